What follows belongs to an exercise in optimizing a design on an open flow for small area, a short achievable clock period and few clock cycles per item; a production flow would make more cautious choices.
Function was checked by simulation only, so behaviour that the tests miss may differ from the original.
Order is by start time. A run may have started before the one above it ended, and the first run may already hold edits.
Some runs may be left out. An edit can pass the tests and still lose a function that they never use.
Power figures rest on the tool's default switching activity, not on a simulated workload.

==> design/flow/design.v <==
module input_buffer #(parameter DATA_WIDTH = 8, parameter SIZE = 64)(
    input logic clk,
    input logic rst,
    input logic write_en,
    input logic [DATA_WIDTH-1:0] data_in,
    output logic [DATA_WIDTH-1:0] data_out,
    input logic [$clog2(SIZE)-1:0] read_addr,
    input logic [$clog2(SIZE)-1:0] write_addr
);
    logic [DATA_WIDTH-1:0] buffer [0:SIZE-1];
    always_ff @(posedge clk or posedge rst) begin
        if (rst)
            for (int i = 0; i < SIZE; i++) buffer[i] <= 0;
        else if (write_en)
            buffer[write_addr] <= data_in;
    end
    assign data_out = buffer[read_addr];
endmodule
module weight_buffer #(parameter DATA_WIDTH = 8, parameter SIZE = 9)(
    input logic clk,
    input logic rst,
    input logic write_en,
    input logic [DATA_WIDTH-1:0] data_in,
    input logic [$clog2(SIZE)-1:0] write_addr,
    output logic [SIZE*DATA_WIDTH-1:0] weights
);
    logic [DATA_WIDTH-1:0] buffer [0:SIZE-1];
    always_ff @(posedge clk or posedge rst) begin
        if (rst)
            for (int i = 0; i < SIZE; i++) buffer[i] <= 0;
        else if (write_en)
            buffer[write_addr] <= data_in;
    end
    for (genvar g = 0; g < SIZE; g++) begin : g_out
        assign weights[g*DATA_WIDTH +: DATA_WIDTH] = buffer[g];
    end
endmodule
module conv2d_core #(parameter DATA_WIDTH = 8)(
    input logic clk,
    input logic rst,
    input logic [9*DATA_WIDTH-1:0] input_window,
    input logic [9*DATA_WIDTH-1:0] weights,
    output logic signed [2*DATA_WIDTH-1:0] conv_out
);
    logic signed [2*DATA_WIDTH-1:0] acc, acc_next;
    always_comb begin
        acc_next = 0;
        for (int i = 0; i < 9; i++) begin
            acc_next += $signed(input_window[i*DATA_WIDTH +: DATA_WIDTH]) * $signed(weights[i*DATA_WIDTH +: DATA_WIDTH]);
        end
    end
    always_ff @(posedge clk or posedge rst) begin
        if (rst)
            acc <= 0;
        else
            acc <= acc_next;
    end
    assign conv_out = acc;
endmodule
module relu #(parameter DATA_WIDTH = 16)(
    input logic signed [DATA_WIDTH-1:0] in,
    output logic signed [DATA_WIDTH-1:0] out
);
    assign out = (in > 0) ? in : 0;
endmodule
module max_pool #(parameter DATA_WIDTH = 8)(
    input logic [DATA_WIDTH-1:0] in0, in1, in2, in3,
    output logic [DATA_WIDTH-1:0] out
);
    assign out = (in0 > in1) ? (in0 > in2 ? (in0 > in3 ? in0 : in3) : (in2 > in3 ? in2 : in3)) :
                              (in1 > in2 ? (in1 > in3 ? in1 : in3) : (in2 > in3 ? in2 : in3));
endmodule
module cnn_accel (
    input  logic        clk,
    input  logic        rst,
    input  logic        wr_en,
    input  logic        wr_sel,      
    input  logic [5:0]  wr_addr,
    input  logic [7:0]  wr_data,
    input  logic        start,
    output logic        ready,
    output logic        out_valid,
    output logic [15:0] out_data
);
    typedef enum logic [1:0] {S_IDLE, S_READ, S_CONV, S_POOL} state_t;
    state_t state;
    logic [3:0] k;           
    logic [1:0] s;           
    logic [1:0] py, px;      
    logic [7:0]  pix;
    logic [5:0]  rd_addr;
    logic [71:0] weights;
    logic [7:0]  win [0:8];
    logic [71:0] win_flat;
    logic signed [15:0] conv_out, relu_out;
    logic [15:0] pool_r [0:3];
    logic [15:0] pool_out;
    logic        out_valid_r;
    assign ready = (state == S_IDLE);
    input_buffer #(.DATA_WIDTH(8), .SIZE(64)) u_ibuf (
        .clk(clk), .rst(rst),
        .write_en(wr_en & ~wr_sel & ready),
        .data_in(wr_data),
        .data_out(pix),
        .read_addr(rd_addr),
        .write_addr(wr_addr)
    );
    weight_buffer #(.DATA_WIDTH(8), .SIZE(9)) u_wbuf (
        .clk(clk), .rst(rst),
        .write_en(wr_en & wr_sel & ready),
        .data_in(wr_data),
        .write_addr(wr_addr[3:0]),
        .weights(weights)
    );
    conv2d_core #(.DATA_WIDTH(8)) u_conv (
        .clk(clk), .rst(rst),
        .input_window(win_flat),
        .weights(weights),
        .conv_out(conv_out)
    );
    for (genvar g = 0; g < 9; g++) begin : g_win
        assign win_flat[g*8 +: 8] = win[g];
    end
    relu #(.DATA_WIDTH(16)) u_relu (.in(conv_out), .out(relu_out));
    max_pool #(.DATA_WIDTH(16)) u_pool (
        .in0(pool_r[0]), .in1(pool_r[1]), .in2(pool_r[2]), .in3(pool_r[3]),
        .out(pool_out)
    );
    logic [1:0] ky, kx;
    always_comb begin
        case (k)
            4'd0: begin ky = 2'd0; kx = 2'd0; end
            4'd1: begin ky = 2'd0; kx = 2'd1; end
            4'd2: begin ky = 2'd0; kx = 2'd2; end
            4'd3: begin ky = 2'd1; kx = 2'd0; end
            4'd4: begin ky = 2'd1; kx = 2'd1; end
            4'd5: begin ky = 2'd1; kx = 2'd2; end
            4'd6: begin ky = 2'd2; kx = 2'd0; end
            4'd7: begin ky = 2'd2; kx = 2'd1; end
            default: begin ky = 2'd2; kx = 2'd2; end
        endcase
    end
    logic [2:0] row, col;
    assign row = {py, 1'b0} + {2'b00, s[1]} + {1'b0, ky};
    assign col = {px, 1'b0} + {2'b00, s[0]} + {1'b0, kx};
    assign rd_addr = {row, col};
    always_ff @(posedge clk or posedge rst) begin
        if (rst) begin
            state       <= S_IDLE;
            k           <= 4'd0;
            s           <= 2'd0;
            py          <= 2'd0;
            px          <= 2'd0;
            out_valid_r <= 1'b0;
            for (int i = 0; i < 9; i++) win[i] <= 8'd0;
            for (int i = 0; i < 4; i++) pool_r[i] <= 16'd0;
        end else begin
            out_valid_r <= 1'b0;
            case (state)
                S_IDLE: begin
                    if (start) begin
                        state <= S_READ;
                        k  <= 4'd0;
                        s  <= 2'd0;
                        py <= 2'd0;
                        px <= 2'd0;
                    end
                end
                S_READ: begin
                    win[k] <= pix;
                    if (k == 4'd8) state <= S_CONV;
                    else k <= k + 4'd1;
                end
                S_CONV: begin
                    state <= S_POOL;
                end
                S_POOL: begin
                    pool_r[s] <= relu_out;
                    k <= 4'd0;
                    if (s == 2'd3) begin
                        out_valid_r <= 1'b1;
                        s <= 2'd0;
                        if (px == 2'd2) begin
                            px <= 2'd0;
                            if (py == 2'd2) begin
                                py <= 2'd0;
                                state <= S_IDLE;
                            end else begin
                                py <= py + 2'd1;
                                state <= S_READ;
                            end
                        end else begin
                            px <= px + 2'd1;
                            state <= S_READ;
                        end
                    end else begin
                        s <= s + 2'd1;
                        state <= S_READ;
                    end
                end
                default: state <= S_IDLE;
            endcase
        end
    end
    assign out_valid = out_valid_r;
    assign out_data  = pool_out;
endmodule
==> design/flow/run.sh <==
#!/bin/bash
# synth_recipe.tcl (not shown) runs the flow's synth.tcl, then flattens the netlist and writes it again
# the make line also repeats each setting of config.mk as NAME=value (left out here)
make -C /OpenROAD-flow-scripts/flow DESIGN_CONFIG=/design/flow/config.mk WORK_HOME=/design/flow/orfs CLKGATE_MAP_FILE= SYNTH_SCRIPT=/design/flow/synth_recipe.tcl finish
==> design/flow/config.mk <==
export PLATFORM = sky130hd
export DESIGN_NAME = cnn_accel
export DESIGN_NICKNAME = cnn_accel
export VERILOG_FILES = /design/flow/design.v
export SDC_FILE = /design/flow/constraint.sdc
export NUM_CORES = 4
export LEC_CHECK = 0
export CAP_MARGIN = 20
export CORE_MARGIN = 2
export CORE_UTILIZATION = 40
export SLEW_MARGIN = 20
==> design/flow/constraint.sdc <==
create_clock -name core_clock -period 10.0 [get_ports {clk}]
set_input_delay 2.0000 -clock core_clock [delete_from_list [all_inputs] [get_ports {clk}]]
set_output_delay 2.0000 -clock core_clock [all_outputs]
set_load 0.01 [all_outputs]
==> flow_summary.toml, run 1 <==
[critical_path]
critPathRequiredTime_ps = 10500
cpPeakStageDelay_ps = 1030
reg2reg_depth = 25
critical-path-top-delay-family = "adder cells"
worstPathArrival_ps = 9540
path_class = "reg2reg"
r2r_end = "u_conv.acc[15]"
cpMostUsedCell = "fa_1"
crit_fanout = 9
path_buf_inv = 8
reg2reg_from = "u_wbuf.buffer[7][0]"
end_kind = "flop"
cp_slowest_cell = "o41ai_1"
start_kind = "flop"
rrSetupSlack_ps = 960

[job]
max-cap-violations = 0

[logic_synthesis]
synth.largest_area_cell = "dfrtp_1"
synth_common_cells = "860 x inv_1, 749 x dfrtp_1, 691 x fa_1"
synth_edf_count = 0
syn_avg_cell_area_um2 = 10.8
synth_ff_type = "dfrtp_1"
ys_types = 88
yosysTopAreaCellShare_pct = 31.3
yosysMostFrequentCell = "inv_1"
yosys_warnings = 10
ys_seq_area_share_pct = 31.3
synthTopCellsByArea = "dfrtp_1 31%, fa_1 23%, mux2_2 11%"
synth_cells = 5561
async_flop_share_pct = 100
synth_nets = 6564
yosys_register_bits = 749
syn_area_um2 = 59900

[worst_hold_path]
hp-start = "pool_r[3][9]"
hold_path.class = "reg2reg"
whs_endpoint = "pool_r[3][9]"
hold-path-cell-count = 2

[timing]
post-route-min-period_ps = 9040
setup_ws_ps = 960
rsz0062_at_grt = "false"
skew_ps = 88.7
setup_viol = 0
worst_pin_slew_ps = 1270
slew_viol_final = 0
slew_headroom_pct = 15.4
whs_ps = 480
hold_violations = 0
fmax_mhz = 111
period_share_pct = 90.4

[layout]
syn2layout_area_growth_pct = 9.46
register_area_um2 = 18700
fillers = 14010
fin_nets = 6524
drive_above_1_share_pct = 16.1
multi_input_area_um2 = 37100

[place]
pre_cts_slack_ps = 1160
dp_hpwl_um = 143000
gp_congestion = 0.946
io_buffers = 36

[detailed_routing]
first_pass_iters = 6
drc = 0
wl_per_cell_um = 25.5
ant_nets = 0
vias = 42455
vias_per_cell = 5.63
drt_iter0_drc = 3767
wirelength_um = 192000

[clocking]
cts_resized = 0
post_cts_buffers = 0
cts_root_buffer = "clkbuf_16"
ctsHtreeMaxLevel = 3
cts_buffer_depth = 3
clock-sinks = 749
clk_pin_slew_ps = 60
clk_latency_ps = 750
hold_buffers = 0
cts_tree = "done"
numCtsBuffers = 88

[global_routing]
antenna_found_initial = 3
grt_usage_pct = 25.6
grt_pass1_wl_um = 292000
grt_start_max_net_pins = 169
grt_pass1_vias = 44075
grt_overflow = 0

[floorplanning]
ios = 37
core_um2 = 149000
std_cell_rows = 142
die_area_um2 = 153000
start_util_pct = 40.2
die_h_um = 391
die_x_um = 391

[status]
status = "no timing/DRC/antenna violations"
-- layout by cell type, fill, tap and decap left out, types with 13 or more instances in the layout --
master and instances:
a211oi_1 24, a221oi_1 26, mux2i_1 37, clkbuf_16 88, dfrtp_1 749, clkdlybuf4s50_1 28, nor3_1 40, ha_1 291
a22oi_1 54, nand3_1 86, fa_1 689, a21oi_1 76, clkbuf_8 19, buf_4 89, o22ai_1 30, clkinv_2 13
nor2b_1 54, and3_1 27, a21o_1 27, or4_1 18, inv_1 859, nand4_1 36, xnor2_1 78, a22o_1 22
o31ai_1 48, nand2b_1 51, o311ai_0 31, a32o_1 17, nand2_1 486, o21ai_0 161, a32oi_1 22, nor2_1 102
o2111ai_1 20, o211ai_1 39, clkbuf_1 19, mux2_2 608, a31oi_1 24, and2_1 292
-- registers in the layout, summed over array words and instances (netlist names), 4 cells and up --
| signal | flops |
|---|---|
| k | 4 |
| u_ibuf.buffer | 512 |
| pool_r | 64 |
| u_wbuf.buffer | 72 |
| u_conv.acc | 16 |
| win | 72 |
-- routing by layer --
layer,global-route usage (%),share of wire (%)
met5,0.415,0.056
met2,41.6,47
met3,4.53,7.0
met4,11.1,5.0
met1,33.5,41
-- worst max path at each step --
| stage | start | end | slack [ps] | cells after the start |
|---|---|---|---|---|
| 2_1_floorplan | rst | k[0] | -2270 | 1 |
| 3_3_place_gp | win[3][5] | u_conv.acc[15] | 1260 | 22 |
| 3_5_place_dp | u_wbuf.buffer[7][0] | u_conv.acc[15] | 1160 | 25 |
| 4_1_cts | u_wbuf.buffer[7][0] | u_conv.acc[15] | 1070 | 25 |
| 5_1_grt | u_wbuf.buffer[7][0] | u_conv.acc[15] | 690 | 25 |
| 6_report | u_wbuf.buffer[7][0] | u_conv.acc[15] | 960 | 25 |
-- cells by family (layout without fill, tap and decap cells) --
group	after synthesis	after routing	share of synthesized area, %
simple gates	1255	1255	10.6
buf+inv	1120	1149	7.14
fa+ha+maj	984	984	29.2
flops	749	749	31.3
compound gates	714	714	8.35
mux	646	646	12.1
xor+xnor	93	93	1.38
other cells	0	1	0
-- worst reg2reg max path, delay by kind of cell (launching register included) --
| kind | cells | cell delay (ps) |
|---|---|---|
| fa+ha+maj | 11 | 5240 |
| compound gates | 3 | 1740 |
| simple gates | 2 | 630 |
| buf+inv | 8 | 580 |
| flops | 1 | 510 |
| xor+xnor | 1 | 130 |
-- through the flow --
step,setup TNS [ps],utilization (%),instances,area [um^2]
6_report,0,44.0,7535,65600
5_1_grt,0,44.0,7534,65600
4_1_cts,0,43.9,7532,65600
3_5_place_dp,0,41.9,7373,62500
3_3_place_gp,0,41.9,7371,62500
2_1_floorplan,-1698260,-,5561,59900
-- layout make-up --
class                           instances  area share [%]
Timing Repair Buffer                  127            1.66
Inverter                              863            4.94
Clock buffer                          126            3.86
Sequential cell                       749            28.6
Multi-Input combinational cell       3692            56.5
Antenna cell                            1         0.00381
Clock inverter                         33           0.769
Tap cell                             1944            3.71
Testbench counts, summed over its fixed seeds: cycles 45,120, frames 96.
Power of run 1 is not shown: default switching activity piles up to over one toggle a cycle in this logic, so the estimate is an artifact.
==> run 2, diff against run 1 <==
==> design/flow/design.v (replaced) <==
module input_buffer (
    input  logic        clk,
    input  logic        rst,
    input  logic        write_en,
    input  logic [5:0]  write_addr,
    input  logic [7:0]  data_in,
    input  logic [2:0]  rd_row,
    input  logic [2:0]  rd_col,
    output logic [23:0] data_out
);
    logic [7:0] buffer [0:63];
    always_ff @(posedge clk or posedge rst) begin
        if (rst)
            for (int i = 0; i < 64; i++) buffer[i] <= 8'd0;
        else if (write_en)
            buffer[write_addr] <= data_in;
    end
    logic [7:0] colv [0:7];
    always_comb
        for (int y = 0; y < 8; y++) colv[y] = buffer[{y[2:0], rd_col}];
    assign data_out[7:0]   = colv[rd_row];
    assign data_out[15:8]  = colv[rd_row + 3'd1];
    assign data_out[23:16] = colv[rd_row + 3'd2];
endmodule
module weight_buffer (
    input  logic        clk,
    input  logic        rst,
    input  logic        write_en,
    input  logic [3:0]  write_addr,
    input  logic [7:0]  data_in,
    input  logic        load,
    output logic [71:0] weights
);
    logic [7:0] buffer [0:8];
    logic [7:0] active [0:8];
    always_ff @(posedge clk or posedge rst) begin
        if (rst)
            for (int i = 0; i < 9; i++) buffer[i] <= 8'd0;
        else if (write_en)
            buffer[write_addr] <= data_in;
    end
    always_ff @(posedge clk)
        if (load) for (int i = 0; i < 9; i++) active[i] <= buffer[i];
    for (genvar g = 0; g < 9; g++) begin : g_out
        assign weights[g*8 +: 8] = active[g];
    end
endmodule
module conv2d_core (
    input  logic        clk,
    input  logic [23:0] column,
    input  logic [71:0] weights,
    output logic [15:0] conv_out
);
    logic signed [7:0]  p [0:2];
    logic signed [7:0]  w [0:8];
    logic signed [15:0] m [0:8];    
    for (genvar g = 0; g < 3; g++) begin : g_p
        assign p[g] = column[g*8 +: 8];
    end
    for (genvar g = 0; g < 9; g++) begin : g_m
        assign w[g] = weights[g*8 +: 8];
        assign m[g] = p[g/3] * w[g];
    end
    logic [15:0] acc1, acc2;
    always_ff @(posedge clk) begin
        acc1     <= m[0] + m[3] + m[6];
        acc2     <= acc1 + m[1] + m[4] + m[7];
        conv_out <= acc2 + m[2] + m[5] + m[8];
    end
endmodule
module relu (
    input  logic [15:0] in,
    output logic [14:0] out
);
    assign out = in[15] ? 15'd0 : in[14:0];
endmodule
module max_pool (
    input  logic [14:0] a,
    input  logic [14:0] b,
    output logic [14:0] out
);
    assign out = (a > b) ? a : b;
endmodule
module cnn_accel (
    input  logic        clk,
    input  logic        rst,
    input  logic        wr_en,
    input  logic        wr_sel,      
    input  logic [5:0]  wr_addr,
    input  logic [7:0]  wr_data,
    input  logic        start,
    output logic        ready,
    output logic        out_valid,
    output logic [15:0] out_data
);
    logic       a_v, a_st, a_sel, b_v, b_st, b_sel;
    logic [5:0] a_addr, b_addr;
    logic [7:0] a_data, b_data;
    logic       ready_q;
    logic       busy;            
    logic [2:0] r, j;            
    logic       h_v, h_st, h_sel, h_blk, apply;
    logic [5:0] h_addr;
    logic [7:0] h_data;
    assign h_v    = b_v | a_v;
    assign h_st   = b_v ? b_st   : a_st;
    assign h_sel  = b_v ? b_sel  : a_sel;
    assign h_addr = b_v ? b_addr : a_addr;
    assign h_data = b_v ? b_data : a_data;
    assign h_blk  = busy & (h_st | (~h_sel & (h_addr[5:3] >= r)));
    assign apply  = h_v & ~h_blk;
    always_ff @(posedge clk or posedge rst) begin
        if (rst) begin
            a_v <= 1'b0; a_st <= 1'b0;
            b_v <= 1'b0; b_st <= 1'b0;
            ready_q <= 1'b1;
        end else begin
            if (b_v) begin
                if (apply) begin
                    b_v <= a_v; b_st <= a_st;
                    a_v <= 1'b0;
                end
                ready_q <= apply & ~a_v;
            end else begin
                if (a_v & h_blk) begin
                    b_v <= 1'b1; b_st <= a_st;
                end
                a_v <= wr_en | start; a_st <= start;
                ready_q <= ~(a_v & h_blk);
            end
        end
    end
    always_ff @(posedge clk) begin
        if (b_v) begin
            if (apply) begin
                b_sel <= a_sel; b_addr <= a_addr; b_data <= a_data;
            end
        end else begin
            if (a_v & h_blk) begin
                b_sel <= a_sel; b_addr <= a_addr; b_data <= a_data;
            end
            a_sel <= wr_sel; a_addr <= wr_addr; a_data <= wr_data;
        end
    end
    assign ready = ready_q;
    logic do_start;
    assign do_start = apply & h_st;
    logic [23:0] column;
    logic [71:0] weights;
    input_buffer u_ibuf (
        .clk(clk), .rst(rst),
        .write_en(apply & ~h_st & ~h_sel),
        .write_addr(h_addr),
        .data_in(h_data),
        .rd_row(r), .rd_col(j),
        .data_out(column)
    );
    weight_buffer u_wbuf (
        .clk(clk), .rst(rst),
        .write_en(apply & ~h_st & h_sel),
        .write_addr(h_addr[3:0]),
        .data_in(h_data),
        .load(do_start),
        .weights(weights)
    );
    always_ff @(posedge clk or posedge rst) begin
        if (rst) begin
            busy <= 1'b0; r <= 3'd0; j <= 3'd0;
        end else if (do_start) begin
            busy <= 1'b1; r <= 3'd0; j <= 3'd0;
        end else if (busy) begin
            j <= j + 3'd1;
            if (j == 3'd7) begin
                r <= r + 3'd1;
                if (r == 3'd5) busy <= 1'b0;
            end
        end
    end
    logic [23:0] col_q;
    logic        v1, v2, v3;
    logic [2:0]  j1, j2;
    logic        ro1, ro2, ro3;       
    always_ff @(posedge clk) col_q <= column;
    always_ff @(posedge clk or posedge rst) begin
        if (rst) begin
            v1 <= 1'b0; v2 <= 1'b0;
        end else begin
            v1 <= busy;
            v2 <= v1;
        end
    end
    always_ff @(posedge clk) begin
        j1 <= j;  ro1 <= r[0];
        j2 <= j1; ro2 <= ro1;
    end
    logic [15:0] conv_out;
    conv2d_core u_conv (
        .clk(clk), .column(col_q), .weights(weights), .conv_out(conv_out)
    );
    logic [14:0] rl, pm, pair_max, pair;
    relu u_relu (.in(conv_out), .out(rl));
    max_pool u_pair (.a(pm), .b(rl), .out(pair_max));
    logic c_ok;
    assign c_ok = v2 & (j2[2] | j2[1]);
    always_ff @(posedge clk) begin
        if (c_ok & ~j2[0]) pm <= rl;
        if (c_ok & j2[0])  pair <= pair_max;
        if (v3) begin
            rb2 <= pair; rb1 <= rb2; rb0 <= rb1;
        end
        ro3 <= ro2;
    end
    logic [14:0] rb0, rb1, rb2, win_max;
    max_pool u_pool (.a(rb0), .b(pair), .out(win_max));
    logic        ov;
    logic [14:0] od;
    always_ff @(posedge clk or posedge rst) begin
        if (rst) begin
            v3 <= 1'b0; ov <= 1'b0;
        end else begin
            v3 <= c_ok & j2[0];
            ov <= v3 & ro3;
        end
    end
    always_ff @(posedge clk) if (v3 & ro3) od <= win_max;
    assign out_valid = ov;
    assign out_data  = {1'b0, od};
endmodule
==> run 2 against run 1 <==
Compared with the run above: final cell count fell by 1.6%; clock-buffer cell count rose by 6; die area increased by 1.7%; area after synthesis increased by 1.7%; first-iteration DRC count down 10%; critical path type unchanged; critical endpoint is now u_conv.conv_out[15]; largest cell class unchanged.
==> flow_summary.toml, run 2 <==
[status]
status = "no timing/DRC/antenna violations"

[global_routing]
grt_pass1_vias = 41871
grt_overflow = 0
grt_usage_pct = 21.3
grt_start_max_net_pins = 167
grt_pass1_wl_um = 255000
antenna_found_initial = 7

[critical_path]
cpMostUsedCell = "fa_1"
path_class = "reg2reg"
cpPeakStageDelay_ps = 550
worstPathArrival_ps = 7420
reg2reg_from = "col_q[7]"
critPathRequiredTime_ps = 10570
start_kind = "flop"
cp_slowest_cell = "fa_1"
rrSetupSlack_ps = 3150
crit_fanout = 24
reg2reg_depth = 19
path_cells = "buf_4 > and2_1 > inv_1 > fa_1 > fa_1 > inv_1 > fa_1 > fa_1 > fa_1 > fa_1 > inv_1 > fa_1 > inv_1 > ha_1 > o41ai_1 > o21ai_0 > o41ai_1 > o21ai_0 > xnor2_1"
r2r_end = "u_conv.conv_out[15]"
end_kind = "flop"

[timing]
rsz0062_at_grt = "false"
skew_ps = 37.0
slew_viol_final = 0
fmax_mhz = 146
worst_pin_slew_ps = 1070
period_share_pct = 68.5
finalSetupTns_ps = 0
hold_violations = 0
slew_headroom_pct = 27.2
setup_viol = 0
post-route-min-period_ps = 6850
setup_ws_ps = 3150

[logic_synthesis]
ys_seq_area_share_pct = 36.8
yosysMostFrequentCell = "inv_1"
ys_types = 70
synth_edf_count = 192
yosysTopAreaCellShare_pct = 24.6
syn_area_um2 = 60900
async_flop_share_pct = 68.7
yosys_register_bits = 873
synth_nets = 6305
synth_ff_type = "dfrtp_1"
syn_avg_cell_area_um2 = 11.4
synth.largest_area_cell = "dfrtp_1"
synthTopCellsByArea = "dfrtp_1 25%, fa_1 22%, mux2_2 11%"
synth_cells = 5330
yosys_warnings = 11
synth_common_cells = "868 x inv_1, 663 x fa_1, 600 x mux2_2"

[place]
dp_hpwl_um = 115000
io_buffers = 35
pre_cts_slack_ps = 3160
gp_congestion = 0.922
place_inst = 7237

[clocking]
cts_root_buffer = "clkbuf_16"
numCtsBuffers = 93
clk_pin_slew_ps = 60
post_cts_buffers = 0
cts_buffer_depth = 3
clock-sinks = 873
ctsHtreeMaxLevel = 3
cts_resized = 0
cts_tree = "done"
clk_latency_ps = 720
hold_buffers = 0

[floorplanning]
core_um2 = 152000
start_util_pct = 40.2
die_x_um = 394
die_h_um = 394
die_area_um2 = 155000
ios = 37
std_cell_rows = 143

[detailed_routing]
wirelength_um = 162000
drt-met1-wl_um = 72500
vias = 39524
wl_met3_um = 9530
drc = 0
first_pass_iters = 8
wl_per_cell_um = 21.9
routed.top_layer = "met4"
ant_nets = 0
vias_per_cell = 5.33
drt_iter0_drc = 3382
route.met2.wl_um = 75900

[layout]
drive_above_1_share_pct = 16.0
fin_cells = 7416
final_cell_mix = "867 x inv_1, 663 x fa_1, 600 x mux2_2"
layout_commonest_cell = "inv_1"
fin_nets = 6278
max_flop_register = "u_ibuf.buffer"
largest_reg_flops = 512
final_util_pct = 44.1
largestRegisters = "u_ibuf.buffer x512, u_wbuf.active x72, u_wbuf.buffer x72"
syn2layout_area_growth_pct = 9.73

[worst_hold_path]
hold_path.class = "reg2reg"
hold-path-cell-count = 0
hp-start = "j1[0]"
whs_endpoint = "j2[0]"

[job]
max-cap-violations = 0
[run 2: changes by cell type in the layout (fill, tap and decap cells not counted), sizes merged, moves of 46 or more]
cell    before  now
o31ai       48    1
dfxtp        0   81
nor2       109  189
a222oi       4   88
edfxtp       0  192
nand3       87   29
nand2      487  441
dfrtp      749  599
[run 2: layout make-up]
class | instances | area (um^2)
flip-flops and latches | 873 | 22400
inverters | 870 | 3270
clock buffers | 132 | 2730
clock inverters | 44 | 528
repair buffers | 115 | 1010
diodes | 2 | 5.00
well taps | 2030 | 2540
fillers | 14089 | 84700
multi-input cells | 3350 | 34400
[run 2: routing by layer]
metal / vias to the layer above / track usage (%)
met4: 0 / 5.71
li1: 17473 / -
met2: 1109 / 34.3
met5: - / 0
met1: 20721 / 29.8
met3: 221 / 3.43
[run 2: worst max-delay path by stage]
stage / depth (start not counted) / slack, ps / from / endpoint
global placement: 19 / 3280 / col_q[7] / u_conv.conv_out[15]
global route: 19 / 2770 / col_q[7] / u_conv.conv_out[15]
CTS: 19 / 3130 / col_q[7] / u_conv.conv_out[15]
detailed placement: 19 / 3160 / col_q[7] / u_conv.conv_out[15]
finish: 19 / 3150 / col_q[7] / u_conv.conv_out[15]
floorplan: 1 / -180 / rst / a_st
[run 2: kinds of logic (layout without fill, tap and decap cells)]
kind of cell / count (synthesis) / in the layout / synth area share (%)
adders and majority gates: 957 / 957 / 27.8
other: 1 / 3 / 0.00615
muxes: 632 / 632 / 11.6
xor gates and xnor gates: 113 / 113 / 1.62
and+or+nand+nor: 1135 / 1135 / 8.98
buffers and inverters: 1107 / 1161 / 6.88
DFF: 873 / 873 / 36.8
AOI/OAI and AO/OA: 512 / 512 / 6.29
[run 2: critical path, delay by kind of cell, from the launching register on]
| family | cells | cell delay (ps) |
|---|---|---|
| buffers and inverters | 5 | 660 |
| flip-flops | 1 | 310 |
| XOR/XNOR | 1 | 150 |
| AND/OR/NAND/NOR | 1 | 480 |
| AO/OA/AOI/OAI | 4 | 1490 |
| adder cells (fa/ha/maj) | 8 | 3630 |
[run 2: metrics by stage]
| step | area, um^2 | hold slack, ps |
|---|---|---|
| floorplan | 60900 | 310 |
| global placement | 63600 | 311 |
| detailed placement | 63600 | 315 |
| CTS | 66800 | 330 |
| global route | 66900 | 338 |
| finish | 66900 | 328 |
Testbench counts for the RTL of run 2, summed over its fixed seeds: cycles 7,520, frames 96.
Power of run 2 is left out for the same reason.
--- run 3: outline of the changes from run 2 ---
design/flow/design.v: 228 -> 1499 lines; modules unchanged: 2
  input_buffer: edited, 24 -> 38 lines
  weight_buffer: edited, 23 -> 49 lines
  conv2d_core: edited, 23 -> 1249 lines, shown in part
  cnn_accel: edited, 145 -> 150 lines
==> module input_buffer as of run 3 <==
module input_buffer (
    input  logic        clk,
    input  logic        rst,
    input  logic        write_en,
    input  logic [5:0]  write_addr,
    input  logic [7:0]  data_in,
    input  logic [2:0]  rd_row,
    input  logic [2:0]  rd_col,
    output logic [23:0] data_out
);
    logic [7:0] buffer [0:63];
    logic [7:0] rv;
    logic [2:0] wy, wx;
    assign wy = write_addr[5:3];
    assign wx = write_addr[2:0];
    always_ff @(posedge clk or posedge rst) begin
        if (rst) rv <= 8'd0;
        else if (write_en) rv[wy] <= 1'b1;
    end
    logic [7:0] dcol [0:7];
    always_comb
        for (int x = 0; x < 8; x++) dcol[x] = (wx == 3'(x)) ? data_in : 8'd0;
    always_ff @(posedge clk) begin
        for (int y = 0; y < 8; y++)
            for (int x = 0; x < 8; x++)
                if (write_en & (wy == 3'(y)) & ((wx == 3'(x)) | ~rv[y]))
                    buffer[y*8+x] <= dcol[x];
    end
    logic [7:0] colv [0:7];
    always_comb
        for (int y = 0; y < 8; y++) colv[y] = buffer[{y[2:0], rd_col}];
    logic [2:0] r1, r2;
    assign r1 = rd_row + 3'd1;
    assign r2 = rd_row + 3'd2;
    assign data_out[7:0]   = rv[rd_row] ? colv[rd_row] : 8'd0;
    assign data_out[15:8]  = rv[r1]     ? colv[r1]     : 8'd0;
    assign data_out[23:16] = rv[r2]     ? colv[r2]     : 8'd0;
endmodule
==> module weight_buffer as of run 3 <==
module weight_buffer (
    input  logic        clk,
    input  logic        rst,
    input  logic        write_en,
    input  logic [3:0]  write_addr,
    input  logic [7:0]  data_in,
    input  logic        load,
    output logic [35:0] dg_one,
    output logic [35:0] dg_two,
    output logic [35:0] dg_neg,
    output logic [15:0] k
);
    logic [7:0] buffer [0:8];
    logic       wv;
    always_ff @(posedge clk or posedge rst) begin
        if (rst) wv <= 1'b0;
        else if (write_en) wv <= 1'b1;
    end
    always_ff @(posedge clk) begin
        for (int i = 0; i < 9; i++)
            if (write_en & ((write_addr == 4'(i)) | ~wv))
                buffer[i] <= (write_addr == 4'(i)) ? data_in : 8'd0;
    end
    logic [35:0] one_n, two_n, neg_n;
    always_comb begin
        for (int i = 0; i < 9; i++) begin
            logic [8:0] w;
            w = {wv ? buffer[i] : 8'd0, 1'b0};      
            for (int d = 0; d < 4; d++) begin
                one_n[i*4+d] = w[2*d+1] ^ w[2*d];
                two_n[i*4+d] = (w[2*d+2] & ~w[2*d+1] & ~w[2*d]) |
                               (~w[2*d+2] & w[2*d+1] & w[2*d]);
                neg_n[i*4+d] = w[2*d+2] & ~(w[2*d+1] & w[2*d]);
            end
        end
    end
    always_ff @(posedge clk) begin
        if (load) begin
            dg_one <= one_n; dg_two <= two_n; dg_neg <= neg_n;
        end
    end
    logic [15:0] k_n;
    always_comb begin
        k_n = 16'd1536;
        for (int i = 0; i < 9; i++)
            k_n = k_n + {9'd0, dg_neg[i*4+3], 1'b0, dg_neg[i*4+2], 1'b0, dg_neg[i*4+1], 1'b0, dg_neg[i*4]};
    end
    always_ff @(posedge clk) k <= k_n;
endmodule
==> module conv2d_core, changes in run 3, first 41 of 1266 lines <==
@@ -1,23 +1,1249 @@
 module conv2d_core (
     input  logic        clk,
     input  logic [23:0] column,
-    input  logic [71:0] weights,
-    output logic [15:0] conv_out
+    input  logic [35:0] dg_one,
+    input  logic [35:0] dg_two,
+    input  logic [35:0] dg_neg,
+    input  logic [15:0] k,
+    output logic [15:0] conv_s,
+    output logic [15:0] conv_c
 );
-    logic signed [7:0]  p [0:2];
-    logic signed [7:0]  w [0:8];
-    logic signed [15:0] m [0:8];    
-    for (genvar g = 0; g < 3; g++) begin : g_p
-        assign p[g] = column[g*8 +: 8];
-    end
-    for (genvar g = 0; g < 9; g++) begin : g_m
-        assign w[g] = weights[g*8 +: 8];
-        assign m[g] = p[g/3] * w[g];
-    end
-    logic [15:0] acc1, acc2;
+    logic [7:0] p0, p1, p2, p1d1, p2d1;
+    assign p0 = column[7:0];
+    assign p1 = column[15:8];
+    assign p2 = column[23:16];
+    logic [15:0] acc0_s, acc0_c, acc1_s, acc1_c, acc2_s, acc2_c;
+    logic [15:0] n0_s, n0_c, n1_s, n1_c, n2_s, n2_c, n3_s, n3_c;
+    wire pp1 = ((dg_one[0] & p0[0])) ^ dg_neg[0];
+    wire pp2 = ((dg_one[0] & p0[1]) | (dg_two[0] & p0[0])) ^ dg_neg[0];
+    wire pp3 = ((dg_one[0] & p0[2]) | (dg_two[0] & p0[1])) ^ dg_neg[0];
+    wire pp4 = ((dg_one[0] & p0[3]) | (dg_two[0] & p0[2])) ^ dg_neg[0];
+    wire pp5 = ((dg_one[0] & p0[4]) | (dg_two[0] & p0[3])) ^ dg_neg[0];
+    wire pp6 = ((dg_one[0] & p0[5]) | (dg_two[0] & p0[4])) ^ dg_neg[0];
+    wire pp7 = ((dg_one[0] & p0[6]) | (dg_two[0] & p0[5])) ^ dg_neg[0];
+    wire pp8 = ((dg_one[0] & p0[7]) | (dg_two[0] & p0[6])) ^ dg_neg[0];
+    wire pp9 = ((dg_one[0] & p0[7]) | (dg_two[0] & p0[7])) ^ dg_neg[0];
+    wire pp10 = ~(((dg_one[0] & p0[7]) | (dg_two[0] & p0[7])) ^ dg_neg[0]);
+    wire pp11 = ((dg_one[1] & p0[0])) ^ dg_neg[1];
==> module cnn_accel as of run 3 <==
module cnn_accel (
    input  logic        clk,
    input  logic        rst,
    input  logic        wr_en,
    input  logic        wr_sel,      
    input  logic [5:0]  wr_addr,
    input  logic [7:0]  wr_data,
    input  logic        start,
    output logic        ready,
    output logic        out_valid,
    output logic [15:0] out_data
);
    logic       a_v, a_st, a_sel, b_v, b_st, b_sel;
    logic [5:0] a_addr, b_addr;
    logic [7:0] a_data, b_data;
    logic       ready_q;
    logic       busy;            
    logic       v1;              
    logic [2:0] r, j;            
    logic       h_v, h_st, h_sel, h_blk, apply;
    logic [5:0] h_addr;
    logic [7:0] h_data;
    assign h_v    = b_v | a_v;
    assign h_st   = b_v ? b_st   : a_st;
    assign h_sel  = b_v ? b_sel  : a_sel;
    assign h_addr = b_v ? b_addr : a_addr;
    assign h_data = b_v ? b_data : a_data;
    assign h_blk  = h_st ? (busy | v1) : (busy & ~h_sel & (h_addr[5:3] >= r));
    assign apply  = h_v & ~h_blk;
    always_ff @(posedge clk or posedge rst) begin
        if (rst) begin
            a_v <= 1'b0; a_st <= 1'b0;
            b_v <= 1'b0; b_st <= 1'b0;
            ready_q <= 1'b1;
        end else begin
            if (b_v) begin
                if (apply) begin
                    b_v <= a_v; b_st <= a_st;
                    a_v <= 1'b0;
                end
                ready_q <= apply & ~a_v;
            end else begin
                if (a_v & h_blk) begin
                    b_v <= 1'b1; b_st <= a_st;
                end
                a_v <= wr_en | start; a_st <= start;
                ready_q <= ~(a_v & h_blk);
            end
        end
    end
    always_ff @(posedge clk) begin
        if (b_v) begin
            if (apply) begin
                b_sel <= a_sel; b_addr <= a_addr; b_data <= a_data;
            end
        end else begin
            if (a_v & h_blk) begin
                b_sel <= a_sel; b_addr <= a_addr; b_data <= a_data;
            end
            a_sel <= wr_sel; a_addr <= wr_addr; a_data <= wr_data;
        end
    end
    assign ready = ready_q;
    logic do_start;
    assign do_start = apply & h_st;
    logic [23:0] column;
    logic [35:0] dg_one, dg_two, dg_neg;
    logic [15:0] kc;
    input_buffer u_ibuf (
        .clk(clk), .rst(rst),
        .write_en(apply & ~h_st & ~h_sel),
        .write_addr(h_addr),
        .data_in(h_data),
        .rd_row(r), .rd_col(j),
        .data_out(column)
    );
    weight_buffer u_wbuf (
        .clk(clk), .rst(rst),
        .write_en(apply & ~h_st & h_sel),
        .write_addr(h_addr[3:0]),
        .data_in(h_data),
        .load(do_start),
        .dg_one(dg_one), .dg_two(dg_two), .dg_neg(dg_neg), .k(kc)
    );
    always_ff @(posedge clk or posedge rst) begin
        if (rst) begin
            busy <= 1'b0; r <= 3'd0; j <= 3'd0;
        end else if (do_start) begin
            busy <= 1'b1; r <= 3'd0; j <= 3'd0;
        end else if (busy) begin
            j <= j + 3'd1;
            if (j == 3'd7) begin
                r <= r + 3'd1;
                if (r == 3'd5) busy <= 1'b0;
            end
        end
    end
    logic [23:0] col_q;
    always_ff @(posedge clk) col_q <= column;
    logic [4:0] cv;      
    logic [4:0] codd;    
    logic [4:0] rodd;    
    always_ff @(posedge clk or posedge rst) begin
        if (rst) begin
            v1 <= 1'b0;
            cv <= 5'd0;
        end else begin
            v1 <= busy;
            cv <= {cv[3:0], busy & ~(j[2] & j[1])};
        end
    end
    always_ff @(posedge clk) begin
        codd <= {codd[3:0], j[0]};
        rodd <= {rodd[3:0], r[0]};
    end
    logic [15:0] conv_s, conv_c, conv_sum;
    conv2d_core u_conv (
        .clk(clk), .column(col_q),
        .dg_one(dg_one), .dg_two(dg_two), .dg_neg(dg_neg), .k(kc),
        .conv_s(conv_s), .conv_c(conv_c)
    );
    assign conv_sum = conv_s + conv_c;
    logic [14:0] rl, pm, pair_max, pair;
    relu u_relu (.in(conv_sum), .out(rl));
    max_pool u_pair (.a(pm), .b(rl), .out(pair_max));
    logic        v3, ro3;
    logic [14:0] rb0, rb1, rb2, win_max;
    always_ff @(posedge clk) begin
        if (cv[4] & ~codd[4]) pm <= rl;
        if (cv[4] & codd[4])  pair <= pair_max;
        if (v3) begin
            rb2 <= pair; rb1 <= rb2; rb0 <= rb1;
        end
        ro3 <= rodd[4];
    end
    max_pool u_pool (.a(rb0), .b(pair), .out(win_max));
    logic        ov;
    logic [14:0] od;
    always_ff @(posedge clk or posedge rst) begin
        if (rst) begin
            v3 <= 1'b0; ov <= 1'b0;
        end else begin
            v3 <= cv[4] & codd[4];
            ov <= v3 & ro3;
        end
    end
    always_ff @(posedge clk) if (v3 & ro3) od <= win_max;
    assign out_valid = ov;
    assign out_data  = {1'b0, od};
endmodule
==> run 3 against run 2 <==
Compared with the run above: still clean; utilization rose by 0.66 points; sequential cell count grew 159; via count fell by 11%; final cell count shrank 17%; register-to-register slack improved by 1600 ps; critical path type unchanged; highest routed layer is now met5.
==> flow_summary.toml, run 3 <==
[critical_path]
r2r_end = "col_q[15]"
start_kind = "flop"
worstPathArrival_ps = 5870
reg2reg_depth = 11
critPathRequiredTime_ps = 10620
end_kind = "flop"
reg2reg_from = "j[2]"
path_class = "reg2reg"
rrSetupSlack_ps = 4750
crit_fanout = 68

[worst_hold_path]
hp-start = "codd[2]"
whs_endpoint = "codd[3]"
hold-path-cell-count = 0
hold_path.class = "reg2reg"

[clocking]
hold_buffers = 0
ctsHtreeMaxLevel = 3
cts_buffer_depth = 3
clock-sinks = 1032
clk_pin_slew_ps = 60
numCtsBuffers = 109
cts_resized = 0
cts_root_buffer = "clkbuf_16"
clk_latency_ps = 760
post_cts_buffers = 0
cts_tree = "done"

[floorplanning]
core_um2 = 136000
start_util_pct = 40.3
die_area_um2 = 140000
ios = 37
die_h_um = 374
die_x_um = 374
std_cell_rows = 135

[timing]
slew_viol_final = 0
period_share_pct = 52.5
fmax_mhz = 190
setup_viol = 0
finalSetupTns_ps = 0
skew_ps = 96.5
rsz0062_at_grt = "false"
setup_ws_ps = 4750
post-route-min-period_ps = 5250
worst_pin_slew_ps = 1290
hold_violations = 0
slew_headroom_pct = 14.3

[global_routing]
grt_pass1_wl_um = 241000
grt_start_max_net_pins = 108
grt_overflow = 0
grt_usage_pct = 23.6
grt_pass1_vias = 33999
antenna_found_initial = 6

[logic_synthesis]
synth_edf_count = 812
async_flop_share_pct = 2.81
yosysTopAreaCellShare_pct = 44.6
ys_seq_area_share_pct = 52.9
yosys_register_bits = 1032
syn_area_um2 = 54700
synth_common_cells = "812 x edfxtp_1, 436 x inv_1, 339 x fa_1"
syn_avg_cell_area_um2 = 12.6
ys_types = 79
synth_cells = 4347
synth_nets = 4867
yosysMostFrequentCell = "edfxtp_1"
synth.largest_area_cell = "edfxtp_1"
synthTopCellsByArea = "edfxtp_1 45%, fa_1 12%, dfxtp_1 7.0%"
yosys_warnings = 8
synth_ff_type = "edfxtp_1"

[place]
gp_congestion = 0.934
io_buffers = 35
place_inst = 5948
pre_cts_slack_ps = 4870
dp_hpwl_um = 120000

[layout]
max_flop_register = "u_ibuf.buffer"
multi_input_area_um2 = 23000
fin_cells = 6156
largest_reg_flops = 512
fillers = 12214
final_util_pct = 44.8
largestRegisters = "u_ibuf.buffer x512, u_wbuf.buffer x72"
syn2layout_area_growth_pct = 11.0
fin_nets = 4800
drive_above_1_share_pct = 10.1
layout_commonest_cell = "edfxtp_1"
final_cell_mix = "812 x edfxtp_1, 435 x inv_1, 339 x fa_1"
register_area_um2 = 28900

[status]
status = "no timing/DRC/antenna violations"

[detailed_routing]
ant_nets = 0
drt_iter0_drc = 4995
first_pass_iters = 8
vias_per_cell = 5.72
wirelength_um = 168000
drc = 0
vias = 35222
wl_per_cell_um = 27.2

[job]
max-cap-violations = 0
run 3: cell types whose count changed after synthesis, moves of 74 or more:
cell and change:
clkbuf_1 +74, ha_1 -131, dfrtp_1 -571, xnor2_1 +116, inv_1 -432, edfxtp_1 +620
mux2_2 -501, xor2_1 +139, dfxtp_1 +110, a21oi_1 +95, and2_1 -191, nand2_1 -210
fa_1 -324, a22oi_1 +277
run 3: worst max path at each step:
stage | start | end | slack, ps | cells past startpoint
final | j[2] | col_q[15] | 4750 | 11
after global routing | j[2] | col_q[15] | 4490 | 11
after CTS | j[2] | col_q[15] | 4860 | 11
after detailed placement | j[2] | col_q[15] | 4870 | 11
after global placement | u_conv.conv_s[1] | pair[0] | 4860 | 13
after floorplan | b_v | u_wbuf.dg_neg[0] | 510 | 4
run 3: logic make-up (layout without fill, tap and decap cells):
logic type / after synthesis / count (layout) / synth area share, %
adder cells (fa/ha/maj): 503 / 503 / 16.2
other: 1 / 4 / 0.00686
XOR/XNOR: 368 / 368 / 5.89
multiplexers: 124 / 124 / 2.58
flip-flops: 1032 / 1032 / 52.9
AND/OR/NAND/NOR: 724 / 724 / 5.99
buffers and inverters: 753 / 778 / 5.36
AO/OA/AOI/OAI: 842 / 842 / 11.1
run 3: final cells by class:
class	count	share of cell area, %
inverter	437	2.70
tap	1781	3.67
clock buffer	144	4.91
timing repair buffer	138	1.85
clock inverter	59	1.34
antenna	3	0.0124
sequential	1032	47.6
multi-input combinational	2562	37.9
run 3: per-layer routing:
layer / vias up / track usage [%] / share of wire, %
met5: - / 0 / 0.021
met2: 2057 / 36.2 / 45
met4: 6 / 11.5 / 5.4
met3: 384 / 4.33 / 9.5
met1: 17621 / 32.4 / 40
li1: 15154 / - / -
run 3: through the flow:
stage | hold WS (ps) | instance area [um^2]
global placement | 310 | 56900
detailed placement | 312 | 56900
floorplan | 310 | 54700
global route | 317 | 60700
finish | 302 | 60700
CTS | 299 | 60700
run 3: worst max-delay path, cell delays in order, from the launching register on:
cell and delay, ps:
dfrtp_4 710, inv_1 800, ha_2 320, buf_4 610, or4_4 320, or2_4 450, buf_4 660, a41oi_1 360
a22o_1 320, nor3_1 170, a31oi_1 60, o221a_1 250
Testbench counts for the RTL of run 3, summed over its fixed seeds: cycles 7,528, frames 96.
Power of run 3 is not shown: the default activity estimate is doubtful for this run.
==> run 4, diff against run 3 <==
--- a/design/flow/design.v
+++ b/design/flow/design.v
@@ -1,44 +1,35 @@
 module input_buffer (
     input  logic        clk,
-    input  logic        rst,
+    input  logic [2:0]  ph,
+    input  logic        flip,
+    input  logic        flush,
     input  logic        write_en,
     input  logic [5:0]  write_addr,
     input  logic [7:0]  data_in,
-    input  logic [2:0]  rd_row,
-    input  logic [2:0]  rd_col,
-    output logic [23:0] data_out
+    output logic [63:0] taps           
 );
-    logic [7:0] buffer [0:63];
-    logic [7:0] rv;
-    logic [2:0] wy, wx;
+    logic [7:0] ring [0:7][0:7];
+    logic [2:0] wy, tq;
     assign wy = write_addr[5:3];
-    assign wx = write_addr[2:0];
-    always_ff @(posedge clk or posedge rst) begin
-        if (rst) rv <= 8'd0;
-        else if (write_en) rv[wy] <= 1'b1;
-    end
-    logic [7:0] dcol [0:7];
-    always_comb
-        for (int x = 0; x < 8; x++) dcol[x] = (wx == 3'(x)) ? data_in : 8'd0;
+    assign tq = write_addr[2:0] - ph - {2'd0, flip} - 3'd1;
+    logic [7:0] dport;
+    assign dport = flush ? 8'd0 : data_in;
     always_ff @(posedge clk) begin
         for (int y = 0; y < 8; y++)
-            for (int x = 0; x < 8; x++)
-                if (write_en & (wy == 3'(y)) & ((wx == 3'(x)) | ~rv[y]))
-                    buffer[y*8+x] <= dcol[x];
+            for (int q = 0; q < 8; q++) begin
+                if (q[0] && (flush || (write_en && wy == 3'(y) && tq[2:1] == 2'(q >> 1))))
+                    ring[y][q] <= dport;
+                else
+                    ring[y][q] <= ring[y][(q + 1) % 8];
+            end
+    end
+    for (genvar y = 0; y < 8; y++) begin : g_tap
+        assign taps[8*y +: 8] = ring[y][0];
     end
-    logic [7:0] colv [0:7];
-    always_comb
-        for (int y = 0; y < 8; y++) colv[y] = buffer[{y[2:0], rd_col}];
-    logic [2:0] r1, r2;
-    assign r1 = rd_row + 3'd1;
-    assign r2 = rd_row + 3'd2;
-    assign data_out[7:0]   = rv[rd_row] ? colv[rd_row] : 8'd0;
-    assign data_out[15:8]  = rv[r1]     ? colv[r1]     : 8'd0;
-    assign data_out[23:16] = rv[r2]     ? colv[r2]     : 8'd0;
 endmodule
 module weight_buffer (
     input  logic        clk,
-    input  logic        rst,
+    input  logic        flush,
     input  logic        write_en,
     input  logic [3:0]  write_addr,
     input  logic [7:0]  data_in,
@@ -49,21 +40,16 @@
     output logic [15:0] k
 );
     logic [7:0] buffer [0:8];
-    logic       wv;
-    always_ff @(posedge clk or posedge rst) begin
-        if (rst) wv <= 1'b0;
-        else if (write_en) wv <= 1'b1;
-    end
     always_ff @(posedge clk) begin
         for (int i = 0; i < 9; i++)
-            if (write_en & ((write_addr == 4'(i)) | ~wv))
-                buffer[i] <= (write_addr == 4'(i)) ? data_in : 8'd0;
+            if (flush | (write_en & (write_addr == 4'(i))))
+                buffer[i] <= flush ? 8'd0 : data_in;
     end
     logic [35:0] one_n, two_n, neg_n;
     always_comb begin
         for (int i = 0; i < 9; i++) begin
             logic [8:0] w;
-            w = {wv ? buffer[i] : 8'd0, 1'b0};      
+            w = {buffer[i], 1'b0};               
             for (int d = 0; d < 4; d++) begin
                 one_n[i*4+d] = w[2*d+1] ^ w[2*d];
                 two_n[i*4+d] = (w[2*d+2] & ~w[2*d+1] & ~w[2*d]) |
@@ -1359,14 +1345,20 @@
     output logic        out_valid,
     output logic [15:0] out_data
 );
+    logic [1:0] fl;              
+    logic       flush;
+    logic [2:0] ph;              
+    logic       virgin;          
+    logic       armed;           
+    logic       busy;            
+    logic [2:0] r;               
+    logic       v1;              
+    assign flush = (fl != 2'd0);
     logic       a_v, a_st, a_sel, b_v, b_st, b_sel;
     logic [5:0] a_addr, b_addr;
     logic [7:0] a_data, b_data;
     logic       ready_q;
-    logic       busy;            
-    logic       v1;              
-    logic [2:0] r, j;            
-    logic       h_v, h_st, h_sel, h_blk, apply;
+    logic       h_v, h_st, h_sel, h_blk, apply, flip;
     logic [5:0] h_addr;
     logic [7:0] h_data;
     assign h_v    = b_v | a_v;
@@ -1374,14 +1366,24 @@
     assign h_sel  = b_v ? b_sel  : a_sel;
     assign h_addr = b_v ? b_addr : a_addr;
     assign h_data = b_v ? b_data : a_data;
-    assign h_blk  = h_st ? (busy | v1) : (busy & ~h_sel & (h_addr[5:3] >= r));
-    assign apply  = h_v & ~h_blk;
+    logic misal, pix_blk;
+    assign misal   = h_addr[0] ^ ph[0];
+    assign flip    = virgin & ~armed & ~busy & misal;
+    assign pix_blk = armed | (busy & (h_addr > {r, ph})) | (misal & ~flip);
+    assign h_blk   = h_st ? (armed | busy | v1) : (~h_sel & pix_blk);
+    assign apply   = h_v & ~h_blk & ~flush;
+    logic pix_we, wgt_we, do_start;
+    assign pix_we   = apply & ~h_st & ~h_sel;
+    assign wgt_we   = apply & ~h_st & h_sel;
+    assign do_start = apply & h_st;
     always_ff @(posedge clk or posedge rst) begin
         if (rst) begin
             a_v <= 1'b0; a_st <= 1'b0;
             b_v <= 1'b0; b_st <= 1'b0;
-            ready_q <= 1'b1;
+            ready_q <= 1'b0;
+            fl <= 2'd2;
         end else begin
+            if (flush) fl <= fl - 2'd1;
             if (b_v) begin
                 if (apply) begin
                     b_v <= a_v; b_st <= a_st;
@@ -1389,11 +1391,11 @@
                 end
                 ready_q <= apply & ~a_v;
             end else begin
-                if (a_v & h_blk) begin
+                if (a_v & ~apply) begin
                     b_v <= 1'b1; b_st <= a_st;
                 end
                 a_v <= wr_en | start; a_st <= start;
-                ready_q <= ~(a_v & h_blk);
+                ready_q <= ~(a_v & ~apply) & (fl[1] == 1'b0);
             end
         end
     end
@@ -1403,49 +1405,49 @@
                 b_sel <= a_sel; b_addr <= a_addr; b_data <= a_data;
             end
         end else begin
-            if (a_v & h_blk) begin
+            if (a_v & ~apply) begin
                 b_sel <= a_sel; b_addr <= a_addr; b_data <= a_data;
             end
             a_sel <= wr_sel; a_addr <= wr_addr; a_data <= wr_data;
         end
     end
     assign ready = ready_q;
-    logic do_start;
-    assign do_start = apply & h_st;
-    logic [23:0] column;
+    logic [63:0] taps;
     logic [35:0] dg_one, dg_two, dg_neg;
     logic [15:0] kc;
     input_buffer u_ibuf (
-        .clk(clk), .rst(rst),
-        .write_en(apply & ~h_st & ~h_sel),
-        .write_addr(h_addr),
-        .data_in(h_data),
-        .rd_row(r), .rd_col(j),
-        .data_out(column)
+        .clk(clk), .ph(ph), .flip(flip), .flush(flush),
+        .write_en(pix_we), .write_addr(h_addr), .data_in(h_data),
+        .taps(taps)
     );
     weight_buffer u_wbuf (
-        .clk(clk), .rst(rst),
-        .write_en(apply & ~h_st & h_sel),
-        .write_addr(h_addr[3:0]),
-        .data_in(h_data),
+        .clk(clk), .flush(flush),
+        .write_en(wgt_we), .write_addr(h_addr[3:0]), .data_in(h_data),
         .load(do_start),
         .dg_one(dg_one), .dg_two(dg_two), .dg_neg(dg_neg), .k(kc)
     );
     always_ff @(posedge clk or posedge rst) begin
         if (rst) begin
-            busy <= 1'b0; r <= 3'd0; j <= 3'd0;
-        end else if (do_start) begin
-            busy <= 1'b1; r <= 3'd0; j <= 3'd0;
-        end else if (busy) begin
-            j <= j + 3'd1;
-            if (j == 3'd7) begin
+            ph <= 3'd0; virgin <= 1'b1;
+            armed <= 1'b0; busy <= 1'b0; r <= 3'd0;
+        end else begin
+            ph <= ph + 3'd1 + {2'd0, flip & pix_we};
+            if (pix_we) virgin <= 1'b0;
+            if (do_start) armed <= 1'b1;
+            else if (armed & (ph == 3'd7)) begin
+                armed <= 1'b0; busy <= 1'b1; r <= 3'd0;
+            end else if (busy & (ph == 3'd7)) begin
                 r <= r + 3'd1;
                 if (r == 3'd5) busy <= 1'b0;
             end
         end
     end
+    logic [7:0] tap [0:7];
+    for (genvar y = 0; y < 8; y++) begin : g_tap
+        assign tap[y] = taps[8*y +: 8];
+    end
     logic [23:0] col_q;
-    always_ff @(posedge clk) col_q <= column;
+    always_ff @(posedge clk) col_q <= {tap[r + 3'd2], tap[r + 3'd1], tap[r]};
     logic [4:0] cv;      
     logic [4:0] codd;    
     logic [4:0] rodd;    
@@ -1455,11 +1457,11 @@
             cv <= 5'd0;
         end else begin
             v1 <= busy;
-            cv <= {cv[3:0], busy & ~(j[2] & j[1])};
+            cv <= {cv[3:0], busy & ~(ph[2] & ph[1])};
         end
     end
     always_ff @(posedge clk) begin
-        codd <= {codd[3:0], j[0]};
+        codd <= {codd[3:0], ph[0]};
         rodd <= {rodd[3:0], r[0]};
     end
     logic [15:0] conv_s, conv_c, conv_sum;
@@ -1469,22 +1471,20 @@
         .conv_s(conv_s), .conv_c(conv_c)
     );
     assign conv_sum = conv_s + conv_c;
-    logic [14:0] rl, pm, pair_max, pair;
+    logic [14:0] rl, pm, pair_max;
     relu u_relu (.in(conv_sum), .out(rl));
     max_pool u_pair (.a(pm), .b(rl), .out(pair_max));
-    logic        v3, ro3;
+    logic v3, ro3, ov;
+    always_ff @(posedge clk)
+        if (cv[4]) pm <= codd[4] ? pair_max : rl;
     logic [14:0] rb0, rb1, rb2, win_max;
+    max_pool u_pool (.a(rb0), .b(pm), .out(win_max));
     always_ff @(posedge clk) begin
-        if (cv[4] & ~codd[4]) pm <= rl;
-        if (cv[4] & codd[4])  pair <= pair_max;
         if (v3) begin
-            rb2 <= pair; rb1 <= rb2; rb0 <= rb1;
+            rb2 <= ro3 ? win_max : pm; rb1 <= rb2; rb0 <= rb1;
         end
         ro3 <= rodd[4];
     end
-    max_pool u_pool (.a(rb0), .b(pair), .out(win_max));
-    logic        ov;
-    logic [14:0] od;
     always_ff @(posedge clk or posedge rst) begin
         if (rst) begin
             v3 <= 1'b0; ov <= 1'b0;
@@ -1493,7 +1493,6 @@
             ov <= v3 & ro3;
         end
     end
-    always_ff @(posedge clk) if (v3 & ro3) od <= win_max;
     assign out_valid = ov;
-    assign out_data  = {1'b0, od};
+    assign out_data  = {1'b0, rb2};
 endmodule
==> run 4 against run 3 <==
Compared with the run above: still clean; first-iteration DRC count shrank 54%; non-clock buffer count down 53; clock skew down 42 ps; routed wire length fell by 34%; register-to-register slack improved by 890 ps; critical path depth up 3; worst setup slack better by 890 ps; via count is 20% lower; maximum frequency rose by 20%; area after synthesis is 13% lower; sequential cell count down 35; largest cell class unchanged.
==> flow_summary.toml, run 4 <==
[critical_path]
cp_slowest_cell = "a2111oi_0"
path_cells = "ha_1 > fa_1 > a21oi_1 > o2111a_1 > o21ai_0 > a2111oi_0 > o21a_1 > o21ai_0 > ha_1 > and4_1 > nand3_1 > o31a_1 > a21boi_1 > buf_4"
path_class = "reg2reg"
critPathRequiredTime_ps = 10350
end_kind = "flop"
reg2reg_depth = 14
crit_fanout = 13
rrSetupSlack_ps = 5640
reg2reg_from = "u_conv.conv_s[0]"
cpPeakStageDelay_ps = 530
crit_path_start = "u_conv.conv_s[0]"
start_kind = "flop"
worstPathArrival_ps = 4710
r2r_end = "pm[12]"

[logic_synthesis]
yosysMostFrequentCell = "dfxtp_1"
ys_types = 68
synth.largest_area_cell = "dfxtp_1"
synth_edf_count = 270
yosys_register_bits = 997
ys_seq_area_share_pct = 48.1
yosysTopAreaCellShare_pct = 29.7
syn_avg_cell_area_um2 = 11.8
synth_nets = 4530
synth_common_cells = "703 x dfxtp_1, 416 x inv_1, 366 x nand2_1"
syn_area_um2 = 47300
async_flop_share_pct = 2.41
yosys_warnings = 7
synthTopCellsByArea = "dfxtp_1 30%, edfxtp_1 17%, fa_1 14%"
synth_ff_type = "dfxtp_1"
synth_cells = 4010

[timing]
slew_viol_final = 0
period_share_pct = 43.6
setup_viol = 0
skew_ps = 55.0
post-route-min-period_ps = 4360
whs_ps = 284
worst_pin_slew_ps = 1140
fmax_mhz = 229
hold_violations = 0
slew_headroom_pct = 23.5
finalSetupTns_ps = 0
rsz0062_at_grt = "false"

[detailed_routing]
drc = 0
wl_per_cell_um = 20.0
drt_iter0_drc = 2299
wirelength_um = 111000
vias_per_cell = 5.05
ant_nets = 0
vias = 28062
first_pass_iters = 6

[clocking]
cts_root_buffer = "clkbuf_16"
clock-sinks = 997
numCtsBuffers = 102
cts_tree = "done"
ctsHtreeMaxLevel = 3
hold_buffers = 0
clk_latency_ps = 710
post_cts_buffers = 0
clk_pin_slew_ps = 60
cts_resized = 0
cts_buffer_depth = 3

[layout]
layout_commonest_cell = "dfxtp_1"
fin_cells = 5559
drive_above_1_share_pct = 7.68
syn2layout_area_growth_pct = 10.8
final_cell_mix = "703 x dfxtp_1, 416 x inv_1, 366 x nand2_1"
max_flop_register = "u_ibuf.ring"
largestRegisters = "u_ibuf.ring x512, u_wbuf.buffer x72"
fillers = 10696
antenna_cells = 0
largest_reg_flops = 512
fin_nets = 4456

[job]
max-cap-violations = 0

[floorplanning]
start_util_pct = 40.2
die_area_um2 = 121000
die_h_um = 348
std_cell_rows = 126
die_x_um = 348
core_um2 = 118000
ios = 37

[global_routing]
grt_usage_pct = 18.5
grt_pass1_vias = 28417
grt_overflow = 0
antenna_found_initial = 2
grt_start_max_net_pins = 106
grt_pass1_wl_um = 173000

[worst_hold_path]
whs_endpoint = "u_ibuf.ring[56][7]"
hold_path.class = "reg2reg"
hold-path-cell-count = 0
hp-start = "u_ibuf.ring[57][7]"

[place]
dp_hpwl_um = 78300
gp_congestion = 0.884
place_inst = 5367
io_buffers = 35

[status]
status = "no timing/DRC/antenna violations"
==> run 4: cell count changes after synthesis, sizes merged, moves of 49 or more <==
cell    change
a21oi      -79
and2       -78
dfxtp     +512
a222oi     -49
edfxtp    -542
mux2i     +242
nor2      -174
nand2     +135
==> run 4: layout make-up <==
class / instances / area (um^2) / area share, %
clock buffer: 139 / 2860 / 5.46
tap: 1536 / 1920 / 3.67
clock inverter: 52 / 572 / 1.09
multi-input combinational: 2330 / 22000 / 41.9
inverter: 420 / 1580 / 3.01
timing repair buffer: 85 / 732 / 1.40
sequential: 997 / 22800 / 43.5
==> run 4: worst max-delay path by stage <==
stage	end	slack (ps)
detailed placement	pm[13]	5670
CTS	pm[12]	5610
global placement	pm[13]	5790
global route	pm[12]	5280
floorplan	u_wbuf.dg_neg[0]	2980
finish	pm[12]	5640
==> run 4: kinds of logic (layout without fill, tap and decap cells) <==
| kind of cell | after synthesis | count (layout) | synth area share, % |
|---|---|---|---|
| AOI/OAI and AO/OA | 526 | 526 | 7.76 |
| xor gates and xnor gates | 367 | 367 | 6.79 |
| adders and majority gates | 501 | 501 | 18.6 |
| buffers and inverters | 683 | 696 | 5.47 |
| DFF | 997 | 997 | 48.1 |
| muxes | 319 | 319 | 6.92 |
| other | 1 | 1 | 0.00792 |
| and+or+nand+nor | 616 | 616 | 6.27 |
==> run 4: routing by layer <==
metal | share of wire [%] | track usage (%)
met1 | 45 | 25.7
met2 | 47 | 30.1
met3 | 5.5 | 2.96
met4 | 2.1 | 4.73
met5 | 0 | 0
==> run 4: worst max-delay path, delay by kind of cell, from the launching register on <==
| family | cells | cell delay (ps) |
|---|---|---|
| flops | 1 | 300 |
| compound gates | 8 | 2090 |
| fa+ha+maj | 3 | 980 |
| buf+inv | 1 | 290 |
| simple gates | 2 | 350 |
==> run 4: metrics by stage <==
step                      area, um^2  utilization (%)  setup slack, ps
after detailed placement       49000             41.6             5670
final                          52400             44.5             5640
after global placement         49000             41.6             5790
after floorplan                47300                -             2980
after global routing           52400             44.5             5280
after CTS                      52400             44.5             5610
Testbench counts for the RTL of run 4, summed over its fixed seeds: cycles 7,568, frames 96.
Power of run 4 is not shown: default switching activity piles up to over one toggle a cycle in this logic, so the estimate is an artifact.
==> run 5: too many edits to list; what changed since run 4 <==
design/flow/design.v: 1498 -> 1548 lines; modules unchanged: 3
  weight_buffer: edited, 44 -> 36 lines
  conv2d_core: edited, 1249 -> 1310 lines, shown in part
  cnn_accel: edited, 163 -> 160 lines
==> module weight_buffer, changes in run 5 <==
@@ -7,8 +7,7 @@
     input  logic        load,
     output logic [35:0] dg_one,
     output logic [35:0] dg_two,
-    output logic [35:0] dg_neg,
-    output logic [15:0] k
+    output logic [35:0] dg_neg
 );
     logic [7:0] buffer [0:8];
     always_ff @(posedge clk) begin
@@ -34,11 +33,4 @@
             dg_one <= one_n; dg_two <= two_n; dg_neg <= neg_n;
         end
     end
-    logic [15:0] k_n;
-    always_comb begin
-        k_n = 16'd1536;
-        for (int i = 0; i < 9; i++)
-            k_n = k_n + {9'd0, dg_neg[i*4+3], 1'b0, dg_neg[i*4+2], 1'b0, dg_neg[i*4+1], 1'b0, dg_neg[i*4]};
-    end
-    always_ff @(posedge clk) k <= k_n;
 endmodule
==> module conv2d_core as of run 5, first 30 of 1310 lines <==
module conv2d_core (
    input  logic        clk,
    input  logic [23:0] column,
    input  logic [35:0] dg_one,
    input  logic [35:0] dg_two,
    input  logic [35:0] dg_neg,
    output logic [15:0] conv_s,
    output logic [15:0] conv_c
);
    logic [7:0] p_00, p_10, p_20, p_01, p_11, p_21, p_02, p_12, p_22;
    logic [15:0] acc0_s, acc0_c, acc1_s, acc1_c, acc2_s, acc2_c;
    logic [15:0] n0_s, n0_c, n1_s, n1_c, n2_s, n2_c, n3_s, n3_c;
    wire pp1 = ((dg_one[0] & p_00[0])) ^ dg_neg[0];
    wire pp2 = ((dg_one[0] & p_00[1]) | (dg_two[0] & p_00[0])) ^ dg_neg[0];
    wire pp3 = ((dg_one[0] & p_00[2]) | (dg_two[0] & p_00[1])) ^ dg_neg[0];
    wire pp4 = ((dg_one[0] & p_00[3]) | (dg_two[0] & p_00[2])) ^ dg_neg[0];
    wire pp5 = ((dg_one[0] & p_00[4]) | (dg_two[0] & p_00[3])) ^ dg_neg[0];
    wire pp6 = ((dg_one[0] & p_00[5]) | (dg_two[0] & p_00[4])) ^ dg_neg[0];
    wire pp7 = ((dg_one[0] & p_00[6]) | (dg_two[0] & p_00[5])) ^ dg_neg[0];
    wire pp8 = ((dg_one[0] & p_00[7]) | (dg_two[0] & p_00[6])) ^ dg_neg[0];
    wire pp9 = ((dg_one[0] & p_00[7]) | (dg_two[0] & p_00[7])) ^ dg_neg[0];
    wire pp10 = ~(((dg_one[0] & p_00[7]) | (dg_two[0] & p_00[7])) ^ dg_neg[0]);
    wire pp11 = ((dg_one[1] & p_00[0])) ^ dg_neg[1];
    wire pp12 = ((dg_one[1] & p_00[1]) | (dg_two[1] & p_00[0])) ^ dg_neg[1];
    wire pp13 = ((dg_one[1] & p_00[2]) | (dg_two[1] & p_00[1])) ^ dg_neg[1];
    wire pp14 = ((dg_one[1] & p_00[3]) | (dg_two[1] & p_00[2])) ^ dg_neg[1];
    wire pp15 = ((dg_one[1] & p_00[4]) | (dg_two[1] & p_00[3])) ^ dg_neg[1];
    wire pp16 = ((dg_one[1] & p_00[5]) | (dg_two[1] & p_00[4])) ^ dg_neg[1];
    wire pp17 = ((dg_one[1] & p_00[6]) | (dg_two[1] & p_00[5])) ^ dg_neg[1];
    wire pp18 = ((dg_one[1] & p_00[7]) | (dg_two[1] & p_00[6])) ^ dg_neg[1];
==> module cnn_accel as of run 5 <==
module cnn_accel (
    input  logic        clk,
    input  logic        rst,
    input  logic        wr_en,
    input  logic        wr_sel,      
    input  logic [5:0]  wr_addr,
    input  logic [7:0]  wr_data,
    input  logic        start,
    output logic        ready,
    output logic        out_valid,
    output logic [15:0] out_data
);
    logic [1:0] fl;              
    logic       flush;
    logic [2:0] ph;              
    logic       virgin;          
    logic       armed;           
    logic       busy;            
    logic [2:0] r, r1, r2;       
    logic       v1;              
    assign flush = (fl != 2'd0);
    logic       h_v, h_st, h_sel, t_v, t_st, t_sel;
    logic [5:0] h_addr, t_addr;
    logic [7:0] h_data, t_data;
    logic       ready_q;
    logic       in_v;
    assign in_v = wr_en | start;
    logic h_blk, apply, flip;
    logic misal, pix_blk;
    assign misal   = h_addr[0] ^ ph[0];
    assign flip    = virgin & ~armed & ~busy & misal;
    assign pix_blk = armed | (busy & (h_addr > {r, ph})) | (misal & ~flip);
    assign h_blk   = h_st ? (armed | busy | v1) : (~h_sel & pix_blk);
    assign apply   = h_v & ~h_blk;
    logic pix_we, wgt_we, do_start;
    assign pix_we   = apply & ~h_st & ~h_sel;
    assign wgt_we   = apply & ~h_st & h_sel;
    assign do_start = apply & h_st;
    logic h_free;
    assign h_free = ~h_v | apply;
    always_ff @(posedge clk or posedge rst) begin
        if (rst) begin
            h_v <= 1'b0; h_st <= 1'b0;
            t_v <= 1'b0; t_st <= 1'b0;
            ready_q <= 1'b0;
            fl <= 2'd2;
        end else begin
            if (flush) fl <= fl - 2'd1;
            if (h_free) begin
                if (t_v) begin
                    h_st <= t_st; t_v <= 1'b0;
                end else begin
                    h_v <= in_v; h_st <= start;
                end
            end else if (~t_v) begin
                t_v <= in_v; t_st <= start;
            end
            ready_q <= ~(~h_free & (t_v | in_v)) & ~fl[1];
        end
    end
    always_ff @(posedge clk) begin
        if (h_free) begin
            if (t_v) begin
                h_sel <= t_sel; h_addr <= t_addr; h_data <= t_data;
            end else begin
                h_sel <= wr_sel; h_addr <= wr_addr; h_data <= wr_data;
            end
        end else if (~t_v) begin
            t_sel <= wr_sel; t_addr <= wr_addr; t_data <= wr_data;
        end
    end
    assign ready = ready_q;
    logic [63:0] taps;
    logic [35:0] dg_one, dg_two, dg_neg;
    input_buffer u_ibuf (
        .clk(clk), .ph(ph), .flip(flip), .flush(flush),
        .write_en(pix_we), .write_addr(h_addr), .data_in(h_data),
        .taps(taps)
    );
    weight_buffer u_wbuf (
        .clk(clk), .flush(flush),
        .write_en(wgt_we), .write_addr(h_addr[3:0]), .data_in(h_data),
        .load(load_q),
        .dg_one(dg_one), .dg_two(dg_two), .dg_neg(dg_neg)
    );
    logic load_q;
    always_ff @(posedge clk or posedge rst)
        if (rst) load_q <= 1'b0;
        else     load_q <= do_start;
    always_ff @(posedge clk or posedge rst) begin
        if (rst) begin
            ph <= 3'd0; virgin <= 1'b1;
            armed <= 1'b0; busy <= 1'b0; r <= 3'd0; r1 <= 3'd1; r2 <= 3'd2;
        end else begin
            ph <= ph + 3'd1 + {2'd0, flip & pix_we};
            if (pix_we) virgin <= 1'b0;
            if (do_start) armed <= 1'b1;
            else if (armed & (ph == 3'd7)) begin
                armed <= 1'b0; busy <= 1'b1; r <= 3'd0; r1 <= 3'd1; r2 <= 3'd2;
            end else if (busy & (ph == 3'd7)) begin
                r <= r1; r1 <= r2; r2 <= r2 + 3'd1;
                if (r == 3'd5) busy <= 1'b0;
            end
        end
    end
    logic [7:0] tap [0:7];
    for (genvar y = 0; y < 8; y++) begin : g_tap
        assign tap[y] = taps[8*y +: 8];
    end
    logic [23:0] column;
    assign column = {tap[r2], tap[r1], tap[r]};
    logic [5:0] cv;      
    logic [5:0] codd;    
    logic [5:0] rodd;    
    always_ff @(posedge clk or posedge rst) begin
        if (rst) begin
            v1 <= 1'b0;
            cv <= 6'd0;
        end else begin
            v1 <= busy;
            cv <= {cv[4:0], busy & ~(ph[2] & ph[1])};
        end
    end
    always_ff @(posedge clk) begin
        codd <= {codd[4:0], ph[0]};
        rodd <= {rodd[4:0], r[0]};
    end
    logic [15:0] conv_s, conv_c, conv_sum;
    conv2d_core u_conv (
        .clk(clk), .column(column),
        .dg_one(dg_one), .dg_two(dg_two), .dg_neg(dg_neg),
        .conv_s(conv_s), .conv_c(conv_c)
    );
    assign conv_sum = conv_s + conv_c;
    logic [14:0] rl_n, rl, pm, pair_max;
    relu u_relu (.in(conv_sum), .out(rl_n));
    always_ff @(posedge clk) rl <= rl_n;
    max_pool u_pair (.a(pm), .b(rl), .out(pair_max));
    logic v3, ro3, ov;
    always_ff @(posedge clk)
        if (cv[5]) pm <= codd[5] ? pair_max : rl;
    logic [14:0] rb0, rb1, rb2, win_max;
    max_pool u_pool (.a(rb0), .b(pm), .out(win_max));
    always_ff @(posedge clk) begin
        if (v3) begin
            rb2 <= ro3 ? win_max : pm; rb1 <= rb2; rb0 <= rb1;
        end
        ro3 <= rodd[5];
    end
    always_ff @(posedge clk or posedge rst) begin
        if (rst) begin
            v3 <= 1'b0; ov <= 1'b0;
        end else begin
            v3 <= cv[5] & codd[5];
            ov <= v3 & ro3;
        end
    end
    assign out_valid = ov;
    assign out_data  = {1'b0, rb2};
endmodule
==> run 5 against run 4 <==
Compared with the run above: register-to-register slack worse by 160 ps; utilization down 0.082 points; area after synthesis up 2.3%; critical path depth down 3; global-route usage up 0.16 points.
==> flow_summary.toml, run 5 <==
[timing]
slew_headroom_pct = 19.5
setup_viol = 0
skew_ps = 48.4
rsz0062_at_grt = "false"
hold_violations = 0
fmax_mhz = 221
period_share_pct = 45.2
finalSetupTns_ps = 0
post-route-min-period_ps = 4520
slew_viol_final = 0
worst_pin_slew_ps = 1210

[logic_synthesis]
synth_nets = 4579
yosysTopAreaCellShare_pct = 29.3
synth_top_family_by_area = "adder cells"
syn_area_um2 = 48400
synth_common_cells = "708 x dfxtp_1, 472 x inv_1, 331 x fa_1"
yosys_warnings = 7
async_flop_share_pct = 3.17
yosys_register_bits = 1010
synth_edf_count = 270
synth.largest_area_cell = "dfxtp_1"
synthXorXnorAreaFrac_pct = 6.75
syn_avg_cell_area_um2 = 11.8
ys_seq_area_share_pct = 47.7
ys_types = 75
yosysMostFrequentCell = "dfxtp_1"
synth_cells = 4086
synthSimpleGateAreaFrac_pct = 7.90
synth_adder_area_share_pct = 17.6
synth_ff_type = "dfxtp_1"
synthTopCellsByArea = "dfxtp_1 29%, edfxtp_1 17%, fa_1 14%"
synth_compound_area_share_pct = 7.14
muxShareOfSynthArea_pct = 7.07

[detailed_routing]
drc = 0
first_pass_iters = 5
vias_per_cell = 5.01
drt_iter0_drc = 1996
vias = 28430
wirelength_um = 113000
wl_per_cell_um = 20.0
ant_nets = 0

[clocking]
cts_tree = "done"
clk_pin_slew_ps = 60
cts_resized = 0
numCtsBuffers = 100
cts_root_buffer = "clkbuf_16"
clock-sinks = 1010
post_cts_buffers = 0
clk_latency_ps = 690
cts_buffer_depth = 3
hold_buffers = 0
ctsHtreeMaxLevel = 3

[place]
gp_congestion = 0.882
io_buffers = 35
place_inst = 5493
dp_hpwl_um = 80900

[job]
max-cap-violations = 0

[layout]
fin_cells = 5675
drive_above_1_share_pct = 6.69
layout_commonest_cell = "dfxtp_1"
max_flop_register = "u_ibuf.ring"
largest_reg_flops = 512
largestRegisters = "u_ibuf.ring x512, u_wbuf.buffer x72"
fin_nets = 4477
fillers = 11039
final_cell_mix = "708 x dfxtp_1, 472 x inv_1, 331 x fa_1"
multi_input_area_um2 = 22500
syn2layout_area_growth_pct = 10.2
register_area_um2 = 23100
antenna_cells = 0

[floorplanning]
die_x_um = 352
core_um2 = 120000
die_h_um = 352
ios = 37
std_cell_rows = 127
die_area_um2 = 124000
start_util_pct = 40.3

[global_routing]
grt_overflow = 0
grt_pass1_vias = 28954
grt_usage_pct = 18.6
antenna_found_initial = 3
grt_start_max_net_pins = 107
grt_pass1_wl_um = 176000

[critical_path]
cp_slowest_cell = "dfxtp_1"
start_kind = "flop"
critPathRequiredTime_ps = 10530
path_class = "reg2reg"
worstPathArrival_ps = 5050
end_kind = "flop"
crit_fanout = 24
cpPeakStageDelay_ps = 1110
cpMostUsedCell = "fa_1"
path_cells = "a22oi_1 > xnor2_1 > fa_1 > inv_1 > fa_1 > inv_1 > fa_1 > inv_1 > fa_1 > inv_1 > fa_1"

[worst_hold_path]
hold_path.class = "reg2reg"

[pwr]
peakVddDrop_mv = 0.171
pwr_density_cell_nw_per_um2 = 293
leakagePower_uw = 0.0211

[status]
status = "no timing/DRC/antenna violations"
[run 5: per-layer routing]
metal	GRT usage (%)	vias to the layer above	share of wire, %
met5	0	-	0
met4	6.04	0	2.6
met2	30.5	754	47
met1	25.6	14237	45
li1	-	13246	-
met3	2.50	193	4.7
[run 5: area by class of cell]
class                      count  area share, %
clock buffer                 157           5.49
clock inverter                24          0.605
inverter                     473           3.33
multi-input combinational   2323           42.2
sequential                  1010           43.3
tap                         1612           3.78
timing repair buffer          76           1.23
[run 5: worst max-delay path, delay by kind of cell (launching register included)]
family | cells | cell delay [ps]
fa+ha+maj | 5 | 2520
flops | 1 | 1110
compound gates | 1 | 250
xor+xnor | 1 | 220
buf+inv | 4 | 220
[run 5: power by group]
part	total (uW)	internal (uW)	switching (uW)
combinational	6070	2470	3600
clock	3670	2080	1590
sequential	5860	5330	530
[run 5: worst paths after layout]
kind                                     from            endpoint  slack [ps]  cells after the start
hold reg to reg            u_ibuf.ring[37][1]  u_ibuf.ring[36][1]         320                      0
setup / recovery               u_conv.p_00[4]    u_conv.acc1_c[4]        5480                     11
min in group asynchronous                 rst                  ov        1710                      3
hold / removal             u_ibuf.ring[37][1]  u_ibuf.ring[36][1]         320                      0
max in group asynchronous                 rst              virgin        7940                      3
setup reg to reg               u_conv.p_00[4]    u_conv.acc1_c[4]        5480                     11
[run 5: metrics by stage]
stage	total power, uW	setup slack [ps]	instance area, um^2	util (%)	hold WS, ps
after CTS	15900	5510	53300	44.4	307
after floorplan	10000	6220	48400	-	310
final	15600	5480	53300	44.4	315
after detailed placement	12200	5570	50100	41.7	312
after global routing	17000	5350	53300	44.4	307
after global placement	11900	5630	50000	41.7	310
[run 5: kinds of logic (layout without fill, tap and decap cells)]
kind of cell | Yosys count | after routing
flops | 1010 | 1010
compound gates | 496 | 496
other cells | 1 | 1
simple gates | 650 | 650
mux | 321 | 321
buf+inv | 753 | 730
fa+ha+maj | 482 | 482
xor+xnor | 373 | 373
Testbench counts for the RTL of run 5, summed over its fixed seeds: cycles 7,576, frames 96.
==> run 6, diff against run 5 <==
==> design/flow/flow/run.sh (new file) <==
#!/bin/bash
# The standard layout, with the timing repair aiming at a 3 ns period
# (setup margin 7 ns on the design's 10 ns clock) on the worst paths only.
set -euo pipefail
bash standard.sh SETUP_SLACK_MARGIN=7 TNS_END_PERCENT=0 finish > flow_make.log 2>&1
==> design/flow/standard.sh (new file) <==
#!/bin/bash
# synth_recipe.tcl (not shown) runs the flow's synth.tcl, then flattens the netlist and writes it again
# the make line also repeats each setting of config.mk as NAME=value (left out here)
make -C /OpenROAD-flow-scripts/flow DESIGN_CONFIG=/design/flow/config.mk WORK_HOME=/design/flow/orfs CLKGATE_MAP_FILE= SYNTH_SCRIPT=/design/flow/synth_recipe.tcl "${@:-finish}"
removed: design/flow/run.sh
==> run 6 against run 5 <==
Compared with the run above: synthesized cell count is the same; die area stayed put; area after synthesis stayed put; cell area grew 4.8%; clock skew rose by 7.8 ps; routed wire length increased by 5.5%; final cell count is 3.2% higher; register-to-register slack gained 930 ps; critical path depth stayed put; sequential cell count did not move.
==> flow_summary.toml, run 6 <==
[detailed_routing]
vias = 29394
wl_per_cell_um = 20.4
drt_iter0_drc = 2187
first_pass_iters = 8
wirelength_um = 120000
ant_nets = 0
drc = 0
vias_per_cell = 5.02

[layout]
max_flop_register = "u_ibuf.ring"
largestRegisters = "u_ibuf.ring x512, u_wbuf.buffer x72"
fillers = 10810
final_cell_mix = "689 x dfxtp_1, 470 x inv_1, 305 x nor2b_1"
antenna_cells = 0
drive_above_1_share_pct = 14.3
layout_commonest_cell = "dfxtp_1"
largest_reg_flops = 512
syn2layout_area_growth_pct = 15.5
fin_nets = 4646

[clocking]
cts_buffer_depth = 3
clk_latency_ps = 700
cts_tree = "done"
clk_pin_slew_ps = 70
numCtsBuffers = 102
clock-sinks = 1010
hold_buffers = 0
ctsHtreeMaxLevel = 3
cts_root_buffer = "clkbuf_16"

[critical_path]
critPathRequiredTime_ps = 10650
worstPathArrival_ps = 4240
cp_slowest_cell = "edfxtp_1"
reg2reg_from = "u_wbuf.dg_one[6]"
path_cells = "nand2_2 > xnor2_2 > fa_1 > inv_1 > fa_1 > inv_1 > fa_1 > inv_1 > fa_1 > inv_1 > fa_2"
crit_path_start = "u_wbuf.dg_one[6]"
start_kind = "flop"
end_kind = "flop"
critical-path-top-delay-family = "adder cells"
path_buf_inv = 4
crit_fanout = 8
cpPeakStageDelay_ps = 560
path_class = "reg2reg"

[floorplanning]
core_um2 = 120000
start_util_pct = 40.3
die_area_um2 = 124000
ios = 37
std_cell_rows = 127
die_x_um = 352
die_h_um = 352

[timing]
post-route-min-period_ps = 3590
setup_viol = 0
worst_pin_slew_ps = 1070
period_share_pct = 35.9
fmax_mhz = 278
slew_headroom_pct = 28.4
slew_viol_final = 0
rsz0062_at_grt = "true"
setup_ws_ps = 6410
finalSetupTns_ps = 0
skew_ps = 56.2
hold_violations = 0

[global_routing]
grt_pass1_vias = 29372
grt_start_max_net_pins = 103
grt_usage_pct = 19.5
antenna_found_initial = 0
grt_pass1_wl_um = 183000
grt_overflow = 0

[logic_synthesis]
async_flop_share_pct = 3.17
synth_common_cells = "708 x dfxtp_1, 472 x inv_1, 331 x fa_1"
syn_avg_cell_area_um2 = 11.8
synth_nets = 4579
syn_area_um2 = 48400
synth_ff_type = "dfxtp_1"
ys_seq_area_share_pct = 47.7
yosysMostFrequentCell = "dfxtp_1"
yosys_warnings = 7
synth_edf_count = 270
ys_types = 75
synth.largest_area_cell = "dfxtp_1"
synth_cells = 4086
yosys_register_bits = 1010
synthTopCellsByArea = "dfxtp_1 29%, edfxtp_1 17%, fa_1 14%"
yosysTopAreaCellShare_pct = 29.3

[pwr]
p_comb_share_pct = 38.9
peakVddDrop_mv = 0.169
p_int_uw = 10200
power_switching_uw = 5860
clkPwrFrac_pct = 24.7
leakagePower_uw = 0.0223
p_seq_share_pct = 36.4
swShare_pct = 36.5
pwr_density_cell_nw_per_um2 = 287

[place]
pre_cts_slack_ps = 5950
io_buffers = 35
gp_congestion = 0.884
dp_hpwl_um = 80100

[worst_hold_path]
hold_path.class = "reg2reg"
hp-start = "u_ibuf.ring[35][2]"

[status]
status = "no timing/DRC/antenna violations"

[job]
max-cap-violations = 0
run 6: path summary, 6_finish.rpt:
kind,depth (start not counted),slack [ps],endpoint
setup / recovery,11,6410,u_conv.acc1_c[4]
hold / removal,0,320,u_ibuf.ring[34][2]
setup reg to reg,11,6410,u_conv.acc1_c[4]
hold reg to reg,0,320,u_ibuf.ring[34][2]
max in group asynchronous,3,7910,load_q
min in group asynchronous,3,1710,fl[0]
run 6: kinds of logic after synthesis:
group,share of synthesized area (%)
buf+inv,5.87
mux,7.07
other cells,0.00775
compound gates,7.14
flops,47.7
simple gates,7.90
fa+ha+maj,17.6
xor+xnor,6.75
run 6: repair_timing:
action                     CTS  global route
resized for setup          109            25
gates cloned                 2             0
setup buffers              129            42
setup endpoints to repair  431           442
pin swaps                   25            25
run 6: layout make-up:
class | count | area (um^2) | area share, %
flip-flops and latches | 1010 | 23100 | 41.4
repair buffers | 243 | 2290 | 4.10
inverters | 473 | 1780 | 3.18
clock inverters | 55 | 688 | 1.23
well taps | 1612 | 2020 | 3.61
clock buffers | 139 | 2880 | 5.16
multi-input cells | 2323 | 23100 | 41.3
run 6: power by group through the flow:
stage | Clock [uW] | Combinational (uW) | Sequential, uW
floorplan | 0 | 4420 | 5650
global placement | 0 | 6030 | 5940
detailed placement | 0 | 6180 | 5960
CTS | 4060 | 6360 | 5860
global route | 4230 | 7260 | 5930
finish | 3960 | 6240 | 5850
run 6: stage by stage:
stage / total power, uW / utilization, % / std cells / cell area, um^2 / hold WS (ps)
global route: 17400 / 46.6 / 5855 / 55900 / 321
finish: 16100 / 46.6 / 5855 / 55900 / 319
global placement: 12000 / 41.9 / 5488 / 50300 / 310
detailed placement: 12100 / 41.9 / 5488 / 50300 / 312
CTS: 16300 / 46.1 / 5813 / 55300 / 320
floorplan: 10100 / - / 4086 / 49100 / 310
run 6: metal layers:
layer	up-vias	track usage, %	part of all wire (%)
met3	208	3.22	5.5
li1	13596	-	-
met4	0	5.91	2.9
met1	14724	26.6	45
met2	866	31.7	47
met5	-	0	0
==> run 7: too many edits to list; what changed since run 6 <==
design/flow/design.v: 1548 -> 1548 lines; modules unchanged: 3
  input_buffer: edited, 29 -> 29 lines
  conv2d_core: edited, 1310 -> 1310 lines, shown in part
  cnn_accel: edited, 160 -> 160 lines
==> module input_buffer as of run 7 <==
module input_buffer (
    input  logic        clk,
    input  logic [2:0]  ph,
    input  logic        flip,
    input  logic        flush,
    input  logic        write_en,
    input  logic [5:0]  write_addr,
    input  logic [7:0]  data_in,
    output logic [63:0] taps           
);
    logic [7:0] ring [0:7][0:7];
    logic [2:0] wy, tq;
    assign wy = write_addr[5:3];
    assign tq = write_addr[2:0] - ph - {2'd0, flip} - 3'd1;
    always_ff @(posedge clk) begin
        for (int y = 0; y < 8; y++)
            for (int q = 0; q < 8; q++) begin
                if (!q[0] && write_en && wy == 3'(y) && tq[2:1] == 2'(q >> 1))
                    ring[y][q] <= data_in;
                else if (q == 7)
                    ring[y][q] <= flush ? 8'd0 : ring[y][0];
                else
                    ring[y][q] <= ring[y][q + 1];
            end
    end
    for (genvar y = 0; y < 8; y++) begin : g_tap
        assign taps[8*y +: 8] = ring[y][0];
    end
endmodule
==> module conv2d_core, changes in run 7, first 34 of 1577 lines <==
@@ -370,212 +370,212 @@
     wire pp358 = ((dg_one[35] & p_22[7]) | (dg_two[35] & p_22[6])) ^ dg_neg[35];
     wire pp359 = ((dg_one[35] & p_22[7]) | (dg_two[35] & p_22[7])) ^ dg_neg[35];
     wire pp360 = ~(((dg_one[35] & p_22[7]) | (dg_two[35] & p_22[7])) ^ dg_neg[35]);
-    wire t0_s361 = pp5 ^ pp13 ^ pp21;
-    wire t0_c362 = (pp5 & pp13) | (pp5 & pp21) | (pp13 & pp21);
+    wire t0_s361, t0_c362;
+    assign {t0_c362, t0_s361} = {1'b0, pp5} + {1'b0, pp13} + {1'b0, pp21};
     wire t0_s363 = pp6 ^ pp14;
     wire t0_c364 = pp6 & pp14;
-    wire t0_s365 = pp7 ^ pp15 ^ pp23;
-    wire t0_c366 = (pp7 & pp15) | (pp7 & pp23) | (pp15 & pp23);
-    wire t0_s367 = pp31 ^ pp47 ^ pp55;
-    wire t0_c368 = (pp31 & pp47) | (pp31 & pp55) | (pp47 & pp55);
+    wire t0_s365, t0_c366;
+    assign {t0_c366, t0_s365} = {1'b0, pp7} + {1'b0, pp15} + {1'b0, pp23};
+    wire t0_s367, t0_c368;
+    assign {t0_c368, t0_s367} = {1'b0, pp31} + {1'b0, pp47} + {1'b0, pp55};
     wire t0_s369 = pp63 ^ pp71;
     wire t0_c370 = pp63 & pp71;
-    wire t0_s371 = pp8 ^ pp16 ^ pp24;
-    wire t0_c372 = (pp8 & pp16) | (pp8 & pp24) | (pp16 & pp24);
-    wire t0_s373 = pp32 ^ pp48 ^ pp56;
-    wire t0_c374 = (pp32 & pp48) | (pp32 & pp56) | (pp48 & pp56);
-    wire t0_s375 = pp64 ^ pp72 ^ pp88;
-    wire t0_c376 = (pp64 & pp72) | (pp64 & pp88) | (pp72 & pp88);
-    wire t0_s377 = pp9 ^ pp17 ^ pp25;
-    wire t0_c378 = (pp9 & pp17) | (pp9 & pp25) | (pp17 & pp25);
-    wire t0_s379 = pp33 ^ pp49 ^ pp57;
-    wire t0_c380 = (pp33 & pp49) | (pp33 & pp57) | (pp49 & pp57);
-    wire t0_s381 = pp65 ^ pp73 ^ pp89;
-    wire t0_c382 = (pp65 & pp73) | (pp65 & pp89) | (pp73 & pp89);
-    wire t0_s383 = pp10 ^ pp18 ^ pp26;
-    wire t0_c384 = (pp10 & pp18) | (pp10 & pp26) | (pp18 & pp26);
==> module cnn_accel, changes in run 7 <==
@@ -10,7 +10,7 @@
     output logic        out_valid,
     output logic [15:0] out_data
 );
-    logic [1:0] fl;              
+    logic [3:0] fl;              
     logic       flush;
     logic [2:0] ph;              
     logic       virgin;          
@@ -18,7 +18,7 @@
     logic       busy;            
     logic [2:0] r, r1, r2;       
     logic       v1;              
-    assign flush = (fl != 2'd0);
+    assign flush = (fl != 4'd0);
     logic       h_v, h_st, h_sel, t_v, t_st, t_sel;
     logic [5:0] h_addr, t_addr;
     logic [7:0] h_data, t_data;
@@ -27,7 +27,7 @@
     assign in_v = wr_en | start;
     logic h_blk, apply, flip;
     logic misal, pix_blk;
-    assign misal   = h_addr[0] ^ ph[0];
+    assign misal   = ~(h_addr[0] ^ ph[0]);
     assign flip    = virgin & ~armed & ~busy & misal;
     assign pix_blk = armed | (busy & (h_addr > {r, ph})) | (misal & ~flip);
     assign h_blk   = h_st ? (armed | busy | v1) : (~h_sel & pix_blk);
@@ -43,9 +43,9 @@
             h_v <= 1'b0; h_st <= 1'b0;
             t_v <= 1'b0; t_st <= 1'b0;
             ready_q <= 1'b0;
-            fl <= 2'd2;
+            fl <= 4'd8;
         end else begin
-            if (flush) fl <= fl - 2'd1;
+            if (flush) fl <= fl - 4'd1;
             if (h_free) begin
                 if (t_v) begin
                     h_st <= t_st; t_v <= 1'b0;
@@ -55,7 +55,7 @@
             end else if (~t_v) begin
                 t_v <= in_v; t_st <= start;
             end
-            ready_q <= ~(~h_free & (t_v | in_v)) & ~fl[1];
+            ready_q <= ~(~h_free & (t_v | in_v)) & (fl[3:1] == 3'd0);
         end
     end
     always_ff @(posedge clk) begin
==> run 7 against run 6 <==
Compared with the run above: still clean; maximum frequency is 1.2% higher; critical path depth is 3 lower; final cell count is 7.9% lower.
==> flow_summary.toml, run 7 <==
[status]
status = "no timing/DRC/antenna violations"

[layout]
final_cell_mix = "693 x dfxtp_1, 390 x inv_1, 331 x fa_1"
drive_above_1_share_pct = 19.2
fin_nets = 4281
max_flop_register = "u_ibuf.ring"
largest_reg_flops = 512
layout_commonest_cell = "dfxtp_1"
largestRegisters = "u_ibuf.ring x512, u_wbuf.buffer x72"
syn2layout_area_growth_pct = 13.6

[critical_path]
cp_slowest_cell = "fa_1"
crit_fanout = 4
path_buf_inv = 1
end_kind = "flop"
critical-path-top-delay-family = "adder cells"
cpMostUsedCell = "fa_1"
path_class = "reg2reg"
start_kind = "flop"
critPathRequiredTime_ps = 10570
worstPathArrival_ps = 4120
cpPeakStageDelay_ps = 570
path_cells = "buf_4 > a22oi_2 > xnor2_1 > fa_1 > fa_2 > fa_1 > fa_1 > fa_1"

[global_routing]
grt_usage_pct = 19.1
grt_overflow = 0
grt_pass1_wl_um = 174000
grt_pass1_vias = 27877
grt_start_max_net_pins = 85
use_met3_pct = 3.15
global_route.peak_usage_layer = "met2"
use_met1_pct = 25.9
grt_use_met2_pct = 30.8
antenna_found_initial = 6

[clocking]
hold_buffers = 0
cts_buffer_depth = 3
ctsHtreeMaxLevel = 3
cts_tree = "done"
clk_pin_slew_ps = 60
clk_latency_ps = 730
cts_root_buffer = "clkbuf_16"
clock-sinks = 1012
numCtsBuffers = 102

[floorplanning]
core_um2 = 116000
die_area_um2 = 120000
std_cell_rows = 125
die_h_um = 347
start_util_pct = 40.4
die_x_um = 347
ios = 37

[detailed_routing]
wl_per_cell_um = 21.1
vias_per_cell = 5.05
drc = 0
first_pass_iters = 5
drt_iter0_drc = 1953
ant_nets = 0
wirelength_um = 114000
vias = 27227

[logic_synthesis]
syn_area_um2 = 47000
yosys_warnings = 7
synth_nets = 4241
synth_ff_type = "dfxtp_1"
syn_avg_cell_area_um2 = 12.6
yosysMostFrequentCell = "dfxtp_1"
yosysTopAreaCellShare_pct = 30.2
async_flop_share_pct = 3.36
synth_cells = 3742
synthTopCellsByArea = "dfxtp_1 30%, edfxtp_1 17%, fa_1 15%"
synth.largest_area_cell = "dfxtp_1"
synth_edf_count = 270
ys_types = 76
synth_common_cells = "708 x dfxtp_1, 390 x inv_1, 343 x fa_1"
ys_seq_area_share_pct = 49.2
yosys_register_bits = 1012

[job]
max-cap-violations = 0

[timing]
skew_ps = 44.0
worst_pin_slew_ps = 1040
fmax_mhz = 282
slew_viol_final = 0
period_share_pct = 35.5
finalSetupTns_ps = 0
slew_headroom_pct = 30.5
setup_viol = 0
setup_ws_ps = 6450
hold_violations = 0
rsz0062_at_grt = "true"
post-route-min-period_ps = 3550

[pwr]
pwr_density_cell_nw_per_um2 = 293
leakagePower_uw = 0.0211
fin_total_pwr_uw = 15600
peakVddDrop_mv = 0.187

[place]
pre_cts_slack_ps = 5530
dp_hpwl_um = 78100
io_buffers = 35
gp_congestion = 0.887

[worst_hold_path]
hold_path.class = "reg2reg"
-- run 7: cell count changes in the layout (fill, tap and decap cells not counted), sizes merged, moves of 20 or more --
cell / delta
inv: -74
nor2b: -253
xnor2: -31
xor2: +20
buf: -74
mux2i: -257
and2: +73
mux2: +261
-- run 7: worst paths after layout --
kind                                     from            endpoint  slack, ps  cells past startpoint
max reg2reg                 u_wbuf.dg_one[28]    u_conv.acc2_c[8]       6450                      8
max                         u_wbuf.dg_one[28]    u_conv.acc2_c[8]       6450                      8
min reg2reg                u_ibuf.ring[52][6]  u_ibuf.ring[51][6]        290                      0
min in group asynchronous                 rst                  ov       1690                      3
min                        u_ibuf.ring[52][6]  u_ibuf.ring[51][6]        290                      0
max in group asynchronous                 rst              load_q       7940                      3
-- run 7: final cells by class --
| type | instances | area [um^2] |
|---|---|---|
| clock buffers | 142 | 2900 |
| multi-input cells | 2097 | 21900 |
| clock inverters | 47 | 500 |
| fillers | 10569 | 63000 |
| diodes | 1 | 2.50 |
| well taps | 1524 | 1910 |
| flip-flops and latches | 1012 | 23200 |
| repair buffers | 167 | 1490 |
| inverters | 402 | 1520 |
-- run 7: what timing repair did --
action                                 CTS  global route
setup endpoints to repair              431           431
pin swaps                               10             3
endpoints found under the hold margin    0             0
gates resized for setup                 83            13
setup buffers                           95             3
-- run 7: metrics by stage --
step / cell area (um^2) / util [%] / cells / hold WS (ps)
after floorplan: 47500 / - / 3742 / 310
after global placement: 48800 / 42.0 / 5103 / 309
after detailed placement: 48800 / 42.0 / 5103 / 312
after CTS: 53300 / 45.8 / 5387 / 298
after global routing: 53400 / 45.9 / 5391 / 304
final: 53400 / 45.9 / 5392 / 295
-- run 7: where the power goes --
group / internal [uW] / switching (uW) / total [uW]
combinational: 2570 / 3490 / 6060
sequential: 5300 / 480 / 5780
clock: 2150 / 1630 / 3780
-- run 7: kinds of logic (layout without fill, tap and decap cells) --
kind of cell | after synthesis | after routing | share of synthesized area [%]
AOI/OAI and AO/OA | 497 | 497 | 7.35
xor gates and xnor gates | 362 | 362 | 6.75
adders and majority gates | 480 | 480 | 18.3
buffers and inverters | 633 | 758 | 5.09
DFF | 1012 | 1012 | 49.2
muxes | 324 | 324 | 8.08
other | 1 | 2 | 0.00798
and+or+nand+nor | 433 | 433 | 5.21
-- run 7: worst register-to-register path: cells and delay by family, from the launching register on --
family / cells / cell delay [ps]
xor+xnor: 1 / 170
fa+ha+maj: 5 / 2350
buf+inv: 1 / 220
compound gates: 1 / 150
flops: 1 / 520
-- run 7: metal layers --
layer | up-vias | part of all wire [%]
li1 | 12554 | -
met1 | 13736 | 45
met2 | 742 | 46
met3 | 195 | 5.5
met4 | 0 | 3.3
met5 | - | 0
Testbench counts for the RTL of run 7, summed over its fixed seeds: cycles 7,584, frames 96.
==> run 8: too many edits to list; what changed since run 7 <==
design/flow/design.v: 1548 -> 1718 lines; modules unchanged: 3
  input_buffer: edited, 29 -> 28 lines
  conv2d_core: edited, 1310 -> 1475 lines, shown in part
  cnn_accel: edited, 160 -> 166 lines
==> module input_buffer, changes in run 8 <==
@@ -1,7 +1,6 @@
 module input_buffer (
     input  logic        clk,
     input  logic [2:0]  ph,
-    input  logic        flip,
     input  logic        flush,
     input  logic        write_en,
     input  logic [5:0]  write_addr,
@@ -11,7 +10,7 @@
     logic [7:0] ring [0:7][0:7];
     logic [2:0] wy, tq;
     assign wy = write_addr[5:3];
-    assign tq = write_addr[2:0] - ph - {2'd0, flip} - 3'd1;
+    assign tq = write_addr[2:0] - ph - 3'd1;
     always_ff @(posedge clk) begin
         for (int y = 0; y < 8; y++)
             for (int q = 0; q < 8; q++) begin
==> module conv2d_core as of run 8, first 30 of 1475 lines <==
module conv2d_core (
    input  logic        clk,
    input  logic [23:0] column,
    input  logic [35:0] dg_one,
    input  logic [35:0] dg_two,
    input  logic [35:0] dg_neg,
    output logic [15:0] conv_s,
    output logic [15:0] conv_c
);
    logic [7:0] p_00, p_10, p_20, p_01, p_11, p_21, p_02, p_12, p_22;
    logic [15:0] acc0_s, acc0_c, acc1_s, acc1_c, acc2_s, acc2_c;
    logic [15:0] n0_s, n0_c, n1_s, n1_c, n2_s, n2_c, n3_s, n3_c;
    wire pp1 = ((dg_one[0] & p_00[0])) ^ dg_neg[0];
    wire pp2 = ((dg_one[0] & p_00[1]) | (dg_two[0] & p_00[0])) ^ dg_neg[0];
    wire pp3 = ((dg_one[0] & p_00[2]) | (dg_two[0] & p_00[1])) ^ dg_neg[0];
    wire pp4 = ((dg_one[0] & p_00[3]) | (dg_two[0] & p_00[2])) ^ dg_neg[0];
    wire pp5 = ((dg_one[0] & p_00[4]) | (dg_two[0] & p_00[3])) ^ dg_neg[0];
    wire pp6 = ((dg_one[0] & p_00[5]) | (dg_two[0] & p_00[4])) ^ dg_neg[0];
    wire pp7 = ((dg_one[0] & p_00[6]) | (dg_two[0] & p_00[5])) ^ dg_neg[0];
    wire pp8 = ((dg_one[0] & p_00[7]) | (dg_two[0] & p_00[6])) ^ dg_neg[0];
    wire pp9 = ((dg_one[0] & p_00[7]) | (dg_two[0] & p_00[7])) ^ dg_neg[0];
    wire pp10 = ~(((dg_one[0] & p_00[7]) | (dg_two[0] & p_00[7])) ^ dg_neg[0]);
    wire pp11 = ((dg_one[1] & p_00[0])) ^ dg_neg[1];
    wire pp12 = ((dg_one[1] & p_00[1]) | (dg_two[1] & p_00[0])) ^ dg_neg[1];
    wire pp13 = ((dg_one[1] & p_00[2]) | (dg_two[1] & p_00[1])) ^ dg_neg[1];
    wire pp14 = ((dg_one[1] & p_00[3]) | (dg_two[1] & p_00[2])) ^ dg_neg[1];
    wire pp15 = ((dg_one[1] & p_00[4]) | (dg_two[1] & p_00[3])) ^ dg_neg[1];
    wire pp16 = ((dg_one[1] & p_00[5]) | (dg_two[1] & p_00[4])) ^ dg_neg[1];
    wire pp17 = ((dg_one[1] & p_00[6]) | (dg_two[1] & p_00[5])) ^ dg_neg[1];
    wire pp18 = ((dg_one[1] & p_00[7]) | (dg_two[1] & p_00[6])) ^ dg_neg[1];
==> module cnn_accel, changes in run 8 <==
@@ -26,10 +26,10 @@
     logic       in_v;
     assign in_v = wr_en | start;
     logic h_blk, apply, flip;
-    logic misal, pix_blk;
+    logic misal, pix_blk, ahead;
     assign misal   = ~(h_addr[0] ^ ph[0]);
     assign flip    = virgin & ~armed & ~busy & misal;
-    assign pix_blk = armed | (busy & (h_addr > {r, ph})) | (misal & ~flip);
+    assign pix_blk = armed | (busy & ahead) | (misal & ~flip);
     assign h_blk   = h_st ? (armed | busy | v1) : (~h_sel & pix_blk);
     assign apply   = h_v & ~h_blk;
     logic pix_we, wgt_we, do_start;
@@ -42,7 +42,6 @@
         if (rst) begin
             h_v <= 1'b0; h_st <= 1'b0;
             t_v <= 1'b0; t_st <= 1'b0;
-            ready_q <= 1'b0;
             fl <= 4'd8;
         end else begin
             if (flush) fl <= fl - 4'd1;
@@ -55,9 +54,10 @@
             end else if (~t_v) begin
                 t_v <= in_v; t_st <= start;
             end
-            ready_q <= ~(~h_free & (t_v | in_v)) & (fl[3:1] == 3'd0);
         end
     end
+    always_ff @(posedge clk)
+        ready_q <= ~(~h_free & (t_v | in_v)) & (fl[3:1] == 3'd0);
     always_ff @(posedge clk) begin
         if (h_free) begin
             if (t_v) begin
@@ -70,10 +70,18 @@
         end
     end
     assign ready = ready_q;
+    logic [2:0] r_next;
+    logic [5:0] pos_next;
+    assign r_next   = (ph != 3'd7) ? r : (armed ? 3'd0 : r1);
+    assign pos_next = {r_next, ph + 3'd1};
+    always_ff @(posedge clk) begin
+        if (h_free) ahead <= t_v ? (t_addr > pos_next) : (wr_addr > pos_next);
+        else        ahead <= h_addr > pos_next;
+    end
     logic [63:0] taps;
     logic [35:0] dg_one, dg_two, dg_neg;
     input_buffer u_ibuf (
-        .clk(clk), .ph(ph), .flip(flip), .flush(flush),
+        .clk(clk), .ph(ph), .flush(flush),
         .write_en(pix_we), .write_addr(h_addr), .data_in(h_data),
         .taps(taps)
     );
@@ -139,22 +147,20 @@
     logic v3, ro3, ov;
     always_ff @(posedge clk)
         if (cv[5]) pm <= codd[5] ? pair_max : rl;
-    logic [14:0] rb0, rb1, rb2, win_max;
+    logic [14:0] rb0, rb1, rb2, win_max, od;
     max_pool u_pool (.a(rb0), .b(pm), .out(win_max));
     always_ff @(posedge clk) begin
         if (v3) begin
-            rb2 <= ro3 ? win_max : pm; rb1 <= rb2; rb0 <= rb1;
+            rb2 <= pm; rb1 <= rb2; rb0 <= rb1;
         end
         ro3 <= rodd[5];
+        od  <= win_max;
     end
     always_ff @(posedge clk or posedge rst) begin
-        if (rst) begin
-            v3 <= 1'b0; ov <= 1'b0;
-        end else begin
-            v3 <= cv[5] & codd[5];
-            ov <= v3 & ro3;
-        end
+        if (rst) v3 <= 1'b0;
+        else     v3 <= cv[5] & codd[5];
     end
+    always_ff @(posedge clk) ov <= v3 & ro3 & ~flush;
     assign out_valid = ov;
-    assign out_data  = {1'b0, rb2};
+    assign out_data  = {1'b0, od};
 endmodule
==> design/flow/flow/run.sh (replaced) <==
#!/bin/bash
# The standard layout, with the timing repair aiming at a 2.5 ns period
# (setup margin 7.5 ns on the design's 10 ns clock) on the worst paths only.
set -euo pipefail
bash standard.sh SETUP_SLACK_MARGIN=7.5 TNS_END_PERCENT=0 finish > flow_make.log 2>&1
--- a/design/flow/config.mk
+++ b/design/flow/config.mk
@@ -7,5 +7,7 @@
 export LEC_CHECK = 0
 export CAP_MARGIN = 20
 export CORE_MARGIN = 2
-export CORE_UTILIZATION = 40
+export CORE_UTILIZATION = 60
+export CTS_CLUSTER_DIAMETER = 60
+export CTS_CLUSTER_SIZE = 30
 export SLEW_MARGIN = 20
==> run 8 against run 7 <==
Compared with the run above: non-clock buffer count rose by 94; clock-buffer cell count fell by 61; die area fell by 30%; global-route usage rose by 8.6 points; sequential cell count rose by 16; routed wire length rose by 4.1%; first-iteration DRC count rose by 16%; critical path depth did not move; clock skew fell by 9.7 ps.
==> flow_summary.toml, run 8 <==
[status]
status = "no timing/DRC/antenna violations"

[timing]
slew_viol_final = 0
hold_violations = 0
post-route-min-period_ps = 3210
skew_ps = 34.4
fmax_mhz = 312
rsz0062_at_grt = "true"
setup_viol = 0
worst_pin_slew_ps = 977
slew_headroom_pct = 34.4
period_share_pct = 32.1
finalSetupTns_ps = 0

[detailed_routing]
vias_per_cell = 5.66
first_pass_iters = 6
wl_met3_um = 7250
drt-met1-wl_um = 52600
wirelength_um = 118000
routed.top_layer = "met5"
ant_nets = 0
drt_iter0_drc = 2262
vias = 30923
route.met2.wl_um = 55200
drc = 0
wl_per_cell_um = 21.7

[layout]
drive_above_1_share_pct = 19.9
largestRegisters = "u_ibuf.ring x512, u_wbuf.buffer x72"
fin_cells = 5460
final_util_pct = 68.0
max_flop_register = "u_ibuf.ring"
fin_nets = 4674
layout_commonest_cell = "dfxtp_1"
largest_reg_flops = 512
syn2layout_area_growth_pct = 12.7
final_cell_mix = "707 x dfxtp_1, 436 x xnor2_1, 300 x mux2_2"

[critical_path]
r2r_end = "u_conv.acc0_s[6]"
reg2reg_depth = 8
path_class = "reg2reg"
critPathRequiredTime_ps = 10530
crit_path_start = "u_conv.p_20[5]"
start_kind = "flop"
worstPathArrival_ps = 3740
worstSetupEndpoint = "u_conv.acc0_s[6]"
rrSetupSlack_ps = 6790
reg2reg_from = "u_conv.p_20[5]"
crit_fanout = 9
end_kind = "flop"

[logic_synthesis]
yosys_register_bits = 1028
synth_ff_type = "dfxtp_1"
synth_edf_count = 270
ys_seq_area_share_pct = 47.6
yosysMostFrequentCell = "dfxtp_1"
synth.largest_area_cell = "dfxtp_1"
yosysTopAreaCellShare_pct = 29.5
synth_nets = 4580
synth_cells = 4234
synthTopCellsByArea = "dfxtp_1 30%, edfxtp_1 16%, xnor2_1 8.5%"
async_flop_share_pct = 3.11
ys_types = 83
syn_avg_cell_area_um2 = 11.6
yosys_warnings = 7
syn_area_um2 = 49200
synth_common_cells = "726 x dfxtp_1, 475 x xnor2_1, 300 x mux2_2"

[clocking]
cts_tree = "done"
cts_buffer_depth = 3
clk_latency_ps = 670
numCtsBuffers = 74
hold_buffers = 0
clock-sinks = 1028
clk_pin_slew_ps = 110
ctsHtreeMaxLevel = 3
cts_root_buffer = "clkbuf_16"

[floorplanning]
ios = 37
die_x_um = 290
die_area_um2 = 84300
std_cell_rows = 105
core_um2 = 81600
die_h_um = 290
start_util_pct = 60.3

[place]
place_inst = 5136
gp_congestion = 0.879
io_buffers = 35
dp_hpwl_um = 81700

[worst_hold_path]
hold_path.class = "reg2reg"
hp-start = "u_ibuf.ring[46][4]"

[global_routing]
grt_pass1_wl_um = 179000
grt_start_max_net_pins = 73
grt_pass1_vias = 29759
grt_overflow = 0
grt_usage_pct = 27.6
antenna_found_initial = 6

[job]
max-cap-violations = 0
[run 8: what timing repair did]
action / CTS / global route
cloned: 0 / 2
buffers inserted: 67 / 117
resized for setup: 111 / 132
endpoints found under the setup margin: 499 / 507
pin swaps: 2 / 43
[run 8: worst min-delay path by stage]
stage                                    end  slack, ps  depth (start not counted)
after detailed placement  u_ibuf.ring[61][5]        310                          0
final                     u_ibuf.ring[45][4]        320                          0
after floorplan                      codd[1]        310                          0
after global routing      u_ibuf.ring[11][6]        320                          0
after global placement     u_ibuf.ring[5][7]        310                          0
after CTS                 u_ibuf.ring[11][6]        320                          0
[run 8: metal layers]
layer / global-route usage (%) / up-vias
met5: 0 / -
met2: 44.9 / 941
li1: - / 14549
met3: 3.99 / 212
met1: 38.8 / 15219
met4: 7.53 / 2
[run 8: layout make-up]
| cell class | count | area, um^2 |
|---|---|---|
| Fill cell | 6233 | 26100 |
| Multi-Input combinational cell | 2663 | 24300 |
| Sequential cell | 1028 | 23500 |
| Timing Repair Buffer | 261 | 2290 |
| Clock buffer | 81 | 1980 |
| Tap cell | 1070 | 1340 |
| Inverter | 300 | 1130 |
| Clock inverter | 56 | 953 |
| Antenna cell | 1 | 2.50 |
[run 8: logic make-up (layout without fill, tap and decap cells)]
family,after synthesis,in the layout,share of synthesized area (%)
AND/OR/NAND/NOR,587,587,6.02
other,1,2,0.00762
buffers and inverters,543,698,4.35
multiplexers,325,325,7.65
adder cells (fa/ha/maj),422,422,13.0
XOR/XNOR,679,679,12.7
flip-flops,1028,1028,47.6
AO/OA/AOI/OAI,649,649,8.67
[run 8: through the flow]
stage / hold WS [ps] / instance area [um^2] / setup WS, ps
after global routing: 321 / 55500 / 6690
final: 322 / 55500 / 6790
after global placement: 310 / 50200 / 5950
after CTS: 316 / 53900 / 6760
after detailed placement: 312 / 50200 / 5970
after floorplan: 310 / 49200 / 6680
[run 8: critical path, stage by stage, from the launching register on]
cell	delay, ps
dfxtp_1	710
a22oi_1	200
xor2_1	200
fa_1	510
inv_1	50
fa_1	480
inv_1	50
fa_1	490
maj3_1	360
Testbench counts for the RTL of run 8, summed over its fixed seeds: cycles 7,584, frames 96.
Power of run 8 is not shown: the default activity estimate is doubtful for this run.
==> run 9, diff against run 8 <==
--- a/design/flow/design.v
+++ b/design/flow/design.v
@@ -14,9 +14,12 @@
     always_ff @(posedge clk) begin
         for (int y = 0; y < 8; y++)
             for (int q = 0; q < 8; q++) begin
-                if (!q[0] && write_en && wy == 3'(y) && tq[2:1] == 2'(q >> 1))
-                    ring[y][q] <= data_in;
-                else if (q == 7)
+                if (!q[0]) begin
+                    if (write_en && wy == 3'(y) && tq[2:1] == 2'(q >> 1))
+                        ring[y][q] <= (q % 4 == 0) ? data_in : ~data_in;
+                    else
+                        ring[y][q] <= ~ring[y][q + 1];
+                end else if (q == 7)
                     ring[y][q] <= flush ? 8'd0 : ring[y][0];
                 else
                     ring[y][q] <= ring[y][q + 1];
@@ -434,20 +437,24 @@
     wire pp358 = ((dg_one[35] & p_22[7]) | (dg_two[35] & p_22[6])) ^ dg_neg[35];
     wire pp359 = ((dg_one[35] & p_22[7]) | (dg_two[35] & p_22[7])) ^ dg_neg[35];
     wire pp360 = ~(((dg_one[35] & p_22[7]) | (dg_two[35] & p_22[7])) ^ dg_neg[35]);
-    wire t0_s361 = dg_neg[14] ^ dg_neg[30] ^ pp5;
-    wire t0_c362 = (dg_neg[14] & dg_neg[30]) | (dg_neg[14] & pp5) | (dg_neg[30] & pp5);
+    wire t0_x363 = dg_neg[14] ^ dg_neg[30];
+    wire t0_s361 = t0_x363 ^ pp5;
+    wire t0_c362 = t0_x363 ? pp5 : dg_neg[14];
     wire t0_s364 = pp6 ^ pp14;
     wire t0_c365 = pp6 & pp14;
-    wire t0_s366 = dg_neg[27] ^ pp7 ^ pp15;
-    wire t0_c367 = (dg_neg[27] & pp7) | (dg_neg[27] & pp15) | (pp7 & pp15);
+    wire t0_x368 = dg_neg[27] ^ pp7;
+    wire t0_s366 = t0_x368 ^ pp15;
+    wire t0_c367 = t0_x368 ? pp15 : dg_neg[27];
     wire t0_s369 = pp23 ^ pp31 ^ pp47;
     wire t0_c370 = (pp23 & pp31) | (pp23 & pp47) | (pp31 & pp47);
     wire t0_s372 = pp55 ^ pp63;
     wire t0_c373 = pp55 & pp63;
-    wire t0_s374 = pp8 ^ pp16 ^ pp24;
-    wire t0_c375 = (pp8 & pp16) | (pp8 & pp24) | (pp16 & pp24);
-    wire t0_s377 = pp32 ^ pp48 ^ pp56;
-    wire t0_c378 = (pp32 & pp48) | (pp32 & pp56) | (pp48 & pp56);
+    wire t0_x376 = pp8 ^ pp16;
+    wire t0_s374 = t0_x376 ^ pp24;
+    wire t0_c375 = t0_x376 ? pp24 : pp8;
+    wire t0_x379 = pp32 ^ pp48;
+    wire t0_s377 = t0_x379 ^ pp56;
+    wire t0_c378 = t0_x379 ? pp56 : pp32;
     wire t0_s380 = pp64 ^ pp72 ^ pp88;
     wire t0_c381 = (pp64 & pp72) | (pp64 & pp88) | (pp72 & pp88);
     wire t0_x385 = pp9 ^ pp17;
@@ -456,18 +463,21 @@
     wire t0_x388 = pp33 ^ pp49;
     wire t0_s386 = t0_x388 ^ pp57;
     wire t0_c387 = t0_x388 ? pp57 : pp33;
-    wire t0_s389 = pp65 ^ pp73 ^ pp89;
-    wire t0_c390 = (pp65 & pp73) | (pp65 & pp89) | (pp73 & pp89);
+    wire t0_x391 = pp65 ^ pp73;
+    wire t0_s389 = t0_x391 ^ pp89;
+    wire t0_c390 = t0_x391 ? pp89 : pp65;
     wire t0_x394 = pp10 ^ pp18;
     wire t0_s392 = t0_x394 ^ pp26;
     wire t0_c393 = t0_x394 ? pp26 : pp10;
     wire t0_x397 = pp34 ^ pp50;
     wire t0_s395 = t0_x397 ^ pp58;
     wire t0_c396 = t0_x397 ? pp58 : pp34;
-    wire t0_s398 = pp66 ^ pp74 ^ pp90;
-    wire t0_c399 = (pp66 & pp74) | (pp66 & pp90) | (pp74 & pp90);
-    wire t0_s401 = pp19 ^ pp27 ^ pp35;
-    wire t0_c402 = (pp19 & pp27) | (pp19 & pp35) | (pp27 & pp35);
+    wire t0_x400 = pp66 ^ pp74;
+    wire t0_s398 = t0_x400 ^ pp90;
+    wire t0_c399 = t0_x400 ? pp90 : pp66;
+    wire t0_x403 = pp19 ^ pp27;
+    wire t0_s401 = t0_x403 ^ pp35;
+    wire t0_c402 = t0_x403 ? pp35 : pp19;
     wire t0_s404 = pp59 ^ pp67;
     wire t0_c405 = pp59 & pp67;
     wire t0_x408 = pp20 ^ pp28;
@@ -483,60 +493,73 @@
     wire t0_c418 = (pp13 & pp21) | (pp13 & pp45) | (pp21 & pp45);
     wire t0_s420 = pp53 ^ pp61 ^ pp85;
     wire t0_c421 = (pp53 & pp61) | (pp53 & pp85) | (pp61 & pp85);
-    wire t0_s423 = pp22 ^ pp46 ^ pp54;
-    wire t0_c424 = (pp22 & pp46) | (pp22 & pp54) | (pp46 & pp54);
+    wire t0_x425 = pp22 ^ pp46;
+    wire t0_s423 = t0_x425 ^ pp54;
+    wire t0_c424 = t0_x425 ? pp54 : pp22;
     wire t0_s426 = pp62 ^ pp86 ^ pp94;
     wire t0_c427 = (pp62 & pp86) | (pp62 & pp94) | (pp86 & pp94);
     wire t0_s429 = pp102 ^ t0_c362;
     wire t0_c430 = pp102 & t0_c362;
-    wire t0_s431 = pp71 ^ pp87 ^ pp95;
-    wire t0_c432 = (pp71 & pp87) | (pp71 & pp95) | (pp87 & pp95);
+    wire t0_x433 = pp71 ^ pp87;
+    wire t0_s431 = t0_x433 ^ pp95;
+    wire t0_c432 = t0_x433 ? pp95 : pp71;
     wire t0_x436 = pp103 ^ pp111;
     wire t0_s434 = t0_x436 ^ t0_c365;
     wire t0_c435 = t0_x436 ? t0_c365 : pp103;
     wire t0_x439 = t0_s372 ^ t0_s366;
     wire t0_s437 = t0_x439 ^ t0_s369;
     wire t0_c438 = t0_x439 ? t0_s369 : t0_s372;
-    wire t0_s440 = pp96 ^ pp104 ^ pp112;
-    wire t0_c441 = (pp96 & pp104) | (pp96 & pp112) | (pp104 & pp112);
-    wire t0_s443 = t0_c373 ^ t0_s374 ^ t0_s377;
-    wire t0_c444 = (t0_c373 & t0_s374) | (t0_c373 & t0_s377) | (t0_s374 & t0_s377);
-    wire t0_s446 = t0_s380 ^ t0_c367 ^ t0_c370;
-    wire t0_c447 = (t0_s380 & t0_c367) | (t0_s380 & t0_c370) | (t0_c367 & t0_c370);
-    wire t0_s449 = pp97 ^ pp105 ^ pp113;
-    wire t0_c450 = (pp97 & pp105) | (pp97 & pp113) | (pp105 & pp113);
+    wire t0_x442 = pp96 ^ pp104;
+    wire t0_s440 = t0_x442 ^ pp112;
+    wire t0_c441 = t0_x442 ? pp112 : pp96;
+    wire t0_x445 = t0_c373 ^ t0_s374;
+    wire t0_s443 = t0_x445 ^ t0_s377;
+    wire t0_c444 = t0_x445 ? t0_s377 : t0_c373;
+    wire t0_x448 = t0_s380 ^ t0_c367;
+    wire t0_s446 = t0_x448 ^ t0_c370;
+    wire t0_c447 = t0_x448 ? t0_c370 : t0_s380;
+    wire t0_x451 = pp97 ^ pp105;
+    wire t0_s449 = t0_x451 ^ pp113;
+    wire t0_c450 = t0_x451 ? pp113 : pp97;
     wire t0_x454 = t0_s383 ^ t0_s386;
     wire t0_s452 = t0_x454 ^ t0_s389;
     wire t0_c453 = t0_x454 ? t0_s389 : t0_s383;
-    wire t0_s455 = t0_c375 ^ t0_c378 ^ t0_c381;
-    wire t0_c456 = (t0_c375 & t0_c378) | (t0_c375 & t0_c381) | (t0_c378 & t0_c381);
-    wire t0_s458 = pp98 ^ pp106 ^ pp114;
-    wire t0_c459 = (pp98 & pp106) | (pp98 & pp114) | (pp106 & pp114);
+    wire t0_x457 = t0_c375 ^ t0_c378;
+    wire t0_s455 = t0_x457 ^ t0_c381;
+    wire t0_c456 = t0_x457 ? t0_c381 : t0_c375;
+    wire t0_x460 = pp98 ^ pp106;
+    wire t0_s458 = t0_x460 ^ pp114;
+    wire t0_c459 = t0_x460 ? pp114 : pp98;
     wire t0_x463 = t0_s392 ^ t0_s395;
     wire t0_s461 = t0_x463 ^ t0_s398;
     wire t0_c462 = t0_x463 ? t0_s398 : t0_s392;
     wire t0_x466 = t0_c384 ^ t0_c387;
     wire t0_s464 = t0_x466 ^ t0_c390;
     wire t0_c465 = t0_x466 ? t0_c390 : t0_c384;
-    wire t0_s467 = pp75 ^ pp99 ^ pp107;
-    wire t0_c468 = (pp75 & pp99) | (pp75 & pp107) | (pp99 & pp107);
+    wire t0_x469 = pp75 ^ pp99;
+    wire t0_s467 = t0_x469 ^ pp107;
+    wire t0_c468 = t0_x469 ? pp107 : pp75;
     wire t0_x472 = pp115 ^ t0_s404;
     wire t0_s470 = t0_x472 ^ t0_s401;
     wire t0_c471 = t0_x472 ? t0_s401 : pp115;
     wire t0_x475 = t0_c393 ^ t0_c396;
     wire t0_s473 = t0_x475 ^ t0_c399;
     wire t0_c474 = t0_x475 ? t0_c399 : t0_c393;
-    wire t0_s476 = pp60 ^ pp68 ^ pp76;
-    wire t0_c477 = (pp60 & pp68) | (pp60 & pp76) | (pp68 & pp76);
-    wire t0_s479 = pp100 ^ pp108 ^ pp116;
-    wire t0_c480 = (pp100 & pp108) | (pp100 & pp116) | (pp108 & pp116);
+    wire t0_x478 = pp60 ^ pp68;
+    wire t0_s476 = t0_x478 ^ pp76;
+    wire t0_c477 = t0_x478 ? pp76 : pp60;
+    wire t0_x481 = pp100 ^ pp108;
+    wire t0_s479 = t0_x481 ^ pp116;
+    wire t0_c480 = t0_x481 ? pp116 : pp100;
     wire t0_x484 = t0_c405 ^ t0_s406;
     wire t0_s482 = t0_x484 ^ t0_c402;
     wire t0_c483 = t0_x484 ? t0_c402 : t0_c405;
-    wire t0_s485 = pp29 ^ pp37 ^ pp69;
-    wire t0_c486 = (pp29 & pp37) | (pp29 & pp69) | (pp37 & pp69);
-    wire t0_s488 = pp77 ^ pp109 ^ pp117;
-    wire t0_c489 = (pp77 & pp109) | (pp77 & pp117) | (pp109 & pp117);
+    wire t0_x487 = pp29 ^ pp37;
+    wire t0_s485 = t0_x487 ^ pp69;
+    wire t0_c486 = t0_x487 ? pp69 : pp29;
+    wire t0_x490 = pp77 ^ pp109;
+    wire t0_s488 = t0_x490 ^ pp117;
+    wire t0_c489 = t0_x490 ? pp117 : pp77;
     wire t0_s491 = pp30 ^ pp38 ^ pp70;
     wire t0_c492 = (pp30 & pp38) | (pp30 & pp70) | (pp38 & pp70);
     wire t0_s494 = dg_neg[0] ^ dg_neg[4] ^ dg_neg[20];
@@ -549,14 +572,18 @@
     wire t0_c504 = t0_c410 & t0_c413;
     wire t0_s505 = pp93 ^ pp101 ^ t0_s361;
     wire t0_c506 = (pp93 & pp101) | (pp93 & t0_s361) | (pp101 & t0_s361);
-    wire t0_s508 = t0_s417 ^ t0_s420 ^ t0_c415;
-    wire t0_c509 = (t0_s417 & t0_s420) | (t0_s417 & t0_c415) | (t0_s420 & t0_c415);
-    wire t0_s511 = t0_s364 ^ t0_s423 ^ t0_s426;
-    wire t0_c512 = (t0_s364 & t0_s423) | (t0_s364 & t0_s426) | (t0_s423 & t0_s426);
-    wire t0_s514 = t0_c418 ^ t0_c421 ^ t0_s429;
-    wire t0_c515 = (t0_c418 & t0_c421) | (t0_c418 & t0_s429) | (t0_c421 & t0_s429);
-    wire t0_s517 = t0_s431 ^ t0_c424 ^ t0_c427;
-    wire t0_c518 = (t0_s431 & t0_c424) | (t0_s431 & t0_c427) | (t0_c424 & t0_c427);
+    wire t0_x510 = t0_s417 ^ t0_s420;
+    wire t0_s508 = t0_x510 ^ t0_c415;
+    wire t0_c509 = t0_x510 ? t0_c415 : t0_s417;
+    wire t0_x513 = t0_s364 ^ t0_s423;
+    wire t0_s511 = t0_x513 ^ t0_s426;
+    wire t0_c512 = t0_x513 ? t0_s426 : t0_s364;
+    wire t0_x516 = t0_c418 ^ t0_c421;
+    wire t0_s514 = t0_x516 ^ t0_s429;
+    wire t0_c515 = t0_x516 ? t0_s429 : t0_c418;
+    wire t0_x519 = t0_s431 ^ t0_c424;
+    wire t0_s517 = t0_x519 ^ t0_c427;
+    wire t0_c518 = t0_x519 ? t0_c427 : t0_s431;
     wire t0_x522 = t0_s434 ^ t0_c430;
     wire t0_s520 = t0_x522 ^ t0_s437;
     wire t0_c521 = t0_x522 ? t0_s437 : t0_s434;
@@ -584,20 +611,23 @@
     wire t0_x546 = t0_c462 ^ t0_s473;
     wire t0_s544 = t0_x546 ^ t0_c465;
     wire t0_c545 = t0_x546 ? t0_c465 : t0_c462;
-    wire t0_s547 = t0_s476 ^ t0_s479 ^ t0_c468;
-    wire t0_c548 = (t0_s476 & t0_s479) | (t0_s476 & t0_c468) | (t0_s479 & t0_c468);
+    wire t0_x549 = t0_s476 ^ t0_s479;
+    wire t0_s547 = t0_x549 ^ t0_c468;
+    wire t0_c548 = t0_x549 ? t0_c468 : t0_s476;
     wire t0_x552 = t0_c471 ^ t0_s482;
     wire t0_s550 = t0_x552 ^ t0_c474;
     wire t0_c551 = t0_x552 ? t0_c474 : t0_c471;
-    wire t0_s553 = t0_s485 ^ t0_s488 ^ t0_c477;
-    wire t0_c554 = (t0_s485 & t0_s488) | (t0_s485 & t0_c477) | (t0_s488 & t0_c477);
+    wire t0_x555 = t0_s485 ^ t0_s488;
+    wire t0_s553 = t0_x555 ^ t0_c477;
+    wire t0_c554 = t0_x555 ? t0_c477 : t0_s485;
     wire t0_x558 = t0_c480 ^ t0_c407;
     wire t0_s556 = t0_x558 ^ t0_c483;
     wire t0_c557 = t0_x558 ? t0_c483 : t0_c480;
     wire t0_s559 = pp78 ^ pp110 ^ pp118;
     wire t0_c560 = (pp78 & pp110) | (pp78 & pp118) | (pp110 & pp118);
-    wire t0_s562 = t0_s491 ^ t0_c486 ^ t0_c489;
-    wire t0_c563 = (t0_s491 & t0_c486) | (t0_s491 & t0_c489) | (t0_c486 & t0_c489);
+    wire t0_x564 = t0_s491 ^ t0_c486;
+    wire t0_s562 = t0_x564 ^ t0_c489;
+    wire t0_c563 = t0_x564 ? t0_c489 : t0_s491;
     wire t0_s565 = pp39 ^ pp79 ^ pp119;
     wire t0_c566 = (pp39 & pp79) | (pp39 & pp119) | (pp79 & pp119);
     wire t0_s568 = t0_s494 ^ pp1;
@@ -606,12 +636,15 @@
     wire t0_c571 = (pp2 & pp42) | (pp2 & pp82) | (pp42 & pp82);
     wire t0_s573 = pp83 ^ pp91 ^ t0_s412;
     wire t0_c574 = (pp83 & pp91) | (pp83 & t0_s412) | (pp91 & t0_s412);
-    wire t0_s576 = t0_s500 ^ t0_s414 ^ t0_c498;
-    wire t0_c577 = (t0_s500 & t0_s414) | (t0_s500 & t0_c498) | (t0_s414 & t0_c498);
-    wire t0_s579 = t0_s505 ^ t0_c501 ^ t0_c504;
-    wire t0_c580 = (t0_s505 & t0_c501) | (t0_s505 & t0_c504) | (t0_c501 & t0_c504);
-    wire t0_s582 = t0_c506 ^ t0_s511 ^ t0_c509;
-    wire t0_c583 = (t0_c506 & t0_s511) | (t0_c506 & t0_c509) | (t0_s511 & t0_c509);
+    wire t0_x578 = t0_s500 ^ t0_s414;
+    wire t0_s576 = t0_x578 ^ t0_c498;
+    wire t0_c577 = t0_x578 ? t0_c498 : t0_s500;
+    wire t0_x581 = t0_s505 ^ t0_c501;
+    wire t0_s579 = t0_x581 ^ t0_c504;
+    wire t0_c580 = t0_x581 ? t0_c504 : t0_s505;
+    wire t0_x584 = t0_c506 ^ t0_s511;
+    wire t0_s582 = t0_x584 ^ t0_c509;
+    wire t0_c583 = t0_x584 ? t0_c509 : t0_c506;
     wire t0_x587 = t0_c512 ^ t0_s517;
     wire t0_s585 = t0_x587 ^ t0_c515;
     wire t0_c586 = t0_x587 ? t0_c515 : t0_c512;
@@ -678,10 +711,12 @@
     wire t0_x655 = t0_c557 ^ t0_s606;
     wire t0_s653 = t0_x655 ^ t0_c604;
     wire t0_c654 = t0_x655 ? t0_c604 : t0_c557;
-    wire t0_s656 = t0_s609 ^ t0_c563 ^ t0_c607;
-    wire t0_c657 = (t0_s609 & t0_c563) | (t0_s609 & t0_c607) | (t0_c563 & t0_c607);
-    wire t0_s659 = t0_s612 ^ t0_c566 ^ t0_c610;
-    wire t0_c660 = (t0_s612 & t0_c566) | (t0_s612 & t0_c610) | (t0_c566 & t0_c610);
+    wire t0_x658 = t0_s609 ^ t0_c563;
+    wire t0_s656 = t0_x658 ^ t0_c607;
+    wire t0_c657 = t0_x658 ? t0_c607 : t0_s609;
+    wire t0_x661 = t0_s612 ^ t0_c566;
+    wire t0_s659 = t0_x661 ^ t0_c610;
+    wire t0_c660 = t0_x661 ? t0_c610 : t0_s612;
     assign n0_s[0] = t0_s615;
     assign n0_c[0] = t0_s568;
     assign n0_s[1] = t0_c616;
@@ -714,8 +749,9 @@
     assign n0_c[14] = t0_s656;
     assign n0_s[15] = t0_c657;
     assign n0_c[15] = t0_s659;
-    wire t1_s662 = ~acc0_s[4] ^ ~acc0_c[4] ^ dg_neg[2];
-    wire t1_c663 = (~acc0_s[4] & ~acc0_c[4]) | (~acc0_s[4] & dg_neg[2]) | (~acc0_c[4] & dg_neg[2]);
+    wire t1_x664 = ~acc0_s[4] ^ ~acc0_c[4];
+    wire t1_s662 = t1_x664 ^ dg_neg[2];
+    wire t1_c663 = t1_x664 ? dg_neg[2] : ~acc0_s[4];
     wire t1_x667 = ~acc0_s[6] ^ ~acc0_c[6];
     wire t1_s665 = t1_x667 ^ dg_neg[3];
     wire t1_c666 = t1_x667 ? dg_neg[3] : ~acc0_s[6];
@@ -734,10 +770,12 @@
     wire t1_c680 = pp137 & pp145;
     wire t1_s681 = 1'b1 ^ ~acc0_s[9] ^ ~acc0_c[9];
     wire t1_c682 = (1'b1 & ~acc0_s[9]) | (1'b1 & ~acc0_c[9]) | (~acc0_s[9] & ~acc0_c[9]);
-    wire t1_s684 = pp130 ^ pp138 ^ pp146;
-    wire t1_c685 = (pp130 & pp138) | (pp130 & pp146) | (pp138 & pp146);
-    wire t1_s687 = 1'b1 ^ ~acc0_s[10] ^ ~acc0_c[10];
-    wire t1_c688 = (1'b1 & ~acc0_s[10]) | (1'b1 & ~acc0_c[10]) | (~acc0_s[10] & ~acc0_c[10]);
+    wire t1_x686 = pp130 ^ pp138;
+    wire t1_s684 = t1_x686 ^ pp146;
+    wire t1_c685 = t1_x686 ? pp146 : pp130;
+    wire t1_x689 = 1'b1 ^ ~acc0_s[10];
+    wire t1_s687 = t1_x689 ^ ~acc0_c[10];
+    wire t1_c688 = t1_x689 ? ~acc0_c[10] : 1'b1;
     wire t1_s690 = ~acc0_s[2] ^ ~acc0_c[2] ^ dg_neg[5];
     wire t1_c691 = (~acc0_s[2] & ~acc0_c[2]) | (~acc0_s[2] & dg_neg[5]) | (~acc0_c[2] & dg_neg[5]);
     wire t1_s693 = ~acc0_s[3] ^ ~acc0_c[3];
@@ -754,10 +792,12 @@
     wire t1_c705 = (pp126 & pp134) | (pp126 & pp142) | (pp134 & pp142);
     wire t1_s707 = pp166 ^ pp174;
     wire t1_c708 = pp166 & pp174;
-    wire t1_s709 = t1_s665 ^ pp135 ^ pp143;
-    wire t1_c710 = (t1_s665 & pp135) | (t1_s665 & pp143) | (pp135 & pp143);
-    wire t1_s712 = pp151 ^ pp167 ^ pp175;
-    wire t1_c713 = (pp151 & pp167) | (pp151 & pp175) | (pp167 & pp175);
+    wire t1_x711 = t1_s665 ^ pp135;
+    wire t1_s709 = t1_x711 ^ pp143;
+    wire t1_c710 = t1_x711 ? pp143 : t1_s665;
+    wire t1_x714 = pp151 ^ pp167;
+    wire t1_s712 = t1_x714 ^ pp175;
+    wire t1_c713 = t1_x714 ? pp175 : pp151;
     wire t1_x717 = pp183 ^ pp191;
     wire t1_s715 = t1_x717 ^ t1_s668;
     wire t1_c716 = t1_x717 ? t1_s668 : pp183;
@@ -767,8 +807,9 @@
     wire t1_x723 = pp176 ^ pp184;
     wire t1_s721 = t1_x723 ^ pp192;
     wire t1_c722 = t1_x723 ? pp192 : pp176;
-    wire t1_s724 = t1_s671 ^ t1_c669 ^ t1_s674;
-    wire t1_c725 = (t1_s671 & t1_c669) | (t1_s671 & t1_s674) | (t1_c669 & t1_s674);
+    wire t1_x726 = t1_s671 ^ t1_c669;
+    wire t1_s724 = t1_x726 ^ t1_s674;
+    wire t1_c725 = t1_x726 ? t1_s674 : t1_s671;
     wire t1_x729 = pp153 ^ pp169;
     wire t1_s727 = t1_x729 ^ pp177;
     wire t1_c728 = t1_x729 ? pp177 : pp153;
@@ -795,14 +836,17 @@
     wire t1_x753 = pp187 ^ pp195;
     wire t1_s751 = t1_x753 ^ t1_c685;
     wire t1_c752 = t1_x753 ? t1_c685 : pp187;
-    wire t1_s754 = ~acc0_s[11] ^ ~acc0_c[11] ^ t1_c688;
-    wire t1_c755 = (~acc0_s[11] & ~acc0_c[11]) | (~acc0_s[11] & t1_c688) | (~acc0_c[11] & t1_c688);
-    wire t1_s757 = pp140 ^ pp148 ^ pp156;
-    wire t1_c758 = (pp140 & pp148) | (pp140 & pp156) | (pp148 & pp156);
+    wire t1_x756 = ~acc0_s[11] ^ ~acc0_c[11];
+    wire t1_s754 = t1_x756 ^ t1_c688;
+    wire t1_c755 = t1_x756 ? t1_c688 : ~acc0_s[11];
+    wire t1_x759 = pp140 ^ pp148;
+    wire t1_s757 = t1_x759 ^ pp156;
+    wire t1_c758 = t1_x759 ? pp156 : pp140;
     wire t1_s760 = pp180 ^ pp188 ^ pp196;
     wire t1_c761 = (pp180 & pp188) | (pp180 & pp196) | (pp188 & pp196);
-    wire t1_s763 = ~acc0_s[12] ^ ~acc0_c[12] ^ pp149;
-    wire t1_c764 = (~acc0_s[12] & ~acc0_c[12]) | (~acc0_s[12] & pp149) | (~acc0_c[12] & pp149);
+    wire t1_x765 = ~acc0_s[12] ^ ~acc0_c[12];
+    wire t1_s763 = t1_x765 ^ pp149;
+    wire t1_c764 = t1_x765 ? pp149 : ~acc0_s[12];
     wire t1_s766 = pp157 ^ pp189;
     wire t1_c767 = pp157 & pp189;
     wire t1_s768 = ~acc0_s[13] ^ ~acc0_c[13] ^ pp150;
@@ -811,27 +855,32 @@
     wire t1_c772 = (~acc0_s[0] & ~acc0_c[0]) | (~acc0_s[0] & dg_neg[8]) | (~acc0_c[0] & dg_neg[8]);
     wire t1_s774 = ~acc0_s[1] ^ ~acc0_c[1];
     wire t1_c775 = ~acc0_s[1] & ~acc0_c[1];
-    wire t1_s776 = dg_neg[21] ^ t1_s690 ^ pp123;
-    wire t1_c777 = (dg_neg[21] & t1_s690) | (dg_neg[21] & pp123) | (t1_s690 & pp123);
+    wire t1_x778 = dg_neg[21] ^ t1_s690;
+    wire t1_s776 = t1_x778 ^ pp123;
+    wire t1_c777 = t1_x778 ? pp123 : dg_neg[21];
     wire t1_s779 = pp131 ^ pp163;
     wire t1_c780 = pp131 & pp163;
-    wire t1_s781 = t1_s693 ^ t1_c691 ^ pp124;
-    wire t1_c782 = (t1_s693 & t1_c691) | (t1_s693 & pp124) | (t1_c691 & pp124);
+    wire t1_x783 = t1_s693 ^ t1_c691;
+    wire t1_s781 = t1_x783 ^ pp124;
+    wire t1_c782 = t1_x783 ? pp124 : t1_s693;
     wire t1_s784 = pp132 ^ pp164 ^ pp172;
     wire t1_c785 = (pp132 & pp164) | (pp132 & pp172) | (pp164 & pp172);
     wire t1_s787 = t1_c694 ^ t1_s695 ^ pp165;
     wire t1_c788 = (t1_c694 & t1_s695) | (t1_c694 & pp165) | (t1_s695 & pp165);
-    wire t1_s790 = pp173 ^ pp181 ^ t1_s698;
-    wire t1_c791 = (pp173 & pp181) | (pp173 & t1_s698) | (pp181 & t1_s698);
+    wire t1_x792 = pp173 ^ pp181;
+    wire t1_s790 = t1_x792 ^ t1_s698;
+    wire t1_c791 = t1_x792 ? t1_s698 : pp173;
     wire t1_s793 = pp182 ^ t1_c696 ^ t1_s701;
     wire t1_c794 = (pp182 & t1_c696) | (pp182 & t1_s701) | (t1_c696 & t1_s701);
-    wire t1_s796 = t1_s707 ^ t1_s704 ^ t1_c699;
-    wire t1_c797 = (t1_s707 & t1_s704) | (t1_s707 & t1_c699) | (t1_s704 & t1_c699);
+    wire t1_x798 = t1_s707 ^ t1_s704;
+    wire t1_s796 = t1_x798 ^ t1_c699;
+    wire t1_c797 = t1_x798 ? t1_c699 : t1_s707;
     wire t1_x801 = t1_c702 ^ t1_c708;
     wire t1_s799 = t1_x801 ^ t1_s709;
     wire t1_c800 = t1_x801 ? t1_s709 : t1_c702;
-    wire t1_s802 = t1_s712 ^ t1_s715 ^ t1_c705;
-    wire t1_c803 = (t1_s712 & t1_s715) | (t1_s712 & t1_c705) | (t1_s715 & t1_c705);
+    wire t1_x804 = t1_s712 ^ t1_s715;
+    wire t1_s802 = t1_x804 ^ t1_c705;
+    wire t1_c803 = t1_x804 ? t1_c705 : t1_s712;
     wire t1_x807 = t1_s718 ^ t1_s721;
     wire t1_s805 = t1_x807 ^ t1_c710;
     wire t1_c806 = t1_x807 ? t1_c710 : t1_s718;
@@ -841,12 +890,15 @@
     wire t1_x813 = t1_s727 ^ t1_s730;
     wire t1_s811 = t1_x813 ^ t1_c719;
     wire t1_c812 = t1_x813 ? t1_c719 : t1_s727;
-    wire t1_s814 = t1_c722 ^ t1_c725 ^ t1_s733;
-    wire t1_c815 = (t1_c722 & t1_c725) | (t1_c722 & t1_s733) | (t1_c725 & t1_s733);
-    wire t1_s817 = t1_s736 ^ t1_s739 ^ t1_c728;
-    wire t1_c818 = (t1_s736 & t1_s739) | (t1_s736 & t1_c728) | (t1_s739 & t1_c728);
-    wire t1_s820 = t1_c731 ^ t1_s742 ^ t1_c734;
-    wire t1_c821 = (t1_c731 & t1_s742) | (t1_c731 & t1_c734) | (t1_s742 & t1_c734);
+    wire t1_x816 = t1_c722 ^ t1_c725;
+    wire t1_s814 = t1_x816 ^ t1_s733;
+    wire t1_c815 = t1_x816 ? t1_s733 : t1_c722;
+    wire t1_x819 = t1_s736 ^ t1_s739;
+    wire t1_s817 = t1_x819 ^ t1_c728;
+    wire t1_c818 = t1_x819 ? t1_c728 : t1_s736;
+    wire t1_x822 = t1_c731 ^ t1_s742;
+    wire t1_s820 = t1_x822 ^ t1_c734;
+    wire t1_c821 = t1_x822 ? t1_c734 : t1_c731;
     wire t1_x825 = t1_s745 ^ t1_s748;
     wire t1_s823 = t1_x825 ^ t1_c737;
     wire t1_c824 = t1_x825 ? t1_c737 : t1_s745;
@@ -859,15 +911,16 @@
     wire t1_x834 = t1_s760 ^ t1_c749;
     wire t1_s832 = t1_x834 ^ t1_c752;
     wire t1_c833 = t1_x834 ? t1_c752 : t1_s760;
-    wire t1_x837 = pp197 ^ t1_c755;
-    wire t1_s835 = t1_x837 ^ t1_s763;
-    wire t1_c836 = t1_x837 ? t1_s763 : pp197;
-    wire t1_s838 = t1_s766 ^ t1_c758 ^ t1_c761;
-    wire t1_c839 = (t1_s766 & t1_c758) | (t1_s766 & t1_c761) | (t1_c758 & t1_c761);
+    wire t1_s835 = pp197 ^ t1_c755 ^ t1_s763;
+    wire t1_c836 = (pp197 & t1_c755) | (pp197 & t1_s763) | (t1_c755 & t1_s763);
+    wire t1_x840 = t1_s766 ^ t1_c758;
+    wire t1_s838 = t1_x840 ^ t1_c761;
+    wire t1_c839 = t1_x840 ? t1_c761 : t1_s766;
     wire t1_s841 = pp158 ^ pp190 ^ pp198;
     wire t1_c842 = (pp158 & pp190) | (pp158 & pp198) | (pp190 & pp198);
-    wire t1_s844 = t1_s768 ^ t1_c764 ^ t1_c767;
-    wire t1_c845 = (t1_s768 & t1_c764) | (t1_s768 & t1_c767) | (t1_c764 & t1_c767);
+    wire t1_x846 = t1_s768 ^ t1_c764;
+    wire t1_s844 = t1_x846 ^ t1_c767;
+    wire t1_c845 = t1_x846 ? t1_c767 : t1_s768;
     wire t1_s847 = ~acc0_s[14] ^ ~acc0_c[14] ^ pp159;
     wire t1_c848 = (~acc0_s[14] & ~acc0_c[14]) | (~acc0_s[14] & pp159) | (~acc0_c[14] & pp159);
     wire t1_s850 = pp199 ^ t1_c769;
@@ -878,12 +931,15 @@
     wire t1_c856 = dg_neg[24] & t1_s771;
     wire t1_s857 = t1_s774 ^ t1_c772 ^ pp122;
     wire t1_c858 = (t1_s774 & t1_c772) | (t1_s774 & pp122) | (t1_c772 & pp122);
-    wire t1_s860 = t1_c775 ^ pp171 ^ t1_s776;
-    wire t1_c861 = (t1_c775 & pp171) | (t1_c775 & t1_s776) | (pp171 & t1_s776);
-    wire t1_s863 = t1_s781 ^ t1_c777 ^ t1_c780;
-    wire t1_c864 = (t1_s781 & t1_c777) | (t1_s781 & t1_c780) | (t1_c777 & t1_c780);
-    wire t1_s866 = t1_c782 ^ t1_s787 ^ t1_c785;
-    wire t1_c867 = (t1_c782 & t1_s787) | (t1_c782 & t1_c785) | (t1_s787 & t1_c785);
+    wire t1_x862 = t1_c775 ^ pp171;
+    wire t1_s860 = t1_x862 ^ t1_s776;
+    wire t1_c861 = t1_x862 ? t1_s776 : t1_c775;
+    wire t1_x865 = t1_s781 ^ t1_c777;
+    wire t1_s863 = t1_x865 ^ t1_c780;
+    wire t1_c864 = t1_x865 ? t1_c780 : t1_s781;
+    wire t1_x868 = t1_c782 ^ t1_s787;
+    wire t1_s866 = t1_x868 ^ t1_c785;
+    wire t1_c867 = t1_x868 ? t1_c785 : t1_c782;
     wire t1_x871 = t1_c788 ^ t1_s793;
     wire t1_s869 = t1_x871 ^ t1_c791;
     wire t1_c870 = t1_x871 ? t1_c791 : t1_c788;
@@ -911,28 +967,33 @@
     wire t1_x895 = t1_s841 ^ t1_c836;
     wire t1_s893 = t1_x895 ^ t1_s844;
     wire t1_c894 = t1_x895 ? t1_s844 : t1_s841;
-    wire t1_s896 = t1_s847 ^ t1_c842 ^ t1_s850;
-    wire t1_c897 = (t1_s847 & t1_c842) | (t1_s847 & t1_s850) | (t1_c842 & t1_s850);
-    wire t1_s899 = pp200 ^ t1_s852 ^ t1_c848;
-    wire t1_c900 = (pp200 & t1_s852) | (pp200 & t1_c848) | (t1_s852 & t1_c848);
+    wire t1_x898 = t1_s847 ^ t1_c842;
+    wire t1_s896 = t1_x898 ^ t1_s850;
+    wire t1_c897 = t1_x898 ? t1_s850 : t1_s847;
+    wire t1_x901 = pp200 ^ t1_s852;
+    wire t1_s899 = t1_x901 ^ t1_c848;
+    wire t1_c900 = t1_x901 ? t1_c848 : pp200;
     wire t1_s902 = pp121 ^ pp161;
     wire t1_c903 = pp121 & pp161;
     wire t1_s904 = pp162 ^ t1_c856 ^ t1_s857;
     wire t1_c905 = (pp162 & t1_c856) | (pp162 & t1_s857) | (t1_c856 & t1_s857);
     wire t1_s907 = t1_c858 ^ t1_s779 ^ t1_s860;
     wire t1_c908 = (t1_c858 & t1_s779) | (t1_c858 & t1_s860) | (t1_s779 & t1_s860);
-    wire t1_s910 = t1_s784 ^ t1_c861 ^ t1_s863;
-    wire t1_c911 = (t1_s784 & t1_c861) | (t1_s784 & t1_s863) | (t1_c861 & t1_s863);
+    wire t1_x912 = t1_s784 ^ t1_c861;
+    wire t1_s910 = t1_x912 ^ t1_s863;
+    wire t1_c911 = t1_x912 ? t1_s863 : t1_s784;
     wire t1_x915 = t1_s790 ^ t1_c864;
     wire t1_s913 = t1_x915 ^ t1_s866;
     wire t1_c914 = t1_x915 ? t1_s866 : t1_s790;
-    wire t1_s916 = t1_s796 ^ t1_c867 ^ t1_s869;
-    wire t1_c917 = (t1_s796 & t1_c867) | (t1_s796 & t1_s869) | (t1_c867 & t1_s869);
+    wire t1_x918 = t1_s796 ^ t1_c867;
+    wire t1_s916 = t1_x918 ^ t1_s869;
+    wire t1_c917 = t1_x918 ? t1_s869 : t1_s796;
     wire t1_x921 = t1_c797 ^ t1_c870;
     wire t1_s919 = t1_x921 ^ t1_s872;
     wire t1_c920 = t1_x921 ? t1_s872 : t1_c797;
-    wire t1_s922 = t1_s808 ^ t1_c873 ^ t1_s875;
-    wire t1_c923 = (t1_s808 & t1_c873) | (t1_s808 & t1_s875) | (t1_c873 & t1_s875);
+    wire t1_x924 = t1_s808 ^ t1_c873;
+    wire t1_s922 = t1_x924 ^ t1_s875;
+    wire t1_c923 = t1_x924 ? t1_s875 : t1_s808;
     wire t1_x927 = t1_s814 ^ t1_c876;
     wire t1_s925 = t1_x927 ^ t1_s878;
     wire t1_c926 = t1_x927 ? t1_s878 : t1_s814;
@@ -948,12 +1009,15 @@
     wire t1_x939 = t1_c833 ^ t1_s890;
     wire t1_s937 = t1_x939 ^ t1_c888;
     wire t1_c938 = t1_x939 ? t1_c888 : t1_c833;
-    wire t1_s940 = t1_s893 ^ t1_c839 ^ t1_c891;
-    wire t1_c941 = (t1_s893 & t1_c839) | (t1_s893 & t1_c891) | (t1_c839 & t1_c891);
-    wire t1_s943 = t1_c845 ^ t1_s896 ^ t1_c894;
-    wire t1_c944 = (t1_c845 & t1_s896) | (t1_c845 & t1_c894) | (t1_s896 & t1_c894);
-    wire t1_s946 = t1_c851 ^ t1_s899 ^ t1_c897;
-    wire t1_c947 = (t1_c851 & t1_s899) | (t1_c851 & t1_c897) | (t1_s899 & t1_c897);
+    wire t1_x942 = t1_s893 ^ t1_c839;
+    wire t1_s940 = t1_x942 ^ t1_c891;
+    wire t1_c941 = t1_x942 ? t1_c891 : t1_s893;
+    wire t1_x945 = t1_c845 ^ t1_s896;
+    wire t1_s943 = t1_x945 ^ t1_c894;
+    wire t1_c944 = t1_x945 ? t1_c894 : t1_c845;
+    wire t1_x948 = t1_c851 ^ t1_s899;
+    wire t1_s946 = t1_x948 ^ t1_c897;
+    wire t1_c947 = t1_x948 ? t1_c897 : t1_c851;
     assign n1_s[0] = t1_s902;
     assign n1_c[0] = t1_s855;
     assign n1_s[1] = t1_c903;
@@ -1025,10 +1089,12 @@
     wire t2_c989 = (pp206 & pp214) | (pp206 & pp222) | (pp214 & pp222);
     wire t2_s991 = pp246 ^ pp254;
     wire t2_c992 = pp246 & pp254;
-    wire t2_s993 = t2_s951 ^ pp215 ^ pp223;
-    wire t2_c994 = (t2_s951 & pp215) | (t2_s951 & pp223) | (pp215 & pp223);
-    wire t2_s996 = pp231 ^ pp247 ^ pp255;
-    wire t2_c997 = (pp231 & pp247) | (pp231 & pp255) | (pp247 & pp255);
+    wire t2_x995 = t2_s951 ^ pp215;
+    wire t2_s993 = t2_x995 ^ pp223;
+    wire t2_c994 = t2_x995 ? pp223 : t2_s951;
+    wire t2_x998 = pp231 ^ pp247;
+    wire t2_s996 = t2_x998 ^ pp255;
+    wire t2_c997 = t2_x998 ? pp255 : pp231;
     wire t2_x1001 = pp263 ^ pp271;
     wire t2_s999 = t2_x1001 ^ t2_s954;
     wire t2_c1000 = t2_x1001 ? t2_s954 : pp263;
@@ -1038,8 +1104,9 @@
     wire t2_x1007 = pp256 ^ pp264;
     wire t2_s1005 = t2_x1007 ^ pp272;
     wire t2_c1006 = t2_x1007 ? pp272 : pp256;
-    wire t2_s1008 = t2_s957 ^ t2_c955 ^ t2_s960;
-    wire t2_c1009 = (t2_s957 & t2_c955) | (t2_s957 & t2_s960) | (t2_c955 & t2_s960);
+    wire t2_x1010 = t2_s957 ^ t2_c955;
+    wire t2_s1008 = t2_x1010 ^ t2_s960;
+    wire t2_c1009 = t2_x1010 ? t2_s960 : t2_s957;
     wire t2_x1013 = pp233 ^ pp249;
     wire t2_s1011 = t2_x1013 ^ pp257;
     wire t2_c1012 = t2_x1013 ? pp257 : pp233;
@@ -1054,8 +1121,9 @@
     wire t2_x1025 = pp266 ^ pp274;
     wire t2_s1023 = t2_x1025 ^ t2_s967;
     wire t2_c1024 = t2_x1025 ? t2_s967 : pp266;
-    wire t2_s1026 = t2_c963 ^ t2_c966 ^ t2_s970;
-    wire t2_c1027 = (t2_c963 & t2_c966) | (t2_c963 & t2_s970) | (t2_c966 & t2_s970);
+    wire t2_x1028 = t2_c963 ^ t2_c966;
+    wire t2_s1026 = t2_x1028 ^ t2_s970;
+    wire t2_c1027 = t2_x1028 ? t2_s970 : t2_c963;
     wire t2_x1031 = t2_s972 ^ pp219;
     wire t2_s1029 = t2_x1031 ^ pp227;
     wire t2_c1030 = t2_x1031 ? pp227 : t2_s972;
@@ -1070,10 +1138,12 @@
     wire t2_x1043 = pp220 ^ pp228;
     wire t2_s1041 = t2_x1043 ^ pp236;
     wire t2_c1042 = t2_x1043 ? pp236 : pp220;
-    wire t2_s1044 = pp260 ^ pp268 ^ pp276;
-    wire t2_c1045 = (pp260 & pp268) | (pp260 & pp276) | (pp268 & pp276);
-    wire t2_s1047 = ~acc1_s[12] ^ ~acc1_c[12] ^ pp229;
-    wire t2_c1048 = (~acc1_s[12] & ~acc1_c[12]) | (~acc1_s[12] & pp229) | (~acc1_c[12] & pp229);
+    wire t2_x1046 = pp260 ^ pp268;
+    wire t2_s1044 = t2_x1046 ^ pp276;
+    wire t2_c1045 = t2_x1046 ? pp276 : pp260;
+    wire t2_x1049 = ~acc1_s[12] ^ ~acc1_c[12];
+    wire t2_s1047 = t2_x1049 ^ pp229;
+    wire t2_c1048 = t2_x1049 ? pp229 : ~acc1_s[12];
     wire t2_s1050 = pp237 ^ pp269;
     wire t2_c1051 = pp237 & pp269;
     wire t2_s1052 = ~acc1_s[13] ^ ~acc1_c[13] ^ pp230;
@@ -1082,27 +1152,34 @@
     wire t2_c1056 = (~acc1_s[0] & ~acc1_c[0]) | (~acc1_s[0] & dg_neg[12]) | (~acc1_c[0] & dg_neg[12]);
     wire t2_s1058 = ~acc1_s[1] ^ ~acc1_c[1];
     wire t2_c1059 = ~acc1_s[1] & ~acc1_c[1];
-    wire t2_s1060 = dg_neg[25] ^ t2_s974 ^ pp203;
-    wire t2_c1061 = (dg_neg[25] & t2_s974) | (dg_neg[25] & pp203) | (t2_s974 & pp203);
+    wire t2_x1062 = dg_neg[25] ^ t2_s974;
+    wire t2_s1060 = t2_x1062 ^ pp203;
+    wire t2_c1061 = t2_x1062 ? pp203 : dg_neg[25];
     wire t2_s1063 = pp211 ^ pp243;
     wire t2_c1064 = pp211 & pp243;
-    wire t2_s1065 = t2_s977 ^ t2_c975 ^ pp204;
-    wire t2_c1066 = (t2_s977 & t2_c975) | (t2_s977 & pp204) | (t2_c975 & pp204);
+    wire t2_x1067 = t2_s977 ^ t2_c975;
+    wire t2_s1065 = t2_x1067 ^ pp204;
+    wire t2_c1066 = t2_x1067 ? pp204 : t2_s977;
     wire t2_s1068 = pp212 ^ pp244 ^ pp252;
     wire t2_c1069 = (pp212 & pp244) | (pp212 & pp252) | (pp244 & pp252);
-    wire t2_s1071 = t2_c978 ^ t2_s979 ^ pp245;
-    wire t2_c1072 = (t2_c978 & t2_s979) | (t2_c978 & pp245) | (t2_s979 & pp245);
-    wire t2_s1074 = pp253 ^ pp261 ^ t2_s982;
-    wire t2_c1075 = (pp253 & pp261) | (pp253 & t2_s982) | (pp261 & t2_s982);
-    wire t2_s1077 = t2_s985 ^ pp262 ^ t2_c980;
-    wire t2_c1078 = (t2_s985 & pp262) | (t2_s985 & t2_c980) | (pp262 & t2_c980);
-    wire t2_s1080 = t2_s991 ^ t2_s988 ^ t2_c983;
-    wire t2_c1081 = (t2_s991 & t2_s988) | (t2_s991 & t2_c983) | (t2_s988 & t2_c983);
+    wire t2_x1073 = t2_c978 ^ t2_s979;
+    wire t2_s1071 = t2_x1073 ^ pp245;
+    wire t2_c1072 = t2_x1073 ? pp245 : t2_c978;
+    wire t2_x1076 = pp253 ^ pp261;
+    wire t2_s1074 = t2_x1076 ^ t2_s982;
+    wire t2_c1075 = t2_x1076 ? t2_s982 : pp253;
+    wire t2_x1079 = t2_s985 ^ pp262;
+    wire t2_s1077 = t2_x1079 ^ t2_c980;
+    wire t2_c1078 = t2_x1079 ? t2_c980 : t2_s985;
+    wire t2_x1082 = t2_s991 ^ t2_s988;
+    wire t2_s1080 = t2_x1082 ^ t2_c983;
+    wire t2_c1081 = t2_x1082 ? t2_c983 : t2_s991;
     wire t2_x1085 = t2_c986 ^ t2_c992;
     wire t2_s1083 = t2_x1085 ^ t2_s993;
     wire t2_c1084 = t2_x1085 ? t2_s993 : t2_c986;
-    wire t2_s1086 = t2_s996 ^ t2_s999 ^ t2_c989;
-    wire t2_c1087 = (t2_s996 & t2_s999) | (t2_s996 & t2_c989) | (t2_s999 & t2_c989);
+    wire t2_x1088 = t2_s996 ^ t2_s999;
+    wire t2_s1086 = t2_x1088 ^ t2_c989;
+    wire t2_c1087 = t2_x1088 ? t2_c989 : t2_s996;
     wire t2_x1091 = t2_s1002 ^ t2_s1005;
     wire t2_s1089 = t2_x1091 ^ t2_c994;
     wire t2_c1090 = t2_x1091 ? t2_c994 : t2_s1002;
@@ -1112,10 +1189,12 @@
     wire t2_x1097 = t2_s1011 ^ t2_s1014;
     wire t2_s1095 = t2_x1097 ^ t2_c1003;
     wire t2_c1096 = t2_x1097 ? t2_c1003 : t2_s1011;
-    wire t2_s1098 = t2_c1006 ^ t2_c1009 ^ t2_s1017;
-    wire t2_c1099 = (t2_c1006 & t2_c1009) | (t2_c1006 & t2_s1017) | (t2_c1009 & t2_s1017);
-    wire t2_s1101 = t2_s1020 ^ t2_s1023 ^ t2_c1012;
-    wire t2_c1102 = (t2_s1020 & t2_s1023) | (t2_s1020 & t2_c1012) | (t2_s1023 & t2_c1012);
+    wire t2_x1100 = t2_c1006 ^ t2_c1009;
+    wire t2_s1098 = t2_x1100 ^ t2_s1017;
+    wire t2_c1099 = t2_x1100 ? t2_s1017 : t2_c1006;
+    wire t2_x1103 = t2_s1020 ^ t2_s1023;
+    wire t2_s1101 = t2_x1103 ^ t2_c1012;
+    wire t2_c1102 = t2_x1103 ? t2_c1012 : t2_s1020;
     wire t2_x1106 = t2_c1015 ^ t2_s1026;
     wire t2_s1104 = t2_x1106 ^ t2_c1018;
     wire t2_c1105 = t2_x1106 ? t2_c1018 : t2_c1015;
@@ -1134,12 +1213,14 @@
     wire t2_x1121 = t2_c1039 ^ pp277;
     wire t2_s1119 = t2_x1121 ^ t2_s1047;
     wire t2_c1120 = t2_x1121 ? t2_s1047 : t2_c1039;
-    wire t2_s1122 = t2_s1050 ^ t2_c1042 ^ t2_c1045;
-    wire t2_c1123 = (t2_s1050 & t2_c1042) | (t2_s1050 & t2_c1045) | (t2_c1042 & t2_c1045);
+    wire t2_x1124 = t2_s1050 ^ t2_c1042;
+    wire t2_s1122 = t2_x1124 ^ t2_c1045;
+    wire t2_c1123 = t2_x1124 ? t2_c1045 : t2_s1050;
     wire t2_s1125 = pp238 ^ pp270 ^ pp278;
     wire t2_c1126 = (pp238 & pp270) | (pp238 & pp278) | (pp270 & pp278);
-    wire t2_s1128 = t2_s1052 ^ t2_c1048 ^ t2_c1051;
-    wire t2_c1129 = (t2_s1052 & t2_c1048) | (t2_s1052 & t2_c1051) | (t2_c1048 & t2_c1051);
+    wire t2_x1130 = t2_s1052 ^ t2_c1048;
+    wire t2_s1128 = t2_x1130 ^ t2_c1051;
+    wire t2_c1129 = t2_x1130 ? t2_c1051 : t2_s1052;
     wire t2_s1131 = ~acc1_s[14] ^ ~acc1_c[14] ^ pp239;
     wire t2_c1132 = (~acc1_s[14] & ~acc1_c[14]) | (~acc1_s[14] & pp239) | (~acc1_c[14] & pp239);
     wire t2_s1134 = pp279 ^ t2_c1053;
@@ -1150,12 +1231,15 @@
     wire t2_c1140 = dg_neg[28] & t2_s1055;
     wire t2_s1141 = t2_s1058 ^ t2_c1056 ^ pp202;
     wire t2_c1142 = (t2_s1058 & t2_c1056) | (t2_s1058 & pp202) | (t2_c1056 & pp202);
-    wire t2_s1144 = t2_c1059 ^ pp251 ^ t2_s1060;
-    wire t2_c1145 = (t2_c1059 & pp251) | (t2_c1059 & t2_s1060) | (pp251 & t2_s1060);
-    wire t2_s1147 = t2_s1065 ^ t2_c1061 ^ t2_c1064;
-    wire t2_c1148 = (t2_s1065 & t2_c1061) | (t2_s1065 & t2_c1064) | (t2_c1061 & t2_c1064);
-    wire t2_s1150 = t2_c1066 ^ t2_s1071 ^ t2_c1069;
-    wire t2_c1151 = (t2_c1066 & t2_s1071) | (t2_c1066 & t2_c1069) | (t2_s1071 & t2_c1069);
+    wire t2_x1146 = t2_c1059 ^ pp251;
+    wire t2_s1144 = t2_x1146 ^ t2_s1060;
+    wire t2_c1145 = t2_x1146 ? t2_s1060 : t2_c1059;
+    wire t2_x1149 = t2_s1065 ^ t2_c1061;
+    wire t2_s1147 = t2_x1149 ^ t2_c1064;
+    wire t2_c1148 = t2_x1149 ? t2_c1064 : t2_s1065;
+    wire t2_x1152 = t2_c1066 ^ t2_s1071;
+    wire t2_s1150 = t2_x1152 ^ t2_c1069;
+    wire t2_c1151 = t2_x1152 ? t2_c1069 : t2_c1066;
     wire t2_x1155 = t2_s1077 ^ t2_c1072;
     wire t2_s1153 = t2_x1155 ^ t2_c1075;
     wire t2_c1154 = t2_x1155 ? t2_c1075 : t2_s1077;
@@ -1183,26 +1267,33 @@
     wire t2_x1179 = t2_s1125 ^ t2_c1120;
     wire t2_s1177 = t2_x1179 ^ t2_s1128;
     wire t2_c1178 = t2_x1179 ? t2_s1128 : t2_s1125;
-    wire t2_s1180 = t2_s1131 ^ t2_c1126 ^ t2_s1134;
-    wire t2_c1181 = (t2_s1131 & t2_c1126) | (t2_s1131 & t2_s1134) | (t2_c1126 & t2_s1134);
-    wire t2_s1183 = pp280 ^ t2_s1136 ^ t2_c1132;
-    wire t2_c1184 = (pp280 & t2_s1136) | (pp280 & t2_c1132) | (t2_s1136 & t2_c1132);
+    wire t2_x1182 = t2_s1131 ^ t2_c1126;
+    wire t2_s1180 = t2_x1182 ^ t2_s1134;
+    wire t2_c1181 = t2_x1182 ? t2_s1134 : t2_s1131;
+    wire t2_x1185 = pp280 ^ t2_s1136;
+    wire t2_s1183 = t2_x1185 ^ t2_c1132;
+    wire t2_c1184 = t2_x1185 ? t2_c1132 : pp280;
     wire t2_s1186 = pp201 ^ pp241;
     wire t2_c1187 = pp201 & pp241;
     wire t2_s1188 = pp242 ^ t2_c1140 ^ t2_s1141;
     wire t2_c1189 = (pp242 & t2_c1140) | (pp242 & t2_s1141) | (t2_c1140 & t2_s1141);
     wire t2_s1191 = t2_c1142 ^ t2_s1063 ^ t2_s1144;
     wire t2_c1192 = (t2_c1142 & t2_s1063) | (t2_c1142 & t2_s1144) | (t2_s1063 & t2_s1144);
-    wire t2_s1194 = t2_s1068 ^ t2_c1145 ^ t2_s1147;
-    wire t2_c1195 = (t2_s1068 & t2_c1145) | (t2_s1068 & t2_s1147) | (t2_c1145 & t2_s1147);
-    wire t2_s1197 = t2_s1074 ^ t2_c1148 ^ t2_s1150;
-    wire t2_c1198 = (t2_s1074 & t2_c1148) | (t2_s1074 & t2_s1150) | (t2_c1148 & t2_s1150);
-    wire t2_s1200 = t2_s1080 ^ t2_c1151 ^ t2_s1153;
-    wire t2_c1201 = (t2_s1080 & t2_c1151) | (t2_s1080 & t2_s1153) | (t2_c1151 & t2_s1153);
-    wire t2_s1203 = t2_c1081 ^ t2_c1154 ^ t2_s1156;
-    wire t2_c1204 = (t2_c1081 & t2_c1154) | (t2_c1081 & t2_s1156) | (t2_c1154 & t2_s1156);
-    wire t2_s1206 = t2_s1092 ^ t2_c1157 ^ t2_s1159;
-    wire t2_c1207 = (t2_s1092 & t2_c1157) | (t2_s1092 & t2_s1159) | (t2_c1157 & t2_s1159);
+    wire t2_x1196 = t2_s1068 ^ t2_c1145;
+    wire t2_s1194 = t2_x1196 ^ t2_s1147;
+    wire t2_c1195 = t2_x1196 ? t2_s1147 : t2_s1068;
+    wire t2_x1199 = t2_s1074 ^ t2_c1148;
+    wire t2_s1197 = t2_x1199 ^ t2_s1150;
+    wire t2_c1198 = t2_x1199 ? t2_s1150 : t2_s1074;
+    wire t2_x1202 = t2_s1080 ^ t2_c1151;
+    wire t2_s1200 = t2_x1202 ^ t2_s1153;
+    wire t2_c1201 = t2_x1202 ? t2_s1153 : t2_s1080;
+    wire t2_x1205 = t2_c1081 ^ t2_c1154;
+    wire t2_s1203 = t2_x1205 ^ t2_s1156;
+    wire t2_c1204 = t2_x1205 ? t2_s1156 : t2_c1081;
+    wire t2_x1208 = t2_s1092 ^ t2_c1157;
+    wire t2_s1206 = t2_x1208 ^ t2_s1159;
+    wire t2_c1207 = t2_x1208 ? t2_s1159 : t2_s1092;
     wire t2_x1211 = t2_s1098 ^ t2_c1160;
     wire t2_s1209 = t2_x1211 ^ t2_s1162;
     wire t2_c1210 = t2_x1211 ? t2_s1162 : t2_s1098;
@@ -1221,10 +1312,12 @@
     wire t2_x1226 = t2_s1177 ^ t2_c1123;
     wire t2_s1224 = t2_x1226 ^ t2_c1175;
     wire t2_c1225 = t2_x1226 ? t2_c1175 : t2_s1177;
-    wire t2_s1227 = t2_c1129 ^ t2_s1180 ^ t2_c1178;
-    wire t2_c1228 = (t2_c1129 & t2_s1180) | (t2_c1129 & t2_c1178) | (t2_s1180 & t2_c1178);
-    wire t2_s1230 = t2_c1135 ^ t2_s1183 ^ t2_c1181;
-    wire t2_c1231 = (t2_c1135 & t2_s1183) | (t2_c1135 & t2_c1181) | (t2_s1183 & t2_c1181);
+    wire t2_x1229 = t2_c1129 ^ t2_s1180;
+    wire t2_s1227 = t2_x1229 ^ t2_c1178;
+    wire t2_c1228 = t2_x1229 ? t2_c1178 : t2_c1129;
+    wire t2_x1232 = t2_c1135 ^ t2_s1183;
+    wire t2_s1230 = t2_x1232 ^ t2_c1181;
+    wire t2_c1231 = t2_x1232 ? t2_c1181 : t2_c1135;
     assign n2_s[0] = t2_s1186;
     assign n2_c[0] = t2_s1139;
     assign n2_s[1] = t2_c1187;
@@ -1291,14 +1384,17 @@
     wire t3_c1266 = (pp285 & pp293) | (pp285 & pp301) | (pp293 & pp301);
     wire t3_s1268 = ~acc2_s[5] ^ ~acc2_c[5] ^ t3_c1234;
     wire t3_c1269 = (~acc2_s[5] & ~acc2_c[5]) | (~acc2_s[5] & t3_c1234) | (~acc2_c[5] & t3_c1234);
-    wire t3_s1271 = pp286 ^ pp294 ^ pp302;
-    wire t3_c1272 = (pp286 & pp294) | (pp286 & pp302) | (pp294 & pp302);
+    wire t3_x1273 = pp286 ^ pp294;
+    wire t3_s1271 = t3_x1273 ^ pp302;
+    wire t3_c1272 = t3_x1273 ? pp302 : pp286;
     wire t3_s1274 = pp326 ^ pp334;
     wire t3_c1275 = pp326 & pp334;
-    wire t3_s1276 = t3_s1235 ^ pp295 ^ pp303;
-    wire t3_c1277 = (t3_s1235 & pp295) | (t3_s1235 & pp303) | (pp295 & pp303);
-    wire t3_s1279 = pp311 ^ pp327 ^ pp335;
-    wire t3_c1280 = (pp311 & pp327) | (pp311 & pp335) | (pp327 & pp335);
+    wire t3_x1278 = t3_s1235 ^ pp295;
+    wire t3_s1276 = t3_x1278 ^ pp303;
+    wire t3_c1277 = t3_x1278 ? pp303 : t3_s1235;
+    wire t3_x1281 = pp311 ^ pp327;
+    wire t3_s1279 = t3_x1281 ^ pp335;
+    wire t3_c1280 = t3_x1281 ? pp335 : pp311;
     wire t3_x1284 = pp343 ^ pp351;
     wire t3_s1282 = t3_x1284 ^ t3_s1238;
     wire t3_c1283 = t3_x1284 ? t3_s1238 : pp343;
@@ -1308,24 +1404,27 @@
     wire t3_x1290 = pp336 ^ pp344;
     wire t3_s1288 = t3_x1290 ^ pp352;
     wire t3_c1289 = t3_x1290 ? pp352 : pp336;
-    wire t3_s1291 = t3_s1240 ^ t3_c1239 ^ t3_s1243;
-    wire t3_c1292 = (t3_s1240 & t3_c1239) | (t3_s1240 & t3_s1243) | (t3_c1239 & t3_s1243);
+    wire t3_x1293 = t3_s1240 ^ t3_c1239;
+    wire t3_s1291 = t3_x1293 ^ t3_s1243;
+    wire t3_c1292 = t3_x1293 ? t3_s1243 : t3_s1240;
     wire t3_x1296 = pp313 ^ pp329;
     wire t3_s1294 = t3_x1296 ^ pp337;
     wire t3_c1295 = t3_x1296 ? pp337 : pp313;
     wire t3_x1299 = pp345 ^ pp353;
     wire t3_s1297 = t3_x1299 ^ t3_s1245;
     wire t3_c1298 = t3_x1299 ? t3_s1245 : pp345;
-    wire t3_s1300 = t3_c1241 ^ t3_c1244 ^ t3_s1248;
-    wire t3_c1301 = (t3_c1241 & t3_c1244) | (t3_c1241 & t3_s1248) | (t3_c1244 & t3_s1248);
+    wire t3_x1302 = t3_c1241 ^ t3_c1244;
+    wire t3_s1300 = t3_x1302 ^ t3_s1248;
+    wire t3_c1301 = t3_x1302 ? t3_s1248 : t3_c1241;
     wire t3_x1305 = pp314 ^ pp330;
     wire t3_s1303 = t3_x1305 ^ pp338;
     wire t3_c1304 = t3_x1305 ? pp338 : pp314;
     wire t3_x1308 = pp346 ^ pp354;
     wire t3_s1306 = t3_x1308 ^ t3_s1250;
     wire t3_c1307 = t3_x1308 ? t3_s1250 : pp346;
-    wire t3_s1309 = t3_c1246 ^ t3_c1249 ^ t3_s1253;
-    wire t3_c1310 = (t3_c1246 & t3_c1249) | (t3_c1246 & t3_s1253) | (t3_c1249 & t3_s1253);
+    wire t3_x1311 = t3_c1246 ^ t3_c1249;
+    wire t3_s1309 = t3_x1311 ^ t3_s1253;
+    wire t3_c1310 = t3_x1311 ? t3_s1253 : t3_c1246;
     wire t3_x1314 = t3_s1255 ^ pp299;
     wire t3_s1312 = t3_x1314 ^ pp307;
     wire t3_c1313 = t3_x1314 ? pp307 : t3_s1255;
@@ -1340,10 +1439,12 @@
     wire t3_x1326 = pp300 ^ pp308;
     wire t3_s1324 = t3_x1326 ^ pp316;
     wire t3_c1325 = t3_x1326 ? pp316 : pp300;
-    wire t3_s1327 = pp340 ^ pp348 ^ pp356;
-    wire t3_c1328 = (pp340 & pp348) | (pp340 & pp356) | (pp348 & pp356);
-    wire t3_s1330 = ~acc2_s[12] ^ ~acc2_c[12] ^ pp309;
-    wire t3_c1331 = (~acc2_s[12] & ~acc2_c[12]) | (~acc2_s[12] & pp309) | (~acc2_c[12] & pp309);
+    wire t3_x1329 = pp340 ^ pp348;
+    wire t3_s1327 = t3_x1329 ^ pp356;
+    wire t3_c1328 = t3_x1329 ? pp356 : pp340;
+    wire t3_x1332 = ~acc2_s[12] ^ ~acc2_c[12];
+    wire t3_s1330 = t3_x1332 ^ pp309;
+    wire t3_c1331 = t3_x1332 ? pp309 : ~acc2_s[12];
     wire t3_s1333 = pp317 ^ pp349;
     wire t3_c1334 = pp317 & pp349;
     wire t3_s1335 = ~acc2_s[13] ^ ~acc2_c[13] ^ pp310;
@@ -1352,27 +1453,34 @@
     wire t3_c1339 = (~acc2_s[0] & ~acc2_c[0]) | (~acc2_s[0] & dg_neg[16]) | (~acc2_c[0] & dg_neg[16]);
     wire t3_s1341 = ~acc2_s[1] ^ ~acc2_c[1];
     wire t3_c1342 = ~acc2_s[1] & ~acc2_c[1];
-    wire t3_s1343 = dg_neg[29] ^ t3_s1257 ^ pp283;
-    wire t3_c1344 = (dg_neg[29] & t3_s1257) | (dg_neg[29] & pp283) | (t3_s1257 & pp283);
+    wire t3_x1345 = dg_neg[29] ^ t3_s1257;
+    wire t3_s1343 = t3_x1345 ^ pp283;
+    wire t3_c1344 = t3_x1345 ? pp283 : dg_neg[29];
     wire t3_s1346 = pp291 ^ pp323;
     wire t3_c1347 = pp291 & pp323;
-    wire t3_s1348 = t3_s1260 ^ t3_c1258 ^ pp284;
-    wire t3_c1349 = (t3_s1260 & t3_c1258) | (t3_s1260 & pp284) | (t3_c1258 & pp284);
+    wire t3_x1350 = t3_s1260 ^ t3_c1258;
+    wire t3_s1348 = t3_x1350 ^ pp284;
+    wire t3_c1349 = t3_x1350 ? pp284 : t3_s1260;
     wire t3_s1351 = pp292 ^ pp324 ^ pp332;
     wire t3_c1352 = (pp292 & pp324) | (pp292 & pp332) | (pp324 & pp332);
-    wire t3_s1354 = t3_c1261 ^ t3_s1262 ^ pp325;
-    wire t3_c1355 = (t3_c1261 & t3_s1262) | (t3_c1261 & pp325) | (t3_s1262 & pp325);
-    wire t3_s1357 = pp333 ^ pp341 ^ t3_s1265;
-    wire t3_c1358 = (pp333 & pp341) | (pp333 & t3_s1265) | (pp341 & t3_s1265);
-    wire t3_s1360 = t3_s1268 ^ pp342 ^ t3_c1263;
-    wire t3_c1361 = (t3_s1268 & pp342) | (t3_s1268 & t3_c1263) | (pp342 & t3_c1263);
-    wire t3_s1363 = t3_s1274 ^ t3_s1271 ^ t3_c1266;
-    wire t3_c1364 = (t3_s1274 & t3_s1271) | (t3_s1274 & t3_c1266) | (t3_s1271 & t3_c1266);
+    wire t3_x1356 = t3_c1261 ^ t3_s1262;
+    wire t3_s1354 = t3_x1356 ^ pp325;
+    wire t3_c1355 = t3_x1356 ? pp325 : t3_c1261;
+    wire t3_x1359 = pp333 ^ pp341;
+    wire t3_s1357 = t3_x1359 ^ t3_s1265;
+    wire t3_c1358 = t3_x1359 ? t3_s1265 : pp333;
+    wire t3_x1362 = t3_s1268 ^ pp342;
+    wire t3_s1360 = t3_x1362 ^ t3_c1263;
+    wire t3_c1361 = t3_x1362 ? t3_c1263 : t3_s1268;
+    wire t3_x1365 = t3_s1274 ^ t3_s1271;
+    wire t3_s1363 = t3_x1365 ^ t3_c1266;
+    wire t3_c1364 = t3_x1365 ? t3_c1266 : t3_s1274;
     wire t3_x1368 = t3_c1269 ^ t3_c1275;
     wire t3_s1366 = t3_x1368 ^ t3_s1276;
     wire t3_c1367 = t3_x1368 ? t3_s1276 : t3_c1269;
-    wire t3_s1369 = t3_s1279 ^ t3_c1272 ^ t3_s1282;
-    wire t3_c1370 = (t3_s1279 & t3_c1272) | (t3_s1279 & t3_s1282) | (t3_c1272 & t3_s1282);
+    wire t3_x1371 = t3_s1279 ^ t3_c1272;
+    wire t3_s1369 = t3_x1371 ^ t3_s1282;
+    wire t3_c1370 = t3_x1371 ? t3_s1282 : t3_s1279;
     wire t3_x1374 = t3_s1285 ^ t3_s1288;
     wire t3_s1372 = t3_x1374 ^ t3_c1277;
     wire t3_c1373 = t3_x1374 ? t3_c1277 : t3_s1285;
@@ -1382,10 +1490,12 @@
     wire t3_x1380 = t3_s1294 ^ t3_s1297;
     wire t3_s1378 = t3_x1380 ^ t3_c1286;
     wire t3_c1379 = t3_x1380 ? t3_c1286 : t3_s1294;
-    wire t3_s1381 = t3_c1289 ^ t3_s1300 ^ t3_c1292;
-    wire t3_c1382 = (t3_c1289 & t3_s1300) | (t3_c1289 & t3_c1292) | (t3_s1300 & t3_c1292);
-    wire t3_s1384 = t3_s1303 ^ t3_s1306 ^ t3_c1295;
-    wire t3_c1385 = (t3_s1303 & t3_s1306) | (t3_s1303 & t3_c1295) | (t3_s1306 & t3_c1295);
+    wire t3_x1383 = t3_c1289 ^ t3_s1300;
+    wire t3_s1381 = t3_x1383 ^ t3_c1292;
+    wire t3_c1382 = t3_x1383 ? t3_c1292 : t3_c1289;
+    wire t3_x1386 = t3_s1303 ^ t3_s1306;
+    wire t3_s1384 = t3_x1386 ^ t3_c1295;
+    wire t3_c1385 = t3_x1386 ? t3_c1295 : t3_s1303;
     wire t3_x1389 = t3_c1298 ^ t3_s1309;
     wire t3_s1387 = t3_x1389 ^ t3_c1301;
     wire t3_c1388 = t3_x1389 ? t3_c1301 : t3_c1298;
@@ -1404,12 +1514,14 @@
     wire t3_x1404 = t3_c1322 ^ pp357;
     wire t3_s1402 = t3_x1404 ^ t3_s1330;
     wire t3_c1403 = t3_x1404 ? t3_s1330 : t3_c1322;
-    wire t3_s1405 = t3_s1333 ^ t3_c1325 ^ t3_c1328;
-    wire t3_c1406 = (t3_s1333 & t3_c1325) | (t3_s1333 & t3_c1328) | (t3_c1325 & t3_c1328);
+    wire t3_x1407 = t3_s1333 ^ t3_c1325;
+    wire t3_s1405 = t3_x1407 ^ t3_c1328;
+    wire t3_c1406 = t3_x1407 ? t3_c1328 : t3_s1333;
     wire t3_s1408 = pp318 ^ pp350 ^ pp358;
     wire t3_c1409 = (pp318 & pp350) | (pp318 & pp358) | (pp350 & pp358);
-    wire t3_s1411 = t3_s1335 ^ t3_c1331 ^ t3_c1334;
-    wire t3_c1412 = (t3_s1335 & t3_c1331) | (t3_s1335 & t3_c1334) | (t3_c1331 & t3_c1334);
+    wire t3_x1413 = t3_s1335 ^ t3_c1331;
+    wire t3_s1411 = t3_x1413 ^ t3_c1334;
+    wire t3_c1412 = t3_x1413 ? t3_c1334 : t3_s1335;
     wire t3_s1414 = ~acc2_s[14] ^ ~acc2_c[14] ^ pp319;
     wire t3_c1415 = (~acc2_s[14] & ~acc2_c[14]) | (~acc2_s[14] & pp319) | (~acc2_c[14] & pp319);
     wire t3_s1417 = pp359 ^ t3_c1336;
@@ -1420,12 +1532,15 @@
     wire t3_c1423 = dg_neg[32] & t3_s1338;
     wire t3_s1424 = t3_s1341 ^ t3_c1339 ^ pp282;
     wire t3_c1425 = (t3_s1341 & t3_c1339) | (t3_s1341 & pp282) | (t3_c1339 & pp282);
-    wire t3_s1427 = t3_c1342 ^ pp331 ^ t3_s1343;
-    wire t3_c1428 = (t3_c1342 & pp331) | (t3_c1342 & t3_s1343) | (pp331 & t3_s1343);
-    wire t3_s1430 = t3_s1348 ^ t3_c1344 ^ t3_c1347;
-    wire t3_c1431 = (t3_s1348 & t3_c1344) | (t3_s1348 & t3_c1347) | (t3_c1344 & t3_c1347);
-    wire t3_s1433 = t3_c1349 ^ t3_s1354 ^ t3_c1352;
-    wire t3_c1434 = (t3_c1349 & t3_s1354) | (t3_c1349 & t3_c1352) | (t3_s1354 & t3_c1352);
+    wire t3_x1429 = t3_c1342 ^ pp331;
+    wire t3_s1427 = t3_x1429 ^ t3_s1343;
+    wire t3_c1428 = t3_x1429 ? t3_s1343 : t3_c1342;
+    wire t3_x1432 = t3_s1348 ^ t3_c1344;
+    wire t3_s1430 = t3_x1432 ^ t3_c1347;
+    wire t3_c1431 = t3_x1432 ? t3_c1347 : t3_s1348;
+    wire t3_x1435 = t3_c1349 ^ t3_s1354;
+    wire t3_s1433 = t3_x1435 ^ t3_c1352;
+    wire t3_c1434 = t3_x1435 ? t3_c1352 : t3_c1349;
     wire t3_x1438 = t3_s1360 ^ t3_c1355;
     wire t3_s1436 = t3_x1438 ^ t3_c1358;
     wire t3_c1437 = t3_x1438 ? t3_c1358 : t3_s1360;
@@ -1453,26 +1568,33 @@
     wire t3_x1462 = t3_s1408 ^ t3_c1403;
     wire t3_s1460 = t3_x1462 ^ t3_s1411;
     wire t3_c1461 = t3_x1462 ? t3_s1411 : t3_s1408;
-    wire t3_s1463 = t3_s1414 ^ t3_c1409 ^ t3_s1417;
-    wire t3_c1464 = (t3_s1414 & t3_c1409) | (t3_s1414 & t3_s1417) | (t3_c1409 & t3_s1417);
-    wire t3_s1466 = pp360 ^ t3_s1419 ^ t3_c1415;
-    wire t3_c1467 = (pp360 & t3_s1419) | (pp360 & t3_c1415) | (t3_s1419 & t3_c1415);
+    wire t3_x1465 = t3_s1414 ^ t3_c1409;
+    wire t3_s1463 = t3_x1465 ^ t3_s1417;
+    wire t3_c1464 = t3_x1465 ? t3_s1417 : t3_s1414;
+    wire t3_x1468 = pp360 ^ t3_s1419;
+    wire t3_s1466 = t3_x1468 ^ t3_c1415;
+    wire t3_c1467 = t3_x1468 ? t3_c1415 : pp360;
     wire t3_s1469 = pp281 ^ pp321;
     wire t3_c1470 = pp281 & pp321;
     wire t3_s1471 = pp322 ^ t3_c1423 ^ t3_s1424;
     wire t3_c1472 = (pp322 & t3_c1423) | (pp322 & t3_s1424) | (t3_c1423 & t3_s1424);
     wire t3_s1474 = t3_c1425 ^ t3_s1346 ^ t3_s1427;
     wire t3_c1475 = (t3_c1425 & t3_s1346) | (t3_c1425 & t3_s1427) | (t3_s1346 & t3_s1427);
-    wire t3_s1477 = t3_s1351 ^ t3_c1428 ^ t3_s1430;
-    wire t3_c1478 = (t3_s1351 & t3_c1428) | (t3_s1351 & t3_s1430) | (t3_c1428 & t3_s1430);
-    wire t3_s1480 = t3_s1357 ^ t3_c1431 ^ t3_s1433;
-    wire t3_c1481 = (t3_s1357 & t3_c1431) | (t3_s1357 & t3_s1433) | (t3_c1431 & t3_s1433);
-    wire t3_s1483 = t3_s1363 ^ t3_c1434 ^ t3_s1436;
-    wire t3_c1484 = (t3_s1363 & t3_c1434) | (t3_s1363 & t3_s1436) | (t3_c1434 & t3_s1436);
-    wire t3_s1486 = t3_s1369 ^ t3_c1437 ^ t3_s1439;
-    wire t3_c1487 = (t3_s1369 & t3_c1437) | (t3_s1369 & t3_s1439) | (t3_c1437 & t3_s1439);
-    wire t3_s1489 = t3_s1375 ^ t3_c1440 ^ t3_s1442;
-    wire t3_c1490 = (t3_s1375 & t3_c1440) | (t3_s1375 & t3_s1442) | (t3_c1440 & t3_s1442);
+    wire t3_x1479 = t3_s1351 ^ t3_c1428;
+    wire t3_s1477 = t3_x1479 ^ t3_s1430;
+    wire t3_c1478 = t3_x1479 ? t3_s1430 : t3_s1351;
+    wire t3_x1482 = t3_s1357 ^ t3_c1431;
+    wire t3_s1480 = t3_x1482 ^ t3_s1433;
+    wire t3_c1481 = t3_x1482 ? t3_s1433 : t3_s1357;
+    wire t3_x1485 = t3_s1363 ^ t3_c1434;
+    wire t3_s1483 = t3_x1485 ^ t3_s1436;
+    wire t3_c1484 = t3_x1485 ? t3_s1436 : t3_s1363;
+    wire t3_x1488 = t3_s1369 ^ t3_c1437;
+    wire t3_s1486 = t3_x1488 ^ t3_s1439;
+    wire t3_c1487 = t3_x1488 ? t3_s1439 : t3_s1369;
+    wire t3_x1491 = t3_s1375 ^ t3_c1440;
+    wire t3_s1489 = t3_x1491 ^ t3_s1442;
+    wire t3_c1490 = t3_x1491 ? t3_s1442 : t3_s1375;
     wire t3_x1494 = t3_s1381 ^ t3_c1443;
     wire t3_s1492 = t3_x1494 ^ t3_s1445;
     wire t3_c1493 = t3_x1494 ? t3_s1445 : t3_s1381;
@@ -1491,10 +1613,12 @@
     wire t3_x1509 = t3_s1460 ^ t3_c1406;
     wire t3_s1507 = t3_x1509 ^ t3_c1458;
     wire t3_c1508 = t3_x1509 ? t3_c1458 : t3_s1460;
-    wire t3_s1510 = t3_c1412 ^ t3_s1463 ^ t3_c1461;
-    wire t3_c1511 = (t3_c1412 & t3_s1463) | (t3_c1412 & t3_c1461) | (t3_s1463 & t3_c1461);
-    wire t3_s1513 = t3_c1418 ^ t3_s1466 ^ t3_c1464;
-    wire t3_c1514 = (t3_c1418 & t3_s1466) | (t3_c1418 & t3_c1464) | (t3_s1466 & t3_c1464);
+    wire t3_x1512 = t3_c1412 ^ t3_s1463;
+    wire t3_s1510 = t3_x1512 ^ t3_c1461;
+    wire t3_c1511 = t3_x1512 ? t3_c1461 : t3_c1412;
+    wire t3_x1515 = t3_c1418 ^ t3_s1466;
+    wire t3_s1513 = t3_x1515 ^ t3_c1464;
+    wire t3_c1514 = t3_x1515 ? t3_c1464 : t3_c1418;
     assign n3_s[0] = t3_s1469;
     assign n3_c[0] = t3_s1422;
     assign n3_s[1] = t3_c1470;
==> run 9 against run 8 <==
Compared with the run above: critical path depth fell by 7; routed wire length decreased by 1.8%; synthesized cell count up 7.4%; highest routed layer is now met4; maximum frequency rose by 2.9%; first-iteration DRC count is 9.0% higher; global-route usage shrank 0.55 points; final cell count rose by 3.6%; critical path type is now reg2out.
==> flow_summary.toml, run 9 <==
[status]
status = "no timing/DRC/antenna violations"

[floorplanning]
ios = 37
die_x_um = 291
core_um2 = 81800
std_cell_rows = 105
start_util_pct = 60.4
die_h_um = 291
die_area_um2 = 84700

[logic_synthesis]
synth_adder_area_share_pct = 10.1
yosysMostFrequentCell = "dfxtp_1"
synth_edf_count = 270
ys_seq_area_share_pct = 47.4
synthXorXnorAreaFrac_pct = 16.4
synth_cells = 4546
synth_common_cells = "726 x dfxtp_1, 661 x xnor2_1, 272 x nor2_1"
synth_compound_area_share_pct = 10.2
synth_nets = 4781
yosys_register_bits = 1028
syn_avg_cell_area_um2 = 10.9
synth_ff_type = "dfxtp_1"
yosys_warnings = 7
muxShareOfSynthArea_pct = 4.37
syn_area_um2 = 49400
async_flop_share_pct = 3.11
yosysTopAreaCellShare_pct = 29.4
ys_types = 90
synthSimpleGateAreaFrac_pct = 7.52
synth_top_family_by_area = "XOR/XNOR gates"
synthTopCellsByArea = "dfxtp_1 29%, edfxtp_1 16%, xnor2_1 12%"
synth.largest_area_cell = "dfxtp_1"

[critical_path]
end_kind = "primary output"
path_cells = "buf_6"
worstPathArrival_ps = 1120
cp_slowest_cell = "dfxtp_2"
start_kind = "flop"
path_class = "reg2out"
critical-path-top-delay-family = "flip-flops"
cpPeakStageDelay_ps = 340
crit_fanout = 1
path_buf_inv = 1
critPathRequiredTime_ps = 8000

[detailed_routing]
first_pass_iters = 6
wirelength_um = 116000
vias = 31656
wl_per_cell_um = 20.6
drt_iter0_drc = 2465
drc = 0
vias_per_cell = 5.60
ant_nets = 0

[layout]
final_cell_mix = "709 x dfxtp_1, 651 x xnor2_1, 270 x nor2_1, 270 x edfxtp_1, 247 x a22oi_1"
syn2layout_area_growth_pct = 10.1
fin_nets = 4758
drive_above_1_share_pct = 11.1
largestRegisters = "u_ibuf.ring x512, u_wbuf.buffer x72"
final_area_um2 = 54400
largest_reg_flops = 512
max_flop_register = "u_ibuf.ring"
layout_commonest_cell = "dfxtp_1"
fillers = 6477
fin_cells = 5656

[global_routing]
global_route.peak_usage_layer = "met2"
antenna_found_initial = 1
grt_overflow = 0
grt_usage_pct = 27.1
grt_pass1_vias = 29722
grt_start_max_net_pins = 71
use_met3_pct = 3.72
grt_use_met2_pct = 43.6
grt_pass1_wl_um = 177000
use_met1_pct = 38.5

[timing]
slew_headroom_pct = 24.3
skew_ps = 48.4
slew_viol_final = 0
hold_violations = 0
rsz0062_at_grt = "true"
worst_pin_slew_ps = 1130
finalSetupTns_ps = 0
fmax_mhz = 321
post-route-min-period_ps = 3120
setup_ws_ps = 6880
period_share_pct = 31.2
setup_viol = 0

[clocking]
numCtsBuffers = 75
cts_tree = "done"
cts_root_buffer = "clkbuf_16"
cts_buffer_depth = 3
clk_latency_ps = 690
clock-sinks = 1028
ctsHtreeMaxLevel = 3
clk_pin_slew_ps = 100
hold_buffers = 0

[place]
place_inst = 5421
gp_congestion = 0.897
pre_cts_slack_ps = 6060
io_buffers = 35
dpl-instance-area_um2 = 50300
dp_hpwl_um = 82500

[job]
max-cap-violations = 0

[worst_hold_path]
hold_path.class = "reg2reg"
## run 9: cell count changes after synthesis, moves of 65 or more
cell / delta
a21oi_1: +130
fa_1: -112
inv_1: -87
maj3_1: +65
mux2_2: -262
mux2i_1: +132
nor2_1: +153
xnor2_1: +186
## run 9: cell families (layout without fill, tap and decap cells)
group                      Yosys count  after routing
muxes                              196            196
buffers and inverters              480            518
xor gates and xnor gates           890            890
DFF                               1028           1028
and+or+nand+nor                    780            780
AOI/OAI and AO/OA                  778            779
other                                1              2
adders and majority gates          393            393
## run 9: timing repair
action,in CTS,in global routing
endpoints found under the setup margin,479,494
pin swaps,6,14
cloned,1,0
resized for setup,110,82
buffers inserted,21,73
## run 9: through the flow
stage / util (%) / hold slack, ps
floorplan: - / 310
global placement: 61.4 / 310
detailed placement: 61.4 / 312
CTS: 65.4 / 322
global route: 66.5 / 322
finish: 66.5 / 326
## run 9: worst paths after layout
check / from / endpoint / slack (ps) / depth (start not counted)
hold reg to reg: u_ibuf.ring[26][0] / u_ibuf.ring[25][0] / 330 / 0
max in group asynchronous: rst / load_q / 7820 / 3
setup reg to reg: u_wbuf.dg_one[20] / u_conv.conv_s[12] / 6930 / 7
setup / recovery: ready_q / ready / 6880 / 1
min in group asynchronous: rst / v3 / 1740 / 3
hold / removal: u_ibuf.ring[26][0] / u_ibuf.ring[25][0] / 330 / 0
## run 9: cell type report
cell class                 instances  area (um^2)  share of cell area [%]
multi-input combinational       3039        24400                    44.8
antenna                            1         2.50                 0.00460
clock buffer                      79         1940                    3.57
sequential                      1028        23500                    43.2
timing repair buffer             170         1470                    2.70
tap                             1070         1340                    2.46
clock inverter                    60          986                    1.81
inverter                         209          785                    1.44
## run 9: layer usage
metal | routed length [um] | vias up
li1 | - | 15404
met1 | 53200 | 15228
met2 | 53500 | 845
met3 | 6230 | 179
met4 | 3370 | 0
met5 | 0 | -
Testbench counts for the RTL of run 9, summed over its fixed seeds: cycles 7,584, frames 96.
Power of run 9 is not shown: the default activity estimate is doubtful for this run.

==> re-timing with driven ports <==
No port has a modelled driver above. Below, the same layouts with a new extraction and two added sets of constraints.
Step 1 (the two cells are an assumption about what drives the block):
set clk [get_ports {clk}]
set_driving_cell -lib_cell sky130_fd_sc_hd__clkbuf_16 $clk
set_driving_cell -lib_cell sky130_fd_sc_hd__buf_2 [delete_from_list [all_inputs] $clk]
Step 2 adds t to the input delays and takes it off the output delays; t is the mean of the earliest and latest rising clock arrival at the registers after step 1. Input paths then give back, and output paths get back, about the clock's delay inside the block.
a / b / c = ideal / step 1 / step 2; a / b = the first two.
run | t, ns | slack for setup (ns) | worst setup path after step 2 | worst data-port slew with drivers (ns)
run 1 | 0.771 | 0.960 / 0.960 / 0.960 | register to register | 0.12
run 2 | 0.784 | 3.146 / 3.146 / 3.146 | register to register | 0.05
run 3 | 0.803 | 4.748 / 4.748 / 4.748 | register to register | 0.09
run 4 | 0.764 | 5.637 / 5.637 / 5.637 | register to register | 0.05
run 5 | 0.746 | 5.479 / 5.479 / 5.479 | register to register | 0.05
run 6 | 0.743 | 6.408 / 6.408 / 6.408 | register to register | 0.05
run 7 | 0.776 | 6.450 / 6.450 / 6.450 | register to register | 0.04
run 8 | 0.722 | 6.793 / 6.737 / 6.183 | input to register | 0.03
run 9 | 0.723 | 6.884 / 6.813 / 6.255 | input to register | 0.04
After both steps every run listed still meets setup and hold. For run 9, which loses most, drivers alone change the setup slack by -0.071 ns; drivers and shift together by -0.629 ns.
